This is an optimization exercise on Yosys and OpenROAD, whose aim is small area, not a production implementation.
Where RTL was checked, it was by simulation tests only, not by an equivalence proof against the original.
The runs stand in the order in which they began. Some may have run side by side, so a run need not build on the results above it, and the first need not be the original design.
The series may have gaps, and a smaller design here may also do less where the tests do not look.
Function not checked in runs 15 and 16: the RTL went through the layout flow alone.
No driver is modelled on the clock port, so clocking that relies on it looks cheaper here than on a real chip.

**design/flow/run.sh**
```bash
#!/bin/bash
# synth_recipe.tcl (not shown) runs the flow's synth.tcl, then flattens the netlist and writes it again
# the make line also repeats each setting of config.mk as NAME=value (left out here)
make -C /OpenROAD-flow-scripts/flow DESIGN_CONFIG=/design/flow/config.mk WORK_HOME=/design/flow/orfs CLKGATE_MAP_FILE= SYNTH_SCRIPT=/design/flow/synth_recipe.tcl finish
```
**design/flow/config.mk**
```make
export PLATFORM = sky130hd
export DESIGN_NAME = toplevel
export DESIGN_NICKNAME = toplevel
export VERILOG_FILES = /design/flow/design.v
export SDC_FILE = /design/flow/constraint.sdc
export NUM_CORES = 4
export LEC_CHECK = 0
export CAP_MARGIN = 20
export CORE_MARGIN = 2
export CORE_UTILIZATION = 40
export SLEW_MARGIN = 20
```
**design/flow/constraint.sdc**
```tcl
create_clock -name core_clock -period 10.0 [get_ports {clock}]
set_input_delay 2.0000 -clock core_clock [delete_from_list [all_inputs] [get_ports {clock}]]
set_output_delay 2.0000 -clock core_clock [all_outputs]
set_load 0.01 [all_outputs]
```
**design/flow/design.v**
```verilog
 module mult_tc(a,b,product);
 parameter       a_width = 8;
 parameter       b_width = 8;
 input   [a_width-1:0]   a;
 input   [b_width-1:0]   b;
 output  [a_width+b_width-1:0]   product;
 wire    sign;
 wire    [a_width-1:0]   temp_a;
 wire    [b_width-1:0]   temp_b;
 wire    [a_width+b_width-1:0]   long_temp;
 assign sign = a[a_width-1] ^ b[b_width-1];  
 assign temp_a = (a[a_width-1] == 1'b1)? ~(a - 1'b1) : a;   
 assign temp_b = (b[b_width-1] == 1'b1)? ~(b - 1'b1) : b;   
 assign long_temp = temp_a * temp_b; 
 assign product = (sign == 1'b1) ? ~(long_temp - 1'b1) : long_temp;   
 endmodule
module clkgen ( clock , reset , mclk, sclk, lrck, seq ,
                seq_nxt , lrck_nxt , sclk_rise , sclk_fall , lrck_rise , lrck_fall ) ;
parameter RESET_TIME  =11'd511 ;
parameter COUNTER_DEPTH1 = 7'd10 ;
input clock ;
input reset ;
output mclk ;
output sclk ;
output lrck ;
output [COUNTER_DEPTH1:0] seq ;
output [COUNTER_DEPTH1:0] seq_nxt ;
output lrck_nxt ;
output sclk_rise , sclk_fall , lrck_rise , lrck_fall ;
reg mclk , sclk , lrck;
reg [COUNTER_DEPTH1:0 ] seq  ;
assign seq_nxt   = ( seq == RESET_TIME ) ? {(COUNTER_DEPTH1+1){1'b0}} : seq + 1'b1 ;
assign lrck_nxt  = seq [8] ;
assign sclk_rise =  seq [2] & ~sclk ;
assign sclk_fall = ~seq [2] &  sclk ;
assign lrck_rise =  seq [8] & ~lrck ;
assign lrck_fall = ~seq [8] &  lrck ;
always @ (posedge clock )
begin
	if (reset == 1'b0)
	begin
		seq  <= 0 ;
		mclk <= 1'b0 ;
		sclk <= 1'b0 ;
		lrck <= 1'b0 ;
	end
	else
	begin
		seq  <= seq_nxt ;
		mclk <= seq [0] ;
		sclk <= seq [2] ;
		lrck <= seq [8] ;
	end
end
endmodule
module codec_interface(
			clock, 
			reset, 
			mclk, 
			sclk, 
			lrck, 
			seq, 
			seq_nxt,
			lrck_nxt,
			sclk_rise,
			sclk_fall,
			lrck_fall,
			sdin, 
			l_fpga_to_codec, 
			r_fpga_to_codec, 
			sdout, 
			r_codec_to_fpga, 
			l_codec_to_fpga, 
			test_sdout);
parameter ARRAY_SIZE = 6'd20;
parameter SHIFT_REG = 6'd32;
parameter COUNTER_DEPTH = 7'd10;
input clock; 
input reset; 
input mclk; 
input sclk; 
input lrck; 
input [COUNTER_DEPTH:0] seq; 
input [COUNTER_DEPTH:0] seq_nxt; 
input lrck_nxt;
input sclk_rise;
input sclk_fall;
input lrck_fall;
output sdin; reg sdin;
input [ARRAY_SIZE - 1:0] l_fpga_to_codec; 
input [ARRAY_SIZE - 1:0] r_fpga_to_codec; 
input sdout; 
output [ARRAY_SIZE - 1:0] r_codec_to_fpga;
output [ARRAY_SIZE - 1:0] l_codec_to_fpga; 
output test_sdout; 
reg [SHIFT_REG - 1:0] r_in_shift;
reg [SHIFT_REG - 1:0] r_out_shift;
reg [SHIFT_REG - 1:0] r_out_shift_int;
reg [6:0] r_codec_q;
always
  @(posedge clock) begin
    if (reset == 1'b0) begin
      r_in_shift <= 0;
    end
    else if (sclk_rise) begin
      if (lrck_nxt == 1'b1) begin
        r_in_shift[SHIFT_REG - 1:0] <= {r_in_shift[30:0], sdout};
      end
    end
  end
always
  @(posedge clock) begin
    if (reset == 1'b0) begin
      sdin <= 1'b0;
      r_out_shift <= 0;
      r_out_shift_int <= 0;
    end
    else if (sclk_fall) begin
      if (seq_nxt < 11'h1D8) begin
        if (lrck_nxt == 0) begin
          sdin <= 1'b0;
        end
        else begin
          sdin <= r_out_shift_int[SHIFT_REG - 1];
          r_out_shift_int[SHIFT_REG - 1:0] <= {r_out_shift_int[30:0], r_out_shift_int[SHIFT_REG - 1]};
        end
      end
      else if (seq_nxt > 11'h1D8) begin
        r_out_shift[30:11] <= r_fpga_to_codec[ARRAY_SIZE - 1:0];
        r_out_shift_int[SHIFT_REG - 1:0] <= r_out_shift[SHIFT_REG - 1:0];
      end
    end
  end
assign l_codec_to_fpga[ARRAY_SIZE - 1:0] = 0;
assign r_codec_to_fpga[ARRAY_SIZE - 1:0] = {1'b0, r_codec_q, 12'd0};
assign test_sdout = 1'b0;
always
  @(posedge clock) begin
    if (reset == 1'b0)
      r_codec_q <= 0;
    else if (lrck_fall)
      r_codec_q <= r_in_shift[29:23];
  end
endmodule  
module filter(
			clock, 
			reset, 
			mclk, 
			sclk, 
			lrck, 
			seq, 
			lrck_rise,
			lrck_fall,
			l_codec_to_fpga, 
			r_codec_to_fpga, 
			l_fpga_to_codec, 
			r_fpga_to_codec);
parameter COUNTER_DEPTH1 = 7'd10;
parameter ARRAY_WIDTH = 7'd20;
parameter COEFF_WIDTH = 10'd8;
input clock; 
input reset; 
input mclk; 
input sclk; 
input lrck; 
input [COUNTER_DEPTH1:0] seq; 
input lrck_rise;
input lrck_fall;
input [ARRAY_WIDTH - 1:0] l_codec_to_fpga; 
input [ARRAY_WIDTH - 1:0] r_codec_to_fpga; 
output [ARRAY_WIDTH - 1:0] l_fpga_to_codec;
output [ARRAY_WIDTH - 1:0] r_fpga_to_codec; reg [ARRAY_WIDTH - 1:0] r_fpga_to_codec;
parameter divisor = 2'd11;
parameter coeff1 = 8'hF4;
parameter coeff2 = 8'hFC;
parameter coeff3 = 8'h18;
parameter coeff4 = 8'h33;
reg [7:0] r_tap1;
reg [7:0] r_tap2;
reg [7:0] r_tap3;
reg [7:0] r_tap4;
reg [7:0] r_tap5;
reg [7:0] r_tap6;
reg [7:0] r_tap7;
reg [7:0] r_tap8;
wire [ARRAY_WIDTH - 1:0] r_factor1;
wire [ARRAY_WIDTH - 1:0] r_factor2;
wire [ARRAY_WIDTH - 1:0] r_factor3;
wire [ARRAY_WIDTH - 1:0] r_factor4;
wire [ARRAY_WIDTH - 1:0] r_factor5;
wire [ARRAY_WIDTH - 1:0] r_factor6;
wire [ARRAY_WIDTH - 1:0] r_factor7;
wire [ARRAY_WIDTH - 1:0] r_factor8;
reg [ARRAY_WIDTH - 1:0] r_temp;
mult_tc m1 (coeff1, r_tap1, r_factor1[ARRAY_WIDTH - 1:4]);
mult_tc m2 (coeff2, r_tap2, r_factor2[ARRAY_WIDTH - 1:4]);
mult_tc m3 (coeff3, r_tap3, r_factor3[ARRAY_WIDTH - 1:4]);
mult_tc m4 (coeff4, r_tap4, r_factor4[ARRAY_WIDTH - 1:4]);
mult_tc m5 (coeff4, r_tap5, r_factor5[ARRAY_WIDTH - 1:4]);
mult_tc m6 (coeff3, r_tap6, r_factor6[ARRAY_WIDTH - 1:4]);
mult_tc m7 (coeff2, r_tap7, r_factor7[ARRAY_WIDTH - 1:4]);
mult_tc m8 (coeff1, r_tap8, r_factor8[ARRAY_WIDTH - 1:4]);
assign r_factor1[3:0] = 4'd0;
assign r_factor2[3:0] = 4'd0;
assign r_factor3[3:0] = 4'd0;
assign r_factor4[3:0] = 4'd0;
assign r_factor5[3:0] = 4'd0;
assign r_factor6[3:0] = 4'd0;
assign r_factor7[3:0] = 4'd0;
assign r_factor8[3:0] = 4'd0;
assign l_fpga_to_codec = 0;
always
  @(posedge clock) begin
    if (reset == 1'b0) begin
      r_tap1 <= 0;
      r_tap2 <= 0;
      r_tap3 <= 0;
      r_tap4 <= 0;
      r_tap5 <= 0;
      r_tap6 <= 0;
      r_tap7 <= 0;
      r_tap8 <= 0;
      r_temp <= 0;
      r_fpga_to_codec <= 0;
    end
    else if (lrck_rise) begin
      r_tap1 <= {r_codec_to_fpga[ARRAY_WIDTH - 2], r_codec_to_fpga[ARRAY_WIDTH - 2:12]};
      r_tap2 <= r_tap1;
      r_tap3 <= r_tap2;
      r_tap4 <= r_tap3;
      r_tap5 <= r_tap4;
      r_tap6 <= r_tap5;
      r_tap7 <= r_tap6;
      r_tap8 <= r_tap7;
      r_temp <= r_factor1 + r_factor2 + r_factor3 + r_factor4 + r_factor5 + r_factor6 + r_factor7 + r_factor8;
      r_fpga_to_codec[ARRAY_WIDTH - 1:0] <= {r_temp[ARRAY_WIDTH - 1:0]};
    end
  end
endmodule  
module toplevel (reset , clock, mclk, sclk, lrck, sdin , sdout , test_sdout) ;
parameter ARRAY_SIZE = 6'd20 ;
parameter COUNTER_DEPTH = 7'd10 ;
input reset ;
input clock ;
input sdout ;
output mclk ;
output sclk ;
output lrck ;
output sdin ;
output test_sdout ;
wire [ARRAY_SIZE-1:0] l_fpga_to_codec, r_fpga_to_codec ,l_codec_to_fpga , r_codec_to_fpga ;
wire [COUNTER_DEPTH:0] w4 ;
wire [COUNTER_DEPTH:0] w4_nxt ;
wire lrck_nxt , sclk_rise , sclk_fall , lrck_rise , lrck_fall ;
clkgen 		cod1 ( clock , reset , mclk , sclk , lrck , w4 , w4_nxt , lrck_nxt , sclk_rise , sclk_fall , lrck_rise , lrck_fall ) ;
codec_interface  in1 ( clock , reset , mclk , sclk , lrck , w4 , w4_nxt , lrck_nxt , sclk_rise , sclk_fall , lrck_fall , sdin , l_fpga_to_codec , r_fpga_to_codec , sdout , r_codec_to_fpga , l_codec_to_fpga , test_sdout ) ;
filter 		fil1 ( clock , reset , mclk , sclk , lrck , w4 , lrck_rise , lrck_fall , l_codec_to_fpga , r_codec_to_fpga, l_fpga_to_codec, r_fpga_to_codec) ;
endmodule   
```
==> results.txt, run 1 <==
## CTS
- **worst-case clock buffer depth** 2
- **Sink Count** 188
- **H-Tree Depth** 4
- **hold bufs inserted after CTS** 0
- **post-cts sizing count** 0
- **clock tree root driver cell** clkbuf_16
- **buffers inserted by post-CTS timing repair** 0
- **post-CTS clock slew at the launch and capture registers of the worst setup and hold paths** 0.08 ns
- **TritonCTS clock tree** yes
- **clock buffers created by TritonCTS** 17
- **worst skew pair latency** 0.46 ns

## Critical path
- **crit path kind** register to register
- **worst setup slack for register-to-register paths** 1.49 ns
- **data arrival at the endpoint of the critical path** 8.89 ns
- **delay of the slowest critical-path stage** 0.55 ns
- **Top cell by count, worst path** fa_1
- **critical path fanouts, max** 8
- **Critical Path End Type** register
- **worst path required time** 10.37 ns
- **startpoint type of the worst setup path** register
- **slowest library cell on the worst path** fa_1

## Final layout
- **utilization after layout** 43.55%
- **sequential cell area** 3764 µm²
- **Total Nets Final** 1952
- **layout-stage area growth over the synthesis result** 7.273%
- **commonest non-fill, non-tap cells in the layout** nand2_1, dfxtp_1, inv_1, a21boi_0, ha_1
- **most frequent standard cell in the layout excluding fill and tap cells** nand2_1
- **layout cells sized above 1** 3.617%
- **filler instances** 3648
- **multi-input logic area** 10250 µm²

## Detailed routing
- **post-route met1 wirelength** 15860 µm
- **drc violations** 0
- **top layer reached by signal wires** met4
- **routed via count divided by cell count** 5.059
- **post-detailed-route wirelength per cell** 14.43 µm
- **WL met2** 14830 µm
- **number of search-and-repair iterations in the first detailed-routing pass** 5
- **Detailed Route WL** 31910 µm
- **antenna viol nets, final** 0
- **via count** 11190
- **drt first-iter violations** 575
- **met3 wire length** 645 µm

## Global routing
- **gr usage total** 17.52%
- **largest net degree at the start of global routing** 95
- **wire length of the first global-routing pass** 54880 µm
- **number of antenna violations at the first check in global routing** 0
- **Remaining Overflow, GRT** 0
- **vias in the first global route** 11180

## Outcome
- **result of the run** no timing/DRC/antenna violations

## Yosys
- **number of distinct library cells after synthesis** 60
- **top post-synthesis cells by area** dfxtp_1, fa_1, ha_1, nand2_1, a21boi_0
- **portion of the post-synthesis area used by sequential elements** 25.32%
- **post-synthesis instance area** 14860 µm²
- **Most used DFF post-synth** dfxtp_1
- **yosys synthesis warning count** 4
- **Yosys top cell area share** 25.32%
- **number of instances in the synthesized netlist** 1760
- **post-synthesis async set-or-reset flop share** 0%
- **count of flip-flops with a built-in enable after synthesis** 0
- **syn_area_per_cell** 8.446 µm²
- **Yosys reg bits** 188
- **library cell with the largest summed area after synthesis** dfxtp_1

## Timing
- **total negative slack** 0 ns
- **highest attainable clock frequency** 0.1175 GHz
- **total of endpoints with negative setup slack in the final report** 0
- **headroom to the max-slew limit** 35.66%
- **Slew Viols, Final** 0
- **Worst-Margin Slew** 0.9530 ns
- **fin crit period** 8.512 ns
- **number of hold violations in the final report** 0
- **unrepaired setup endpoints after global routing** no
- **final setup skew** 0.01790 ns
- **final worst-path cycle share** 85.12%

## Placed design
- **weighted congestion at the end of routability-driven global placement** 0.8700
- **count of input and output buffers** 6
- **total half-perimeter wirelength after legalization and detailed placement** 24720 µm

## Floorplanning
- **I/O pin count** 8
- **core box area** 36610 µm²
- **floorplan die area** 38720 µm²
- **initial core utilization** 40.60%
- **row count** 70
- **Die X-Extent** 196.8 µm
- **Die Y-Extent** 196.8 µm

## Hold path
- **worst hold path class** register to register

## Job
- **Maximum Capacitance Violations** 0

## worst max-delay path: cells and delay by family, from the launching register on
| kind | cells | cell delay [ns] |
|---|---|---|
| AND/OR/NAND/NOR | 5 | 1.25 |
| AO/OA/AOI/OAI | 6 | 1.12 |
| flip-flops | 1 | 0.50 |
| XOR/XNOR | 4 | 0.92 |
| buffers and inverters | 5 | 0.34 |
| adder cells (fa/ha/maj) | 10 | 4.28 |
## per-stage QoR
stage | instances | hold WS [ns] | area [µm²] | setup WS, ns
global placement | 2178 | 0.4495 | 15320 | 1.629
detailed placement | 2178 | 0.4591 | 15320 | 1.500
floorplan | 1778 | 0.4371 | 14930 | 2.100
finish | 2211 | 0.4606 | 15950 | 1.488
global route | 2210 | 0.4832 | 15940 | 0.9589
CTS | 2210 | 0.4644 | 15930 | 1.479
## cell type report
| type | count | area share [%] |
|---|---|---|
| tap | 468 | 3.672 |
| antenna | 1 | 0.01569 |
| timing repair buffer | 12 | 0.6434 |
| multi-input combinational | 1342 | 64.30 |
| clock buffer | 18 | 2.691 |
| inverter | 168 | 3.955 |
| clock inverter | 14 | 1.122 |
| sequential | 188 | 23.60 |
## final timing paths
check,endpoint,cells past startpoint,startpoint
setup / recovery,fil1.r_temp[19],30,fil1.r_tap4[0]
hold / removal,in1.r_in_shift[7],2,in1.r_in_shift[6]
setup reg to reg,fil1.r_temp[19],30,fil1.r_tap4[0]
hold reg to reg,in1.r_in_shift[7],2,in1.r_in_shift[6]
## cells in the mapped netlist, types with 18 or more instances
master	number
a21o_1	18
nor3_1	28
fa_1	93
nand2_1	349
clkbuf_1	66
inv_1	168
nand2b_1	23
a21boi_0	132
o21ai_0	40
nand3_1	19
nor2_1	52
nor2b_1	36
xor2_1	49
ha_1	127
a21oi_1	42
dfxtp_1	188
xnor2_1	98
mux2i_1	31
## per-layer routing
metal  GRT usage (%)  vias up
li1                -     5740
met1           23.81     5295
met2           28.98      121
met3           2.310       30
met5               0        -
met4           5.402        0
## registers in the layout (all words and copies together), names as in the netlist
register,cells
fil1.r_temp,16
fil1.r_tap6,7
fil1.r_tap7,7
in1.r_codec_q,7
fil1.r_tap5,7
fil1.r_tap1,7
in1.r_in_shift,30
fil1.r_tap2,7
fil1.r_tap8,7
cod1.seq,11
in1.r_out_shift,16
cod1.lrck,1
cod1.mclk,1
in1.sdin,1
in1.r_out_shift_int,32
fil1.r_fpga_to_codec,16
cod1.sclk,1
fil1.r_tap4,7
fil1.r_tap3,7
## cells by family after synthesis
group                    count (synthesis)  synth area share (%)
multiplexers                            32                 2.163
AO/OA/AOI/OAI                          355                 17.10
adder cells (fa/ha/maj)                220                 23.22
AND/OR/NAND/NOR                        569                 17.10
buffers and inverters                  248                 6.406
XOR/XNOR                               147                 8.662
other                                    1               0.02523
flip-flops                             188                 25.32
Power of run 1 is not shown: the default activity estimate is doubtful for this run.
==> run 2, diff against run 1 <==
==> design/flow/design.v (replaced) <==
module toplevel (reset, clock, mclk, sclk, lrck, sdin, sdout, test_sdout);
input  reset;
input  clock;
input  sdout;
output mclk;
output sclk;
output lrck;
output sdin;
output test_sdout;
reg [8:0] p;
reg       f;
always @(posedge clock) begin
  if (reset == 1'b0) begin
    p <= 9'd0;
    f <= 1'b1;
  end else begin
    p <= p + {8'd0, ~f};
    f <= 1'b0;
  end
end
assign mclk = p[0];
assign sclk = p[2];
assign lrck = p[8];
assign test_sdout = 1'b0;
reg fresh;
always @(posedge clock) begin
  if (reset == 1'b0)
    fresh <= 1'b1;
  else if (p[4])
    fresh <= 1'b0;
end
reg [10:0] r0;
wire ins0 = (p == 9'd323);
always @(posedge clock) r0 <= {r0[9:0], fresh ? 1'b0 : (ins0 ? sdout : r0[10])};
reg [10:0] r1;
wire ins1 = (p == 9'd315);
always @(posedge clock) r1 <= {r1[9:0], fresh ? 1'b0 : (ins1 ? sdout : r1[10])};
reg [10:0] r2;
wire ins2 = (p == 9'd307);
always @(posedge clock) r2 <= {r2[9:0], fresh ? 1'b0 : (ins2 ? sdout : r2[10])};
reg [10:0] r3;
wire ins3 = (p == 9'd299);
always @(posedge clock) r3 <= {r3[9:0], fresh ? 1'b0 : (ins3 ? sdout : r3[10])};
reg [10:0] r4;
wire ins4 = (p == 9'd291);
always @(posedge clock) r4 <= {r4[9:0], fresh ? 1'b0 : (ins4 ? sdout : r4[10])};
reg [10:0] r5;
wire ins5 = (p == 9'd283);
always @(posedge clock) r5 <= {r5[9:0], fresh ? 1'b0 : (ins5 ? sdout : r5[10])};
reg [10:0] r6;
wire ins6 = (p == 9'd275);
always @(posedge clock) r6 <= {r6[9:0], fresh ? 1'b0 : (ins6 ? sdout : r6[10])};
wire [6:0] x = {r6[4], r5[7], r4[10], r3[2], r2[5], r1[8], r0[0]};
reg en, sub, dblm;
always @(*) begin
  en = 1'b0;
  sub = 1'b0;
  dblm = 1'b0;
  case (p)
    9'd400: begin dblm = 1'b1; end
    9'd403: begin en = 1'b1; end
    9'd409: begin en = 1'b1; end
    9'd411: begin dblm = 1'b1; end
    9'd414: begin en = 1'b1; end
    9'd415: begin en = 1'b1; end
    9'd419: begin en = 1'b1; end
    9'd420: begin en = 1'b1; end
    9'd422: begin dblm = 1'b1; end
    9'd426: begin en = 1'b1; end
    9'd427: begin en = 1'b1; sub = 1'b1; end
    9'd429: begin en = 1'b1; sub = 1'b1; end
    9'd430: begin en = 1'b1; end
    9'd433: begin dblm = 1'b1; end
    9'd435: begin en = 1'b1; sub = 1'b1; end
    9'd438: begin en = 1'b1; sub = 1'b1; end
    9'd440: begin en = 1'b1; sub = 1'b1; end
    9'd443: begin en = 1'b1; sub = 1'b1; end
    9'd444: begin dblm = 1'b1; end
    9'd447: begin en = 1'b1; end
    9'd453: begin en = 1'b1; end
    9'd455: begin dblm = 1'b1; end
    9'd458: begin en = 1'b1; end
    9'd464: begin en = 1'b1; end
    default: ;
  endcase
end
wire txw  = p[8] & (p[7] ? (p[6:3] == 4'd0) : (p[6:3] != 4'd0));
wire dbl  = fresh | dblm | (txw & (p[2:0] == 3'b111));
reg  [15:0] acc;
wire [15:0] xe = {{9{x[6]}}, x};
wire [15:0] bop = dbl ? acc : (en ? (sub ? ~xe : xe) : 16'd0);
always @(posedge clock)
  acc <= acc + bop + {15'd0, en & sub};
assign sdin = txw & acc[15];
endmodule
==> results.txt, run 2 <==
## Outcome
- **result of the run** no timing/DRC/antenna violations

## Floorplanning
- **core box area** 9284 µm²
- **Die X-Extent** 101.9 µm
- **I/O pin count** 8
- **row count** 35
- **Die Y-Extent** 101.9 µm
- **initial core utilization** 41.25%
- **floorplan die area** 10370 µm²

## Yosys
- **yosys synthesis warning count** 1
- **cell with the most instances after synthesis** dfxtp_1
- **library cell with the largest summed area after synthesis** dfxtp_1
- **top post-synthesis cells by count** dfxtp_1, nor2_1, a21oi_1
- **number of distinct library cells after synthesis** 58
- **Most used DFF post-synth** dfxtp_1
- **count of flip-flops with a built-in enable after synthesis** 0
- **Yosys reg bits** 104
- **syn_area_per_cell** 10.79 µm²
- **portion of the post-synthesis area used by sequential elements** 54.36%
- **post-synthesis instance area** 3830 µm²
- **top post-synthesis cells by area** dfxtp_1, ha_1, nor2_1, xnor2_1, a21oi_1
- **number of instances in the synthesized netlist** 355
- **Yosys top cell area share** 54.36%
- **post-synthesis async set-or-reset flop share** 0%

## CTS
- **worst-case clock buffer depth** 2
- **buffers inserted by post-CTS timing repair** 0
- **Sink Count** 104
- **clock buffers created by TritonCTS** 9
- **post-CTS clock slew at the launch and capture registers of the worst setup and hold paths** 0.10 ns
- **clock tree root driver cell** clkbuf_8
- **post-cts sizing count** 0
- **H-Tree Depth** 3
- **TritonCTS clock tree** yes
- **worst skew pair latency** 0.37 ns
- **hold bufs inserted after CTS** 0

## Critical path
- **startpoint type of the worst setup path** register
- **data arrival at the endpoint of the critical path** 4.87 ns
- **Worst Setup EP** acc[14]
- **r2r worst-path depth** 13
- **crit path kind** register to register
- **worst flop-to-flop path endpoint** acc[14]
- **Reg2Reg Launch Point** p[3]
- **worst setup slack for register-to-register paths** 5.39 ns
- **worst path required time** 10.26 ns
- **Critical Path End Type** register
- **critical path fanouts, max** 25
- **launch point of the worst path** p[3]

## Timing
- **number of hold violations in the final report** 0
- **unrepaired setup endpoints after global routing** no
- **Slew Viols, Final** 0
- **total negative slack** 0 ns
- **final worst-path cycle share** 46.07%
- **Worst-Margin Slew** 0.8885 ns
- **fin crit period** 4.607 ns
- **headroom to the max-slew limit** 40.57%
- **highest attainable clock frequency** 0.2171 GHz
- **final setup skew** 0.01113 ns
- **total of endpoints with negative setup slack in the final report** 0

## Global routing
- **number of antenna violations at the first check in global routing** 0
- **Remaining Overflow, GRT** 0
- **largest net degree at the start of global routing** 26
- **vias in the first global route** 2287
- **wire length of the first global-routing pass** 10820 µm
- **gr usage total** 13.71%

## Final layout
- **Total Nets Final** 378
- **Diodes inserted** 0
- **most frequent standard cell in the layout excluding fill and tap cells** dfxtp_1
- **commonest non-fill, non-tap cells in the layout** dfxtp_1, nor2_1, a21oi_1, nand2_1, ha_1
- **layout cells sized above 1** 8.864%
- **Largest Register** acc
- **layout-stage area growth over the synthesis result** 7.449%
- **max FFs per register** 16
- **utilization after layout** 44.33%

## Detailed routing
- **post-detailed-route wirelength per cell** 12.98 µm
- **routed via count divided by cell count** 4.865
- **drc violations** 0
- **drt first-iter violations** 72
- **via count** 2384
- **Detailed Route WL** 6359 µm
- **antenna viol nets, final** 0
- **number of search-and-repair iterations in the first detailed-routing pass** 4

## Placed design
- **total half-perimeter wirelength after legalization and detailed placement** 4261 µm
- **weighted congestion at the end of routability-driven global placement** 0.9163
- **count of input and output buffers** 6

## Job
- **Maximum Capacitance Violations** 0

## Hold path
- **worst hold path class** register to register

[run 2: changes by cell type in the layout (fill, tap and decap cells not counted), moves of 41 or more]
cell	previous run	this run
a21boi_0	132	1
dfxtp_1	188	104
fa_1	93	2
ha_1	127	16
inv_1	168	13
nand2_1	349	16
xnor2_1	98	11
xor2_1	49	8
[run 2: through the flow]
| step | instance area, µm² | instances | hold WS, ns | worst slack (ns) |
|---|---|---|---|---|
| finish | 4115 | 490 | 0.3284 | 5.393 |
| global route | 4115 | 490 | 0.3341 | 4.958 |
| CTS | 4115 | 490 | 0.3318 | 5.389 |
| detailed placement | 3939 | 475 | 0.3121 | 5.426 |
| global placement | 3939 | 475 | 0.3099 | 5.609 |
| floorplan | 3830 | 355 | 0.3096 | 6.333 |
[run 2: cells by family (layout without fill, tap and decap cells)]
group / Yosys count / after routing / share of synthesized area, %
fa+ha+maj: 18 / 18 / 6.272
mux: 13 / 13 / 3.561
simple gates: 101 / 101 / 14.24
buf+inv: 30 / 36 / 4.410
other cells: 1 / 1 / 0.09791
flops: 104 / 104 / 54.36
xor+xnor: 19 / 19 / 4.345
compound gates: 69 / 69 / 12.71
[run 2: routing by layer]
metal	track usage, %	part of all wire, %	vias up
met3	4.446	4.1	13
met5	0	0	-
met1	17.74	50	1087
met2	20.34	44	52
met4	7.487	2.5	0
li1	-	-	1232
[run 2: worst min-delay path by stage]
| stage | startpoint | endpoint | slack, ns | depth (start not counted) |
|---|---|---|---|---|
| 6_report | r2[8] | r2[9] | 0.33 | 0 |
| 3_5_place_dp | r6[1] | r6[2] | 0.31 | 0 |
| 5_1_grt | r2[8] | r2[9] | 0.33 | 0 |
| 4_1_cts | r2[8] | r2[9] | 0.33 | 0 |
| 2_1_floorplan | r0[9] | r0[10] | 0.31 | 0 |
| 3_3_place_gp | r1[9] | r1[10] | 0.31 | 0 |
[run 2: critical path, cell delays in order, from the launching register on]
cell and delay [ns]:
dfxtp_1 0.53, or3_4 0.48, nor3_2 0.17, a2111oi_2 0.10, nor3_4 0.78, o211ai_2 0.36
o21a_1 0.21, ha_1 0.33, a21oi_1 0.17, o21ai_0 0.16, or4_1 0.44, o211ai_1 0.20
or4b_1 0.45, o311ai_0 0.11
[run 2: area by class of cell]
type,instances,area (µm²)
clock buffer,9,123.9
clock inverter,6,52.55
sequential,104,2082
fill,882,5169
multi-input combinational,221,1579
tap,129,161.4
inverter,15,56.30
timing repair buffer,6,60.06
Power of run 2 is not shown: the default activity estimate is doubtful for this run.
==> run 3, diff against run 2 <==
--- a/design/flow/design.v
+++ b/design/flow/design.v
@@ -50,46 +50,53 @@
 reg [10:0] r6;
 wire ins6 = (p == 9'd275);
 always @(posedge clock) r6 <= {r6[9:0], fresh ? 1'b0 : (ins6 ? sdout : r6[10])};
-wire [6:0] x = {r6[4], r5[7], r4[10], r3[2], r2[5], r1[8], r0[0]};
+wire [6:0] x = {r6[5], r5[8], r4[0], r3[3], r2[6], r1[9], r0[1]};
 reg en, sub, dblm;
 always @(*) begin
   en = 1'b0;
   sub = 1'b0;
   dblm = 1'b0;
   case (p)
-    9'd400: begin dblm = 1'b1; end
-    9'd403: begin en = 1'b1; end
-    9'd409: begin en = 1'b1; end
-    9'd411: begin dblm = 1'b1; end
-    9'd414: begin en = 1'b1; end
-    9'd415: begin en = 1'b1; end
-    9'd419: begin en = 1'b1; end
-    9'd420: begin en = 1'b1; end
-    9'd422: begin dblm = 1'b1; end
-    9'd426: begin en = 1'b1; end
-    9'd427: begin en = 1'b1; sub = 1'b1; end
-    9'd429: begin en = 1'b1; sub = 1'b1; end
-    9'd430: begin en = 1'b1; end
-    9'd433: begin dblm = 1'b1; end
-    9'd435: begin en = 1'b1; sub = 1'b1; end
-    9'd438: begin en = 1'b1; sub = 1'b1; end
-    9'd440: begin en = 1'b1; sub = 1'b1; end
-    9'd443: begin en = 1'b1; sub = 1'b1; end
-    9'd444: begin dblm = 1'b1; end
-    9'd447: begin en = 1'b1; end
-    9'd453: begin en = 1'b1; end
-    9'd455: begin dblm = 1'b1; end
-    9'd458: begin en = 1'b1; end
-    9'd464: begin en = 1'b1; end
+    9'd128: begin en = 1'b1; end
+    9'd129: begin en = 1'b1; end
+    9'd134: begin en = 1'b1; end
+    9'd135: begin en = 1'b1; end
+    9'd143: begin dblm = 1'b1; end
+    9'd145: begin en = 1'b1; end
+    9'd151: begin en = 1'b1; end
+    9'd159: begin dblm = 1'b1; end
+    9'd160: begin en = 1'b1; sub = 1'b1; end
+    9'd161: begin en = 1'b1; sub = 1'b1; end
+    9'd168: begin en = 1'b1; sub = 1'b1; end
+    9'd169: begin en = 1'b1; sub = 1'b1; end
+    9'd175: begin dblm = 1'b1; end
+    9'd177: begin en = 1'b1; sub = 1'b1; end
+    9'd180: begin en = 1'b1; sub = 1'b1; end
+    9'd182: begin en = 1'b1; sub = 1'b1; end
+    9'd185: begin en = 1'b1; sub = 1'b1; end
+    9'd191: begin dblm = 1'b1; end
+    9'd195: begin en = 1'b1; end
+    9'd200: begin en = 1'b1; end
+    9'd207: begin dblm = 1'b1; end
+    9'd211: begin en = 1'b1; end
+    9'd217: begin en = 1'b1; end
     default: ;
   endcase
 end
 wire txw  = p[8] & (p[7] ? (p[6:3] == 4'd0) : (p[6:3] != 4'd0));
 wire dbl  = fresh | dblm | (txw & (p[2:0] == 3'b111));
 reg  [15:0] acc;
-wire [15:0] xe = {{9{x[6]}}, x};
-wire [15:0] bop = dbl ? acc : (en ? (sub ? ~xe : xe) : 16'd0);
-always @(posedge clock)
-  acc <= acc + bop + {15'd0, en & sub};
+wire [6:0]  y  = {7{en}} & (x ^ {7{sub}});
+wire        sx = en & (x[6] ^ sub);
+wire [15:0] bop = dbl ? acc : {{9{sx}}, y};
+wire [16:0] cy;
+assign cy[0] = en & sub;
+genvar i;
+generate
+  for (i = 0; i < 16; i = i + 1) begin : add
+    assign cy[i+1] = (acc[i] & bop[i]) | (acc[i] & cy[i]) | (bop[i] & cy[i]);
+    always @(posedge clock) acc[i] <= acc[i] ^ bop[i] ^ cy[i];
+  end
+endgenerate
 assign sdin = txw & acc[15];
 endmodule
==> results.txt, run 3 <==
## Final layout
- **multi-input logic area** 1145 µm²
- **number of non-filler instances in the completed layout** 407
- **commonest non-fill, non-tap cells in the layout** dfxtp_1, inv_1, a21oi_1, nand2_1, o21ai_0
- **Total Nets Final** 317
- **filler instances** 746
- **max FFs per register** 16
- **layout cells sized above 1** 9.934%
- **final non-filler cell area** 3731 µm²
- **layout-stage area growth over the synthesis result** 9.834%
- **Diodes inserted** 0
- **most frequent standard cell in the layout excluding fill and tap cells** dfxtp_1
- **sequential cell area** 2082 µm²
- **Largest Register** acc

## Placed design
- **weighted congestion at the end of routability-driven global placement** 0.8254
- **Cell Area, Placed** 3531 µm²
- **total half-perimeter wirelength after legalization and detailed placement** 3392 µm
- **Placed Instances** 391
- **worst slack at placement** 1.949 ns
- **count of input and output buffers** 6

## Global routing
- **Remaining Overflow, GRT** 0
- **largest net degree at the start of global routing** 27
- **gr usage total** 12.56%
- **vias in the first global route** 1865
- **wire length of the first global-routing pass** 8659 µm
- **number of antenna violations at the first check in global routing** 0

## CTS
- **TritonCTS clock tree** yes
- **H-Tree Depth** 3
- **Sink Count** 104
- **clock buffers created by TritonCTS** 9
- **clock tree root driver cell** clkbuf_8
- **hold bufs inserted after CTS** 0
- **worst-case clock buffer depth** 2
- **post-cts sizing count** 0
- **buffers inserted by post-CTS timing repair** 0
- **post-CTS clock slew at the launch and capture registers of the worst setup and hold paths** 0.10 ns
- **worst skew pair latency** 0.35 ns

## Yosys
- **count of flip-flops with a built-in enable after synthesis** 0
- **yosys synthesis warning count** 1
- **syn_area_per_cell** 11.71 µm²
- **post-synthesis async set-or-reset flop share** 0%
- **Yosys reg bits** 104
- **top post-synthesis cells by count** dfxtp_1, inv_1, a21oi_1
- **top post-synthesis cells by area** dfxtp_1, fa_1, inv_1, a21oi_1, o21ai_0
- **portion of the post-synthesis area used by sequential elements** 61.29%
- **post-synthesis instance area** 3397 µm²
- **number of distinct library cells after synthesis** 47
- **share of cell area taken by muxes after synthesis** 2.136%
- **largest family of logic cells by synthesized area** simple AND/OR/NAND/NOR gates
- **synthesized-area fraction occupied by xor and xnor cells** 1.547%
- **library cell with the largest summed area after synthesis** dfxtp_1
- **Simple-Gate Fraction of Synth Area** 11.93%
- **adder and majority cell fraction of the synthesized area** 9.576%
- **Most used DFF post-synth** dfxtp_1
- **Yosys top cell area share** 61.29%
- **compound-gate portion of the synthesized area** 8.398%
- **cell with the most instances after synthesis** dfxtp_1
- **number of instances in the synthesized netlist** 290

## Critical path
- **slowest library cell on the worst path** dfxtp_1
- **crit path kind** register to register
- **r2r worst-path depth** 25
- **worst flop-to-flop path endpoint** acc[15]
- **Top cell by count, worst path** fa_1
- **critical path fanouts, max** 12
- **data arrival at the endpoint of the critical path** 8.26 ns
- **worst path required time** 10.25 ns
- **worst setup slack for register-to-register paths** 1.99 ns
- **delay of the slowest critical-path stage** 0.59 ns
- **Reg2Reg Launch Point** p[2]
- **Critical Path End Type** register
- **startpoint type of the worst setup path** register

## Detailed routing
- **top layer reached by signal wires** met4
- **number of search-and-repair iterations in the first detailed-routing pass** 4
- **via count** 1849
- **drt first-iter violations** 57
- **antenna viol nets, final** 0
- **met3 wire length** 113 µm
- **WL met2** 2281 µm
- **drc violations** 0
- **post-route met1 wirelength** 2521 µm
- **Detailed Route WL** 4976 µm
- **routed via count divided by cell count** 4.543
- **post-detailed-route wirelength per cell** 12.23 µm

## Timing
- **total negative slack** 0 ns
- **Worst Setup Slack, final** 1.994 ns
- **headroom to the max-slew limit** 58.94%
- **Slew Viols, Final** 0
- **Worst-Margin Slew** 0.6136 ns
- **total of endpoints with negative setup slack in the final report** 0
- **number of hold violations in the final report** 0
- **fin crit period** 8.006 ns
- **unrepaired setup endpoints after global routing** no
- **final setup skew** 0.008806 ns
- **final worst-path cycle share** 80.06%
- **highest attainable clock frequency** 0.1249 GHz

## Floorplanning
- **row count** 33
- **core box area** 8217 µm²
- **I/O pin count** 8
- **Die Y-Extent** 96.16 µm
- **Die X-Extent** 96.16 µm
- **initial core utilization** 41.34%
- **floorplan die area** 9246 µm²

## Hold path
- **Min-Delay Endpoint** r1[6]
- **Hold Path Depth** 0
- **worst hold path class** register to register
- **worst hold path startpoint** r1[5]

## Job
- **Maximum Capacitance Violations** 0

## Outcome
- **result of the run** no timing/DRC/antenna violations

[run 3: worst max path at each step]
stage / from / endpoint / cells past startpoint
after floorplan: p[2] / acc[15] / 26
after global placement: p[2] / acc[15] / 25
after detailed placement: p[2] / acc[15] / 25
after CTS: p[2] / acc[15] / 25
after global routing: p[4] / acc[15] / 24
final: p[2] / acc[15] / 25
[run 3: logic make-up after synthesis]
logic type,count (synthesis)
multiplexers,7
adder cells (fa/ha/maj),17
flip-flops,104
XOR/XNOR,6
AO/OA/AOI/OAI,44
buffers and inverters,40
other,1
AND/OR/NAND/NOR,71
[run 3: stage by stage]
step	util [%]	hold slack, ns
detailed placement	42.97	0.3121
global placement	42.97	0.3098
finish	45.41	0.3301
CTS	45.41	0.3352
floorplan	-	0.3096
global route	45.41	0.3316
[run 3: final cells by class]
cell class / count / area share, %
Sequential cell: 104 / 55.80
Clock buffer: 11 / 4.058
Timing Repair Buffer: 6 / 1.610
Inverter: 30 / 3.018
Clock inverter: 5 / 1.308
Tap cell: 105 / 3.521
Multi-Input combinational cell: 146 / 30.68
[run 3: routing by layer]
layer	up-vias	track usage, %
met5	-	0
met4	0	5.714
met3	6	4.072
met1	871	16.49
met2	17	18.81
li1	955	-
[run 3: worst max-delay path, delay by kind of cell (launching register included)]
family | cells | cell delay [ns]
fa+ha+maj | 15 | 5.10
simple gates | 4 | 1.43
mux | 1 | 0.26
flops | 1 | 0.59
compound gates | 3 | 0.38
buf+inv | 2 | 0.12
Power of run 3 is not shown: the default activity estimate is doubtful for this run.
==> run 4, diff against run 3 <==
--- a/design/flow/config.mk
+++ b/design/flow/config.mk
@@ -8,4 +8,6 @@
 export CAP_MARGIN = 20
 export CORE_MARGIN = 2
 export CORE_UTILIZATION = 40
+export CTS_BUF_LIST = sky130_fd_sc_hd__clkbuf_16
+export CTS_CLUSTER_SIZE = 40
 export SLEW_MARGIN = 20
==> results.txt, run 4 <==
## Yosys
- **Yosys reg bits** 104
- **yosys synthesis warning count** 1
- **library cell with the largest summed area after synthesis** dfxtp_1
- **top post-synthesis cells by area** dfxtp_1, fa_1, inv_1, a21oi_1, o21ai_0
- **syn_area_per_cell** 11.71 µm²
- **portion of the post-synthesis area used by sequential elements** 61.29%
- **Most used DFF post-synth** dfxtp_1
- **number of distinct library cells after synthesis** 47
- **number of instances in the synthesized netlist** 290
- **count of flip-flops with a built-in enable after synthesis** 0
- **Yosys top cell area share** 61.29%
- **top post-synthesis cells by count** dfxtp_1, inv_1, a21oi_1
- **post-synthesis async set-or-reset flop share** 0%
- **cell with the most instances after synthesis** dfxtp_1
- **post-synthesis instance area** 3397 µm²

## Floorplanning
- **initial core utilization** 41.34%
- **core box area** 8217 µm²
- **I/O pin count** 8
- **row count** 33
- **Die X-Extent** 96.16 µm
- **floorplan die area** 9246 µm²
- **Die Y-Extent** 96.16 µm

## Critical path
- **worst flop-to-flop path endpoint** acc[15]
- **data arrival at the endpoint of the critical path** 8.23 ns
- **startpoint type of the worst setup path** register
- **worst setup slack for register-to-register paths** 2.00 ns
- **critical path fanouts, max** 12
- **r2r worst-path depth** 25
- **crit path kind** register to register
- **launch point of the worst path** p[2]
- **worst path required time** 10.22 ns
- **Reg2Reg Launch Point** p[2]
- **Critical Path End Type** register

## CTS
- **clock buffers created by TritonCTS** 9
- **TritonCTS clock tree** yes
- **worst-case clock buffer depth** 2
- **clock tree root driver cell** clkbuf_16
- **H-Tree Depth** 3
- **worst skew pair latency** 0.33 ns
- **post-cts sizing count** 0
- **buffers inserted by post-CTS timing repair** 0
- **hold bufs inserted after CTS** 0
- **post-CTS clock slew at the launch and capture registers of the worst setup and hold paths** 0.07 ns
- **Sink Count** 104

## Timing
- **total of endpoints with negative setup slack in the final report** 0
- **highest attainable clock frequency** 0.1250 GHz
- **final worst-path cycle share** 80.02%
- **fin crit period** 8.002 ns
- **Slew Viols, Final** 0
- **headroom to the max-slew limit** 59.05%
- **total negative slack** 0 ns
- **Hold Worst Slack** 0.3222 ns
- **number of hold violations in the final report** 0
- **unrepaired setup endpoints after global routing** no
- **final setup skew** 0.006490 ns
- **Worst-Margin Slew** 0.6119 ns

## Global routing
- **number of antenna violations at the first check in global routing** 0
- **global routing usage on met3** 3.837%
- **largest net degree at the start of global routing** 27
- **met2 Usage GRT** 19.04%
- **routing layer with the top usage in global route** met2
- **Remaining Overflow, GRT** 0
- **vias in the first global route** 1858
- **wire length of the first global-routing pass** 8652 µm
- **gr usage total** 12.49%
- **met1 capacity usage during global routing** 16.60%

## Detailed routing
- **drc violations** 0
- **post-detailed-route wirelength per cell** 12.19 µm
- **antenna viol nets, final** 0
- **routed via count divided by cell count** 4.570
- **number of search-and-repair iterations in the first detailed-routing pass** 4
- **Detailed Route WL** 4961 µm
- **via count** 1860
- **drt first-iter violations** 80

## Final layout
- **Diodes inserted** 0
- **most frequent standard cell in the layout excluding fill and tap cells** dfxtp_1
- **layout-stage area growth over the synthesis result** 12.23%
- **Total Nets Final** 317
- **commonest non-fill, non-tap cells in the layout** dfxtp_1, inv_1, a21oi_1, nand2_1, o21ai_0
- **Largest Register** acc
- **max FFs per register** 16
- **layout cells sized above 1** 9.272%

## Placed design
- **total half-perimeter wirelength after legalization and detailed placement** 3392 µm
- **weighted congestion at the end of routability-driven global placement** 0.8254
- **count of input and output buffers** 6

## Hold path
- **worst hold path startpoint** r6[4]
- **worst hold path class** register to register
- **Hold Path Depth** 0
- **Min-Delay Endpoint** r6[5]

## Job
- **Maximum Capacitance Violations** 0

## Outcome
- **result of the run** no timing/DRC/antenna violations

[run 4: cell types whose count changed in the layout (fill, tap and decap cells not counted), sizes merged]
cell    previous run  this run
clkinv             3         5
clkbuf            11         9
[run 4: cell type report]
cell class | count | area [µm²]
repair buffers | 6 | 60.06
well taps | 105 | 131.4
inverters | 30 | 112.6
multi-input cells | 146 | 1145
clock buffers | 9 | 225.2
fillers | 744 | 4404
clock inverters | 7 | 56.30
flip-flops and latches | 104 | 2082
[run 4: metrics by stage]
stage	util, %	setup WS [ns]	cells	cell area [µm²]
final	46.40	1.998	407	3812
after CTS	46.40	1.906	407	3812
after global placement	42.97	2.143	391	3531
after detailed placement	42.97	1.949	391	3531
after global routing	46.40	1.536	407	3812
after floorplan	-	2.601	290	3397
[run 4: cell families (layout without fill, tap and decap cells)]
| group | Yosys count | in the layout | synth area share (%) |
|---|---|---|---|
| xor gates and xnor gates | 6 | 6 | 1.547 |
| buffers and inverters | 40 | 52 | 5.009 |
| muxes | 7 | 7 | 2.136 |
| AOI/OAI and AO/OA | 44 | 44 | 8.398 |
| and+or+nand+nor | 71 | 71 | 11.93 |
| other | 1 | 1 | 0.1104 |
| adders and majority gates | 17 | 17 | 9.576 |
| DFF | 104 | 104 | 61.29 |
[run 4: worst max-delay path by stage]
stage / end / slack, ns / cells past startpoint
finish: acc[15] / 2.00 / 25
floorplan: acc[15] / 2.60 / 26
detailed placement: acc[15] / 1.95 / 25
CTS: acc[15] / 1.91 / 25
global placement: acc[15] / 2.14 / 25
global route: acc[15] / 1.54 / 24
[run 4: layer usage]
layer	part of all wire [%]	routed length [µm]
met5	0	0
met4	1.3	65
met3	3.1	152
met2	46	2261
met1	50	2481
[run 4: critical path, stage by stage (launching register included)]
cell	delay (ns)
dfxtp_1	0.58
nor4bb_1	0.32
a21oi_1	0.10
nor4b_2	0.53
mux2_2	0.26
o21ai_0	0.11
fa_1	0.45
fa_1	0.37
inv_1	0.07
fa_1	0.18
fa_1	0.18
fa_1	0.19
fa_1	0.17
inv_1	0.05
fa_1	0.37
fa_1	0.39
fa_1	0.39
fa_1	0.39
fa_1	0.39
fa_1	0.39
fa_1	0.39
fa_1	0.39
fa_1	0.47
or4_1	0.52
a21oi_1	0.17
nor3_2	0.06
Power of run 4 is not shown: the default activity estimate is doubtful for this run.
==> run 5, diff against run 4 <==
--- a/design/flow/config.mk
+++ b/design/flow/config.mk
@@ -8,6 +8,5 @@
 export CAP_MARGIN = 20
 export CORE_MARGIN = 2
 export CORE_UTILIZATION = 40
-export CTS_BUF_LIST = sky130_fd_sc_hd__clkbuf_16
-export CTS_CLUSTER_SIZE = 40
+export CTS_BUF_LIST = sky130_fd_sc_hd__clkbuf_2 sky130_fd_sc_hd__clkbuf_4 sky130_fd_sc_hd__clkbuf_8
 export SLEW_MARGIN = 20
==> results.txt, run 5 <==
## Outcome
- **result of the run** no timing/DRC/antenna violations

## Job
- **Maximum Capacitance Violations** 0

## Yosys
- **syn_area_per_cell** 11.71 µm²
- **yosys synthesis warning count** 1
- **top post-synthesis cells by count** dfxtp_1, inv_1, a21oi_1
- **library cell with the largest summed area after synthesis** dfxtp_1
- **number of distinct library cells after synthesis** 47
- **Most used DFF post-synth** dfxtp_1
- **top post-synthesis cells by area** dfxtp_1, fa_1, inv_1, a21oi_1, o21ai_0
- **post-synthesis async set-or-reset flop share** 0%
- **post-synthesis instance area** 3397 µm²
- **Yosys reg bits** 104
- **cell with the most instances after synthesis** dfxtp_1
- **count of flip-flops with a built-in enable after synthesis** 0
- **portion of the post-synthesis area used by sequential elements** 61.29%
- **number of instances in the synthesized netlist** 290
- **Yosys top cell area share** 61.29%

## Final layout
- **most frequent standard cell in the layout excluding fill and tap cells** dfxtp_1
- **layout-stage area growth over the synthesis result** 9.834%
- **utilization after layout** 45.41%
- **Largest Register** acc
- **commonest non-fill, non-tap cells in the layout** dfxtp_1, inv_1, a21oi_1, nand2_1, o21ai_0
- **max FFs per register** 16
- **filler instances** 746
- **Diodes inserted** 0
- **layout cells sized above 1** 9.934%
- **Total Nets Final** 317

## CTS
- **clock tree root driver cell** clkbuf_8
- **Sink Count** 104
- **H-Tree Depth** 3
- **clock buffers created by TritonCTS** 9
- **post-cts sizing count** 0
- **worst skew pair latency** 0.35 ns
- **post-CTS clock slew at the launch and capture registers of the worst setup and hold paths** 0.10 ns
- **hold bufs inserted after CTS** 0
- **worst-case clock buffer depth** 2
- **buffers inserted by post-CTS timing repair** 0
- **TritonCTS clock tree** yes

## Floorplanning
- **row count** 33
- **Die X-Extent** 96.16 µm
- **floorplan die area** 9246 µm²
- **Die Y-Extent** 96.16 µm
- **core box area** 8217 µm²
- **initial core utilization** 41.34%
- **I/O pin count** 8

## Critical path
- **crit path kind** register to register
- **worst path required time** 10.25 ns
- **delay of the slowest critical-path stage** 0.59 ns
- **data arrival at the endpoint of the critical path** 8.26 ns
- **critical path fanouts, max** 12
- **startpoint type of the worst setup path** register
- **Critical Path End Type** register
- **top cell family by delay on the critical path** adder cells
- **slowest library cell on the worst path** dfxtp_1
- **crit path buf inv count** 2
- **Top cell by count, worst path** fa_1

## Placed design
- **total half-perimeter wirelength after legalization and detailed placement** 3392 µm
- **weighted congestion at the end of routability-driven global placement** 0.8254
- **count of input and output buffers** 6

## Detailed routing
- **routed via count divided by cell count** 4.543
- **Detailed Route WL** 4976 µm
- **via count** 1849
- **drt first-iter violations** 57
- **drc violations** 0
- **post-detailed-route wirelength per cell** 12.23 µm
- **antenna viol nets, final** 0
- **number of search-and-repair iterations in the first detailed-routing pass** 4

## Global routing
- **number of antenna violations at the first check in global routing** 0
- **gr usage total** 12.56%
- **wire length of the first global-routing pass** 8659 µm
- **largest net degree at the start of global routing** 27
- **Remaining Overflow, GRT** 0
- **vias in the first global route** 1865

## Timing
- **number of hold violations in the final report** 0
- **final worst-path cycle share** 80.06%
- **unrepaired setup endpoints after global routing** no
- **headroom to the max-slew limit** 58.94%
- **Slew Viols, Final** 0
- **total negative slack** 0 ns
- **final setup skew** 0.008806 ns
- **total of endpoints with negative setup slack in the final report** 0
- **fin crit period** 8.006 ns
- **Worst-Margin Slew** 0.6136 ns
- **highest attainable clock frequency** 0.1249 GHz

## Hold path
- **worst hold path class** register to register

## run 5: cell types whose count changed in the layout (fill, tap and decap cells not counted)
| cell | before | now |
|---|---|---|
| clkbuf_8 | 0 | 11 |
| clkbuf_16 | 9 | 0 |
| clkinv_1 | 3 | 1 |
## run 5: worst paths after layout
| kind | depth (start not counted) | start | slack (ns) | end |
|---|---|---|---|---|
| max | 25 | p[2] | 1.99 | acc[15] |
| min | 0 | r1[5] | 0.33 | r1[6] |
| max reg2reg | 25 | p[2] | 1.99 | acc[15] |
| min reg2reg | 0 | r1[5] | 0.33 | r1[6] |
## run 5: layout make-up
cell class | count | area (µm²) | area share, %
sequential | 104 | 2082 | 55.80
multi-input combinational | 146 | 1145 | 30.68
clock buffer | 11 | 151.4 | 4.058
tap | 105 | 131.4 | 3.521
inverter | 30 | 112.6 | 3.018
timing repair buffer | 6 | 60.06 | 1.610
clock inverter | 5 | 48.80 | 1.308
## run 5: kinds of logic (layout without fill, tap and decap cells)
family	count (synthesis)	count (layout)	synth area share [%]
compound gates	44	44	8.398
mux	7	7	2.136
flops	104	104	61.29
fa+ha+maj	17	17	9.576
xor+xnor	6	6	1.547
buf+inv	40	52	5.009
other cells	1	1	0.1104
simple gates	71	71	11.93
## run 5: per-layer routing
layer  global-route usage [%]  vias to the layer above  part of all wire (%)
li1                         -                      955                     -
met1                    16.49                      871                    51
met2                    18.81                       17                    46
met3                    4.072                        6                   2.3
met4                    5.714                        0                   1.2
met5                        0                        -                     0
## run 5: stage by stage
step	setup slack, ns	cells	hold WS, ns	cell area (µm²)
3_5_place_dp	1.949	391	0.3121	3531
2_1_floorplan	2.601	290	0.3096	3397
6_report	1.994	407	0.3301	3731
5_1_grt	1.530	407	0.3316	3731
4_1_cts	1.900	407	0.3352	3731
3_3_place_gp	2.143	391	0.3098	3531
Power of run 5 is not shown: the default activity estimate is doubtful for this run.
==> run 6, diff against run 5 <==
--- a/design/flow/design.v
+++ b/design/flow/design.v
@@ -88,14 +88,18 @@
 reg  [15:0] acc;
 wire [6:0]  y  = {7{en}} & (x ^ {7{sub}});
 wire        sx = en & (x[6] ^ sub);
-wire [15:0] bop = dbl ? acc : {{9{sx}}, y};
+wire [15:0] bop = {{9{sx}}, y};
 wire [16:0] cy;
 assign cy[0] = en & sub;
 genvar i;
 generate
   for (i = 0; i < 16; i = i + 1) begin : add
     assign cy[i+1] = (acc[i] & bop[i]) | (acc[i] & cy[i]) | (bop[i] & cy[i]);
-    always @(posedge clock) acc[i] <= acc[i] ^ bop[i] ^ cy[i];
+    if (i == 0) begin : lsb
+      always @(posedge clock) acc[i] <= dbl ? 1'b0 : acc[i] ^ bop[i] ^ cy[i];
+    end else begin : up
+      always @(posedge clock) acc[i] <= dbl ? acc[i-1] : acc[i] ^ bop[i] ^ cy[i];
+    end
   end
 endgenerate
 assign sdin = txw & acc[15];
--- a/design/flow/config.mk
+++ b/design/flow/config.mk
@@ -8,5 +8,4 @@
 export CAP_MARGIN = 20
 export CORE_MARGIN = 2
 export CORE_UTILIZATION = 40
-export CTS_BUF_LIST = sky130_fd_sc_hd__clkbuf_2 sky130_fd_sc_hd__clkbuf_4 sky130_fd_sc_hd__clkbuf_8
 export SLEW_MARGIN = 20
==> results.txt, run 6 <==
## Outcome
- **result of the run** no timing/DRC/antenna violations

## Yosys
- **cell with the most instances after synthesis** dfxtp_1
- **top post-synthesis cells by count** dfxtp_1, fa_1, nor2_1
- **synthesized-area fraction occupied by xor and xnor cells** 2.117%
- **yosys synthesis warning count** 1
- **portion of the post-synthesis area used by sequential elements** 62.91%
- **number of instances in the synthesized netlist** 254
- **largest family of logic cells by synthesized area** simple AND/OR/NAND/NOR gates
- **adder and majority cell fraction of the synthesized area** 9.830%
- **compound-gate portion of the synthesized area** 4.764%
- **Simple-Gate Fraction of Synth Area** 10.25%
- **syn_area_per_cell** 13.03 µm²
- **post-synthesis instance area** 3309 µm²
- **post-synthesis async set-or-reset flop share** 0%
- **library cell with the largest summed area after synthesis** dfxtp_1
- **count of flip-flops with a built-in enable after synthesis** 0
- **top post-synthesis cells by area** dfxtp_1, fa_1, mux2i_1, mux2_1, mux2_2
- **share of cell area taken by muxes after synthesis** 7.826%
- **Yosys reg bits** 104
- **number of distinct library cells after synthesis** 44
- **Yosys top cell area share** 62.91%
- **Most used DFF post-synth** dfxtp_1

## Final layout
- **sequential cell area** 2082 µm²
- **commonest non-fill, non-tap cells in the layout** dfxtp_1, fa_1, nor2_1, nand3_1
- **filler instances** 754
- **Largest Register** acc
- **layout cells sized above 1** 10.49%
- **utilization after layout** 44.99%
- **Diodes inserted** 0
- **max FFs per register** 16
- **layout-stage area growth over the synthesis result** 10.59%
- **Total Nets Final** 282
- **number of non-filler instances in the completed layout** 372
- **multi-input logic area** 1155 µm²
- **most frequent standard cell in the layout excluding fill and tap cells** dfxtp_1

## Timing
- **Worst-Margin Slew** 0.8697 ns
- **fin crit period** 8.630 ns
- **highest attainable clock frequency** 0.1159 GHz
- **total negative slack** 0 ns
- **Slew Viols, Final** 0
- **total of endpoints with negative setup slack in the final report** 0
- **final setup skew** 0.007355 ns
- **number of hold violations in the final report** 0
- **final worst-path cycle share** 86.30%
- **headroom to the max-slew limit** 41.21%
- **unrepaired setup endpoints after global routing** no
- **Worst Setup Slack, final** 1.370 ns

## CTS
- **post-cts sizing count** 0
- **hold bufs inserted after CTS** 0
- **buffers inserted by post-CTS timing repair** 0
- **worst skew pair latency** 0.37 ns
- **H-Tree Depth** 3
- **clock buffers created by TritonCTS** 9
- **worst-case clock buffer depth** 2
- **Sink Count** 104
- **TritonCTS clock tree** yes
- **post-CTS clock slew at the launch and capture registers of the worst setup and hold paths** 0.10 ns
- **clock tree root driver cell** clkbuf_8

## Critical path
- **startpoint type of the worst setup path** register
- **delay of the slowest critical-path stage** 0.60 ns
- **critical path fanouts, max** 12
- **worst path required time** 10.26 ns
- **slowest library cell on the worst path** o31ai_1
- **crit path kind** register to register
- **list of cells traversed by the critical path** nor2b_1 -> nor4_1 -> o31ai_1 -> mux2i_1 -> fa_1 -> fa_1 -> fa_1 -> fa_1 -> fa_1 -> fa_1 -> fa_1 -> fa_1 -> fa_1 -> fa_1 -> fa_1 -> fa_1 -> fa_1 -> fa_1 -> fa_1 -> xor2_1 -> a2111oi_0 -> o211a_1 -> a211oi_2
- **data arrival at the endpoint of the critical path** 8.89 ns
- **top cell family by delay on the critical path** adder cells
- **crit path buf inv count** 0
- **Critical Path End Type** register
- **worst setup slack for register-to-register paths** 1.37 ns
- **Top cell by count, worst path** fa_1

## Floorplanning
- **Die Y-Extent** 94.96 µm
- **I/O pin count** 8
- **Die X-Extent** 94.96 µm
- **floorplan die area** 9017 µm²
- **core box area** 8134 µm²
- **initial core utilization** 40.69%
- **row count** 33

## Placed design
- **worst slack at placement** 1.388 ns
- **total half-perimeter wirelength after legalization and detailed placement** 3292 µm
- **Placed Instances** 356
- **weighted congestion at the end of routability-driven global placement** 0.7503
- **count of input and output buffers** 6

## Detailed routing
- **routed via count divided by cell count** 4.661
- **antenna viol nets, final** 0
- **drt first-iter violations** 108
- **post-detailed-route wirelength per cell** 13.15 µm
- **Detailed Route WL** 4891 µm
- **via count** 1734
- **drc violations** 0
- **number of search-and-repair iterations in the first detailed-routing pass** 4

## Global routing
- **number of antenna violations at the first check in global routing** 0
- **largest net degree at the start of global routing** 22
- **Remaining Overflow, GRT** 0
- **vias in the first global route** 1799
- **wire length of the first global-routing pass** 8645 µm
- **gr usage total** 13.06%

## Hold path
- **worst hold path class** register to register

## Job
- **Maximum Capacitance Violations** 0

## run 6: kinds of logic (layout without fill, tap and decap cells)
family,count (synthesis),after routing
adder cells (fa/ha/maj),17,17
multiplexers,24,24
flip-flops,104,104
AO/OA/AOI/OAI,21,21
XOR/XNOR,8,8
other,1,1
AND/OR/NAND/NOR,64,64
buffers and inverters,15,28
## run 6: final cells by class
cell class	count	area share [%]
clock buffer	9	3.385
clock inverter	7	2.222
multi-input combinational	135	31.56
sequential	104	56.89
inverter	5	0.5128
tap	105	3.590
timing repair buffer	7	1.846
## run 6: worst register-to-register path, stage by stage, from the launching register on
cell	delay, ns
dfxtp_1	0.55
nor2b_1	0.26
nor4_1	0.09
o31ai_1	0.60
mux2i_1	0.22
fa_1	0.45
fa_1	0.40
fa_1	0.39
fa_1	0.39
fa_1	0.39
fa_1	0.38
fa_1	0.39
fa_1	0.38
fa_1	0.39
fa_1	0.40
fa_1	0.39
fa_1	0.39
fa_1	0.39
fa_1	0.40
fa_1	0.39
xor2_1	0.16
a2111oi_0	0.45
o211a_1	0.24
a211oi_2	0.04
## run 6: through the flow
stage                     area, µm²  hold slack (ns)
after floorplan                3309           0.3096
after global placement         3455           0.3096
after detailed placement       3455           0.3121
after CTS                      3660           0.3341
after global routing           3660           0.3347
final                          3660           0.3330
## run 6: worst paths after layout
path / depth (start not counted) / startpoint / end
worst min register to register: 0 / r4[2] / r4[3]
worst min-delay path: 0 / r4[2] / r4[3]
worst max-delay path: 23 / p[4] / acc[15]
worst max register to register: 23 / p[4] / acc[15]
## run 6: layer usage
| metal | wire length [µm] | up-vias | share of wire [%] | track usage [%] |
|---|---|---|---|---|
| li1 | - | 872 | - | - |
| met4 | 107 | 0 | 2.2 | 5.797 |
| met5 | 0 | - | 0 | 0 |
| met2 | 2113 | 29 | 43 | 18.38 |
| met3 | 244 | 11 | 5.0 | 5.826 |
| met1 | 2425 | 822 | 50 | 17.26 |
Power of run 6 is not shown: the default activity estimate is doubtful for this run.
==> run 7, diff against run 6 <==
==> design/flow/flow/run.sh (new file) <==
#!/bin/bash
# Standard synthesis, then every combinational cell swapped for the smallest
# cell of its family (the synthesis maps for speed and upsizes freely; the
# resizer upsizes again wherever slew or load needs it), then the standard
# layout steps.
set -euo pipefail
R=orfs/results/${FLOW_PLATFORM}/toplevel/base
LIB=${FLOW_HOME}/platforms/${FLOW_PLATFORM}/lib/sky130_fd_sc_hd__tt_025C_1v80.lib
bash standard.sh synth > synth.log 2>&1
sleep 1
python3 flow/downsize.py "$LIB" "$R/1_2_yosys.v" > downsize.log 2>&1
touch "$R/1_2_yosys.v"
bash standard.sh finish > layout.log 2>&1
==> design/flow/flow/downsize.py (new file) <==
#!/usr/bin/env python3
"""Swap each combinational cell in a Yosys netlist for the smallest cell of the same
function family (same base name and pins), e.g. mux2_4 -> mux2_1.  Flip-flops are
left alone.  Usage: downsize.py LIB NETLIST"""
import re, sys
lib = open(sys.argv[1]).read()
cells = {}
for m in re.finditer(r'\n\s*cell\s*\(\s*"?(\w+)"?\s*\)\s*\{', lib):
    name = m.group(1)
    body = lib[m.end():m.end() + 200000]
    nxt = re.search(r'\n\s*cell\s*\(', body)
    if nxt:
        body = body[:nxt.start()]
    a = re.search(r'area\s*:\s*([\d.]+)', body)
    pins = tuple(sorted(re.findall(r'\bpin\s*\(\s*"?(\w+)"?\s*\)', body)))
    seq = bool(re.search(r'\b(ff|latch|statetable)\s*\(', body))
    dont = bool(re.search(r'dont_use\s*:\s*true', body))
    cells[name] = (float(a.group(1)) if a else 1e9, pins, seq, dont)
DONT = set("""probe_p_8 probec_p_8""".split())
best = {}
for n, (a, pins, seq, dont) in cells.items():
    m = re.match(r'(sky130_fd_sc_hd__\w+?)_(\d+)$', n)
    if not m or seq or dont or 'lpflow' in n:
        continue
    key = (m.group(1), pins)
    if key not in best or a < cells[best[key]][0]:
        best[key] = n
net = open(sys.argv[2]).read()
count = 0
def sub(m):
    global count
    n = m.group(1)
    if n not in cells:
        return m.group(0)
    a, pins, seq, dont = cells[n]
    b = re.match(r'(sky130_fd_sc_hd__\w+?)_(\d+)$', n)
    if seq or not b:
        return m.group(0)
    t = best.get((b.group(1), pins), n)
    if t != n and cells[t][0] < a:
        count += 1
        return m.group(0).replace(n, t)
    return m.group(0)
net = re.sub(r'^\s*(sky130_fd_sc_hd__\w+)\s', sub, net, flags=re.M)
open(sys.argv[2], 'w').write(net)
print("downsized", count, "cells")
==> design/flow/standard.sh (new file) <==
#!/bin/bash
# synth_recipe.tcl (not shown) runs the flow's synth.tcl, then flattens the netlist and writes it again
# the make line also repeats each setting of config.mk as NAME=value (left out here)
make -C /OpenROAD-flow-scripts/flow DESIGN_CONFIG=/design/flow/config.mk WORK_HOME=/design/flow/orfs CLKGATE_MAP_FILE= SYNTH_SCRIPT=/design/flow/synth_recipe.tcl "${@:-finish}"
removed: design/flow/run.sh
==> results.txt, run 7 <==
## Outcome
- **result of the run** no timing/DRC/antenna violations

## CTS
- **clock tree root driver cell** clkbuf_8
- **worst skew pair latency** 0.36 ns
- **H-Tree Depth** 3
- **Sink Count** 104
- **buffers inserted by post-CTS timing repair** 0
- **TritonCTS clock tree** yes
- **post-CTS clock slew at the launch and capture registers of the worst setup and hold paths** 0.10 ns
- **hold bufs inserted after CTS** 0
- **clock buffers created by TritonCTS** 9
- **post-cts sizing count** 0
- **worst-case clock buffer depth** 2

## Final layout
- **Largest Register** acc
- **commonest non-fill, non-tap cells in the layout** dfxtp_1, fa_1, nor2_1, nand3_1, clkbuf_8
- **Total Nets Final** 282
- **sequential cell area** 2082 µm²
- **most frequent standard cell in the layout excluding fill and tap cells** dfxtp_1
- **number of non-filler instances in the completed layout** 369
- **multi-input logic area** 1144 µm²
- **Diodes inserted** 0
- **max FFs per register** 16
- **layout cells sized above 1** 9.738%
- **layout-stage area growth over the synthesis result** 11.25%
- **filler instances** 729

## Critical path
- **worst path required time** 10.25 ns
- **slowest library cell on the worst path** o31ai_1
- **Critical Path End Type** register
- **crit path kind** register to register
- **critical path fanouts, max** 12
- **delay of the slowest critical-path stage** 0.60 ns
- **Top cell by count, worst path** fa_1
- **list of cells traversed by the critical path** nor2b_1 -> nor4_1 -> o31ai_1 -> mux2i_1 -> fa_1 -> fa_1 -> fa_1 -> fa_1 -> fa_1 -> fa_1 -> fa_1 -> fa_1 -> fa_1 -> fa_1 -> fa_1 -> fa_1 -> fa_1 -> fa_1 -> fa_1 -> xor2_1 -> a2111oi_0 -> o211a_1 -> a211oi_1
- **data arrival at the endpoint of the critical path** 8.79 ns
- **startpoint type of the worst setup path** register

## Hold path
- **worst hold path class** register to register

## Yosys
- **yosys synthesis warning count** 1
- **syn_area_per_cell** 12.87 µm²
- **post-synthesis instance area** 3269 µm²
- **number of instances in the synthesized netlist** 254

## Detailed routing
- **via count** 1708
- **Detailed Route WL** 4776 µm
- **post-detailed-route wirelength per cell** 12.94 µm
- **routed via count divided by cell count** 4.629
- **drc violations** 0
- **number of search-and-repair iterations in the first detailed-routing pass** 4
- **antenna viol nets, final** 0
- **drt first-iter violations** 90

## Timing
- **Slew Viols, Final** 0
- **highest attainable clock frequency** 0.1170 GHz
- **Hold Worst Slack** 0.3276 ns
- **headroom to the max-slew limit** 38.10%
- **final setup skew** 0.01163 ns
- **Worst-Margin Slew** 0.9156 ns
- **total negative slack** 0 ns
- **unrepaired setup endpoints after global routing** no
- **final worst-path cycle share** 85.47%
- **number of hold violations in the final report** 0
- **fin crit period** 8.547 ns
- **total of endpoints with negative setup slack in the final report** 0

## Global routing
- **Remaining Overflow, GRT** 0
- **number of antenna violations at the first check in global routing** 0
- **vias in the first global route** 1682
- **largest net degree at the start of global routing** 20
- **gr usage total** 12.63%
- **wire length of the first global-routing pass** 8266 µm

## Floorplanning
- **Die X-Extent** 94.41 µm
- **floorplan die area** 8912 µm²
- **initial core utilization** 41.88%
- **row count** 32
- **Die Y-Extent** 94.41 µm
- **I/O pin count** 8
- **core box area** 7807 µm²

## Placed design
- **total half-perimeter wirelength after legalization and detailed placement** 3218 µm
- **count of input and output buffers** 6
- **Placed Instances** 353
- **weighted congestion at the end of routability-driven global placement** 0.7435

## Job
- **Maximum Capacitance Violations** 0

==> run 7: routing by layer <==
layer | global-route usage, % | share of wire (%)
met4 | 5.435 | 1.9
met3 | 5.267 | 4.1
met1 | 17.30 | 51
met5 | 0 | 0
met2 | 17.50 | 43
==> run 7: worst paths after layout <==
check,from,endpoint,slack (ns),cells past startpoint
max,p[4],acc[15],1.45,23
min reg2reg,r0[0],r0[1],0.33,0
min,r0[0],r0[1],0.33,0
max reg2reg,p[4],acc[15],1.45,23
==> run 7: worst max-delay path, delay by kind of cell, from the launching register on <==
kind	cells	cell delay, ns
XOR/XNOR	1	0.16
adder cells (fa/ha/maj)	15	5.90
AO/OA/AOI/OAI	4	1.23
multiplexers	1	0.21
AND/OR/NAND/NOR	2	0.36
flip-flops	1	0.54
==> run 7: area by class of cell <==
cell class	count	share of cell area (%)
sequential	104	57.24
multi-input combinational	135	31.44
inverter	5	0.5160
tap	102	3.509
timing repair buffer	7	1.858
clock buffer	10	3.784
clock inverter	6	1.651
==> run 7: through the flow <==
| step | setup WS (ns) | util [%] | area, µm² |
|---|---|---|---|
| 2_1_floorplan | 1.785 | - | 3269 |
| 3_3_place_gp | 1.691 | 43.96 | 3432 |
| 3_5_place_dp | 1.490 | 44.05 | 3440 |
| 4_1_cts | 1.440 | 46.59 | 3637 |
| 5_1_grt | 0.9411 | 46.59 | 3637 |
| 6_report | 1.453 | 46.59 | 3637 |
Power of run 7 is not shown: the default activity estimate is doubtful for this run.
==> run 8, diff against run 7 <==
--- a/design/flow/flow/run.sh
+++ b/design/flow/flow/run.sh
@@ -10,4 +10,4 @@
 sleep 1
 python3 flow/downsize.py "$LIB" "$R/1_2_yosys.v" > downsize.log 2>&1
 touch "$R/1_2_yosys.v"
-bash standard.sh finish > layout.log 2>&1
+bash standard.sh "CTS_ARGS=-sink_clustering_enable -repair_clock_nets -dont_use_dummy_load -buf_list {sky130_fd_sc_hd__clkbuf_4 sky130_fd_sc_hd__clkbuf_8} -sink_clustering_size 10" finish > layout.log 2>&1
==> results.txt, run 8 <==
## Critical path
- **startpoint type of the worst setup path** register
- **critical path fanouts, max** 12
- **Critical Path End Type** register
- **worst path required time** 10.22 ns
- **data arrival at the endpoint of the critical path** 8.76 ns
- **worst setup slack for register-to-register paths** 1.46 ns
- **crit path kind** register to register

## Floorplanning
- **I/O pin count** 8
- **floorplan die area** 8912 µm²
- **core box area** 7807 µm²
- **initial core utilization** 41.88%
- **Die Y-Extent** 94.41 µm
- **Die X-Extent** 94.41 µm
- **row count** 32

## Final layout
- **Total Nets Final** 282
- **layout-stage area growth over the synthesis result** 8.994%
- **layout cells sized above 1** 7.308%
- **commonest non-fill, non-tap cells in the layout** dfxtp_1, fa_1, nor2_1, nand3_1
- **most frequent standard cell in the layout excluding fill and tap cells** dfxtp_1
- **Diodes inserted** 0
- **Largest Register** acc
- **number of non-filler instances in the completed layout** 362
- **max FFs per register** 16

## CTS
- **clock buffers created by TritonCTS** 9
- **Sink Count** 104
- **post-cts sizing count** 0
- **buffers inserted by post-CTS timing repair** 0
- **clock tree root driver cell** clkbuf_8
- **H-Tree Depth** 3
- **worst-case clock buffer depth** 2
- **post-CTS clock slew at the launch and capture registers of the worst setup and hold paths** 0.08 ns
- **worst skew pair latency** 0.35 ns
- **TritonCTS clock tree** yes
- **hold bufs inserted after CTS** 0

## Global routing
- **Remaining Overflow, GRT** 0
- **vias in the first global route** 1685
- **global routing usage on met3** 4.789%
- **routing layer with the top usage in global route** met2
- **largest net degree at the start of global routing** 20
- **met2 Usage GRT** 17.32%
- **met1 capacity usage during global routing** 17.30%
- **wire length of the first global-routing pass** 8238 µm
- **gr usage total** 12.57%
- **number of antenna violations at the first check in global routing** 0

## Timing
- **final setup skew** 0.02572 ns
- **total of endpoints with negative setup slack in the final report** 0
- **final worst-path cycle share** 85.36%
- **fin crit period** 8.536 ns
- **highest attainable clock frequency** 0.1172 GHz
- **Worst-Margin Slew** 0.9179 ns
- **total negative slack** 0 ns
- **Slew Viols, Final** 0
- **Worst Setup Slack, final** 1.464 ns
- **number of hold violations in the final report** 0
- **headroom to the max-slew limit** 37.94%
- **Hold Worst Slack** 0.3056 ns
- **unrepaired setup endpoints after global routing** no

## Yosys
- **syn_area_per_cell** 12.87 µm²
- **yosys synthesis warning count** 1
- **post-synthesis instance area** 3269 µm²
- **number of instances in the synthesized netlist** 254

## Detailed routing
- **post-detailed-route wirelength per cell** 13.19 µm
- **Detailed Route WL** 4774 µm
- **drt first-iter violations** 88
- **drc violations** 0
- **routed via count divided by cell count** 4.693
- **number of search-and-repair iterations in the first detailed-routing pass** 4
- **via count** 1699
- **antenna viol nets, final** 0

## Hold path
- **worst hold path class** register to register

## Placed design
- **worst slack at placement** 1.490 ns
- **Placed Instances** 353
- **total half-perimeter wirelength after legalization and detailed placement** 3218 µm
- **weighted congestion at the end of routability-driven global placement** 0.7435
- **count of input and output buffers** 6

## Job
- **Maximum Capacitance Violations** 0

## Outcome
- **result of the run** no timing/DRC/antenna violations

## run 8: metal layers
| metal | wire length, µm | up-vias |
|---|---|---|
| li1 | - | 859 |
| met1 | 2426 | 808 |
| met2 | 2031 | 23 |
| met3 | 201 | 9 |
| met4 | 115 | 0 |
| met5 | 0 | - |
## run 8: per-stage QoR
stage | utilization [%] | cell area, µm²
4_1_cts | 45.64 | 3563
3_5_place_dp | 44.05 | 3440
3_3_place_gp | 43.96 | 3432
2_1_floorplan | - | 3269
5_1_grt | 45.64 | 3563
6_report | 45.64 | 3563
## run 8: final timing paths
path / start / endpoint / cells past startpoint
worst max-delay path: p[4] / acc[15] / 23
worst min register to register: r0[0] / r0[1] / 0
worst max register to register: p[4] / acc[15] / 23
worst min-delay path: r0[0] / r0[1] / 0
## run 8: critical path: stages, from the launching register on
cell and delay [ns]:
dfxtp_1 0.53, nor2b_1 0.27, nor4_1 0.09, o31ai_1 0.60, mux2i_1 0.21, fa_1 0.44
fa_1 0.38, fa_1 0.38, fa_1 0.38, fa_1 0.38, fa_1 0.38, fa_1 0.39
fa_1 0.39, fa_1 0.40, fa_1 0.39, fa_1 0.39, fa_1 0.39, fa_1 0.40
fa_1 0.41, fa_1 0.40, xor2_1 0.16, a2111oi_0 0.39, o211a_1 0.21, a211oi_1 0.04
## run 8: cell type report
cell class                      count  area (µm²)
Fill cell                         739        4244
Multi-Input combinational cell    135        1144
Inverter                            5       18.77
Timing Repair Buffer                7       67.56
Clock buffer                        9       123.9
Sequential cell                   104        2082
Tap cell                          102       127.6
Power of run 8 is not shown: the default activity estimate is doubtful for this run.
==> run 9, diff against run 8 <==
--- a/design/flow/flow/run.sh
+++ b/design/flow/flow/run.sh
@@ -10,4 +10,4 @@
 sleep 1
 python3 flow/downsize.py "$LIB" "$R/1_2_yosys.v" > downsize.log 2>&1
 touch "$R/1_2_yosys.v"
-bash standard.sh "CTS_ARGS=-sink_clustering_enable -repair_clock_nets -dont_use_dummy_load -buf_list {sky130_fd_sc_hd__clkbuf_4 sky130_fd_sc_hd__clkbuf_8} -sink_clustering_size 10" finish > layout.log 2>&1
+bash standard.sh "CTS_ARGS=-sink_clustering_enable -repair_clock_nets -dont_use_dummy_load -buf_list sky130_fd_sc_hd__clkbuf_16 -sink_clustering_size 35" finish > layout.log 2>&1
==> results.txt, run 9 <==
## Detailed routing
- **antenna viol nets, final** 0
- **top layer reached by signal wires** met4
- **Detailed Route WL** 4776 µm
- **number of search-and-repair iterations in the first detailed-routing pass** 4
- **post-route met1 wirelength** 2443 µm
- **post-detailed-route wirelength per cell** 13.19 µm
- **met3 wire length** 193 µm
- **drc violations** 0
- **drt first-iter violations** 118
- **routed via count divided by cell count** 4.696
- **WL met2** 2044 µm
- **via count** 1700

## Timing
- **number of hold violations in the final report** 0
- **highest attainable clock frequency** 0.1173 GHz
- **unrepaired setup endpoints after global routing** no
- **final setup skew** 0.01696 ns
- **Slew Viols, Final** 0
- **total negative slack** 0 ns
- **fin crit period** 8.524 ns
- **final worst-path cycle share** 85.24%
- **total of endpoints with negative setup slack in the final report** 0
- **headroom to the max-slew limit** 37.74%
- **Worst-Margin Slew** 0.9209 ns

## Floorplanning
- **Die X-Extent** 94.41 µm
- **I/O pin count** 8
- **initial core utilization** 41.88%
- **core box area** 7807 µm²
- **Die Y-Extent** 94.41 µm
- **floorplan die area** 8912 µm²
- **row count** 32

## Outcome
- **result of the run** no timing/DRC/antenna violations

## Critical path
- **worst path required time** 10.20 ns
- **data arrival at the endpoint of the critical path** 8.73 ns
- **Critical Path End Type** register
- **crit path kind** register to register
- **startpoint type of the worst setup path** register
- **critical path fanouts, max** 12

## CTS
- **buffers inserted by post-CTS timing repair** 0
- **hold bufs inserted after CTS** 0
- **post-cts sizing count** 0
- **TritonCTS clock tree** yes
- **post-CTS clock slew at the launch and capture registers of the worst setup and hold paths** 0.06 ns
- **worst skew pair latency** 0.33 ns
- **worst-case clock buffer depth** 2
- **Sink Count** 104
- **clock tree root driver cell** clkbuf_16
- **H-Tree Depth** 3
- **clock buffers created by TritonCTS** 9

## Final layout
- **utilization after layout** 46.94%
- **filler instances** 729
- **max FFs per register** 16
- **Total Nets Final** 282
- **most frequent standard cell in the layout excluding fill and tap cells** dfxtp_1
- **layout-stage area growth over the synthesis result** 12.09%
- **Largest Register** acc
- **layout cells sized above 1** 7.308%
- **Diodes inserted** 0
- **final non-filler cell area** 3665 µm²
- **commonest non-fill, non-tap cells in the layout** dfxtp_1, fa_1, nor2_1, nand3_1

## Yosys
- **post-synthesis instance area** 3269 µm²
- **yosys synthesis warning count** 1
- **number of instances in the synthesized netlist** 254
- **syn_area_per_cell** 12.87 µm²

## Global routing
- **gr usage total** 12.60%
- **Remaining Overflow, GRT** 0
- **largest net degree at the start of global routing** 20
- **number of antenna violations at the first check in global routing** 0
- **wire length of the first global-routing pass** 8266 µm
- **vias in the first global route** 1686

## Placed design
- **weighted congestion at the end of routability-driven global placement** 0.7435
- **count of input and output buffers** 6
- **total half-perimeter wirelength after legalization and detailed placement** 3218 µm
- **Cell Area, Placed** 3440 µm²

## Job
- **Maximum Capacitance Violations** 0

## Hold path
- **worst hold path class** register to register

-- run 9: per-layer routing --
| metal | track usage (%) | vias to the layer above |
|---|---|---|
| met1 | 17.27 | 804 |
| met2 | 17.62 | 26 |
| met5 | 0 | - |
| li1 | - | 862 |
| met3 | 4.789 | 8 |
| met4 | 5.797 | 0 |
-- run 9: area by class of cell --
class / count / area (µm²) / share of cell area, %
clock buffers: 9 / 225.2 / 6.145
multi-input cells: 135 / 1144 / 31.21
repair buffers: 7 / 67.56 / 1.844
well taps: 102 / 127.6 / 3.482
flip-flops and latches: 104 / 2082 / 56.81
inverters: 5 / 18.77 / 0.5121
-- run 9: final timing paths --
kind / start / end / slack [ns] / depth (start not counted)
setup reg to reg: p[4] / acc[15] / 1.48 / 23
hold reg to reg: r0[0] / r0[1] / 0.31 / 0
hold / removal: r0[0] / r0[1] / 0.31 / 0
setup / recovery: p[4] / acc[15] / 1.48 / 23
-- run 9: through the flow --
stage	worst slack [ns]	hold WS [ns]	instances
5_1_grt	0.9515	0.3192	362
3_5_place_dp	1.490	0.3121	353
6_report	1.476	0.3111	362
2_1_floorplan	1.785	0.3096	254
3_3_place_gp	1.691	0.3106	353
4_1_cts	1.449	0.3191	362
-- run 9: critical path, cell delays in order (launching register included) --
cell and delay, ns:
dfxtp_1 0.52, nor2b_1 0.27, nor4_1 0.09, o31ai_1 0.60
mux2i_1 0.21, fa_1 0.44, fa_1 0.38, fa_1 0.38
fa_1 0.38, fa_1 0.38, fa_1 0.38, fa_1 0.39
fa_1 0.39, fa_1 0.40, fa_1 0.39, fa_1 0.39
fa_1 0.39, fa_1 0.40, fa_1 0.41, fa_1 0.40
xor2_1 0.16, a2111oi_0 0.38, o211a_1 0.21, a211oi_1 0.04
Power of run 9 is not shown: the default activity estimate is doubtful for this run.
==> run 10, diff against run 9 <==
--- a/design/flow/flow/run.sh
+++ b/design/flow/flow/run.sh
@@ -10,4 +10,4 @@
 sleep 1
 python3 flow/downsize.py "$LIB" "$R/1_2_yosys.v" > downsize.log 2>&1
 touch "$R/1_2_yosys.v"
-bash standard.sh "CTS_ARGS=-sink_clustering_enable -repair_clock_nets -dont_use_dummy_load -buf_list sky130_fd_sc_hd__clkbuf_16 -sink_clustering_size 35" finish > layout.log 2>&1
+bash standard.sh "CTS_ARGS=-sink_clustering_enable -repair_clock_nets -dont_use_dummy_load -buf_list sky130_fd_sc_hd__clkbuf_16 -sink_clustering_size 52" finish > layout.log 2>&1
==> results.txt, run 10 <==
## Detailed routing
- **number of search-and-repair iterations in the first detailed-routing pass** 4
- **drt first-iter violations** 118
- **Detailed Route WL** 4776 µm
- **post-detailed-route wirelength per cell** 13.19 µm
- **routed via count divided by cell count** 4.696
- **via count** 1700
- **drc violations** 0
- **antenna viol nets, final** 0

## Timing
- **Worst-Margin Slew** 0.9209 ns
- **final setup skew** 0.01696 ns
- **Hold Worst Slack** 0.3111 ns
- **headroom to the max-slew limit** 37.74%
- **final worst-path cycle share** 85.24%
- **highest attainable clock frequency** 0.1173 GHz
- **number of hold violations in the final report** 0
- **unrepaired setup endpoints after global routing** no
- **total negative slack** 0 ns
- **fin crit period** 8.524 ns
- **total of endpoints with negative setup slack in the final report** 0
- **Slew Viols, Final** 0

## Final layout
- **max FFs per register** 16
- **Total Nets Final** 282
- **commonest non-fill, non-tap cells in the layout** dfxtp_1, fa_1, nor2_1, nand3_1
- **number of non-filler instances in the completed layout** 362
- **final non-filler cell area** 3665 µm²
- **Largest Register** acc
- **layout cells sized above 1** 7.308%
- **filler instances** 729
- **Diodes inserted** 0
- **layout-stage area growth over the synthesis result** 12.09%
- **most frequent standard cell in the layout excluding fill and tap cells** dfxtp_1

## CTS
- **post-cts sizing count** 0
- **worst-case clock buffer depth** 2
- **hold bufs inserted after CTS** 0
- **H-Tree Depth** 3
- **clock buffers created by TritonCTS** 9
- **post-CTS clock slew at the launch and capture registers of the worst setup and hold paths** 0.06 ns
- **buffers inserted by post-CTS timing repair** 0
- **worst skew pair latency** 0.33 ns
- **TritonCTS clock tree** yes
- **Sink Count** 104
- **clock tree root driver cell** clkbuf_16

## Critical path
- **r2r worst-path depth** 23
- **data arrival at the endpoint of the critical path** 8.73 ns
- **startpoint type of the worst setup path** register
- **critical path fanouts, max** 12
- **top cell family by delay on the critical path** adder cells
- **Top cell by count, worst path** fa_1
- **list of cells traversed by the critical path** nor2b_1 -> nor4_1 -> o31ai_1 -> mux2i_1 -> fa_1 -> fa_1 -> fa_1 -> fa_1 -> fa_1 -> fa_1 -> fa_1 -> fa_1 -> fa_1 -> fa_1 -> fa_1 -> fa_1 -> fa_1 -> fa_1 -> fa_1 -> xor2_1 -> a2111oi_0 -> o211a_1 -> a211oi_1
- **Reg2Reg Launch Point** p[4]
- **worst setup slack for register-to-register paths** 1.48 ns
- **delay of the slowest critical-path stage** 0.60 ns
- **crit path buf inv count** 0
- **slowest library cell on the worst path** o31ai_1
- **worst path required time** 10.20 ns
- **Critical Path End Type** register
- **worst flop-to-flop path endpoint** acc[15]
- **crit path kind** register to register

## Global routing
- **largest net degree at the start of global routing** 20
- **wire length of the first global-routing pass** 8266 µm
- **gr usage total** 12.60%
- **vias in the first global route** 1686
- **Remaining Overflow, GRT** 0
- **number of antenna violations at the first check in global routing** 0

## Placed design
- **Placed Instances** 353
- **count of input and output buffers** 6
- **total half-perimeter wirelength after legalization and detailed placement** 3218 µm
- **Cell Area, Placed** 3440 µm²
- **weighted congestion at the end of routability-driven global placement** 0.7435

## Hold path
- **Hold Path Depth** 0
- **Min-Delay Endpoint** r0[1]
- **worst hold path class** register to register
- **worst hold path startpoint** r0[0]

## Yosys
- **syn_area_per_cell** 12.87 µm²
- **yosys synthesis warning count** 1
- **post-synthesis instance area** 3269 µm²
- **number of instances in the synthesized netlist** 254

## Floorplanning
- **initial core utilization** 41.88%
- **row count** 32
- **floorplan die area** 8912 µm²
- **core box area** 7807 µm²
- **Die X-Extent** 94.41 µm
- **I/O pin count** 8
- **Die Y-Extent** 94.41 µm

## Job
- **Maximum Capacitance Violations** 0

## Outcome
- **result of the run** no timing/DRC/antenna violations

run 10: cell counts in the layout (fill, tap and decap cells not counted):
Identical to the previous run, type by type.
run 10: how the worst max path moves through the flow:
stage,startpoint,end,slack (ns),depth (start not counted)
floorplan,p[2],acc[15],1.79,24
detailed placement,p[4],acc[15],1.49,23
global placement,p[2],acc[15],1.69,23
finish,p[4],acc[15],1.48,23
CTS,p[4],acc[15],1.45,23
global route,p[4],acc[15],0.95,23
run 10: routing by layer:
metal,GRT usage (%),vias up,part of all wire [%]
li1,-,862,-
met1,17.27,804,51
met2,17.62,26,43
met3,4.789,8,4.0
met4,5.797,0,1.9
met5,0,-,0
run 10: final cells by class:
class / count / area, µm² / area share, %
Clock buffer: 9 / 225.2 / 6.145
Inverter: 5 / 18.77 / 0.5121
Multi-Input combinational cell: 135 / 1144 / 31.21
Sequential cell: 104 / 2082 / 56.81
Tap cell: 102 / 127.6 / 3.482
Timing Repair Buffer: 7 / 67.56 / 1.844
run 10: worst register-to-register path, delay by kind of cell (launching register included):
kind	cells	cell delay (ns)
multiplexers	1	0.21
AND/OR/NAND/NOR	2	0.36
adder cells (fa/ha/maj)	15	5.90
flip-flops	1	0.52
AO/OA/AOI/OAI	4	1.23
XOR/XNOR	1	0.16
run 10: stage by stage:
step	setup WS, ns	utilization (%)
global route	0.9515	46.94
CTS	1.449	46.94
floorplan	1.785	-
global placement	1.691	43.96
detailed placement	1.490	44.05
finish	1.476	46.94
Power of run 10 is not shown: the default activity estimate is doubtful for this run.
==> run 11, diff against run 10 <==
--- a/design/flow/flow/run.sh
+++ b/design/flow/flow/run.sh
@@ -10,4 +10,4 @@
 sleep 1
 python3 flow/downsize.py "$LIB" "$R/1_2_yosys.v" > downsize.log 2>&1
 touch "$R/1_2_yosys.v"
-bash standard.sh "CTS_ARGS=-sink_clustering_enable -repair_clock_nets -dont_use_dummy_load -buf_list sky130_fd_sc_hd__clkbuf_16 -sink_clustering_size 52" finish > layout.log 2>&1
+bash standard.sh "CTS_ARGS=-repair_clock_nets -dont_use_dummy_load -buf_list {sky130_fd_sc_hd__clkbuf_4 sky130_fd_sc_hd__clkbuf_8 sky130_fd_sc_hd__clkbuf_16}" finish > layout.log 2>&1
==> results.txt, run 11 <==
## Outcome
- **result of the run** no timing/DRC/antenna violations

## Critical path
- **Critical Path End Type** register
- **Top cell by count, worst path** fa_1
- **data arrival at the endpoint of the critical path** 8.76 ns
- **crit path kind** register to register
- **delay of the slowest critical-path stage** 0.60 ns
- **startpoint type of the worst setup path** register
- **r2r worst-path depth** 23
- **slowest library cell on the worst path** o31ai_1
- **worst path required time** 10.22 ns
- **list of cells traversed by the critical path** nor2b_1 -> nor4_1 -> o31ai_1 -> mux2i_1 -> fa_1 -> fa_1 -> fa_1 -> fa_1 -> fa_1 -> fa_1 -> fa_1 -> fa_1 -> fa_1 -> fa_1 -> fa_1 -> fa_1 -> fa_1 -> fa_1 -> fa_1 -> xor2_1 -> a2111oi_0 -> o211a_1 -> a211oi_1
- **critical path fanouts, max** 12

## Floorplanning
- **I/O pin count** 8
- **floorplan die area** 8912 µm²
- **core box area** 7807 µm²
- **row count** 32
- **initial core utilization** 41.88%
- **Die X-Extent** 94.41 µm
- **Die Y-Extent** 94.41 µm

## Timing
- **number of hold violations in the final report** 0
- **fin crit period** 8.536 ns
- **Worst Setup Slack, final** 1.464 ns
- **total of endpoints with negative setup slack in the final report** 0
- **final setup skew** 0.02572 ns
- **final worst-path cycle share** 85.36%
- **Worst-Margin Slew** 0.9179 ns
- **Slew Viols, Final** 0
- **unrepaired setup endpoints after global routing** no
- **headroom to the max-slew limit** 37.94%
- **highest attainable clock frequency** 0.1172 GHz
- **total negative slack** 0 ns

## Final layout
- **most frequent standard cell in the layout excluding fill and tap cells** dfxtp_1
- **layout cells sized above 1** 7.308%
- **sequential cell area** 2082 µm²
- **max FFs per register** 16
- **Diodes inserted** 0
- **commonest non-fill, non-tap cells in the layout** dfxtp_1, fa_1, nor2_1, nand3_1
- **Total Nets Final** 282
- **filler instances** 739
- **multi-input logic area** 1144 µm²
- **layout-stage area growth over the synthesis result** 8.994%
- **Largest Register** acc

## Detailed routing
- **via count** 1699
- **routed via count divided by cell count** 4.693
- **number of search-and-repair iterations in the first detailed-routing pass** 4
- **post-detailed-route wirelength per cell** 13.19 µm
- **Detailed Route WL** 4774 µm
- **antenna viol nets, final** 0
- **drc violations** 0
- **drt first-iter violations** 88

## Job
- **Maximum Capacitance Violations** 0

## CTS
- **clock buffers created by TritonCTS** 9
- **clock tree root driver cell** clkbuf_8
- **hold bufs inserted after CTS** 0
- **worst-case clock buffer depth** 2
- **H-Tree Depth** 3
- **worst skew pair latency** 0.35 ns
- **post-cts sizing count** 0
- **post-CTS clock slew at the launch and capture registers of the worst setup and hold paths** 0.08 ns
- **buffers inserted by post-CTS timing repair** 0
- **TritonCTS clock tree** yes
- **Sink Count** 104

## Global routing
- **Remaining Overflow, GRT** 0
- **vias in the first global route** 1685
- **largest net degree at the start of global routing** 20
- **wire length of the first global-routing pass** 8238 µm
- **gr usage total** 12.57%
- **number of antenna violations at the first check in global routing** 0

## Hold path
- **Hold Path Depth** 0
- **worst hold path class** register to register

## Yosys
- **post-synthesis instance area** 3269 µm²
- **yosys synthesis warning count** 1
- **syn_area_per_cell** 12.87 µm²
- **number of instances in the synthesized netlist** 254

## Placed design
- **total half-perimeter wirelength after legalization and detailed placement** 3218 µm
- **count of input and output buffers** 6
- **weighted congestion at the end of routability-driven global placement** 0.7435
- **worst slack at placement** 1.490 ns

## run 11: cell types whose count changed in the layout (fill, tap and decap cells not counted)
cell       before  now
clkbuf_16       9    0
clkbuf_8        0    9
## run 11: layer usage
| layer | share of wire [%] | wire length, µm | track usage [%] | vias to the layer above |
|---|---|---|---|---|
| met4 | 2.4 | 115 | 6.159 | 0 |
| li1 | - | - | - | 859 |
| met5 | 0 | 0 | 0 | - |
| met3 | 4.2 | 201 | 4.789 | 9 |
| met2 | 43 | 2031 | 17.32 | 23 |
| met1 | 51 | 2426 | 17.30 | 808 |
## run 11: cell type report
cell class                 count  share of cell area [%]
multi-input combinational    135                   32.09
sequential                   104                   58.43
tap                          102                   3.581
clock buffer                   9                   3.476
timing repair buffer           7                   1.896
inverter                       5                  0.5267
## run 11: critical path, delay by kind of cell (launching register included)
kind	cells	cell delay, ns
simple gates	2	0.36
mux	1	0.21
compound gates	4	1.24
fa+ha+maj	15	5.90
xor+xnor	1	0.16
flops	1	0.53
## run 11: metrics by stage
stage / cell area (µm²) / std cells / hold WS [ns] / utilization, %
floorplan: 3269 / 254 / 0.3096 / -
global placement: 3432 / 353 / 0.3106 / 43.96
detailed placement: 3440 / 353 / 0.3121 / 44.05
CTS: 3563 / 362 / 0.3142 / 45.64
global route: 3563 / 362 / 0.3162 / 45.64
finish: 3563 / 362 / 0.3056 / 45.64
## run 11: worst paths after layout
| check | startpoint | to | slack [ns] |
|---|---|---|---|
| hold / removal | r0[0] | r0[1] | 0.31 |
| setup / recovery | p[4] | acc[15] | 1.46 |
| hold reg to reg | r0[0] | r0[1] | 0.31 |
| setup reg to reg | p[4] | acc[15] | 1.46 |
Power of run 11 is not shown: the default activity estimate is doubtful for this run.
==> run 12, diff against run 11 <==
--- a/design/flow/flow/run.sh
+++ b/design/flow/flow/run.sh
@@ -10,4 +10,4 @@
 sleep 1
 python3 flow/downsize.py "$LIB" "$R/1_2_yosys.v" > downsize.log 2>&1
 touch "$R/1_2_yosys.v"
-bash standard.sh "CTS_ARGS=-repair_clock_nets -dont_use_dummy_load -buf_list {sky130_fd_sc_hd__clkbuf_4 sky130_fd_sc_hd__clkbuf_8 sky130_fd_sc_hd__clkbuf_16}" finish > layout.log 2>&1
+bash standard.sh "CTS_ARGS=-sink_clustering_enable -repair_clock_nets -dont_use_dummy_load -buf_list sky130_fd_sc_hd__clkbuf_4 -root_buf sky130_fd_sc_hd__clkbuf_8 -sink_clustering_size 8 -sink_clustering_max_diameter 30 -sink_clustering_levels 1" finish > layout.log 2>&1
==> results.txt, run 12 <==
## Critical path
- **critical path fanouts, max** 12
- **worst path required time** 10.22 ns
- **Reg2Reg Launch Point** p[4]
- **launch point of the worst path** p[4]
- **slowest library cell on the worst path** o31ai_1
- **Worst Setup EP** acc[15]
- **stages on the worst setup path** 23
- **crit path kind** register to register
- **worst flop-to-flop path endpoint** acc[15]
- **Critical Path End Type** register
- **crit path buf inv count** 0
- **top cell family by delay on the critical path** adder cells
- **data arrival at the endpoint of the critical path** 8.76 ns
- **Top cell by count, worst path** fa_1
- **worst setup slack for register-to-register paths** 1.46 ns
- **delay of the slowest critical-path stage** 0.60 ns
- **list of cells traversed by the critical path** nor2b_1 -> nor4_1 -> o31ai_1 -> mux2i_1 -> fa_1 -> fa_1 -> fa_1 -> fa_1 -> fa_1 -> fa_1 -> fa_1 -> fa_1 -> fa_1 -> fa_1 -> fa_1 -> fa_1 -> fa_1 -> fa_1 -> fa_1 -> xor2_1 -> a2111oi_0 -> o211a_1 -> a211oi_1
- **r2r worst-path depth** 23
- **startpoint type of the worst setup path** register

## CTS
- **clock buffers created by TritonCTS** 9
- **buffers inserted by post-CTS timing repair** 0
- **hold bufs inserted after CTS** 0
- **post-cts sizing count** 0
- **H-Tree Depth** 3
- **clock tree root driver cell** clkbuf_8
- **post-CTS clock slew at the launch and capture registers of the worst setup and hold paths** 0.08 ns
- **TritonCTS clock tree** yes
- **Sink Count** 104
- **worst-case clock buffer depth** 2
- **worst skew pair latency** 0.35 ns

## Final layout
- **max FFs per register** 16
- **Diodes inserted** 0
- **Total Nets Final** 282
- **commonest non-fill, non-tap cells in the layout** dfxtp_1, fa_1, nor2_1, nand3_1
- **Largest Register** acc
- **most frequent standard cell in the layout excluding fill and tap cells** dfxtp_1
- **filler instances** 739
- **layout-stage area growth over the synthesis result** 8.994%
- **layout cells sized above 1** 7.308%

## Detailed routing
- **number of search-and-repair iterations in the first detailed-routing pass** 4
- **routed via count divided by cell count** 4.693
- **Detailed Route WL** 4774 µm
- **antenna viol nets, final** 0
- **drt first-iter violations** 88
- **drc violations** 0
- **via count** 1699
- **post-detailed-route wirelength per cell** 13.19 µm

## Timing
- **Hold Worst Slack** 0.3056 ns
- **number of hold violations in the final report** 0
- **Worst-Margin Slew** 0.9179 ns
- **unrepaired setup endpoints after global routing** no
- **total negative slack** 0 ns
- **final worst-path cycle share** 85.36%
- **total of endpoints with negative setup slack in the final report** 0
- **Slew Viols, Final** 0
- **final setup skew** 0.02572 ns
- **headroom to the max-slew limit** 37.94%
- **fin crit period** 8.536 ns
- **highest attainable clock frequency** 0.1172 GHz

## Yosys
- **yosys synthesis warning count** 1
- **post-synthesis instance area** 3269 µm²
- **number of instances in the synthesized netlist** 254
- **syn_area_per_cell** 12.87 µm²

## Floorplanning
- **row count** 32
- **Die X-Extent** 94.41 µm
- **Die Y-Extent** 94.41 µm
- **I/O pin count** 8
- **floorplan die area** 8912 µm²
- **core box area** 7807 µm²
- **initial core utilization** 41.88%

## Hold path
- **worst hold path class** register to register

## Global routing
- **gr usage total** 12.57%
- **wire length of the first global-routing pass** 8238 µm
- **vias in the first global route** 1685
- **largest net degree at the start of global routing** 20
- **Remaining Overflow, GRT** 0
- **number of antenna violations at the first check in global routing** 0

## Outcome
- **result of the run** no timing/DRC/antenna violations

## Placed design
- **total half-perimeter wirelength after legalization and detailed placement** 3218 µm
- **weighted congestion at the end of routability-driven global placement** 0.7435
- **count of input and output buffers** 6

## Job
- **Maximum Capacitance Violations** 0

-- run 12: cell type report --
class,instances,area [µm²],share of cell area [%]
timing repair buffer,7,67.56,1.896
clock buffer,9,123.9,3.476
tap,102,127.6,3.581
sequential,104,2082,58.43
inverter,5,18.77,0.5267
multi-input combinational,135,1144,32.09
-- run 12: through the flow --
stage / instances / utilization, % / cell area [µm²] / setup WS, ns
5_1_grt: 362 / 45.64 / 3563 / 0.9491
2_1_floorplan: 254 / - / 3269 / 1.785
3_5_place_dp: 353 / 44.05 / 3440 / 1.490
3_3_place_gp: 353 / 43.96 / 3432 / 1.691
4_1_cts: 362 / 45.64 / 3563 / 1.445
6_report: 362 / 45.64 / 3563 / 1.464
-- run 12: how the worst min path moves through the flow --
stage	from	end	slack (ns)	cells past startpoint
floorplan	r0[9]	r0[10]	0.31	0
global placement	r0[0]	r0[1]	0.31	0
detailed placement	r0[2]	r0[3]	0.31	0
CTS	r0[0]	r0[1]	0.31	0
global route	r0[0]	r0[1]	0.32	0
finish	r0[0]	r0[1]	0.31	0
-- run 12: layer usage --
metal	part of all wire [%]	GRT usage [%]	up-vias
li1	-	-	859
met1	51	17.30	808
met2	43	17.32	23
met3	4.2	4.789	9
met4	2.4	6.159	0
met5	0	0	-
Power of run 12 is not shown: the default activity estimate is doubtful for this run.
==> run 13, diff against run 12 <==
--- a/design/flow/flow/run.sh
+++ b/design/flow/flow/run.sh
@@ -10,4 +10,4 @@
 sleep 1
 python3 flow/downsize.py "$LIB" "$R/1_2_yosys.v" > downsize.log 2>&1
 touch "$R/1_2_yosys.v"
-bash standard.sh "CTS_ARGS=-sink_clustering_enable -repair_clock_nets -dont_use_dummy_load -buf_list sky130_fd_sc_hd__clkbuf_4 -root_buf sky130_fd_sc_hd__clkbuf_8 -sink_clustering_size 8 -sink_clustering_max_diameter 30 -sink_clustering_levels 1" finish > layout.log 2>&1
+bash standard.sh "CTS_ARGS=-sink_clustering_enable -repair_clock_nets -dont_use_dummy_load -buf_list sky130_fd_sc_hd__clkbuf_4 -root_buf sky130_fd_sc_hd__clkbuf_16 -sink_clustering_size 8 -sink_clustering_max_diameter 30 -sink_clustering_levels 1" finish > layout.log 2>&1
==> results.txt, run 13 <==
## Hold path
- **worst hold path startpoint** r0[0]
- **worst hold path class** register to register
- **Min-Delay Endpoint** r0[1]
- **Hold Path Depth** 0

## Floorplanning
- **core box area** 7807 µm²
- **I/O pin count** 8
- **floorplan die area** 8912 µm²
- **initial core utilization** 41.88%
- **Die X-Extent** 94.41 µm
- **row count** 32
- **Die Y-Extent** 94.41 µm

## Critical path
- **r2r worst-path depth** 23
- **list of cells traversed by the critical path** nor2b_1 -> nor4_1 -> o31ai_1 -> mux2i_1 -> fa_1 -> fa_1 -> fa_1 -> fa_1 -> fa_1 -> fa_1 -> fa_1 -> fa_1 -> fa_1 -> fa_1 -> fa_1 -> fa_1 -> fa_1 -> fa_1 -> fa_1 -> xor2_1 -> a2111oi_0 -> o211a_1 -> a211oi_1
- **worst flop-to-flop path endpoint** acc[15]
- **Critical Path End Type** register
- **Reg2Reg Launch Point** p[4]
- **data arrival at the endpoint of the critical path** 8.73 ns
- **crit path kind** register to register
- **Top cell by count, worst path** fa_1
- **delay of the slowest critical-path stage** 0.60 ns
- **top cell family by delay on the critical path** adder cells
- **startpoint type of the worst setup path** register
- **worst path required time** 10.20 ns
- **worst setup slack for register-to-register paths** 1.48 ns
- **critical path fanouts, max** 12
- **slowest library cell on the worst path** o31ai_1
- **crit path buf inv count** 0
- **stages on the worst setup path** 23

## Global routing
- **wire length of the first global-routing pass** 8266 µm
- **vias in the first global route** 1686
- **Remaining Overflow, GRT** 0
- **largest net degree at the start of global routing** 20
- **gr usage total** 12.60%
- **number of antenna violations at the first check in global routing** 0

## Yosys
- **yosys synthesis warning count** 1
- **syn_area_per_cell** 12.87 µm²
- **number of instances in the synthesized netlist** 254
- **post-synthesis instance area** 3269 µm²

## Detailed routing
- **antenna viol nets, final** 0
- **Detailed Route WL** 4776 µm
- **number of search-and-repair iterations in the first detailed-routing pass** 4
- **via count** 1700
- **drt first-iter violations** 118
- **drc violations** 0
- **post-detailed-route wirelength per cell** 13.19 µm
- **routed via count divided by cell count** 4.696

## Timing
- **headroom to the max-slew limit** 37.74%
- **Worst-Margin Slew** 0.9209 ns
- **unrepaired setup endpoints after global routing** no
- **final worst-path cycle share** 85.24%
- **final setup skew** 0.01696 ns
- **Slew Viols, Final** 0
- **number of hold violations in the final report** 0
- **highest attainable clock frequency** 0.1173 GHz
- **fin crit period** 8.524 ns
- **total negative slack** 0 ns
- **total of endpoints with negative setup slack in the final report** 0

## Final layout
- **Total Nets Final** 282
- **commonest non-fill, non-tap cells in the layout** dfxtp_1, fa_1, nor2_1, nand3_1
- **max FFs per register** 16
- **layout cells sized above 1** 7.308%
- **most frequent standard cell in the layout excluding fill and tap cells** dfxtp_1
- **Diodes inserted** 0
- **layout-stage area growth over the synthesis result** 12.09%
- **Largest Register** acc

## Placed design
- **weighted congestion at the end of routability-driven global placement** 0.7435
- **total half-perimeter wirelength after legalization and detailed placement** 3218 µm
- **count of input and output buffers** 6

## CTS
- **buffers inserted by post-CTS timing repair** 0
- **Sink Count** 104
- **H-Tree Depth** 3
- **worst skew pair latency** 0.33 ns
- **worst-case clock buffer depth** 2
- **post-cts sizing count** 0
- **post-CTS clock slew at the launch and capture registers of the worst setup and hold paths** 0.06 ns
- **TritonCTS clock tree** yes
- **clock buffers created by TritonCTS** 9
- **clock tree root driver cell** clkbuf_16
- **hold bufs inserted after CTS** 0

## Outcome
- **result of the run** no timing/DRC/antenna violations

## Job
- **Maximum Capacitance Violations** 0

[run 13: metrics by stage]
| step | hold WS [ns] | std cells | cell area [µm²] | setup WS, ns | util, % |
|---|---|---|---|---|---|
| floorplan | 0.3096 | 254 | 3269 | 1.785 | - |
| global placement | 0.3106 | 353 | 3432 | 1.691 | 43.96 |
| detailed placement | 0.3121 | 353 | 3440 | 1.490 | 44.05 |
| CTS | 0.3191 | 362 | 3665 | 1.449 | 46.94 |
| global route | 0.3192 | 362 | 3665 | 0.9515 | 46.94 |
| finish | 0.3111 | 362 | 3665 | 1.476 | 46.94 |
[run 13: worst max-delay path by stage]
stage,startpoint,endpoint
final,p[4],acc[15]
after global routing,p[4],acc[15]
after CTS,p[4],acc[15]
after detailed placement,p[4],acc[15]
after global placement,p[2],acc[15]
after floorplan,p[2],acc[15]
[run 13: worst register-to-register path, cell delays in order, from the launching register on]
cell and delay [ns]:
dfxtp_1 0.52, nor2b_1 0.27, nor4_1 0.09, o31ai_1 0.60
mux2i_1 0.21, fa_1 0.44, fa_1 0.38, fa_1 0.38
fa_1 0.38, fa_1 0.38, fa_1 0.38, fa_1 0.39
fa_1 0.39, fa_1 0.40, fa_1 0.39, fa_1 0.39
fa_1 0.39, fa_1 0.40, fa_1 0.41, fa_1 0.40
xor2_1 0.16, a2111oi_0 0.38, o211a_1 0.21, a211oi_1 0.04
[run 13: layout make-up]
cell class,count,area (µm²)
clock buffers,9,225.2
fillers,729,4143
inverters,5,18.77
multi-input cells,135,1144
flip-flops and latches,104,2082
well taps,102,127.6
repair buffers,7,67.56
[run 13: metal layers]
metal	GRT usage, %	part of all wire, %	vias to the layer above
met5	0	0	-
met4	5.797	1.9	0
met3	4.789	4.0	8
met2	17.62	43	26
met1	17.27	51	804
li1	-	-	862
Power of run 13 is not shown: the default activity estimate is doubtful for this run.
==> run 14, diff against run 13 <==
--- a/design/flow/flow/run.sh
+++ b/design/flow/flow/run.sh
@@ -10,4 +10,4 @@
 sleep 1
 python3 flow/downsize.py "$LIB" "$R/1_2_yosys.v" > downsize.log 2>&1
 touch "$R/1_2_yosys.v"
-bash standard.sh "CTS_ARGS=-sink_clustering_enable -repair_clock_nets -dont_use_dummy_load -buf_list sky130_fd_sc_hd__clkbuf_4 -root_buf sky130_fd_sc_hd__clkbuf_16 -sink_clustering_size 8 -sink_clustering_max_diameter 30 -sink_clustering_levels 1" finish > layout.log 2>&1
+bash standard.sh "CTS_ARGS=-sink_clustering_enable -repair_clock_nets -dont_use_dummy_load" finish > layout.log 2>&1
==> results.txt, run 14 <==
## Detailed routing
- **drt first-iter violations** 88
- **Detailed Route WL** 4774 µm
- **via count** 1699
- **number of search-and-repair iterations in the first detailed-routing pass** 4
- **post-detailed-route wirelength per cell** 13.19 µm
- **antenna viol nets, final** 0
- **routed via count divided by cell count** 4.693
- **drc violations** 0

## Final layout
- **layout-stage area growth over the synthesis result** 8.994%
- **layout cells sized above 1** 7.308%
- **max FFs per register** 16
- **Diodes inserted** 0
- **most frequent standard cell in the layout excluding fill and tap cells** dfxtp_1
- **commonest non-fill, non-tap cells in the layout** dfxtp_1, fa_1, nor2_1, nand3_1
- **Largest Register** acc
- **Total Nets Final** 282
- **utilization after layout** 45.64%

## Timing
- **total negative slack** 0 ns
- **final setup skew** 0.02572 ns
- **fin crit period** 8.536 ns
- **total of endpoints with negative setup slack in the final report** 0
- **unrepaired setup endpoints after global routing** no
- **Slew Viols, Final** 0
- **final worst-path cycle share** 85.36%
- **headroom to the max-slew limit** 37.94%
- **number of hold violations in the final report** 0
- **Worst-Margin Slew** 0.9179 ns
- **highest attainable clock frequency** 0.1172 GHz

## Critical path
- **top cell family by delay on the critical path** adder cells
- **list of cells traversed by the critical path** nor2b_1 -> nor4_1 -> o31ai_1 -> mux2i_1 -> fa_1 -> fa_1 -> fa_1 -> fa_1 -> fa_1 -> fa_1 -> fa_1 -> fa_1 -> fa_1 -> fa_1 -> fa_1 -> fa_1 -> fa_1 -> fa_1 -> fa_1 -> xor2_1 -> a2111oi_0 -> o211a_1 -> a211oi_1
- **slowest library cell on the worst path** o31ai_1
- **worst path required time** 10.22 ns
- **crit path buf inv count** 0
- **startpoint type of the worst setup path** register
- **critical path fanouts, max** 12
- **stages on the worst setup path** 23
- **delay of the slowest critical-path stage** 0.60 ns
- **Critical Path End Type** register
- **crit path kind** register to register
- **Top cell by count, worst path** fa_1
- **data arrival at the endpoint of the critical path** 8.76 ns
- **r2r worst-path depth** 23

## CTS
- **clock tree root driver cell** clkbuf_8
- **post-cts sizing count** 0
- **hold bufs inserted after CTS** 0
- **buffers inserted by post-CTS timing repair** 0
- **clock buffers created by TritonCTS** 9
- **worst skew pair latency** 0.35 ns
- **H-Tree Depth** 3
- **worst-case clock buffer depth** 2
- **TritonCTS clock tree** yes
- **post-CTS clock slew at the launch and capture registers of the worst setup and hold paths** 0.08 ns
- **Sink Count** 104

## Yosys
- **syn_area_per_cell** 12.87 µm²
- **yosys synthesis warning count** 1
- **post-synthesis instance area** 3269 µm²
- **number of instances in the synthesized netlist** 254

## Floorplanning
- **I/O pin count** 8
- **initial core utilization** 41.88%
- **core box area** 7807 µm²
- **Die X-Extent** 94.41 µm
- **Die Y-Extent** 94.41 µm
- **floorplan die area** 8912 µm²
- **row count** 32

## Hold path
- **Hold Path Depth** 0
- **worst hold path class** register to register

## Placed design
- **count of input and output buffers** 6
- **total half-perimeter wirelength after legalization and detailed placement** 3218 µm
- **weighted congestion at the end of routability-driven global placement** 0.7435

## Global routing
- **vias in the first global route** 1685
- **Remaining Overflow, GRT** 0
- **gr usage total** 12.57%
- **wire length of the first global-routing pass** 8238 µm
- **number of antenna violations at the first check in global routing** 0
- **largest net degree at the start of global routing** 20

## Outcome
- **result of the run** no timing/DRC/antenna violations

## Job
- **Maximum Capacitance Violations** 0

[run 14: per-stage QoR]
step	worst slack, ns	cells	hold slack, ns	cell area (µm²)
6_report	1.464	362	0.3056	3563
5_1_grt	0.9491	362	0.3162	3563
4_1_cts	1.445	362	0.3142	3563
3_5_place_dp	1.490	353	0.3121	3440
3_3_place_gp	1.691	353	0.3106	3432
2_1_floorplan	1.785	254	0.3096	3269
[run 14: final cells by class]
type                            count  area (µm²)
Multi-Input combinational cell    135        1144
Tap cell                          102       127.6
Timing Repair Buffer                7       67.56
Clock buffer                        9       123.9
Fill cell                         739        4244
Inverter                            5       18.77
Sequential cell                   104        2082
[run 14: routing by layer]
layer  wire length (µm)  track usage, %
met2               2031           17.32
met3                201           4.789
met4                115           6.159
met1               2426           17.30
met5                  0               0
[run 14: final timing paths]
check	startpoint	to	slack [ns]
setup / recovery	p[4]	acc[15]	1.46
hold reg to reg	r0[0]	r0[1]	0.31
setup reg to reg	p[4]	acc[15]	1.46
hold / removal	r0[0]	r0[1]	0.31
[run 14: worst register-to-register path, stage by stage (launching register included)]
cell and delay (ns):
dfxtp_1 0.53, nor2b_1 0.27, nor4_1 0.09, o31ai_1 0.60
mux2i_1 0.21, fa_1 0.44, fa_1 0.38, fa_1 0.38
fa_1 0.38, fa_1 0.38, fa_1 0.38, fa_1 0.39
fa_1 0.39, fa_1 0.40, fa_1 0.39, fa_1 0.39
fa_1 0.39, fa_1 0.40, fa_1 0.41, fa_1 0.40
xor2_1 0.16, a2111oi_0 0.39, o211a_1 0.21, a211oi_1 0.04
Power of run 14 is not shown: the default activity estimate is doubtful for this run.
==> run 15, diff against run 14 <==
==> design/flow/design.v (replaced) <==
module toplevel (reset, clock, mclk, sclk, lrck, sdin, sdout, test_sdout);
input  reset;
input  clock;
input  sdout;
output mclk;
output sclk;
output lrck;
output sdin;
output test_sdout;
reg [8:0] p;
reg       f;
always @(posedge clock) begin
  if (reset == 1'b0) begin
    p <= 9'd0;
    f <= 1'b1;
  end else begin
    p <= p + {8'd0, ~f};
    f <= 1'b0;
  end
end
assign mclk = p[0];
assign sclk = p[2];
assign lrck = p[8];
assign test_sdout = 1'b0;
reg fresh;
always @(posedge clock) begin
  if (reset == 1'b0)
    fresh <= 1'b1;
  else if (p[5])
    fresh <= 1'b0;
end
reg [10:0] r0;
wire ins0 = (p == 9'd323);
always @(posedge clock) r0 <= {r0[9:0], fresh ? 1'b0 : (ins0 ? sdout : r0[10])};
reg [10:0] r1;
wire ins1 = (p == 9'd315);
always @(posedge clock) r1 <= {r1[9:0], fresh ? 1'b0 : (ins1 ? sdout : r1[10])};
reg [10:0] r2;
wire ins2 = (p == 9'd307);
always @(posedge clock) r2 <= {r2[9:0], fresh ? 1'b0 : (ins2 ? sdout : r2[10])};
reg [10:0] r3;
wire ins3 = (p == 9'd299);
always @(posedge clock) r3 <= {r3[9:0], fresh ? 1'b0 : (ins3 ? sdout : r3[10])};
reg [10:0] r4;
wire ins4 = (p == 9'd291);
always @(posedge clock) r4 <= {r4[9:0], fresh ? 1'b0 : (ins4 ? sdout : r4[10])};
reg [10:0] r5;
wire ins5 = (p == 9'd283);
always @(posedge clock) r5 <= {r5[9:0], fresh ? 1'b0 : (ins5 ? sdout : r5[10])};
reg [10:0] r6;
wire ins6 = (p == 9'd275);
always @(posedge clock) r6 <= {r6[9:0], fresh ? 1'b0 : (ins6 ? sdout : r6[10])};
wire [6:0] x = {r6[5], r5[8], r4[0], r3[3], r2[6], r1[9], r0[1]};
wire xp = r6[6];
reg en, sub, dblm;
always @(*) begin
  en = 1'b0;
  sub = 1'b0;
  dblm = 1'b0;
  case (p[8:1])
    8'd34: begin en = 1'b1; end
    8'd37: begin en = 1'b1; end
    8'd40: begin en = 1'b1; end
    8'd42: begin en = 1'b1; end
    8'd47: begin dblm = 1'b1; end
    8'd48: begin en = 1'b1; end
    8'd56: begin en = 1'b1; end
    8'd63: begin dblm = 1'b1; end
    8'd64: begin en = 1'b1; sub = 1'b1; end
    8'd68: begin en = 1'b1; sub = 1'b1; end
    8'd69: begin en = 1'b1; sub = 1'b1; end
    8'd73: begin en = 1'b1; sub = 1'b1; end
    8'd79: begin dblm = 1'b1; end
    8'd80: begin en = 1'b1; sub = 1'b1; end
    8'd83: begin en = 1'b1; sub = 1'b1; end
    8'd87: begin en = 1'b1; sub = 1'b1; end
    8'd90: begin en = 1'b1; sub = 1'b1; end
    8'd95: begin dblm = 1'b1; end
    8'd100: begin en = 1'b1; end
    8'd103: begin en = 1'b1; end
    8'd111: begin dblm = 1'b1; end
    8'd114: begin en = 1'b1; end
    8'd122: begin en = 1'b1; end
    default: ;
  endcase
end
wire txw = p[8] & (p[7] ? (p[6:3] == 4'd0) : (p[6:3] != 4'd0));
wire dbl = fresh | dblm | (txw & (p[2:1] == 2'b11));
wire hi = p[0];
reg  [7:0] r_lo;
reg  [7:0] r_hi;
reg        cr;
wire [6:0] y   = {7{en}} & (x ^ {7{sub}});
wire       sxl = en & (x[6] ^ sub);
wire       sxh = en & (xp ^ sub);
wire [7:0] bop = hi ? {8{sxh}} : {sxl, y};
wire [8:0] cy;
assign cy[0] = hi ? cr : (en & sub);
genvar i;
generate
  for (i = 0; i < 8; i = i + 1) begin : add
    assign cy[i+1] = (r_lo[i] & bop[i]) | (r_lo[i] & cy[i]) | (bop[i] & cy[i]);
    if (i == 0) begin : lsb
      always @(posedge clock) r_hi[i] <= dbl ? (hi & cr) : r_lo[i] ^ bop[i] ^ cy[i];
    end else begin : up
      always @(posedge clock) r_hi[i] <= dbl ? r_lo[i-1] : r_lo[i] ^ bop[i] ^ cy[i];
    end
  end
endgenerate
always @(posedge clock) begin
  r_lo <= r_hi;
  cr   <= dbl ? r_lo[7] : cy[8];
end
assign sdin = txw & (hi ? r_lo[7] : r_hi[7]);
endmodule
==> results.txt, run 15 <==
## CTS
- **H-Tree Depth** 3
- **worst-case clock buffer depth** 2
- **TritonCTS clock tree** yes
- **worst skew pair latency** 0.37 ns
- **buffers inserted by post-CTS timing repair** 0
- **post-cts sizing count** 0
- **clock tree root driver cell** clkbuf_8
- **hold bufs inserted after CTS** 0
- **post-CTS clock slew at the launch and capture registers of the worst setup and hold paths** 0.11 ns
- **clock buffers created by TritonCTS** 9
- **Sink Count** 105

## Global routing
- **largest net degree at the start of global routing** 23
- **global routing usage on met3** 3.957%
- **vias in the first global route** 2035
- **routing layer with the top usage in global route** met2
- **met2 Usage GRT** 19.50%
- **wire length of the first global-routing pass** 10120 µm
- **Remaining Overflow, GRT** 0
- **number of antenna violations at the first check in global routing** 0
- **gr usage total** 13.44%
- **met1 capacity usage during global routing** 19.26%

## Detailed routing
- **routed via count divided by cell count** 5.221
- **number of search-and-repair iterations in the first detailed-routing pass** 4
- **drc violations** 0
- **antenna viol nets, final** 0
- **post-detailed-route wirelength per cell** 14.48 µm
- **Detailed Route WL** 5909 µm
- **drt first-iter violations** 166
- **via count** 2130

## Critical path
- **startpoint type of the worst setup path** register
- **worst path required time** 10.27 ns
- **delay of the slowest critical-path stage** 0.71 ns
- **crit path kind** register to register
- **top cell family by delay on the critical path** adder cells
- **crit path buf inv count** 1
- **critical path fanouts, max** 20
- **data arrival at the endpoint of the critical path** 6.00 ns
- **list of cells traversed by the critical path** nor4bb_1 -> a311oi_1 -> o41ai_2 -> a32oi_1 -> fa_1 -> fa_1 -> fa_1 -> fa_1 -> fa_1 -> fa_1 -> fa_1 -> inv_1 -> fa_1 -> or4b_2 -> nand3_1
- **slowest library cell on the worst path** dfxtp_1
- **Critical Path End Type** register
- **Top cell by count, worst path** fa_1

## Yosys
- **syn_area_per_cell** 11.42 µm²
- **post-synthesis instance area** 3483 µm²
- **number of instances in the synthesized netlist** 305
- **yosys synthesis warning count** 1

## Timing
- **Slew Viols, Final** 0
- **number of hold violations in the final report** 0
- **Worst-Margin Slew** 0.9515 ns
- **Hold Worst Slack** 0.3058 ns
- **total negative slack** 0 ns
- **total of endpoints with negative setup slack in the final report** 0
- **final worst-path cycle share** 57.31%
- **headroom to the max-slew limit** 36.08%
- **unrepaired setup endpoints after global routing** no
- **Worst Setup Slack, final** 4.269 ns
- **highest attainable clock frequency** 0.1745 GHz
- **final setup skew** 0.03848 ns
- **fin crit period** 5.731 ns

## Outcome
- **result of the run** no timing/DRC/antenna violations

## Final layout
- **layout cells sized above 1** 4.667%
- **commonest non-fill, non-tap cells in the layout** dfxtp_1, nor3_1, mux2i_1, nor2_1, nand2_1
- **utilization after layout** 43.51%
- **layout-stage area growth over the synthesis result** 7.328%
- **Total Nets Final** 315
- **filler instances** 818
- **most frequent standard cell in the layout excluding fill and tap cells** dfxtp_1
- **Diodes inserted** 0

## Floorplanning
- **core box area** 8593 µm²
- **initial core utilization** 40.54%
- **floorplan die area** 9471 µm²
- **I/O pin count** 8
- **Die Y-Extent** 97.32 µm
- **row count** 34
- **Die X-Extent** 97.32 µm

## Placed design
- **count of input and output buffers** 6
- **total half-perimeter wirelength after legalization and detailed placement** 3795 µm
- **weighted congestion at the end of routability-driven global placement** 0.8303
- **worst slack at placement** 3.951 ns

## Job
- **Maximum Capacitance Violations** 0

## Hold path
- **worst hold path class** register to register

==> run 15: metrics by stage <==
step | std cells | area [µm²]
finish | 408 | 3739
global route | 408 | 3739
CTS | 408 | 3731
detailed placement | 399 | 3607
global placement | 399 | 3607
floorplan | 305 | 3483
==> run 15: cell type report <==
| type | count | area, µm² | area share (%) |
|---|---|---|---|
| Multi-Input combinational cell | 167 | 1265 | 33.84 |
| Tap cell | 108 | 135.1 | 3.614 |
| Sequential cell | 105 | 2102 | 56.22 |
| Timing Repair Buffer | 7 | 67.56 | 1.807 |
| Inverter | 12 | 45.04 | 1.205 |
| Clock buffer | 9 | 123.9 | 3.313 |
==> run 15: metal layers <==
metal	share of wire (%)	vias to the layer above	routed length, µm
met5	0	-	0
met4	1.4	0	80
met3	3.5	6	205
met2	44	35	2573
met1	52	1029	3049
li1	-	1060	-
==> run 15: final timing paths <==
check,startpoint,to,slack [ns],cells past startpoint
setup reg to reg,p[3],cr,4.27,15
hold reg to reg,r5[4],r5[5],0.31,0
setup / recovery,p[3],cr,4.27,15
hold / removal,r5[4],r5[5],0.31,0
Power of run 15 is not shown: the default activity estimate is doubtful for this run.
==> run 16, diff against run 15 <==
==> design/flow/design.v (replaced) <==
module fir_count (clock, reset, p, fresh);
input clock;
input reset;
output [8:0] p;
output fresh;
reg [8:0] p;
reg       f;
always @(posedge clock) begin
  if (reset == 1'b0) begin
    p <= 9'd0;
    f <= 1'b1;
  end else begin
    p <= p + {8'd0, ~f};
    f <= 1'b0;
  end
end
reg fresh;
always @(posedge clock) begin
  if (reset == 1'b0)
    fresh <= 1'b1;
  else if (p[4])
    fresh <= 1'b0;
end
endmodule
module fir_store (clock, p, fresh, sdout, x);
input clock;
input [8:0] p;
input fresh;
input sdout;
output [6:0] x;
reg [10:0] r0;
wire ins0 = (p == 9'd323);
always @(posedge clock) r0 <= {r0[9:0], fresh ? 1'b0 : (ins0 ? sdout : r0[10])};
reg [10:0] r1;
wire ins1 = (p == 9'd315);
always @(posedge clock) r1 <= {r1[9:0], fresh ? 1'b0 : (ins1 ? sdout : r1[10])};
reg [10:0] r2;
wire ins2 = (p == 9'd307);
always @(posedge clock) r2 <= {r2[9:0], fresh ? 1'b0 : (ins2 ? sdout : r2[10])};
reg [10:0] r3;
wire ins3 = (p == 9'd299);
always @(posedge clock) r3 <= {r3[9:0], fresh ? 1'b0 : (ins3 ? sdout : r3[10])};
reg [10:0] r4;
wire ins4 = (p == 9'd291);
always @(posedge clock) r4 <= {r4[9:0], fresh ? 1'b0 : (ins4 ? sdout : r4[10])};
reg [10:0] r5;
wire ins5 = (p == 9'd283);
always @(posedge clock) r5 <= {r5[9:0], fresh ? 1'b0 : (ins5 ? sdout : r5[10])};
reg [10:0] r6;
wire ins6 = (p == 9'd275);
always @(posedge clock) r6 <= {r6[9:0], fresh ? 1'b0 : (ins6 ? sdout : r6[10])};
assign x = {r6[5], r5[8], r4[0], r3[3], r2[6], r1[9], r0[1]};
endmodule
module fir_sched (p, en, sub, dblm);
input [8:0] p;
output reg en;
output reg sub;
output reg dblm;
always @(*) begin
  en = 1'b0;
  sub = 1'b0;
  dblm = 1'b0;
  case (p)
    9'd128: begin en = 1'b1; end
    9'd129: begin en = 1'b1; end
    9'd134: begin en = 1'b1; end
    9'd135: begin en = 1'b1; end
    9'd143: begin dblm = 1'b1; end
    9'd145: begin en = 1'b1; end
    9'd151: begin en = 1'b1; end
    9'd159: begin dblm = 1'b1; end
    9'd160: begin en = 1'b1; sub = 1'b1; end
    9'd161: begin en = 1'b1; sub = 1'b1; end
    9'd168: begin en = 1'b1; sub = 1'b1; end
    9'd169: begin en = 1'b1; sub = 1'b1; end
    9'd175: begin dblm = 1'b1; end
    9'd177: begin en = 1'b1; sub = 1'b1; end
    9'd180: begin en = 1'b1; sub = 1'b1; end
    9'd182: begin en = 1'b1; sub = 1'b1; end
    9'd185: begin en = 1'b1; sub = 1'b1; end
    9'd191: begin dblm = 1'b1; end
    9'd195: begin en = 1'b1; end
    9'd200: begin en = 1'b1; end
    9'd207: begin dblm = 1'b1; end
    9'd211: begin en = 1'b1; end
    9'd217: begin en = 1'b1; end
    default: ;
  endcase
end
endmodule
module fir_mac (clock, p, fresh, en, sub, dblm, x, sdin);
input clock;
input [8:0] p;
input fresh;
input en;
input sub;
input dblm;
input [6:0] x;
output sdin;
wire txw  = p[8] & (p[7] ? (p[6:3] == 4'd0) : (p[6:3] != 4'd0));
wire dbl  = fresh | dblm | (txw & (p[2:0] == 3'b111));
reg  [15:0] acc;
wire [6:0]  y  = {7{en}} & (x ^ {7{sub}});
wire        sx = en & (x[6] ^ sub);
wire [15:0] bop = {{9{sx}}, y};
wire [16:0] cy;
assign cy[0] = en & sub;
genvar i;
generate
  for (i = 0; i < 16; i = i + 1) begin : add
    assign cy[i+1] = (acc[i] & bop[i]) | (acc[i] & cy[i]) | (bop[i] & cy[i]);
    if (i == 0) begin : lsb
      always @(posedge clock) acc[i] <= dbl ? 1'b0 : acc[i] ^ bop[i] ^ cy[i];
    end else begin : up
      always @(posedge clock) acc[i] <= dbl ? acc[i-1] : acc[i] ^ bop[i] ^ cy[i];
    end
  end
endgenerate
assign sdin = txw & acc[15];
endmodule
module toplevel (reset, clock, mclk, sclk, lrck, sdin, sdout, test_sdout);
input  reset;
input  clock;
input  sdout;
output mclk;
output sclk;
output lrck;
output sdin;
output test_sdout;
wire [8:0] p;
wire       fresh;
wire [6:0] x;
wire       en, sub, dblm;
fir_count u_count (.clock(clock), .reset(reset), .p(p), .fresh(fresh));
fir_store u_store (.clock(clock), .p(p), .fresh(fresh), .sdout(sdout), .x(x));
fir_sched u_sched (.p(p), .en(en), .sub(sub), .dblm(dblm));
fir_mac   u_mac   (.clock(clock), .p(p), .fresh(fresh), .en(en), .sub(sub), .dblm(dblm), .x(x), .sdin(sdin));
assign mclk = p[0];
assign sclk = p[2];
assign lrck = p[8];
assign test_sdout = 1'b0;
endmodule
--- a/design/flow/config.mk
+++ b/design/flow/config.mk
@@ -9,3 +9,5 @@
 export CORE_MARGIN = 2
 export CORE_UTILIZATION = 40
 export SLEW_MARGIN = 20
+export SYNTH_HIERARCHICAL = 1
+export SYNTH_MINIMUM_KEEP_SIZE = 0
==> results.txt, run 16 <==
## Global routing
- **wire length of the first global-routing pass** 7879 µm
- **gr usage total** 11.69%
- **vias in the first global route** 1632
- **number of antenna violations at the first check in global routing** 0
- **Remaining Overflow, GRT** 0
- **largest net degree at the start of global routing** 18

## Detailed routing
- **number of search-and-repair iterations in the first detailed-routing pass** 4
- **via count** 1665
- **drc violations** 0
- **post-detailed-route wirelength per cell** 12.55 µm
- **antenna viol nets, final** 0
- **routed via count divided by cell count** 4.549
- **Detailed Route WL** 4592 µm
- **drt first-iter violations** 47

## Critical path
- **critical path fanouts, max** 12
- **Critical Path End Type** register
- **data arrival at the endpoint of the critical path** 8.45 ns
- **Reg2Reg Launch Point** u_count.p[3]
- **crit path kind** register to register
- **launch point of the worst path** u_count.p[3]
- **worst path required time** 10.21 ns
- **startpoint type of the worst setup path** register

## CTS
- **clock tree root driver cell** clkbuf_8
- **post-CTS clock slew at the launch and capture registers of the worst setup and hold paths** 0.09 ns
- **TritonCTS clock tree** yes
- **worst skew pair latency** 0.35 ns
- **clock buffers created by TritonCTS** 9
- **hold bufs inserted after CTS** 0
- **worst-case clock buffer depth** 2
- **buffers inserted by post-CTS timing repair** 0
- **Sink Count** 104
- **post-cts sizing count** 0
- **H-Tree Depth** 3

## Timing
- **Slew Viols, Final** 0
- **number of hold violations in the final report** 0
- **Worst-Margin Slew** 0.7848 ns
- **final setup skew** 0.02717 ns
- **headroom to the max-slew limit** 47.68%
- **fin crit period** 8.237 ns
- **total negative slack** 0 ns
- **total of endpoints with negative setup slack in the final report** 0
- **final worst-path cycle share** 82.37%
- **unrepaired setup endpoints after global routing** no
- **highest attainable clock frequency** 0.1214 GHz

## Floorplanning
- **floorplan die area** 9109 µm²
- **I/O pin count** 8
- **Die Y-Extent** 95.44 µm
- **core box area** 8175 µm²
- **row count** 33
- **Die X-Extent** 95.44 µm
- **initial core utilization** 40.91%

## Final layout
- **filler instances** 762
- **layout-stage area growth over the synthesis result** 8.418%
- **final non-filler cell area** 3626 µm²
- **Largest Register** u_mac.acc
- **commonest non-fill, non-tap cells in the layout** dfxtp_1, fa_1, xor2_1, and2_1
- **most frequent standard cell in the layout excluding fill and tap cells** dfxtp_1
- **number of non-filler instances in the completed layout** 366
- **layout cells sized above 1** 6.897%
- **Total Nets Final** 283
- **Diodes inserted** 0
- **max FFs per register** 16

## Outcome
- **result of the run** no timing/DRC/antenna violations

## Yosys
- **yosys synthesis warning count** 10
- **syn_area_per_cell** 13.06 µm²
- **post-synthesis instance area** 3344 µm²
- **number of instances in the synthesized netlist** 256

## Placed design
- **Cell Area, Placed** 3502 µm²
- **count of input and output buffers** 6
- **total half-perimeter wirelength after legalization and detailed placement** 3069 µm
- **Placed Instances** 357
- **weighted congestion at the end of routability-driven global placement** 0.7372

## Hold path
- **worst hold path startpoint** u_store.r0[4]
- **worst hold path class** register to register

## Job
- **Maximum Capacitance Violations** 0

run 16: cell type report:
class,count,area (µm²),share of cell area (%)
Multi-Input combinational cell,137,1206,33.26
Inverter,4,15.01,0.4141
Tap cell,105,131.4,3.623
Timing Repair Buffer,7,67.56,1.863
Sequential cell,104,2082,57.42
Clock buffer,9,123.9,3.416
run 16: path summary, 6_finish.rpt:
kind,slack (ns),endpoint,cells after the start
setup / recovery,1.76,u_mac.acc[15],24
hold / removal,0.31,u_store.r0[5],0
setup reg to reg,1.76,u_mac.acc[15],24
hold reg to reg,0.31,u_store.r0[5],0
run 16: critical path: stages (launching register included):
cell and delay, ns:
dfxtp_1 0.55, and2b_1 0.23, o21ai_0 0.14, a221oi_1 0.09, buf_4 0.21, a221o_1 0.34, and2_1 0.18, fa_1 0.41
fa_1 0.39, fa_1 0.39, fa_1 0.39, fa_1 0.39, fa_1 0.39, fa_1 0.39, fa_1 0.39, fa_1 0.39
fa_1 0.39, fa_1 0.39, fa_1 0.38, fa_1 0.38, fa_1 0.39, fa_1 0.38, xnor2_1 0.19, xnor2_1 0.08
mux2_2 0.28
run 16: stage by stage:
stage          setup slack (ns)  utilization (%)  hold WS (ns)
2_1_floorplan             1.829                -        0.3096
3_3_place_gp              1.805            42.84        0.3104
3_5_place_dp              1.746            42.84        0.3121
4_1_cts                   1.738            44.35        0.3095
5_1_grt                   1.381            44.35        0.3170
6_report                  1.763            44.35        0.3123
run 16: per-layer routing:
metal	global-route usage, %	up-vias	share of wire (%)
li1	-	857	-
met1	16.64	786	53
met2	15.96	18	42
met3	3.794	4	3.0
met4	5.595	0	1.1
met5	0	-	0
Power of run 16 is not shown: the default activity estimate is doubtful for this run.
==> run 17, diff against run 16 <==
==> design/flow/design.v (replaced) <==
module fir_count (clock, reset, p, fresh);
input clock;
input reset;
output [8:0] p;
output fresh;
reg [8:0] p;
reg       f;
always @(posedge clock) begin
  if (reset == 1'b0) begin
    p <= 9'd0;
    f <= 1'b1;
  end else begin
    p <= p + {8'd0, ~f};
    f <= 1'b0;
  end
end
reg fresh;
always @(posedge clock) begin
  if (reset == 1'b0)
    fresh <= 1'b1;
  else if (p[5])
    fresh <= 1'b0;
end
endmodule
module fir_store (clock, p, fresh, sdout, x, xp);
input clock;
input [8:0] p;
input fresh;
input sdout;
output [6:0] x;
output xp;
reg [10:0] r0;
wire ins0 = (p == 9'd323);
always @(posedge clock) r0 <= {r0[9:0], fresh ? 1'b0 : (ins0 ? sdout : r0[10])};
reg [10:0] r1;
wire ins1 = (p == 9'd315);
always @(posedge clock) r1 <= {r1[9:0], fresh ? 1'b0 : (ins1 ? sdout : r1[10])};
reg [10:0] r2;
wire ins2 = (p == 9'd307);
always @(posedge clock) r2 <= {r2[9:0], fresh ? 1'b0 : (ins2 ? sdout : r2[10])};
reg [10:0] r3;
wire ins3 = (p == 9'd299);
always @(posedge clock) r3 <= {r3[9:0], fresh ? 1'b0 : (ins3 ? sdout : r3[10])};
reg [10:0] r4;
wire ins4 = (p == 9'd291);
always @(posedge clock) r4 <= {r4[9:0], fresh ? 1'b0 : (ins4 ? sdout : r4[10])};
reg [10:0] r5;
wire ins5 = (p == 9'd283);
always @(posedge clock) r5 <= {r5[9:0], fresh ? 1'b0 : (ins5 ? sdout : r5[10])};
reg [10:0] r6;
wire ins6 = (p == 9'd275);
always @(posedge clock) r6 <= {r6[9:0], fresh ? 1'b0 : (ins6 ? sdout : r6[10])};
assign x = {r6[5], r5[8], r4[0], r3[3], r2[6], r1[9], r0[1]};
assign xp = r6[6];
endmodule
module fir_sched (p, en, sub, dblm);
input [8:0] p;
output reg en;
output reg sub;
output reg dblm;
always @(*) begin
  en = 1'b0;
  sub = 1'b0;
  dblm = 1'b0;
  case (p[8:1])
    8'd34: begin en = 1'b1; end
    8'd37: begin en = 1'b1; end
    8'd40: begin en = 1'b1; end
    8'd42: begin en = 1'b1; end
    8'd47: begin dblm = 1'b1; end
    8'd48: begin en = 1'b1; end
    8'd56: begin en = 1'b1; end
    8'd63: begin dblm = 1'b1; end
    8'd64: begin en = 1'b1; sub = 1'b1; end
    8'd68: begin en = 1'b1; sub = 1'b1; end
    8'd69: begin en = 1'b1; sub = 1'b1; end
    8'd73: begin en = 1'b1; sub = 1'b1; end
    8'd79: begin dblm = 1'b1; end
    8'd80: begin en = 1'b1; sub = 1'b1; end
    8'd83: begin en = 1'b1; sub = 1'b1; end
    8'd87: begin en = 1'b1; sub = 1'b1; end
    8'd90: begin en = 1'b1; sub = 1'b1; end
    8'd95: begin dblm = 1'b1; end
    8'd100: begin en = 1'b1; end
    8'd103: begin en = 1'b1; end
    8'd111: begin dblm = 1'b1; end
    8'd114: begin en = 1'b1; end
    8'd122: begin en = 1'b1; end
    default: ;
  endcase
end
endmodule
module fir_mac (clock, p, fresh, en, sub, dblm, x, xp, sdin);
input clock;
input [8:0] p;
input fresh;
input en;
input sub;
input dblm;
input [6:0] x;
input xp;
output sdin;
wire txw = p[8] & (p[7] ? (p[6:3] == 4'd0) : (p[6:3] != 4'd0));
wire dbl = fresh | dblm | (txw & (p[2:1] == 2'b11));
wire hi = p[0];
reg  [7:0] r_lo;
reg  [7:0] r_hi;
reg        cr;
wire [6:0] y   = {7{en}} & (x ^ {7{sub}});
wire       sxl = en & (x[6] ^ sub);
wire       sxh = en & (xp ^ sub);
wire [7:0] bop = hi ? {8{sxh}} : {sxl, y};
wire [8:0] cy;
assign cy[0] = hi ? cr : (en & sub);
genvar i;
generate
  for (i = 0; i < 8; i = i + 1) begin : add
    assign cy[i+1] = (r_lo[i] & bop[i]) | (r_lo[i] & cy[i]) | (bop[i] & cy[i]);
    if (i == 0) begin : lsb
      always @(posedge clock) r_hi[i] <= dbl ? (hi & cr) : r_lo[i] ^ bop[i] ^ cy[i];
    end else begin : up
      always @(posedge clock) r_hi[i] <= dbl ? r_lo[i-1] : r_lo[i] ^ bop[i] ^ cy[i];
    end
  end
endgenerate
always @(posedge clock) begin
  r_lo <= r_hi;
  cr   <= dbl ? r_lo[7] : cy[8];
end
assign sdin = txw & (hi ? r_lo[7] : r_hi[7]);
endmodule
module toplevel (reset, clock, mclk, sclk, lrck, sdin, sdout, test_sdout);
input  reset;
input  clock;
input  sdout;
output mclk;
output sclk;
output lrck;
output sdin;
output test_sdout;
wire [8:0] p;
wire       fresh;
wire [6:0] x;
wire       xp;
wire       en, sub, dblm;
fir_count u_count (.clock(clock), .reset(reset), .p(p), .fresh(fresh));
fir_store u_store (.clock(clock), .p(p), .fresh(fresh), .sdout(sdout), .x(x), .xp(xp));
fir_sched u_sched (.p(p), .en(en), .sub(sub), .dblm(dblm));
fir_mac   u_mac   (.clock(clock), .p(p), .fresh(fresh), .en(en), .sub(sub), .dblm(dblm), .x(x), .xp(xp), .sdin(sdin));
assign mclk = p[0];
assign sclk = p[2];
assign lrck = p[8];
assign test_sdout = 1'b0;
endmodule
==> results.txt, run 17 <==
## Critical path
- **startpoint type of the worst setup path** register
- **crit path buf inv count** 1
- **crit path kind** register to register
- **critical path fanouts, max** 16
- **data arrival at the endpoint of the critical path** 6.17 ns
- **slowest library cell on the worst path** a31oi_1
- **delay of the slowest critical-path stage** 0.75 ns
- **list of cells traversed by the critical path** nor4b_1 -> o21ai_0 -> a31oi_1 -> a211o_1 -> a31oi_1 -> fa_1 -> fa_1 -> fa_1 -> fa_1 -> fa_1 -> fa_1 -> fa_1 -> inv_1 -> fa_1 -> mux2_1
- **Critical Path End Type** register
- **top cell family by delay on the critical path** adder cells
- **Top cell by count, worst path** fa_1
- **worst path required time** 10.24 ns

## Timing
- **number of hold violations in the final report** 0
- **final setup skew** 0.04260 ns
- **total of endpoints with negative setup slack in the final report** 0
- **unrepaired setup endpoints after global routing** no
- **total negative slack** 0 ns
- **fin crit period** 5.934 ns
- **highest attainable clock frequency** 0.1685 GHz
- **Slew Viols, Final** 0
- **final worst-path cycle share** 59.34%
- **Worst-Margin Slew** 1.016 ns
- **headroom to the max-slew limit** 31.97%

## CTS
- **post-cts sizing count** 0
- **worst skew pair latency** 0.37 ns
- **hold bufs inserted after CTS** 0
- **buffers inserted by post-CTS timing repair** 0
- **clock tree root driver cell** clkbuf_8
- **H-Tree Depth** 3
- **TritonCTS clock tree** yes
- **Sink Count** 105
- **clock buffers created by TritonCTS** 9
- **worst-case clock buffer depth** 2
- **post-CTS clock slew at the launch and capture registers of the worst setup and hold paths** 0.09 ns

## Floorplanning
- **I/O pin count** 8
- **Die Y-Extent** 93.64 µm
- **Die X-Extent** 93.64 µm
- **row count** 32
- **core box area** 7767 µm²
- **floorplan die area** 8768 µm²
- **initial core utilization** 41.38%

## Final layout
- **Total Nets Final** 287
- **layout-stage area growth over the synthesis result** 8.291%
- **most frequent standard cell in the layout excluding fill and tap cells** dfxtp_1
- **commonest non-fill, non-tap cells in the layout** dfxtp_1, mux2i_1, nand2_1, a21oi_1, nor2_1
- **Diodes inserted** 0
- **layout cells sized above 1** 4.044%
- **filler instances** 748

## Global routing
- **gr usage total** 12.47%
- **vias in the first global route** 1633
- **wire length of the first global-routing pass** 7969 µm
- **largest net degree at the start of global routing** 22
- **number of antenna violations at the first check in global routing** 0
- **Remaining Overflow, GRT** 0

## Detailed routing
- **drt first-iter violations** 68
- **routed via count divided by cell count** 4.430
- **post-detailed-route wirelength per cell** 12.45 µm
- **number of search-and-repair iterations in the first detailed-routing pass** 4
- **Detailed Route WL** 4655 µm
- **drc violations** 0
- **via count** 1657
- **antenna viol nets, final** 0

## Placed design
- **total half-perimeter wirelength after legalization and detailed placement** 3043 µm
- **count of input and output buffers** 6
- **weighted congestion at the end of routability-driven global placement** 0.7960

## Yosys
- **number of instances in the synthesized netlist** 270
- **yosys synthesis warning count** 10
- **post-synthesis instance area** 3214 µm²
- **syn_area_per_cell** 11.90 µm²

## Outcome
- **result of the run** no timing/DRC/antenna violations

## Job
- **Maximum Capacitance Violations** 0

## Hold path
- **worst hold path class** register to register

==> run 17: cell types whose count changed in the layout (fill, tap and decap cells not counted), moves of 4 or more <==
cell,change
xnor2_1,+6
nor2_1,+4
mux2_2,-6
a21oi_1,+11
inv_1,+8
mux2_1,-7
nand2_1,+9
and2_1,-5
xor2_1,-8
fa_1,-7
mux2i_1,+8
==> run 17: worst register-to-register path, stage by stage (launching register included) <==
cell	delay [ns]
dfxtp_1	0.64
nor4b_1	0.31
o21ai_0	0.14
a31oi_1	0.75
a211o_1	0.33
a31oi_1	0.15
fa_1	0.44
fa_1	0.40
fa_1	0.39
fa_1	0.39
fa_1	0.39
fa_1	0.39
fa_1	0.36
inv_1	0.07
fa_1	0.40
mux2_1	0.30
==> run 17: stage by stage <==
stage | hold slack (ns) | instance area, µm² | utilization [%] | setup slack [ns] | instances
after floorplan | 0.3096 | 3214 | - | 4.688 | 270
after global routing | 0.3041 | 3481 | 44.81 | 3.669 | 374
after detailed placement | 0.3121 | 3357 | 43.22 | 4.088 | 365
final | 0.2976 | 3481 | 44.81 | 4.066 | 374
after CTS | 0.2932 | 3481 | 44.81 | 4.052 | 374
after global placement | 0.3105 | 3357 | 43.22 | 4.289 | 365
==> run 17: final cells by class <==
cell class / count / area, µm² / share of cell area (%)
repair buffers: 7 / 67.56 / 1.941
inverters: 13 / 48.80 / 1.402
clock buffers: 9 / 123.9 / 3.559
flip-flops and latches: 105 / 2102 / 60.39
multi-input cells: 138 / 1011 / 29.04
well taps: 102 / 127.6 / 3.666
==> run 17: worst paths after layout <==
check                  end     startpoint  slack (ns)  cells after the start
max          u_mac.r_hi[7]   u_count.p[4]        4.07                     15
min          u_store.r4[2]  u_store.r4[1]        0.30                      0
min reg2reg  u_store.r4[2]  u_store.r4[1]        0.30                      0
max reg2reg  u_mac.r_hi[7]   u_count.p[4]        4.07                     15
==> run 17: metal layers <==
layer / vias up / global-route usage, % / share of wire, %
li1: 882 / - / -
met1: 753 / 15.92 / 51
met2: 15 / 17.81 / 43
met3: 7 / 5.479 / 3.2
met4: 0 / 6.522 / 2.5
met5: - / 0 / 0
Power of run 17 is not shown: the default activity estimate is doubtful for this run.
==> run 18, diff against run 17 <==
--- a/design/flow/design.v
+++ b/design/flow/design.v
@@ -5,22 +5,18 @@
 output fresh;
 reg [8:0] p;
 reg       f;
-always @(posedge clock) begin
-  if (reset == 1'b0) begin
-    p <= 9'd0;
-    f <= 1'b1;
-  end else begin
-    p <= p + {8'd0, ~f};
-    f <= 1'b0;
+wire [9:0] pc;
+assign pc[0] = ~f;
+genvar j;
+generate
+  for (j = 0; j < 9; j = j + 1) begin : inc
+    assign pc[j+1] = pc[j] & p[j];
+    always @(posedge clock) p[j] <= reset & (p[j] ^ pc[j]);
   end
-end
+endgenerate
+always @(posedge clock) f <= ~reset;
 reg fresh;
-always @(posedge clock) begin
-  if (reset == 1'b0)
-    fresh <= 1'b1;
-  else if (p[5])
-    fresh <= 1'b0;
-end
+always @(posedge clock) fresh <= ~reset | (fresh & ~p[5]);
 endmodule
 module fir_store (clock, p, fresh, sdout, x, xp);
 input clock;
@@ -50,42 +46,43 @@
 reg [10:0] r6;
 wire ins6 = (p == 9'd275);
 always @(posedge clock) r6 <= {r6[9:0], fresh ? 1'b0 : (ins6 ? sdout : r6[10])};
-assign x = {r6[5], r5[8], r4[0], r3[3], r2[6], r1[9], r0[1]};
-assign xp = r6[6];
+assign x = {r6[2], r5[5], r4[8], r3[0], r2[3], r1[6], r0[9]};
+assign xp = r6[3];
 endmodule
 module fir_sched (p, en, sub, dblm);
 input [8:0] p;
-output reg en;
-output reg sub;
-output reg dblm;
+output en;
+output sub;
+output dblm;
+reg en, sub, dblm;
 always @(*) begin
   en = 1'b0;
   sub = 1'b0;
   dblm = 1'b0;
   case (p[8:1])
-    8'd34: begin en = 1'b1; end
-    8'd37: begin en = 1'b1; end
-    8'd40: begin en = 1'b1; end
-    8'd42: begin en = 1'b1; end
+    8'd33: begin en = 1'b1; end
+    8'd35: begin en = 1'b1; end
+    8'd38: begin en = 1'b1; end
+    8'd41: begin en = 1'b1; end
     8'd47: begin dblm = 1'b1; end
-    8'd48: begin en = 1'b1; end
-    8'd56: begin en = 1'b1; end
+    8'd49: begin en = 1'b1; end
+    8'd52: begin en = 1'b1; end
     8'd63: begin dblm = 1'b1; end
-    8'd64: begin en = 1'b1; sub = 1'b1; end
+    8'd66: begin en = 1'b1; sub = 1'b1; end
     8'd68: begin en = 1'b1; sub = 1'b1; end
-    8'd69: begin en = 1'b1; sub = 1'b1; end
+    8'd72: begin en = 1'b1; sub = 1'b1; end
     8'd73: begin en = 1'b1; sub = 1'b1; end
     8'd79: begin dblm = 1'b1; end
     8'd80: begin en = 1'b1; sub = 1'b1; end
     8'd83: begin en = 1'b1; sub = 1'b1; end
+    8'd84: begin en = 1'b1; sub = 1'b1; end
     8'd87: begin en = 1'b1; sub = 1'b1; end
-    8'd90: begin en = 1'b1; sub = 1'b1; end
     8'd95: begin dblm = 1'b1; end
-    8'd100: begin en = 1'b1; end
-    8'd103: begin en = 1'b1; end
+    8'd96: begin en = 1'b1; end
+    8'd104: begin en = 1'b1; end
     8'd111: begin dblm = 1'b1; end
-    8'd114: begin en = 1'b1; end
-    8'd122: begin en = 1'b1; end
+    8'd115: begin en = 1'b1; end
+    8'd118: begin en = 1'b1; end
     default: ;
   endcase
 end
==> results.txt, run 18 <==
## Timing
- **final worst-path cycle share** 55.55%
- **unrepaired setup endpoints after global routing** no
- **Slew Viols, Final** 0
- **number of hold violations in the final report** 0
- **highest attainable clock frequency** 0.1800 GHz
- **total negative slack** 0 ns
- **final setup skew** 0.02582 ns
- **fin crit period** 5.555 ns
- **total of endpoints with negative setup slack in the final report** 0
- **Worst Setup Slack, final** 4.445 ns

## Placed design
- **total half-perimeter wirelength after legalization and detailed placement** 2883 µm
- **worst slack at placement** 4.477 ns
- **weighted congestion at the end of routability-driven global placement** 0.8562
- **count of input and output buffers** 6
- **Cell Area, Placed** 3337 µm²

## Floorplanning
- **Die Y-Extent** 93.26 µm
- **row count** 32
- **Die X-Extent** 93.26 µm
- **I/O pin count** 8
- **initial core utilization** 41.24%
- **floorplan die area** 8697 µm²
- **core box area** 7727 µm²

## CTS
- **buffers inserted by post-CTS timing repair** 0
- **clock buffers created by TritonCTS** 9
- **clock tree root driver cell** clkbuf_8
- **Sink Count** 105
- **post-cts sizing count** 0
- **worst-case clock buffer depth** 2
- **hold bufs inserted after CTS** 0
- **TritonCTS clock tree** yes
- **post-CTS clock slew at the launch and capture registers of the worst setup and hold paths** 0.09 ns
- **H-Tree Depth** 3
- **worst skew pair latency** 0.35 ns

## Final layout
- **Total Nets Final** 277
- **layout cells sized above 1** 5.078%
- **final non-filler cell area** 3461 µm²
- **commonest non-fill, non-tap cells in the layout** dfxtp_1, mux2i_1, nand2_1, inv_1, xnor2_1
- **Diodes inserted** 0
- **most frequent standard cell in the layout excluding fill and tap cells** dfxtp_1
- **filler instances** 695
- **layout-stage area growth over the synthesis result** 8.598%

## Critical path
- **critical path fanouts, max** 12
- **list of cells traversed by the critical path** or4b_1 -> o31ai_1 -> o21a_1 -> nand3b_1 -> a31oi_1 -> fa_1 -> fa_1 -> fa_1 -> fa_1 -> fa_1 -> fa_1 -> fa_1 -> inv_1 -> fa_1 -> mux2_1
- **Critical Path End Type** register
- **crit path kind** register to register
- **worst setup slack for register-to-register paths** 4.45 ns
- **data arrival at the endpoint of the critical path** 5.77 ns
- **worst path required time** 10.22 ns
- **crit path buf inv count** 1
- **slowest library cell on the worst path** dfxtp_1
- **Top cell by count, worst path** fa_1
- **top cell family by delay on the critical path** adder cells
- **delay of the slowest critical-path stage** 0.53 ns
- **startpoint type of the worst setup path** register

## Detailed routing
- **antenna viol nets, final** 0
- **via count** 1574
- **drc violations** 0
- **post-detailed-route wirelength per cell** 11.85 µm
- **number of search-and-repair iterations in the first detailed-routing pass** 4
- **drt first-iter violations** 58
- **routed via count divided by cell count** 4.397
- **Detailed Route WL** 4243 µm

## Yosys
- **yosys synthesis warning count** 10
- **syn_area_per_cell** 12.65 µm²
- **number of instances in the synthesized netlist** 252
- **post-synthesis instance area** 3187 µm²

## Global routing
- **gr usage total** 11.53%
- **largest net degree at the start of global routing** 19
- **vias in the first global route** 1510
- **Remaining Overflow, GRT** 0
- **wire length of the first global-routing pass** 7320 µm
- **number of antenna violations at the first check in global routing** 0

## Hold path
- **worst hold path class** register to register

## Job
- **Maximum Capacitance Violations** 0

## Outcome
- **result of the run** no timing/DRC/antenna violations

## run 18: cell count changes in the layout (fill, tap and decap cells not counted), sizes merged, moves of 3 or more
cell / delta
nand3: -5
or3: -3
o21ai: -7
nor2: -6
and2: +6
a21oi: -5
ha: +6
nand4: -4
## run 18: metrics by stage
step,util [%],std cells,hold slack (ns)
after floorplan,-,252,0.3096
after global placement,43.18,349,0.3100
after detailed placement,43.18,349,0.3121
after CTS,44.79,358,0.3121
after global routing,44.79,358,0.3190
final,44.79,358,0.3084
## run 18: path summary, 6_finish.rpt
path | cells after the start | to | from
setup / recovery | 15 | u_mac.r_hi[7] | u_count.p[4]
hold / removal | 0 | u_store.r2[6] | u_store.r2[5]
setup reg to reg | 15 | u_mac.r_hi[7] | u_count.p[4]
hold reg to reg | 0 | u_store.r2[6] | u_store.r2[5]
## run 18: metal layers
layer | part of all wire (%) | vias to the layer above | wire [µm] | GRT usage [%]
met4 | 1.8 | 0 | 77 | 5.882
li1 | - | 822 | - | -
met2 | 44 | 18 | 1848 | 16.19
met3 | 3.1 | 5 | 132 | 4.835
met1 | 51 | 729 | 2183 | 15.15
met5 | 0 | - | 0 | 0
## run 18: layout make-up
cell class              count  area (µm²)  area share [%]
clock buffers               9       123.9           3.579
inverters                  12       45.04           1.302
multi-input cells         123       994.7           28.74
flip-flops and latches    105        2102           60.74
well taps                 102       127.6           3.688
repair buffers              7       67.56           1.952
## run 18: worst register-to-register path, stage by stage, from the launching register on
cell and delay, ns:
dfxtp_1 0.53, or4b_1 0.48, o31ai_1 0.08, o21a_1 0.39, nand3b_1 0.31, a31oi_1 0.15, fa_1 0.42, fa_1 0.39
fa_1 0.39, fa_1 0.39, fa_1 0.39, fa_1 0.38, fa_1 0.36, inv_1 0.07, fa_1 0.41, mux2_1 0.29
Power of run 18 is not shown: the default activity estimate is doubtful for this run.
==> run 19, diff against run 18 <==
--- a/design/flow/design.v
+++ b/design/flow/design.v
@@ -27,25 +27,25 @@
 output xp;
 reg [10:0] r0;
 wire ins0 = (p == 9'd323);
-always @(posedge clock) r0 <= {r0[9:0], fresh ? 1'b0 : (ins0 ? sdout : r0[10])};
+always @(posedge clock) r0 <= {r0[9:0], fresh ? 1'b1 : (ins0 ? ~sdout : r0[10])};
 reg [10:0] r1;
 wire ins1 = (p == 9'd315);
-always @(posedge clock) r1 <= {r1[9:0], fresh ? 1'b0 : (ins1 ? sdout : r1[10])};
+always @(posedge clock) r1 <= {r1[9:0], fresh ? 1'b1 : (ins1 ? ~sdout : r1[10])};
 reg [10:0] r2;
 wire ins2 = (p == 9'd307);
-always @(posedge clock) r2 <= {r2[9:0], fresh ? 1'b0 : (ins2 ? sdout : r2[10])};
+always @(posedge clock) r2 <= {r2[9:0], fresh ? 1'b1 : (ins2 ? ~sdout : r2[10])};
 reg [10:0] r3;
 wire ins3 = (p == 9'd299);
-always @(posedge clock) r3 <= {r3[9:0], fresh ? 1'b0 : (ins3 ? sdout : r3[10])};
+always @(posedge clock) r3 <= {r3[9:0], fresh ? 1'b1 : (ins3 ? ~sdout : r3[10])};
 reg [10:0] r4;
 wire ins4 = (p == 9'd291);
-always @(posedge clock) r4 <= {r4[9:0], fresh ? 1'b0 : (ins4 ? sdout : r4[10])};
+always @(posedge clock) r4 <= {r4[9:0], fresh ? 1'b1 : (ins4 ? ~sdout : r4[10])};
 reg [10:0] r5;
 wire ins5 = (p == 9'd283);
-always @(posedge clock) r5 <= {r5[9:0], fresh ? 1'b0 : (ins5 ? sdout : r5[10])};
+always @(posedge clock) r5 <= {r5[9:0], fresh ? 1'b1 : (ins5 ? ~sdout : r5[10])};
 reg [10:0] r6;
 wire ins6 = (p == 9'd275);
-always @(posedge clock) r6 <= {r6[9:0], fresh ? 1'b0 : (ins6 ? sdout : r6[10])};
+always @(posedge clock) r6 <= {r6[9:0], fresh ? 1'b1 : (ins6 ? ~sdout : r6[10])};
 assign x = {r6[2], r5[5], r4[8], r3[0], r2[3], r1[6], r0[9]};
 assign xp = r6[3];
 endmodule
@@ -100,31 +100,31 @@
 wire txw = p[8] & (p[7] ? (p[6:3] == 4'd0) : (p[6:3] != 4'd0));
 wire dbl = fresh | dblm | (txw & (p[2:1] == 2'b11));
 wire hi = p[0];
-reg  [7:0] r_lo;
-reg  [7:0] r_hi;
+reg  [7:0] n_lo;
+reg  [7:0] n_hi;
 reg        cr;
-wire [6:0] y   = {7{en}} & (x ^ {7{sub}});
-wire       sxl = en & (x[6] ^ sub);
-wire       sxh = en & (xp ^ sub);
-wire [7:0] bop = hi ? {8{sxh}} : {sxl, y};
-wire [8:0] cy;
-assign cy[0] = hi ? cr : (en & sub);
+wire [6:0] y   = {7{en}} & (~x ^ {7{sub}});
+wire       sxl = en & (~x[6] ^ sub);
+wire       sxh = en & (~xp ^ sub);
+wire [7:0] nb  = ~(hi ? {8{sxh}} : {sxl, y});
+wire [8:0] nc;
+assign nc[0] = ~(hi ? cr : (en & sub));
 genvar i;
 generate
   for (i = 0; i < 8; i = i + 1) begin : add
-    assign cy[i+1] = (r_lo[i] & bop[i]) | (r_lo[i] & cy[i]) | (bop[i] & cy[i]);
+    assign nc[i+1] = (n_lo[i] & nb[i]) | (n_lo[i] & nc[i]) | (nb[i] & nc[i]);
     if (i == 0) begin : lsb
-      always @(posedge clock) r_hi[i] <= dbl ? (hi & cr) : r_lo[i] ^ bop[i] ^ cy[i];
+      always @(posedge clock) n_hi[i] <= dbl ? ~(hi & cr) : n_lo[i] ^ nb[i] ^ nc[i];
     end else begin : up
-      always @(posedge clock) r_hi[i] <= dbl ? r_lo[i-1] : r_lo[i] ^ bop[i] ^ cy[i];
+      always @(posedge clock) n_hi[i] <= dbl ? n_lo[i-1] : n_lo[i] ^ nb[i] ^ nc[i];
     end
   end
 endgenerate
 always @(posedge clock) begin
-  r_lo <= r_hi;
-  cr   <= dbl ? r_lo[7] : cy[8];
+  n_lo <= n_hi;
+  cr   <= dbl ? ~n_lo[7] : ~nc[8];
 end
-assign sdin = txw & (hi ? r_lo[7] : r_hi[7]);
+assign sdin = txw & ~(hi ? n_lo[7] : n_hi[7]);
 endmodule
 module toplevel (reset, clock, mclk, sclk, lrck, sdin, sdout, test_sdout);
 input  reset;
==> results.txt, run 19 <==
## Final layout
- **filler instances** 695
- **layout-stage area growth over the synthesis result** 8.619%
- **most frequent standard cell in the layout excluding fill and tap cells** dfxtp_1
- **commonest non-fill, non-tap cells in the layout** dfxtp_1, nor2_1, nand2_1, clkbuf_8
- **Total Nets Final** 264
- **Diodes inserted** 0
- **layout cells sized above 1** 8.642%

## CTS
- **Sink Count** 105
- **clock tree root driver cell** clkbuf_8
- **hold bufs inserted after CTS** 0
- **post-CTS clock slew at the launch and capture registers of the worst setup and hold paths** 0.09 ns
- **TritonCTS clock tree** yes
- **H-Tree Depth** 3
- **worst-case clock buffer depth** 2
- **post-cts sizing count** 0
- **buffers inserted by post-CTS timing repair** 0
- **worst skew pair latency** 0.34 ns
- **clock buffers created by TritonCTS** 9

## Detailed routing
- **number of search-and-repair iterations in the first detailed-routing pass** 4
- **drc violations** 0
- **antenna viol nets, final** 0
- **routed via count divided by cell count** 4.472
- **Detailed Route WL** 4254 µm
- **drt first-iter violations** 72
- **via count** 1543
- **post-detailed-route wirelength per cell** 12.33 µm

## Hold path
- **worst hold path class** register to register

## Floorplanning
- **initial core utilization** 41.00%
- **Die X-Extent** 92.54 µm
- **core box area** 7647 µm²
- **Die Y-Extent** 92.54 µm
- **I/O pin count** 8
- **floorplan die area** 8563 µm²
- **row count** 32

## Yosys
- **syn_area_per_cell** 13.06 µm²
- **post-synthesis instance area** 3136 µm²
- **yosys synthesis warning count** 10
- **number of instances in the synthesized netlist** 240

## Timing
- **number of hold violations in the final report** 0
- **total of endpoints with negative setup slack in the final report** 0
- **total negative slack** 0 ns
- **highest attainable clock frequency** 0.1797 GHz
- **Slew Viols, Final** 0
- **Worst-Margin Slew** 0.5564 ns
- **unrepaired setup endpoints after global routing** no
- **final setup skew** 0.01462 ns
- **headroom to the max-slew limit** 62.86%
- **final worst-path cycle share** 55.65%
- **fin crit period** 5.565 ns

## Job
- **Maximum Capacitance Violations** 0

## Placed design
- **total half-perimeter wirelength after legalization and detailed placement** 2888 µm
- **count of input and output buffers** 6
- **weighted congestion at the end of routability-driven global placement** 0.8150

## Critical path
- **Top cell by count, worst path** fa_1
- **startpoint type of the worst setup path** register
- **data arrival at the endpoint of the critical path** 5.79 ns
- **crit path kind** register to register
- **slowest library cell on the worst path** or4b_1
- **worst path required time** 10.22 ns
- **list of cells traversed by the critical path** or4b_1 -> o31ai_1 -> o21a_1 -> nand3b_1 -> a31oi_1 -> fa_1 -> fa_1 -> fa_1 -> fa_1 -> fa_1 -> fa_1 -> fa_1 -> fa_1 -> mux2_2
- **critical path fanouts, max** 19
- **Critical Path End Type** register
- **delay of the slowest critical-path stage** 0.58 ns

## Global routing
- **vias in the first global route** 1545
- **largest net degree at the start of global routing** 20
- **gr usage total** 11.39%
- **number of antenna violations at the first check in global routing** 0
- **wire length of the first global-routing pass** 7417 µm
- **Remaining Overflow, GRT** 0

## Outcome
- **result of the run** no timing/DRC/antenna violations

run 19: cell types whose count changed in the layout (fill, tap and decap cells not counted), moves of 2 or more:
cell	before	now
nand3_1	4	0
mux2_1	2	0
nand2b_1	9	1
xor2_1	1	8
nor2_1	7	11
mux2_2	0	7
a311oi_1	0	2
inv_1	11	4
nand2_1	13	11
a41oi_1	0	2
xnor2_1	10	3
mux2i_1	15	8
run 19: final cells by class:
cell class	count	area (µm²)	share of cell area [%]
Multi-Input combinational cell	117	965.9	28.36
Sequential cell	105	2102	61.72
Inverter	5	18.77	0.5511
Timing Repair Buffer	7	67.56	1.984
Clock buffer	9	123.9	3.637
Tap cell	102	127.6	3.747
run 19: worst max-delay path, delay by kind of cell (launching register included):
kind | cells | cell delay, ns
muxes | 1 | 0.26
adders and majority gates | 8 | 3.16
DFF | 1 | 0.49
AOI/OAI and AO/OA | 3 | 0.65
and+or+nand+nor | 2 | 0.89
run 19: per-stage QoR:
| stage | setup WS, ns | cell area (µm²) | hold WS (ns) | util, % | std cells |
|---|---|---|---|---|---|
| after CTS | 4.458 | 3406 | 0.3147 | 44.54 | 345 |
| after floorplan | 4.813 | 3136 | 0.3096 | - | 240 |
| after detailed placement | 4.481 | 3282 | 0.3121 | 42.92 | 336 |
| after global routing | 4.204 | 3406 | 0.3126 | 44.54 | 345 |
| after global placement | 4.608 | 3282 | 0.3100 | 42.92 | 336 |
| final | 4.435 | 3406 | 0.3126 | 44.54 | 345 |
run 19: routing by layer:
layer / global-route usage, % / routed length, µm / up-vias / share of wire, %
met4: 5.348 / 97 / 0 / 2.3
li1: - / - / 798 / -
met3: 3.906 / 114 / 10 / 2.7
met2: 16.12 / 1850 / 17 / 43
met1: 15.60 / 2192 / 718 / 52
met5: 0 / 0 / - / 0
run 19: final timing paths:
kind	startpoint	end	slack, ns	cells after the start
max	u_count.p[5]	u_mac.n_hi[7]	4.44	14
min	u_store.r6[4]	u_store.r6[5]	0.31	0
min reg2reg	u_store.r6[4]	u_store.r6[5]	0.31	0
max reg2reg	u_count.p[5]	u_mac.n_hi[7]	4.44	14
Power of run 19 is not shown: the default activity estimate is doubtful for this run.
==> run 20, diff against run 19 <==
--- a/design/flow/flow/run.sh
+++ b/design/flow/flow/run.sh
@@ -10,4 +10,4 @@
 sleep 1
 python3 flow/downsize.py "$LIB" "$R/1_2_yosys.v" > downsize.log 2>&1
 touch "$R/1_2_yosys.v"
-bash standard.sh "CTS_ARGS=-sink_clustering_enable -repair_clock_nets -dont_use_dummy_load" finish > layout.log 2>&1
+bash standard.sh "CTS_ARGS=-sink_clustering_enable -sink_clustering_size 10 -sink_clustering_max_diameter 40 -sink_clustering_buffer sky130_fd_sc_hd__clkbuf_4 -buf_list sky130_fd_sc_hd__clkbuf_8 -repair_clock_nets -dont_use_dummy_load" "BUFFER_PORTS_ARGS=-buffer_cell sky130_fd_sc_hd__buf_1" finish > layout.log 2>&1
==> results.txt, run 20 <==
## Outcome
- **result of the run** no timing/DRC/antenna violations

## Critical path
- **list of cells traversed by the critical path** or4b_1 -> o31ai_1 -> o21a_1 -> nand3b_1 -> a31oi_1 -> fa_1 -> fa_1 -> fa_1 -> fa_1 -> fa_1 -> fa_1 -> fa_1 -> fa_1 -> mux2_2
- **crit path buf inv count** 0
- **delay of the slowest critical-path stage** 0.57 ns
- **worst path required time** 10.23 ns
- **top cell family by delay on the critical path** adder cells
- **startpoint type of the worst setup path** register
- **slowest library cell on the worst path** or4b_1
- **worst setup slack for register-to-register paths** 4.42 ns
- **Critical Path End Type** register
- **crit path kind** register to register
- **Top cell by count, worst path** fa_1
- **data arrival at the endpoint of the critical path** 5.80 ns
- **critical path fanouts, max** 19

## Floorplanning
- **floorplan die area** 8563 µm²
- **I/O pin count** 8
- **row count** 32
- **core box area** 7647 µm²
- **Die Y-Extent** 92.54 µm
- **initial core utilization** 41.00%
- **Die X-Extent** 92.54 µm

## CTS
- **H-Tree Depth** 3
- **worst-case clock buffer depth** 2
- **buffers inserted by post-CTS timing repair** 0
- **post-CTS clock slew at the launch and capture registers of the worst setup and hold paths** 0.11 ns
- **clock buffers created by TritonCTS** 9
- **clock tree root driver cell** clkbuf_8
- **Sink Count** 105
- **worst skew pair latency** 0.37 ns
- **TritonCTS clock tree** yes
- **hold bufs inserted after CTS** 0
- **post-cts sizing count** 0

## Placed design
- **worst slack at placement** 4.467 ns
- **Cell Area, Placed** 3244 µm²
- **count of input and output buffers** 6
- **weighted congestion at the end of routability-driven global placement** 0.8205
- **total half-perimeter wirelength after legalization and detailed placement** 2848 µm

## Final layout
- **Total Nets Final** 264
- **layout cells sized above 1** 8.642%
- **most frequent standard cell in the layout excluding fill and tap cells** dfxtp_1
- **commonest non-fill, non-tap cells in the layout** dfxtp_1, nor2_1, nand2_1, clkbuf_8
- **final non-filler cell area** 3368 µm²
- **filler instances** 695
- **Diodes inserted** 0
- **layout-stage area growth over the synthesis result** 7.422%

## Yosys
- **post-synthesis instance area** 3136 µm²
- **yosys synthesis warning count** 10
- **number of instances in the synthesized netlist** 240
- **syn_area_per_cell** 13.06 µm²

## Timing
- **total negative slack** 0 ns
- **final worst-path cycle share** 55.75%
- **Worst-Margin Slew** 0.5725 ns
- **total of endpoints with negative setup slack in the final report** 0
- **highest attainable clock frequency** 0.1794 GHz
- **number of hold violations in the final report** 0
- **Worst Setup Slack, final** 4.425 ns
- **final setup skew** 0.03360 ns
- **headroom to the max-slew limit** 61.78%
- **unrepaired setup endpoints after global routing** no
- **fin crit period** 5.575 ns
- **Slew Viols, Final** 0

## Detailed routing
- **drt first-iter violations** 75
- **antenna viol nets, final** 0
- **post-detailed-route wirelength per cell** 12.39 µm
- **drc violations** 0
- **via count** 1552
- **number of search-and-repair iterations in the first detailed-routing pass** 4
- **routed via count divided by cell count** 4.499
- **Detailed Route WL** 4275 µm

## Global routing
- **vias in the first global route** 1480
- **largest net degree at the start of global routing** 21
- **gr usage total** 11.25%
- **number of antenna violations at the first check in global routing** 0
- **Remaining Overflow, GRT** 0
- **wire length of the first global-routing pass** 7134 µm

## Hold path
- **worst hold path class** register to register

## Job
- **Maximum Capacitance Violations** 0

[run 20: area by class of cell]
class                      count  area, µm²  area share [%]
clock buffer                   9      123.9           3.678
inverter                       5      18.77          0.5572
multi-input combinational    117      965.9           28.68
sequential                   105       2102           62.41
tap                          102      127.6           3.789
timing repair buffer           7      30.03          0.8915
[run 20: stage by stage]
step	hold slack [ns]	utilization [%]	instances
2_1_floorplan	0.3096	-	240
3_3_place_gp	0.3095	42.42	336
3_5_place_dp	0.3121	42.42	336
4_1_cts	0.3006	44.04	345
5_1_grt	0.2992	44.04	345
6_report	0.3012	44.04	345
[run 20: final timing paths]
check | to | startpoint | cells after the start
max | u_mac.n_hi[7] | u_count.p[5] | 14
min | u_store.r5[1] | u_store.r5[0] | 0
max reg2reg | u_mac.n_hi[7] | u_count.p[5] | 14
min reg2reg | u_store.r5[1] | u_store.r5[0] | 0
[run 20: per-layer routing]
layer  GRT usage [%]  share of wire (%)  routed length [µm]
met4           6.095                2.8                 120
met5               0                  0                   0
met1           14.47                 50                2117
met3           4.150                3.0                 127
met2           16.42                 45                1910
Power of run 20 is not shown: the default activity estimate is doubtful for this run.
==> run 21, diff against run 20 <==
--- a/design/flow/flow/run.sh
+++ b/design/flow/flow/run.sh
@@ -10,4 +10,4 @@
 sleep 1
 python3 flow/downsize.py "$LIB" "$R/1_2_yosys.v" > downsize.log 2>&1
 touch "$R/1_2_yosys.v"
-bash standard.sh "CTS_ARGS=-sink_clustering_enable -sink_clustering_size 10 -sink_clustering_max_diameter 40 -sink_clustering_buffer sky130_fd_sc_hd__clkbuf_4 -buf_list sky130_fd_sc_hd__clkbuf_8 -repair_clock_nets -dont_use_dummy_load" "BUFFER_PORTS_ARGS=-buffer_cell sky130_fd_sc_hd__buf_1" finish > layout.log 2>&1
+bash standard.sh "CTS_ARGS=-sink_clustering_enable -repair_clock_nets -dont_use_dummy_load" "BUFFER_PORTS_ARGS=-buffer_cell sky130_fd_sc_hd__buf_1" finish > layout.log 2>&1
==> results.txt, run 21 <==
## Outcome
- **result of the run** no timing/DRC/antenna violations

## Detailed routing
- **post-detailed-route wirelength per cell** 12.39 µm
- **Detailed Route WL** 4275 µm
- **number of search-and-repair iterations in the first detailed-routing pass** 4
- **via count** 1552
- **routed via count divided by cell count** 4.499
- **drc violations** 0
- **antenna viol nets, final** 0
- **drt first-iter violations** 75

## Floorplanning
- **I/O pin count** 8
- **core box area** 7647 µm²
- **floorplan die area** 8563 µm²
- **row count** 32
- **Die X-Extent** 92.54 µm
- **initial core utilization** 41.00%
- **Die Y-Extent** 92.54 µm

## Yosys
- **number of instances in the synthesized netlist** 240
- **post-synthesis instance area** 3136 µm²
- **syn_area_per_cell** 13.06 µm²
- **yosys synthesis warning count** 10

## Timing
- **Slew Viols, Final** 0
- **Hold Worst Slack** 0.3012 ns
- **Worst Setup Slack, final** 4.425 ns
- **Worst-Margin Slew** 0.5725 ns
- **headroom to the max-slew limit** 61.78%
- **total negative slack** 0 ns
- **number of hold violations in the final report** 0
- **unrepaired setup endpoints after global routing** no
- **final setup skew** 0.03360 ns
- **final worst-path cycle share** 55.75%
- **highest attainable clock frequency** 0.1794 GHz
- **total of endpoints with negative setup slack in the final report** 0
- **fin crit period** 5.575 ns

## Global routing
- **Remaining Overflow, GRT** 0
- **gr usage total** 11.25%
- **largest net degree at the start of global routing** 21
- **wire length of the first global-routing pass** 7134 µm
- **vias in the first global route** 1480
- **number of antenna violations at the first check in global routing** 0

## Critical path
- **worst path required time** 10.23 ns
- **data arrival at the endpoint of the critical path** 5.80 ns
- **Critical Path End Type** register
- **crit path kind** register to register
- **critical path fanouts, max** 19
- **startpoint type of the worst setup path** register

## CTS
- **worst skew pair latency** 0.37 ns
- **buffers inserted by post-CTS timing repair** 0
- **clock buffers created by TritonCTS** 9
- **clock tree root driver cell** clkbuf_8
- **worst-case clock buffer depth** 2
- **post-CTS clock slew at the launch and capture registers of the worst setup and hold paths** 0.11 ns
- **Sink Count** 105
- **H-Tree Depth** 3
- **hold bufs inserted after CTS** 0
- **TritonCTS clock tree** yes
- **post-cts sizing count** 0

## Final layout
- **layout-stage area growth over the synthesis result** 7.422%
- **Total Nets Final** 264
- **layout cells sized above 1** 8.642%
- **Diodes inserted** 0
- **commonest non-fill, non-tap cells in the layout** dfxtp_1, nor2_1, nand2_1, clkbuf_8
- **most frequent standard cell in the layout excluding fill and tap cells** dfxtp_1

## Job
- **Maximum Capacitance Violations** 0

## Placed design
- **count of input and output buffers** 6
- **worst slack at placement** 4.467 ns
- **weighted congestion at the end of routability-driven global placement** 0.8205
- **total half-perimeter wirelength after legalization and detailed placement** 2848 µm

## Hold path
- **worst hold path class** register to register

[run 21: area by class of cell]
cell class / count / area (µm²)
Timing Repair Buffer: 7 / 30.03
Fill cell: 695 / 4279
Sequential cell: 105 / 2102
Tap cell: 102 / 127.6
Clock buffer: 9 / 123.9
Multi-Input combinational cell: 117 / 965.9
Inverter: 5 / 18.77
[run 21: through the flow]
step	instances	cell area, µm²	utilization, %
after detailed placement	336	3244	42.42
after global routing	345	3368	44.04
after CTS	345	3368	44.04
after global placement	336	3244	42.42
final	345	3368	44.04
after floorplan	240	3136	-
[run 21: path summary, 6_finish.rpt]
| path | from | to | depth (start not counted) | slack, ns |
|---|---|---|---|---|
| setup / recovery | u_count.p[5] | u_mac.n_hi[7] | 14 | 4.42 |
| hold / removal | u_store.r5[0] | u_store.r5[1] | 0 | 0.30 |
| setup reg to reg | u_count.p[5] | u_mac.n_hi[7] | 14 | 4.42 |
| hold reg to reg | u_store.r5[0] | u_store.r5[1] | 0 | 0.30 |
[run 21: layer usage]
metal	wire, µm	share of wire (%)	global-route usage (%)
met4	120	2.8	6.095
met3	127	3.0	4.150
met1	2117	50	14.47
met2	1910	45	16.42
met5	0	0	0
[run 21: worst max-delay path, cell delays in order, from the launching register on]
cell,delay (ns)
dfxtp_1,0.50
or4b_1,0.57
o31ai_1,0.08
o21a_1,0.39
nand3b_1,0.31
a31oi_1,0.16
fa_1,0.41
fa_1,0.39
fa_1,0.39
fa_1,0.40
fa_1,0.40
fa_1,0.39
fa_1,0.38
fa_1,0.42
mux2_2,0.27
Power of run 21 is not shown: the default activity estimate is doubtful for this run.
==> run 22, diff against run 21 <==
--- a/design/flow/flow/run.sh
+++ b/design/flow/flow/run.sh
@@ -10,4 +10,4 @@
 sleep 1
 python3 flow/downsize.py "$LIB" "$R/1_2_yosys.v" > downsize.log 2>&1
 touch "$R/1_2_yosys.v"
-bash standard.sh "CTS_ARGS=-sink_clustering_enable -repair_clock_nets -dont_use_dummy_load" "BUFFER_PORTS_ARGS=-buffer_cell sky130_fd_sc_hd__buf_1" finish > layout.log 2>&1
+bash standard.sh "CTS_ARGS=-sink_clustering_enable -repair_clock_nets -dont_use_dummy_load -buf_list sky130_fd_sc_hd__clkbuf_4" "POST_CTS_TCL=$PWD/flow/post_cts.tcl" "BUFFER_PORTS_ARGS=-buffer_cell sky130_fd_sc_hd__buf_1" finish > layout.log 2>&1
==> design/flow/flow/post_cts.tcl (new file) <==
# After CTS (built from clkbuf_4): upsize each clock buffer whose loads would
# see a slew over the threshold, then legalize again.
set thr 0.105
set up [dict create \
  sky130_fd_sc_hd__clkbuf_1 sky130_fd_sc_hd__clkbuf_2 \
  sky130_fd_sc_hd__clkbuf_2 sky130_fd_sc_hd__clkbuf_4 \
  sky130_fd_sc_hd__clkbuf_4 sky130_fd_sc_hd__clkbuf_8 \
  sky130_fd_sc_hd__clkbuf_8 sky130_fd_sc_hd__clkbuf_16]
for {set it 0} {$it < 8} {incr it} {
  estimate_parasitics -placement
  set changed 0
  foreach inst [get_cells *] {
    set m [get_property $inst ref_name]
    if {![dict exists $up $m]} continue
    set net [get_nets -of_objects [get_pins [get_full_name $inst]/X]]
    set worst 0
    foreach ld [get_pins -of_objects $net -filter "direction==input"] {
      set s [get_property $ld slew_max]
      if {$s > $worst} { set worst $s }
    }
    if {$worst > $thr} {
      puts "post_cts: [get_full_name $inst] $m slew $worst -> [dict get $up $m]"
      replace_cell $inst [dict get $up $m]
      set changed 1
    }
  }
  if {!$changed} { break }
}
estimate_parasitics -placement
detailed_placement
check_placement -verbose
==> results.txt, run 22 <==
## Final layout
- **layout-stage area growth over the synthesis result** 7.941%
- **final non-filler cell area** 3385 µm²
- **filler instances** 697
- **number of non-filler instances in the completed layout** 345
- **multi-input logic area** 965.9 µm²
- **sequential cell area** 2102 µm²
- **utilization after layout** 44.26%
- **most frequent standard cell in the layout excluding fill and tap cells** dfxtp_1
- **layout cells sized above 1** 8.642%
- **commonest non-fill, non-tap cells in the layout** dfxtp_1, nor2_1, nand2_1
- **Total Nets Final** 264
- **Diodes inserted** 0

## Critical path
- **worst setup slack for register-to-register paths** 4.44 ns
- **critical path fanouts, max** 19
- **stages on the worst setup path** 14
- **top cell family by delay on the critical path** adder cells
- **crit path kind** register to register
- **slowest library cell on the worst path** or4b_1
- **startpoint type of the worst setup path** register
- **delay of the slowest critical-path stage** 0.57 ns
- **r2r worst-path depth** 14
- **crit path buf inv count** 0
- **Top cell by count, worst path** fa_1
- **Critical Path End Type** register
- **list of cells traversed by the critical path** or4b_1 -> o31ai_1 -> o21a_1 -> nand3b_1 -> a31oi_1 -> fa_1 -> fa_1 -> fa_1 -> fa_1 -> fa_1 -> fa_1 -> fa_1 -> fa_1 -> mux2_2
- **worst path required time** 10.19 ns
- **data arrival at the endpoint of the critical path** 5.75 ns

## Global routing
- **wire length of the first global-routing pass** 7113 µm
- **gr usage total** 11.15%
- **number of antenna violations at the first check in global routing** 0
- **vias in the first global route** 1495
- **Remaining Overflow, GRT** 0
- **largest net degree at the start of global routing** 21

## Floorplanning
- **initial core utilization** 41.00%
- **I/O pin count** 8
- **floorplan die area** 8563 µm²
- **core box area** 7647 µm²
- **row count** 32
- **Die X-Extent** 92.54 µm
- **Die Y-Extent** 92.54 µm

## CTS
- **TritonCTS clock tree** yes
- **post-CTS clock slew at the launch and capture registers of the worst setup and hold paths** 0.09 ns
- **worst skew pair latency** 0.32 ns
- **Sink Count** 105

## Timing
- **number of hold violations in the final report** 0
- **unrepaired setup endpoints after global routing** no
- **final setup skew** 0.02475 ns
- **fin crit period** 5.561 ns
- **highest attainable clock frequency** 0.1798 GHz
- **final worst-path cycle share** 55.61%
- **Slew Viols, Final** 0
- **total of endpoints with negative setup slack in the final report** 0
- **headroom to the max-slew limit** 62.60%
- **total negative slack** 0 ns
- **Worst-Margin Slew** 0.5603 ns

## Yosys
- **yosys synthesis warning count** 10
- **number of instances in the synthesized netlist** 240
- **syn_area_per_cell** 13.06 µm²
- **post-synthesis instance area** 3136 µm²

## Detailed routing
- **drt first-iter violations** 59
- **antenna viol nets, final** 0
- **Detailed Route WL** 4268 µm
- **post-detailed-route wirelength per cell** 12.37 µm
- **drc violations** 0
- **number of search-and-repair iterations in the first detailed-routing pass** 4
- **routed via count divided by cell count** 4.536
- **via count** 1565

## Placed design
- **Cell Area, Placed** 3244 µm²
- **weighted congestion at the end of routability-driven global placement** 0.8205
- **Placed Instances** 336
- **total half-perimeter wirelength after legalization and detailed placement** 2848 µm
- **count of input and output buffers** 6

## Job
- **Maximum Capacitance Violations** 0

## Hold path
- **Hold Path Depth** 0
- **worst hold path class** register to register

## Outcome
- **result of the run** no timing/DRC/antenna violations

run 22: cell count changes in the layout (fill, tap and decap cells not counted):
cell       change
clkbuf_16      +2
clkbuf_4       +1
clkbuf_8       -3
run 22: path summary, 6_finish.rpt:
| path | startpoint | to |
|---|---|---|
| min | u_store.r6[0] | u_store.r6[1] |
| min reg2reg | u_store.r6[0] | u_store.r6[1] |
| max | u_count.p[5] | u_mac.n_hi[7] |
| max reg2reg | u_count.p[5] | u_mac.n_hi[7] |
run 22: through the flow:
step                setup WS, ns  hold WS [ns]
finish                     4.439        0.3044
global route               4.188        0.3049
detailed placement         4.467        0.3121
global placement           4.615        0.3095
floorplan                  4.813        0.3096
run 22: area by class of cell:
| cell class | count | share of cell area, % |
|---|---|---|
| inverters | 5 | 0.5545 |
| well taps | 102 | 3.771 |
| flip-flops and latches | 105 | 62.11 |
| repair buffers | 7 | 0.8872 |
| multi-input cells | 117 | 28.54 |
| clock buffers | 9 | 4.140 |
run 22: worst register-to-register path: cells and delay by family, from the launching register on:
kind / cells / cell delay (ns)
fa+ha+maj: 8 / 3.17
simple gates: 2 / 0.87
compound gates: 3 / 0.63
flops: 1 / 0.49
mux: 1 / 0.27
run 22: routing by layer:
layer,track usage (%),wire length [µm],part of all wire [%]
met5,0,0,0
met4,6.468,125,2.9
met3,3.662,152,3.6
met2,16.36,1885,44
met1,14.37,2105,49
Power of run 22 is not shown: the default activity estimate is doubtful for this run.
==> run 23, diff against run 22 <==
==> design/flow/flow/post_cts.tcl (replaced) <==
# After CTS (built from clkbuf_4): while some flip-flop clock pin would see a
# slew over the threshold, upsize the clock buffer driving the worst one, then
# legalize again.
set thr 0.118
set up [dict create \
  sky130_fd_sc_hd__clkbuf_1 sky130_fd_sc_hd__clkbuf_2 \
  sky130_fd_sc_hd__clkbuf_2 sky130_fd_sc_hd__clkbuf_4 \
  sky130_fd_sc_hd__clkbuf_4 sky130_fd_sc_hd__clkbuf_8 \
  sky130_fd_sc_hd__clkbuf_8 sky130_fd_sc_hd__clkbuf_16]
for {set it 0} {$it < 20} {incr it} {
  estimate_parasitics -placement
  set worst 0
  set worst_inst ""
  foreach inst [get_cells *] {
    set m [get_property $inst ref_name]
    if {![dict exists $up $m]} continue
    set net [get_nets -of_objects [get_pins [get_full_name $inst]/X]]
    foreach ld [get_pins -of_objects $net -filter "direction==input"] {
      if {[get_property $ld is_register_clock] ne "1"} continue
      set s [get_property $ld slew_max]
      if {$s > $worst} { set worst $s; set worst_inst $inst }
    }
  }
  if {$worst <= $thr || $worst_inst eq ""} { break }
  set m [get_property $worst_inst ref_name]
  puts "post_cts: [get_full_name $worst_inst] $m slew $worst -> [dict get $up $m]"
  replace_cell $worst_inst [dict get $up $m]
}
estimate_parasitics -placement
detailed_placement
check_placement -verbose
==> results.txt, run 23 <==
## Outcome
- **result of the run** no timing/DRC/antenna violations

## CTS
- **worst skew pair latency** 0.43 ns
- **Sink Count** 105
- **TritonCTS clock tree** yes
- **post-CTS clock slew at the launch and capture registers of the worst setup and hold paths** 0.11 ns

## Detailed routing
- **drc violations** 0
- **drt first-iter violations** 57
- **number of search-and-repair iterations in the first detailed-routing pass** 4
- **routed via count divided by cell count** 4.516
- **antenna viol nets, final** 0
- **via count** 1558
- **post-detailed-route wirelength per cell** 12.42 µm
- **Detailed Route WL** 4286 µm

## Global routing
- **gr usage total** 11.23%
- **largest net degree at the start of global routing** 21
- **number of antenna violations at the first check in global routing** 0
- **vias in the first global route** 1482
- **Remaining Overflow, GRT** 0
- **wire length of the first global-routing pass** 7120 µm

## Final layout
- **number of non-filler instances in the completed layout** 345
- **layout cells sized above 1** 8.642%
- **most frequent standard cell in the layout excluding fill and tap cells** dfxtp_1
- **Diodes inserted** 0
- **final non-filler cell area** 3349 µm²
- **layout-stage area growth over the synthesis result** 6.824%
- **commonest non-fill, non-tap cells in the layout** dfxtp_1, nor2_1, nand2_1
- **Total Nets Final** 264

## Critical path
- **data arrival at the endpoint of the critical path** 5.84 ns
- **Critical Path End Type** register
- **worst path required time** 10.33 ns
- **critical path fanouts, max** 19
- **Reg2Reg Launch Point** u_count.p[5]
- **startpoint type of the worst setup path** register
- **crit path kind** register to register
- **launch point of the worst path** u_count.p[5]

## Floorplanning
- **Die X-Extent** 92.54 µm
- **floorplan die area** 8563 µm²
- **core box area** 7647 µm²
- **row count** 32
- **initial core utilization** 41.00%
- **I/O pin count** 8
- **Die Y-Extent** 92.54 µm

## Timing
- **fin crit period** 5.511 ns
- **headroom to the max-slew limit** 63.04%
- **number of hold violations in the final report** 0
- **final setup skew** 0.03248 ns
- **Worst-Margin Slew** 0.5537 ns
- **unrepaired setup endpoints after global routing** no
- **highest attainable clock frequency** 0.1815 GHz
- **Slew Viols, Final** 0
- **total of endpoints with negative setup slack in the final report** 0
- **final worst-path cycle share** 55.11%
- **total negative slack** 0 ns

## Job
- **Maximum Capacitance Violations** 0

## Placed design
- **count of input and output buffers** 6
- **weighted congestion at the end of routability-driven global placement** 0.8205
- **total half-perimeter wirelength after legalization and detailed placement** 2848 µm
- **Placed Instances** 336
- **Cell Area, Placed** 3244 µm²

## Hold path
- **worst hold path startpoint** u_store.r5[0]
- **worst hold path class** register to register

## Yosys
- **number of instances in the synthesized netlist** 240
- **post-synthesis instance area** 3136 µm²
- **yosys synthesis warning count** 10
- **syn_area_per_cell** 13.06 µm²

[run 23: cell type report]
cell class	instances	area, µm²
fillers	697	4298
flip-flops and latches	105	2102
multi-input cells	117	965.9
well taps	102	127.6
clock buffers	9	105.1
repair buffers	7	30.03
inverters	5	18.77
[run 23: worst paths after layout]
kind | end | slack (ns) | cells after the start
worst max register to register | u_mac.n_hi[7] | 4.49 | 14
worst max-delay path | u_mac.n_hi[7] | 4.49 | 14
worst min-delay path | u_store.r5[1] | 0.30 | 0
worst min register to register | u_store.r5[1] | 0.30 | 0
[run 23: per-stage QoR]
stage               utilization, %  setup slack [ns]  hold WS [ns]
floorplan                        -             4.813        0.3096
global placement             42.42             4.615        0.3095
detailed placement           42.42             4.467        0.3121
global route                 43.80             4.238        0.3008
finish                       43.80             4.489        0.3003
[run 23: per-layer routing]
layer	wire length (µm)	up-vias	GRT usage, %
met1	2102	729	14.52
met3	157	11	4.150
met4	144	0	6.468
li1	-	797	-
met5	0	-	0
met2	1881	21	16.12
[run 23: worst max-delay path: stages, from the launching register on]
cell and delay, ns:
dfxtp_1 0.49, or4b_1 0.57, o31ai_1 0.08, o21a_1 0.39
nand3b_1 0.30, a31oi_1 0.16, fa_1 0.41, fa_1 0.39
fa_1 0.39, fa_1 0.39, fa_1 0.40, fa_1 0.39
fa_1 0.38, fa_1 0.42, mux2_2 0.27
Power of run 23 is not shown: the default activity estimate is doubtful for this run.
==> run 24, diff against run 23 <==
--- a/design/flow/flow/post_cts.tcl
+++ b/design/flow/flow/post_cts.tcl
@@ -1,12 +1,13 @@
 # After CTS (built from clkbuf_4): while some flip-flop clock pin would see a
 # slew over the threshold, upsize the clock buffer driving the worst one, then
 # legalize again.
-set thr 0.118
+set thr 0.124
 set up [dict create \
   sky130_fd_sc_hd__clkbuf_1 sky130_fd_sc_hd__clkbuf_2 \
   sky130_fd_sc_hd__clkbuf_2 sky130_fd_sc_hd__clkbuf_4 \
   sky130_fd_sc_hd__clkbuf_4 sky130_fd_sc_hd__clkbuf_8 \
   sky130_fd_sc_hd__clkbuf_8 sky130_fd_sc_hd__clkbuf_16]
+replace_cell [get_cells clkbuf_0_clock] sky130_fd_sc_hd__clkbuf_8
 for {set it 0} {$it < 20} {incr it} {
   estimate_parasitics -placement
   set worst 0
==> results.txt, run 24 <==
## Timing
- **fin crit period** 5.513 ns
- **highest attainable clock frequency** 0.1814 GHz
- **headroom to the max-slew limit** 63.07%
- **final worst-path cycle share** 55.13%
- **total of endpoints with negative setup slack in the final report** 0
- **Hold Worst Slack** 0.3099 ns
- **unrepaired setup endpoints after global routing** no
- **number of hold violations in the final report** 0
- **Slew Viols, Final** 0
- **Worst-Margin Slew** 0.5532 ns
- **total negative slack** 0 ns
- **final setup skew** 0.03301 ns

## Floorplanning
- **Die X-Extent** 92.54 µm
- **row count** 32
- **floorplan die area** 8563 µm²
- **I/O pin count** 8
- **Die Y-Extent** 92.54 µm
- **initial core utilization** 41.00%
- **core box area** 7647 µm²

## Yosys
- **post-synthesis instance area** 3136 µm²
- **yosys synthesis warning count** 10
- **syn_area_per_cell** 13.06 µm²
- **number of instances in the synthesized netlist** 240

## Global routing
- **Remaining Overflow, GRT** 0
- **number of antenna violations at the first check in global routing** 0
- **wire length of the first global-routing pass** 7120 µm
- **vias in the first global route** 1486
- **gr usage total** 11.14%
- **largest net degree at the start of global routing** 21

## Detailed routing
- **drc violations** 0
- **routed via count divided by cell count** 4.513
- **post-detailed-route wirelength per cell** 12.40 µm
- **Detailed Route WL** 4278 µm
- **via count** 1557
- **drt first-iter violations** 63
- **number of search-and-repair iterations in the first detailed-routing pass** 4
- **antenna viol nets, final** 0

## CTS
- **TritonCTS clock tree** yes
- **post-CTS clock slew at the launch and capture registers of the worst setup and hold paths** 0.11 ns
- **Sink Count** 105
- **worst skew pair latency** 0.36 ns

## Critical path
- **list of cells traversed by the critical path** or4b_1 -> o31ai_1 -> o21a_1 -> nand3b_1 -> a31oi_1 -> fa_1 -> fa_1 -> fa_1 -> fa_1 -> fa_1 -> fa_1 -> fa_1 -> fa_1 -> mux2_2
- **worst path required time** 10.25 ns
- **crit path kind** register to register
- **launch point of the worst path** u_count.p[5]
- **delay of the slowest critical-path stage** 0.57 ns
- **Reg2Reg Launch Point** u_count.p[5]
- **Critical Path End Type** register
- **critical path fanouts, max** 19
- **Top cell by count, worst path** fa_1
- **startpoint type of the worst setup path** register
- **slowest library cell on the worst path** or4b_1
- **data arrival at the endpoint of the critical path** 5.76 ns

## Hold path
- **worst hold path startpoint** u_store.r5[6]
- **worst hold path class** register to register

## Placed design
- **weighted congestion at the end of routability-driven global placement** 0.8205
- **total half-perimeter wirelength after legalization and detailed placement** 2848 µm
- **count of input and output buffers** 6

## Outcome
- **result of the run** no timing/DRC/antenna violations

## Final layout
- **Diodes inserted** 0
- **commonest non-fill, non-tap cells in the layout** dfxtp_1, nor2_1, nand2_1
- **Total Nets Final** 264
- **layout cells sized above 1** 8.642%
- **most frequent standard cell in the layout excluding fill and tap cells** dfxtp_1
- **layout-stage area growth over the synthesis result** 6.624%
- **filler instances** 701

## Job
- **Maximum Capacitance Violations** 0

[run 24: worst paths after layout]
| check | end | slack (ns) | cells after the start |
|---|---|---|---|
| worst max-delay path | u_mac.n_hi[7] | 4.49 | 14 |
| worst min-delay path | u_store.r5[7] | 0.31 | 0 |
| worst max register to register | u_mac.n_hi[7] | 4.49 | 14 |
| worst min register to register | u_store.r5[7] | 0.31 | 0 |
[run 24: final cells by class]
class                           instances  area, µm²  area share (%)
Clock buffer                            9      98.84           2.957
Inverter                                5      18.77          0.5614
Multi-Input combinational cell        117      965.9           28.89
Sequential cell                       105       2102           62.87
Tap cell                              102      127.6           3.817
Timing Repair Buffer                    7      30.03          0.8982
[run 24: per-stage QoR]
step | cells | setup slack [ns] | utilization [%] | area [µm²]
6_report | 345 | 4.487 | 43.72 | 3343
5_1_grt | 345 | 4.236 | 43.72 | 3343
3_5_place_dp | 336 | 4.467 | 42.42 | 3244
3_3_place_gp | 336 | 4.615 | 42.42 | 3244
2_1_floorplan | 240 | 4.813 | - | 3136
[run 24: worst max-delay path: cells and delay by family, from the launching register on]
kind / cells / cell delay, ns
fa+ha+maj: 8 / 3.17
flops: 1 / 0.49
mux: 1 / 0.27
simple gates: 2 / 0.87
compound gates: 3 / 0.63
[run 24: metal layers]
layer | GRT usage (%) | share of wire, % | vias to the layer above
met5 | 0 | 0 | -
met4 | 6.468 | 3.2 | 0
met3 | 3.662 | 3.3 | 12
met2 | 16.12 | 44 | 21
met1 | 14.57 | 49 | 728
li1 | - | - | 796
Power of run 24 is not shown: the default activity estimate is doubtful for this run.
==> run 25, diff against run 24 <==
--- a/design/flow/flow/post_cts.tcl
+++ b/design/flow/flow/post_cts.tcl
@@ -7,7 +7,6 @@
   sky130_fd_sc_hd__clkbuf_2 sky130_fd_sc_hd__clkbuf_4 \
   sky130_fd_sc_hd__clkbuf_4 sky130_fd_sc_hd__clkbuf_8 \
   sky130_fd_sc_hd__clkbuf_8 sky130_fd_sc_hd__clkbuf_16]
-replace_cell [get_cells clkbuf_0_clock] sky130_fd_sc_hd__clkbuf_8
 for {set it 0} {$it < 20} {incr it} {
   estimate_parasitics -placement
   set worst 0
==> results.txt, run 25 <==
## Outcome
- **result of the run** no timing/DRC/antenna violations

## Yosys
- **post-synthesis instance area** 3136 µm²
- **syn_area_per_cell** 13.06 µm²
- **yosys synthesis warning count** 10
- **number of instances in the synthesized netlist** 240

## Detailed routing
- **Detailed Route WL** 4305 µm
- **post-detailed-route wirelength per cell** 12.48 µm
- **drc violations** 0
- **via count** 1564
- **number of search-and-repair iterations in the first detailed-routing pass** 6
- **routed via count divided by cell count** 4.533
- **drt first-iter violations** 56
- **antenna viol nets, final** 0

## Timing
- **Slew Viols, Final** 0
- **number of hold violations in the final report** 0
- **total negative slack** 0 ns
- **fin crit period** 5.533 ns
- **highest attainable clock frequency** 0.1807 GHz
- **headroom to the max-slew limit** 61.50%
- **final setup skew** 0.03308 ns
- **Worst-Margin Slew** 0.5767 ns
- **unrepaired setup endpoints after global routing** no
- **total of endpoints with negative setup slack in the final report** 0
- **final worst-path cycle share** 55.33%

## Critical path
- **worst setup slack for register-to-register paths** 4.47 ns
- **slowest library cell on the worst path** or4b_1
- **launch point of the worst path** u_count.p[5]
- **delay of the slowest critical-path stage** 0.57 ns
- **list of cells traversed by the critical path** or4b_1 -> o31ai_1 -> o21a_1 -> nand3b_1 -> a31oi_1 -> fa_1 -> fa_1 -> fa_1 -> fa_1 -> fa_1 -> fa_1 -> fa_1 -> fa_1 -> mux2_2
- **crit path buf inv count** 0
- **worst flop-to-flop path endpoint** u_mac.n_hi[7]
- **crit path kind** register to register
- **Reg2Reg Launch Point** u_count.p[5]
- **data arrival at the endpoint of the critical path** 5.86 ns
- **Critical Path End Type** register
- **worst path required time** 10.32 ns
- **stages on the worst setup path** 14
- **Worst Setup EP** u_mac.n_hi[7]
- **startpoint type of the worst setup path** register
- **r2r worst-path depth** 14
- **top cell family by delay on the critical path** adder cells
- **critical path fanouts, max** 19
- **Top cell by count, worst path** fa_1

## Final layout
- **Diodes inserted** 0
- **layout cells sized above 1** 8.642%
- **layout-stage area growth over the synthesis result** 6.425%
- **sequential cell area** 2102 µm²
- **multi-input logic area** 965.9 µm²
- **utilization after layout** 43.64%
- **Total Nets Final** 264
- **filler instances** 701
- **commonest non-fill, non-tap cells in the layout** dfxtp_1, nor2_1, nand2_1
- **most frequent standard cell in the layout excluding fill and tap cells** dfxtp_1

## Hold path
- **worst hold path class** register to register

## Global routing
- **routing layer with the top usage in global route** met2
- **gr usage total** 11.25%
- **wire length of the first global-routing pass** 7134 µm
- **global routing usage on met3** 4.150%
- **met1 capacity usage during global routing** 14.57%
- **largest net degree at the start of global routing** 21
- **Remaining Overflow, GRT** 0
- **vias in the first global route** 1486
- **met2 Usage GRT** 16.12%
- **number of antenna violations at the first check in global routing** 0

## Job
- **Maximum Capacitance Violations** 0

## Floorplanning
- **floorplan die area** 8563 µm²
- **Die Y-Extent** 92.54 µm
- **row count** 32
- **Die X-Extent** 92.54 µm
- **I/O pin count** 8
- **core box area** 7647 µm²
- **initial core utilization** 41.00%

## CTS
- **TritonCTS clock tree** yes
- **worst skew pair latency** 0.43 ns
- **post-CTS clock slew at the launch and capture registers of the worst setup and hold paths** 0.11 ns
- **Sink Count** 105

## Placed design
- **weighted congestion at the end of routability-driven global placement** 0.8205
- **total half-perimeter wirelength after legalization and detailed placement** 2848 µm
- **count of input and output buffers** 6

run 25: how the worst min path moves through the flow:
stage | startpoint | to | slack (ns) | cells after the start
final | u_store.r5[6] | u_store.r5[7] | 0.31 | 0
after detailed placement | u_store.r4[9] | u_store.r4[10] | 0.31 | 0
after global placement | u_mac.n_hi[6] | u_mac.n_lo[6] | 0.31 | 0
after floorplan | u_mac.n_hi[0] | u_mac.n_lo[0] | 0.31 | 0
after global routing | u_store.r6[9] | u_store.r6[10] | 0.31 | 0
run 25: worst reg2reg max path, stage by stage (launching register included):
cell and delay, ns:
dfxtp_1 0.50, or4b_1 0.57, o31ai_1 0.08, o21a_1 0.39
nand3b_1 0.31, a31oi_1 0.16, fa_1 0.41, fa_1 0.39
fa_1 0.39, fa_1 0.40, fa_1 0.40, fa_1 0.39
fa_1 0.38, fa_1 0.42, mux2_2 0.27
run 25: layout make-up:
cell class	count	share of cell area, %
inverters	5	0.5624
repair buffers	7	0.8999
multi-input cells	117	28.95
flip-flops and latches	105	62.99
clock buffers	9	2.775
well taps	102	3.825
run 25: per-stage QoR:
step | cell area, µm² | setup slack (ns) | std cells | hold slack, ns
finish | 3337 | 4.467 | 345 | 0.3077
global route | 3337 | 4.237 | 345 | 0.3068
detailed placement | 3244 | 4.467 | 336 | 0.3121
global placement | 3244 | 4.615 | 336 | 0.3095
floorplan | 3136 | 4.813 | 240 | 0.3096
run 25: per-layer routing:
metal,vias up,wire (µm),share of wire [%]
li1,795,-,-
met1,737,2111,49
met2,21,1888,44
met3,11,155,3.6
met4,0,149,3.5
met5,-,0,0
Power of run 25 is not shown: the default activity estimate is doubtful for this run.
==> run 26, diff against run 25 <==
--- a/design/flow/config.mk
+++ b/design/flow/config.mk
@@ -7,7 +7,7 @@
 export LEC_CHECK = 0
 export CAP_MARGIN = 20
 export CORE_MARGIN = 2
-export CORE_UTILIZATION = 40
+export CORE_UTILIZATION = 55
 export SLEW_MARGIN = 20
 export SYNTH_HIERARCHICAL = 1
 export SYNTH_MINIMUM_KEEP_SIZE = 0
==> results.txt, run 26 <==
## Floorplanning
- **I/O pin count** 8
- **Die X-Extent** 79.51 µm
- **row count** 27
- **core box area** 5507 µm²
- **Die Y-Extent** 79.51 µm
- **floorplan die area** 6321 µm²
- **initial core utilization** 56.94%

## Yosys
- **syn_area_per_cell** 13.06 µm²
- **number of instances in the synthesized netlist** 240
- **post-synthesis instance area** 3136 µm²
- **yosys synthesis warning count** 10

## Timing
- **final setup skew** 0.03515 ns
- **total of endpoints with negative setup slack in the final report** 0
- **Slew Viols, Final** 0
- **total negative slack** 0 ns
- **Worst-Margin Slew** 0.5594 ns
- **fin crit period** 5.624 ns
- **highest attainable clock frequency** 0.1778 GHz
- **number of hold violations in the final report** 0
- **headroom to the max-slew limit** 62.66%
- **final worst-path cycle share** 56.24%
- **unrepaired setup endpoints after global routing** no

## Critical path
- **data arrival at the endpoint of the critical path** 5.91 ns
- **worst path required time** 10.28 ns
- **crit path kind** register to register
- **startpoint type of the worst setup path** register
- **Critical Path End Type** register
- **critical path fanouts, max** 19

## Outcome
- **result of the run** no timing/DRC/antenna violations

## Global routing
- **wire length of the first global-routing pass** 7879 µm
- **largest net degree at the start of global routing** 20
- **vias in the first global route** 1611
- **gr usage total** 16.92%
- **Remaining Overflow, GRT** 0
- **number of antenna violations at the first check in global routing** 0

## Placed design
- **count of input and output buffers** 6
- **weighted congestion at the end of routability-driven global placement** 0.7596
- **total half-perimeter wirelength after legalization and detailed placement** 3086 µm

## Detailed routing
- **number of search-and-repair iterations in the first detailed-routing pass** 4
- **routed via count divided by cell count** 5.067
- **drc violations** 0
- **Detailed Route WL** 4539 µm
- **via count** 1596
- **post-detailed-route wirelength per cell** 14.41 µm
- **antenna viol nets, final** 0
- **drt first-iter violations** 70

## CTS
- **TritonCTS clock tree** yes
- **worst skew pair latency** 0.42 ns
- **Sink Count** 105
- **post-CTS clock slew at the launch and capture registers of the worst setup and hold paths** 0.11 ns

## Job
- **Maximum Capacitance Violations** 0

## Hold path
- **worst hold path class** register to register

## Final layout
- **Total Nets Final** 264
- **commonest non-fill, non-tap cells in the layout** dfxtp_1, nor2_1, nand2_1
- **layout-stage area growth over the synthesis result** 5.028%
- **layout cells sized above 1** 8.642%
- **Diodes inserted** 0
- **filler instances** 462
- **most frequent standard cell in the layout excluding fill and tap cells** dfxtp_1

-- run 26: critical path, cell delays in order (launching register included) --
cell and delay (ns):
dfxtp_1 0.50, or4b_1 0.56, o31ai_1 0.08, o21a_1 0.40
nand3b_1 0.31, a31oi_1 0.15, fa_1 0.41, fa_1 0.39
fa_1 0.39, fa_1 0.40, fa_1 0.41, fa_1 0.39
fa_1 0.40, fa_1 0.43, mux2_2 0.27
-- run 26: final cells by class --
| cell class | instances | area (µm²) | share of cell area (%) |
|---|---|---|---|
| flip-flops and latches | 105 | 2102 | 63.83 |
| multi-input cells | 117 | 965.9 | 29.33 |
| well taps | 72 | 90.09 | 2.736 |
| clock buffers | 9 | 86.33 | 2.622 |
| repair buffers | 7 | 30.03 | 0.9119 |
| inverters | 5 | 18.77 | 0.5699 |
-- run 26: final timing paths --
| check | from | end | slack, ns | cells after the start |
|---|---|---|---|---|
| min reg2reg | u_mac.n_hi[6] | u_mac.n_lo[6] | 0.30 | 0 |
| max | u_count.p[5] | u_mac.n_hi[7] | 4.38 | 14 |
| max reg2reg | u_count.p[5] | u_mac.n_hi[7] | 4.38 | 14 |
| min | u_mac.n_hi[6] | u_mac.n_lo[6] | 0.30 | 0 |
-- run 26: metrics by stage --
step	instances	hold slack (ns)	worst slack [ns]	area [µm²]	utilization (%)
final	315	0.3035	4.376	3293	59.80
after global routing	315	0.3113	4.092	3293	59.80
after detailed placement	306	0.3121	4.415	3207	58.24
after global placement	306	0.3096	4.618	3207	58.24
after floorplan	240	0.3096	4.813	3136	-
-- run 26: layer usage --
metal / vias to the layer above / track usage, % / routed length [µm]
met5: - / 0 / 0
met4: 0 / 8.966 / 106
met3: 14 / 4.186 / 159
met2: 44 / 25.46 / 2114
met1: 742 / 22.59 / 2157
li1: 796 / - / -
Power of run 26 is not shown: the default activity estimate is doubtful for this run.
==> run 27, diff against run 26 <==
--- a/design/flow/config.mk
+++ b/design/flow/config.mk
@@ -7,7 +7,7 @@
 export LEC_CHECK = 0
 export CAP_MARGIN = 20
 export CORE_MARGIN = 2
-export CORE_UTILIZATION = 55
+export CORE_UTILIZATION = 70
 export SLEW_MARGIN = 20
 export SYNTH_HIERARCHICAL = 1
 export SYNTH_MINIMUM_KEEP_SIZE = 0
==> results.txt, run 27 <==
## Final layout
- **multi-input logic area** 965.9 µm²
- **layout cells sized above 1** 8.642%
- **filler instances** 287
- **sequential cell area** 2102 µm²
- **layout-stage area growth over the synthesis result** 4.429%
- **most frequent standard cell in the layout excluding fill and tap cells** dfxtp_1
- **commonest non-fill, non-tap cells in the layout** dfxtp_1, nor2_1, nand2_1
- **Total Nets Final** 264
- **Diodes inserted** 0

## Timing
- **total of endpoints with negative setup slack in the final report** 0
- **final setup skew** 0.03051 ns
- **final worst-path cycle share** 55.88%
- **unrepaired setup endpoints after global routing** no
- **Slew Viols, Final** 0
- **Worst-Margin Slew** 0.5621 ns
- **highest attainable clock frequency** 0.1790 GHz
- **number of hold violations in the final report** 0
- **fin crit period** 5.588 ns
- **headroom to the max-slew limit** 62.47%
- **total negative slack** 0 ns

## Detailed routing
- **post-detailed-route wirelength per cell** 15.14 µm
- **drc violations** 0
- **routed via count divided by cell count** 5.315
- **via count** 1568
- **Detailed Route WL** 4465 µm
- **antenna viol nets, final** 0
- **number of search-and-repair iterations in the first detailed-routing pass** 4
- **drt first-iter violations** 70

## CTS
- **post-CTS clock slew at the launch and capture registers of the worst setup and hold paths** 0.11 ns
- **Sink Count** 105
- **TritonCTS clock tree** yes
- **worst skew pair latency** 0.43 ns

## Global routing
- **largest net degree at the start of global routing** 20
- **number of antenna violations at the first check in global routing** 0
- **wire length of the first global-routing pass** 7776 µm
- **Remaining Overflow, GRT** 0
- **vias in the first global route** 1608
- **gr usage total** 21.13%

## Placed design
- **count of input and output buffers** 6
- **weighted congestion at the end of routability-driven global placement** 0.8350
- **total half-perimeter wirelength after legalization and detailed placement** 3017 µm

## Critical path
- **critical path fanouts, max** 19
- **Critical Path End Type** register
- **data arrival at the endpoint of the critical path** 5.91 ns
- **worst path required time** 10.33 ns
- **crit path kind** register to register
- **startpoint type of the worst setup path** register

## Floorplanning
- **initial core utilization** 72.51%
- **row count** 24
- **Die Y-Extent** 70.93 µm
- **Die X-Extent** 70.93 µm
- **I/O pin count** 8
- **floorplan die area** 5030 µm²
- **core box area** 4324 µm²

## Outcome
- **result of the run** no timing/DRC/antenna violations

## Yosys
- **number of instances in the synthesized netlist** 240
- **post-synthesis instance area** 3136 µm²
- **yosys synthesis warning count** 10
- **syn_area_per_cell** 13.06 µm²

## Hold path
- **worst hold path class** register to register

## Job
- **Maximum Capacitance Violations** 0

run 27: changes by cell type in the layout (fill, tap and decap cells not counted):
cell	change
clkbuf_8	+1
clkbuf_4	-1
run 27: area by class of cell:
cell class | instances | area share (%)
flip-flops and latches | 105 | 64.20
inverters | 5 | 0.5732
well taps | 52 | 1.987
repair buffers | 7 | 0.9171
multi-input cells | 117 | 29.50
clock buffers | 9 | 2.828
run 27: through the flow:
stage	hold WS, ns	setup slack [ns]	area [µm²]	util, %	cells
after global placement	0.3097	4.637	3182	73.58	286
after global routing	0.3060	4.109	3274	75.72	295
after detailed placement	0.3121	4.441	3182	73.58	286
final	0.3111	4.412	3274	75.72	295
after floorplan	0.3096	4.813	3136	-	240
run 27: path summary, 6_finish.rpt:
check | cells after the start | slack (ns) | from | endpoint
min reg2reg | 0 | 0.31 | u_store.r1[5] | u_store.r1[6]
max | 14 | 4.41 | u_count.p[5] | u_mac.n_hi[7]
min | 0 | 0.31 | u_store.r1[5] | u_store.r1[6]
max reg2reg | 14 | 4.41 | u_count.p[5] | u_mac.n_hi[7]
run 27: metal layers:
metal	vias up	GRT usage, %	wire length [µm]
met2	32	33.13	2190
met1	731	26.78	2044
met3	7	7.692	172
met5	-	0	0
met4	0	8.805	57
li1	798	-	-
run 27: critical path: stages (launching register included):
cell and delay (ns):
dfxtp_1 0.50, or4b_1 0.57, o31ai_1 0.08, o21a_1 0.41, nand3b_1 0.31, a31oi_1 0.14
fa_1 0.41, fa_1 0.39, fa_1 0.39, fa_1 0.40, fa_1 0.39, fa_1 0.39
fa_1 0.39, fa_1 0.43, mux2_2 0.27
Power of run 27 is not shown: the default activity estimate is doubtful for this run.
==> run 28, diff against run 27 <==
--- a/design/flow/design.v
+++ b/design/flow/design.v
@@ -5,13 +5,14 @@
 output fresh;
 reg [8:0] p;
 reg       f;
+wire pg = reset & ~f;
 wire [9:0] pc;
-assign pc[0] = ~f;
+assign pc[0] = 1'b1;
 genvar j;
 generate
   for (j = 0; j < 9; j = j + 1) begin : inc
     assign pc[j+1] = pc[j] & p[j];
-    always @(posedge clock) p[j] <= reset & (p[j] ^ pc[j]);
+    always @(posedge clock) p[j] <= pg & (p[j] ^ pc[j]);
   end
 endgenerate
 always @(posedge clock) f <= ~reset;
--- a/design/flow/config.mk
+++ b/design/flow/config.mk
@@ -7,7 +7,7 @@
 export LEC_CHECK = 0
 export CAP_MARGIN = 20
 export CORE_MARGIN = 2
-export CORE_UTILIZATION = 70
+export CORE_UTILIZATION = 40
 export SLEW_MARGIN = 20
 export SYNTH_HIERARCHICAL = 1
 export SYNTH_MINIMUM_KEEP_SIZE = 0
==> results.txt, run 28 <==
## Global routing
- **number of antenna violations at the first check in global routing** 0
- **wire length of the first global-routing pass** 7555 µm
- **largest net degree at the start of global routing** 21
- **vias in the first global route** 1564
- **gr usage total** 11.82%
- **Remaining Overflow, GRT** 0

## Detailed routing
- **post-detailed-route wirelength per cell** 12.22 µm
- **antenna viol nets, final** 0
- **via count** 1552
- **drt first-iter violations** 77
- **number of search-and-repair iterations in the first detailed-routing pass** 4
- **drc violations** 0
- **Detailed Route WL** 4215 µm
- **routed via count divided by cell count** 4.499

## Floorplanning
- **Die X-Extent** 92.47 µm
- **row count** 32
- **initial core utilization** 40.94%
- **Die Y-Extent** 92.47 µm
- **core box area** 7647 µm²
- **floorplan die area** 8550 µm²
- **I/O pin count** 8

## Timing
- **total negative slack** 0 ns
- **number of hold violations in the final report** 0
- **fin crit period** 5.507 ns
- **total of endpoints with negative setup slack in the final report** 0
- **unrepaired setup endpoints after global routing** no
- **final worst-path cycle share** 55.07%
- **final setup skew** 0.03373 ns
- **Worst-Margin Slew** 0.5352 ns
- **Slew Viols, Final** 0
- **highest attainable clock frequency** 0.1816 GHz
- **headroom to the max-slew limit** 64.27%

## Yosys
- **post-synthesis instance area** 3131 µm²
- **yosys synthesis warning count** 10
- **number of instances in the synthesized netlist** 240
- **syn_area_per_cell** 13.04 µm²

## CTS
- **Sink Count** 105
- **worst skew pair latency** 0.44 ns
- **post-CTS clock slew at the launch and capture registers of the worst setup and hold paths** 0.11 ns
- **TritonCTS clock tree** yes

## Critical path
- **startpoint type of the worst setup path** register
- **critical path fanouts, max** 19
- **Critical Path End Type** register
- **delay of the slowest critical-path stage** 0.58 ns
- **list of cells traversed by the critical path** or4b_1 -> o31ai_1 -> o21a_1 -> nand3b_1 -> a31oi_1 -> fa_1 -> fa_1 -> fa_1 -> fa_1 -> fa_1 -> fa_1 -> fa_1 -> fa_1 -> mux2_2
- **top cell family by delay on the critical path** adder cells
- **crit path kind** register to register
- **worst path required time** 10.34 ns
- **crit path buf inv count** 0
- **Top cell by count, worst path** fa_1
- **data arrival at the endpoint of the critical path** 5.85 ns
- **slowest library cell on the worst path** or4b_1

## Final layout
- **Total Nets Final** 263
- **multi-input logic area** 964.7 µm²
- **sequential cell area** 2102 µm²
- **layout-stage area growth over the synthesis result** 6.635%
- **Diodes inserted** 0
- **most frequent standard cell in the layout excluding fill and tap cells** dfxtp_1
- **filler instances** 711
- **commonest non-fill, non-tap cells in the layout** dfxtp_1, nor2_1, nand2_1, and2_1
- **layout cells sized above 1** 8.230%

## Placed design
- **weighted congestion at the end of routability-driven global placement** 0.7205
- **total half-perimeter wirelength after legalization and detailed placement** 2839 µm
- **count of input and output buffers** 6

## Outcome
- **result of the run** no timing/DRC/antenna violations

## Job
- **Maximum Capacitance Violations** 0

## Hold path
- **worst hold path class** register to register

-- run 28: worst reg2reg max path, cell delays in order (launching register included) --
cell and delay [ns]:
dfxtp_1 0.48, or4b_1 0.58, o31ai_1 0.09, o21a_1 0.39, nand3b_1 0.31, a31oi_1 0.15, fa_1 0.41, fa_1 0.39
fa_1 0.39, fa_1 0.39, fa_1 0.39, fa_1 0.39, fa_1 0.39, fa_1 0.43, mux2_2 0.26
-- run 28: area by class of cell --
| class | instances | share of cell area [%] |
|---|---|---|
| clock buffers | 9 | 2.961 |
| multi-input cells | 118 | 28.90 |
| flip-flops and latches | 105 | 62.97 |
| inverters | 4 | 0.4498 |
| repair buffers | 7 | 0.8996 |
| well taps | 102 | 3.823 |
-- run 28: final timing paths --
| path | endpoint | cells after the start | from | slack [ns] |
|---|---|---|---|---|
| worst max-delay path | u_mac.n_hi[7] | 14 | u_count.p[5] | 4.49 |
| worst min-delay path | u_store.r5[2] | 0 | u_store.r5[1] | 0.31 |
| worst max register to register | u_mac.n_hi[7] | 14 | u_count.p[5] | 4.49 |
| worst min register to register | u_store.r5[2] | 0 | u_store.r5[1] | 0.31 |
-- run 28: stage by stage --
step                      cell area (µm²)  setup slack (ns)  utilization, %  instances  hold slack, ns
after floorplan                      3131             4.813               -        240          0.3096
after global placement               3239             4.609           42.36        336          0.3097
after detailed placement             3239             4.434           42.36        336          0.3121
after global routing                 3338             4.261           43.65        345          0.3147
final                                3338             4.493           43.65        345          0.3107
-- run 28: layer usage --
layer  wire [µm]  track usage, %  share of wire [%]  vias up
li1            -               -                  -      799
met1        2181           15.50                 52      732
met2        1806           16.79                 43       14
met3         153           5.533                3.6        7
met4          74           4.851                1.8        0
met5           0               0                  0        -
Power of run 28 is not shown: the default activity estimate is doubtful for this run.
==> run 29, diff against run 28 <==
--- a/design/flow/design.v
+++ b/design/flow/design.v
@@ -1,8 +1,11 @@
-module fir_count (clock, reset, p, fresh);
+module fir_ctrl (clock, reset, p, fresh, en, sub, dblm);
 input clock;
 input reset;
 output [8:0] p;
 output fresh;
+output en;
+output sub;
+output dblm;
 reg [8:0] p;
 reg       f;
 wire pg = reset & ~f;
@@ -18,43 +21,6 @@
 always @(posedge clock) f <= ~reset;
 reg fresh;
 always @(posedge clock) fresh <= ~reset | (fresh & ~p[5]);
-endmodule
-module fir_store (clock, p, fresh, sdout, x, xp);
-input clock;
-input [8:0] p;
-input fresh;
-input sdout;
-output [6:0] x;
-output xp;
-reg [10:0] r0;
-wire ins0 = (p == 9'd323);
-always @(posedge clock) r0 <= {r0[9:0], fresh ? 1'b1 : (ins0 ? ~sdout : r0[10])};
-reg [10:0] r1;
-wire ins1 = (p == 9'd315);
-always @(posedge clock) r1 <= {r1[9:0], fresh ? 1'b1 : (ins1 ? ~sdout : r1[10])};
-reg [10:0] r2;
-wire ins2 = (p == 9'd307);
-always @(posedge clock) r2 <= {r2[9:0], fresh ? 1'b1 : (ins2 ? ~sdout : r2[10])};
-reg [10:0] r3;
-wire ins3 = (p == 9'd299);
-always @(posedge clock) r3 <= {r3[9:0], fresh ? 1'b1 : (ins3 ? ~sdout : r3[10])};
-reg [10:0] r4;
-wire ins4 = (p == 9'd291);
-always @(posedge clock) r4 <= {r4[9:0], fresh ? 1'b1 : (ins4 ? ~sdout : r4[10])};
-reg [10:0] r5;
-wire ins5 = (p == 9'd283);
-always @(posedge clock) r5 <= {r5[9:0], fresh ? 1'b1 : (ins5 ? ~sdout : r5[10])};
-reg [10:0] r6;
-wire ins6 = (p == 9'd275);
-always @(posedge clock) r6 <= {r6[9:0], fresh ? 1'b1 : (ins6 ? ~sdout : r6[10])};
-assign x = {r6[2], r5[5], r4[8], r3[0], r2[3], r1[6], r0[9]};
-assign xp = r6[3];
-endmodule
-module fir_sched (p, en, sub, dblm);
-input [8:0] p;
-output en;
-output sub;
-output dblm;
 reg en, sub, dblm;
 always @(*) begin
   en = 1'b0;
@@ -87,6 +53,37 @@
     default: ;
   endcase
 end
+endmodule
+module fir_store (clock, p, fresh, sdout, x, xp);
+input clock;
+input [8:0] p;
+input fresh;
+input sdout;
+output [6:0] x;
+output xp;
+reg [10:0] r0;
+wire ins0 = (p == 9'd323);
+always @(posedge clock) r0 <= {r0[9:0], fresh ? 1'b1 : (ins0 ? ~sdout : r0[10])};
+reg [10:0] r1;
+wire ins1 = (p == 9'd315);
+always @(posedge clock) r1 <= {r1[9:0], fresh ? 1'b1 : (ins1 ? ~sdout : r1[10])};
+reg [10:0] r2;
+wire ins2 = (p == 9'd307);
+always @(posedge clock) r2 <= {r2[9:0], fresh ? 1'b1 : (ins2 ? ~sdout : r2[10])};
+reg [10:0] r3;
+wire ins3 = (p == 9'd299);
+always @(posedge clock) r3 <= {r3[9:0], fresh ? 1'b1 : (ins3 ? ~sdout : r3[10])};
+reg [10:0] r4;
+wire ins4 = (p == 9'd291);
+always @(posedge clock) r4 <= {r4[9:0], fresh ? 1'b1 : (ins4 ? ~sdout : r4[10])};
+reg [10:0] r5;
+wire ins5 = (p == 9'd283);
+always @(posedge clock) r5 <= {r5[9:0], fresh ? 1'b1 : (ins5 ? ~sdout : r5[10])};
+reg [10:0] r6;
+wire ins6 = (p == 9'd275);
+always @(posedge clock) r6 <= {r6[9:0], fresh ? 1'b1 : (ins6 ? ~sdout : r6[10])};
+assign x = {r6[2], r5[5], r4[8], r3[0], r2[3], r1[6], r0[9]};
+assign xp = r6[3];
 endmodule
 module fir_mac (clock, p, fresh, en, sub, dblm, x, xp, sdin);
 input clock;
@@ -141,9 +138,8 @@
 wire [6:0] x;
 wire       xp;
 wire       en, sub, dblm;
-fir_count u_count (.clock(clock), .reset(reset), .p(p), .fresh(fresh));
+fir_ctrl  u_ctrl  (.clock(clock), .reset(reset), .p(p), .fresh(fresh), .en(en), .sub(sub), .dblm(dblm));
 fir_store u_store (.clock(clock), .p(p), .fresh(fresh), .sdout(sdout), .x(x), .xp(xp));
-fir_sched u_sched (.p(p), .en(en), .sub(sub), .dblm(dblm));
 fir_mac   u_mac   (.clock(clock), .p(p), .fresh(fresh), .en(en), .sub(sub), .dblm(dblm), .x(x), .xp(xp), .sdin(sdin));
 assign mclk = p[0];
 assign sclk = p[2];
==> results.txt, run 29 <==
## Detailed routing
- **via count** 1536
- **post-detailed-route wirelength per cell** 12.10 µm
- **number of search-and-repair iterations in the first detailed-routing pass** 4
- **antenna viol nets, final** 0
- **Detailed Route WL** 4161 µm
- **routed via count divided by cell count** 4.465
- **drt first-iter violations** 108
- **drc violations** 0

## Critical path
- **Reg2Reg Launch Point** u_ctrl.p[5]
- **worst flop-to-flop path endpoint** u_mac.n_hi[7]
- **Critical Path End Type** register
- **worst path required time** 10.31 ns
- **crit path kind** register to register
- **launch point of the worst path** u_ctrl.p[5]
- **Worst Setup EP** u_mac.n_hi[7]
- **startpoint type of the worst setup path** register
- **critical path fanouts, max** 19
- **worst setup slack for register-to-register paths** 3.96 ns
- **r2r worst-path depth** 14
- **data arrival at the endpoint of the critical path** 6.35 ns

## Yosys
- **syn_area_per_cell** 13.00 µm²
- **post-synthesis instance area** 3108 µm²
- **yosys synthesis warning count** 9
- **number of instances in the synthesized netlist** 239

## Global routing
- **Remaining Overflow, GRT** 0
- **number of antenna violations at the first check in global routing** 0
- **gr usage total** 11.30%
- **vias in the first global route** 1470
- **largest net degree at the start of global routing** 20
- **wire length of the first global-routing pass** 7051 µm

## Timing
- **Worst-Margin Slew** 0.9513 ns
- **final worst-path cycle share** 60.39%
- **headroom to the max-slew limit** 36.28%
- **fin crit period** 6.039 ns
- **highest attainable clock frequency** 0.1656 GHz
- **total negative slack** 0 ns
- **total of endpoints with negative setup slack in the final report** 0
- **unrepaired setup endpoints after global routing** no
- **final setup skew** 0.02770 ns
- **number of hold violations in the final report** 0
- **Slew Viols, Final** 0

## Floorplanning
- **Die Y-Extent** 92.15 µm
- **row count** 32
- **I/O pin count** 8
- **initial core utilization** 40.86%
- **Die X-Extent** 92.15 µm
- **floorplan die area** 8491 µm²
- **core box area** 7607 µm²

## Placed design
- **total half-perimeter wirelength after legalization and detailed placement** 2738 µm
- **weighted congestion at the end of routability-driven global placement** 0.8023
- **count of input and output buffers** 6

## Hold path
- **worst hold path startpoint** u_store.r3[1]
- **worst hold path class** register to register

## Final layout
- **filler instances** 730
- **commonest non-fill, non-tap cells in the layout** dfxtp_1, nor2_1, and2_1, nand2_1, xor2_1
- **most frequent standard cell in the layout excluding fill and tap cells** dfxtp_1
- **layout cells sized above 1** 7.851%
- **Total Nets Final** 262
- **layout-stage area growth over the synthesis result** 6.481%
- **Diodes inserted** 0

## Job
- **Maximum Capacitance Violations** 0

## CTS
- **post-CTS clock slew at the launch and capture registers of the worst setup and hold paths** 0.11 ns
- **TritonCTS clock tree** yes
- **worst skew pair latency** 0.43 ns
- **Sink Count** 105

## Outcome
- **result of the run** no timing/DRC/antenna violations

[run 29: cell type report]
| type | instances | area [µm²] | area share [%] |
|---|---|---|---|
| Inverter | 5 | 18.77 | 0.5671 |
| Multi-Input combinational cell | 116 | 938.4 | 28.36 |
| Sequential cell | 105 | 2102 | 63.52 |
| Tap cell | 102 | 127.6 | 3.856 |
| Timing Repair Buffer | 7 | 30.03 | 0.9074 |
| Clock buffer | 9 | 92.59 | 2.798 |
[run 29: worst min path at each step]
stage | end | slack (ns) | depth (start not counted)
finish | u_store.r3[2] | 0.30 | 0
detailed placement | u_store.r0[7] | 0.31 | 0
floorplan | u_mac.n_lo[0] | 0.31 | 0
global route | u_store.r3[2] | 0.31 | 0
global placement | u_mac.n_lo[4] | 0.31 | 0
[run 29: routing by layer]
layer / vias to the layer above / track usage, % / wire [µm] / share of wire [%]
met2: 19 / 16.12 / 1839 / 44
met5: - / 0 / 0 / 0
met4: 0 / 5.597 / 90 / 2.2
met1: 712 / 14.27 / 2061 / 50
met3: 9 / 5.423 / 171 / 4.1
li1: 796 / - / - / -
[run 29: stage by stage]
step	area, µm²	std cells	hold WS (ns)	util (%)	worst slack, ns
final	3309	344	0.3006	43.50	3.961
after global routing	3309	344	0.3058	43.50	3.676
after detailed placement	3217	335	0.3121	42.29	3.992
after global placement	3217	335	0.3101	42.29	4.132
after floorplan	3108	239	0.3096	-	4.853
[run 29: critical path, cell delays in order, from the launching register on]
cell	delay [ns]
dfxtp_1	0.68
and2_1	0.21
o21ai_1	0.06
a31oi_1	0.78
nand3b_1	0.34
a31oi_1	0.15
fa_1	0.48
fa_1	0.42
fa_1	0.43
fa_1	0.44
fa_1	0.43
fa_1	0.41
fa_1	0.38
fa_1	0.43
mux2_2	0.26
Power of run 29 is not shown: the default activity estimate is doubtful for this run.
==> run 30, diff against run 29 <==
--- a/design/flow/config.mk
+++ b/design/flow/config.mk
@@ -5,9 +5,9 @@
 export SDC_FILE = /design/flow/constraint.sdc
 export NUM_CORES = 4
 export LEC_CHECK = 0
-export CAP_MARGIN = 20
+export CAP_MARGIN = 0
 export CORE_MARGIN = 2
 export CORE_UTILIZATION = 40
-export SLEW_MARGIN = 20
+export SLEW_MARGIN = 0
 export SYNTH_HIERARCHICAL = 1
 export SYNTH_MINIMUM_KEEP_SIZE = 0
==> results.txt, run 30 <==
## Floorplanning
- **row count** 32
- **Die Y-Extent** 92.15 µm
- **I/O pin count** 8
- **core box area** 7607 µm²
- **initial core utilization** 40.86%
- **Die X-Extent** 92.15 µm
- **floorplan die area** 8491 µm²

## Critical path
- **crit path kind** register to register
- **Critical Path End Type** register
- **critical path fanouts, max** 19
- **r2r worst-path depth** 14
- **Reg2Reg Launch Point** u_ctrl.p[5]
- **launch point of the worst path** u_ctrl.p[5]
- **data arrival at the endpoint of the critical path** 6.35 ns
- **worst flop-to-flop path endpoint** u_mac.n_hi[7]
- **worst setup slack for register-to-register paths** 3.96 ns
- **worst path required time** 10.31 ns
- **startpoint type of the worst setup path** register

## Detailed routing
- **drt first-iter violations** 108
- **post-detailed-route wirelength per cell** 12.10 µm
- **Detailed Route WL** 4161 µm
- **drc violations** 0
- **via count** 1536
- **antenna viol nets, final** 0
- **routed via count divided by cell count** 4.465
- **number of search-and-repair iterations in the first detailed-routing pass** 4

## Yosys
- **number of instances in the synthesized netlist** 239
- **yosys synthesis warning count** 9
- **post-synthesis instance area** 3108 µm²
- **syn_area_per_cell** 13.00 µm²

## Timing
- **fin crit period** 6.039 ns
- **final worst-path cycle share** 60.39%
- **total of endpoints with negative setup slack in the final report** 0
- **Worst-Margin Slew** 0.9513 ns
- **final setup skew** 0.02770 ns
- **total negative slack** 0 ns
- **Slew Viols, Final** 0
- **number of hold violations in the final report** 0
- **unrepaired setup endpoints after global routing** no
- **highest attainable clock frequency** 0.1656 GHz
- **headroom to the max-slew limit** 36.28%

## Final layout
- **layout-stage area growth over the synthesis result** 6.481%
- **Diodes inserted** 0
- **most frequent standard cell in the layout excluding fill and tap cells** dfxtp_1
- **commonest non-fill, non-tap cells in the layout** dfxtp_1, nor2_1, and2_1, nand2_1, xor2_1
- **number of non-filler instances in the completed layout** 344
- **Total Nets Final** 262
- **layout cells sized above 1** 7.851%
- **final non-filler cell area** 3309 µm²

## Placed design
- **weighted congestion at the end of routability-driven global placement** 0.8023
- **Placed Instances** 335
- **Cell Area, Placed** 3217 µm²
- **count of input and output buffers** 6
- **total half-perimeter wirelength after legalization and detailed placement** 2738 µm

## CTS
- **post-CTS clock slew at the launch and capture registers of the worst setup and hold paths** 0.11 ns
- **Sink Count** 105
- **worst skew pair latency** 0.43 ns
- **TritonCTS clock tree** yes

## Global routing
- **vias in the first global route** 1470
- **Remaining Overflow, GRT** 0
- **number of antenna violations at the first check in global routing** 0
- **gr usage total** 11.30%
- **largest net degree at the start of global routing** 20
- **wire length of the first global-routing pass** 7051 µm

## Hold path
- **worst hold path class** register to register
- **Hold Path Depth** 0
- **worst hold path startpoint** u_store.r3[1]
- **Min-Delay Endpoint** u_store.r3[2]

## Job
- **Maximum Capacitance Violations** 0

## Outcome
- **result of the run** no timing/DRC/antenna violations

## run 30: cell type report
cell class              count  area (µm²)
multi-input cells         116       938.4
clock buffers               9       92.59
fillers                   730        4298
repair buffers              7       30.03
inverters                   5       18.77
well taps                 102       127.6
flip-flops and latches    105        2102
## run 30: metal layers
metal	track usage, %	share of wire (%)	up-vias
met5	0	0	-
met4	5.597	2.2	0
met3	5.423	4.1	9
met2	16.12	44	19
met1	14.27	50	712
li1	-	-	796
## run 30: worst max-delay path: stages (launching register included)
cell and delay (ns):
dfxtp_1 0.68, and2_1 0.21, o21ai_1 0.06, a31oi_1 0.78
nand3b_1 0.34, a31oi_1 0.15, fa_1 0.48, fa_1 0.42
fa_1 0.43, fa_1 0.44, fa_1 0.43, fa_1 0.41
fa_1 0.38, fa_1 0.43, mux2_2 0.26
## run 30: worst max path at each step
| stage | end | slack (ns) | depth (start not counted) |
|---|---|---|---|
| finish | u_mac.n_hi[7] | 3.96 | 14 |
| global route | u_mac.n_hi[7] | 3.68 | 14 |
| detailed placement | u_mac.n_hi[7] | 3.99 | 14 |
| floorplan | u_mac.n_hi[7] | 4.85 | 15 |
| global placement | u_mac.n_hi[7] | 4.13 | 14 |
## run 30: through the flow
stage / util (%) / setup slack [ns] / hold slack (ns)
floorplan: - / 4.853 / 0.3096
global placement: 42.29 / 4.132 / 0.3101
detailed placement: 42.29 / 3.992 / 0.3121
global route: 43.50 / 3.676 / 0.3058
finish: 43.50 / 3.961 / 0.3006
Power of run 30 is not shown: the default activity estimate is doubtful for this run.
==> run 31, diff against run 30 <==
--- a/design/flow/flow/post_cts.tcl
+++ b/design/flow/flow/post_cts.tcl
@@ -26,6 +26,34 @@
   puts "post_cts: [get_full_name $worst_inst] $m slew $worst -> [dict get $up $m]"
   replace_cell $worst_inst [dict get $up $m]
 }
+# then try each clock buffer one size down, keeping the change where every
+# flip-flop clock pin it drives stays under the threshold
+set down [dict create \
+  sky130_fd_sc_hd__clkbuf_2 sky130_fd_sc_hd__clkbuf_1 \
+  sky130_fd_sc_hd__clkbuf_4 sky130_fd_sc_hd__clkbuf_2 \
+  sky130_fd_sc_hd__clkbuf_8 sky130_fd_sc_hd__clkbuf_4 \
+  sky130_fd_sc_hd__clkbuf_16 sky130_fd_sc_hd__clkbuf_8]
+proc worst_clk_slew {} {
+  set worst 0
+  foreach pin [get_pins -hierarchical */CLK] {
+    if {[get_property $pin is_register_clock] ne "1"} continue
+    set s [get_property $pin slew_max]
+    if {$s > $worst} { set worst $s }
+  }
+  return $worst
+}
+foreach inst [get_cells *] {
+  set m [get_property $inst ref_name]
+  if {![dict exists $down $m]} continue
+  replace_cell $inst [dict get $down $m]
+  estimate_parasitics -placement
+  set w [worst_clk_slew]
+  if {$w > $thr} {
+    replace_cell $inst $m
+  } else {
+    puts "post_cts: [get_full_name $inst] $m -> [dict get $down $m] (worst $w)"
+  }
+}
 estimate_parasitics -placement
 detailed_placement
 check_placement -verbose
--- a/design/flow/config.mk
+++ b/design/flow/config.mk
@@ -5,9 +5,9 @@
 export SDC_FILE = /design/flow/constraint.sdc
 export NUM_CORES = 4
 export LEC_CHECK = 0
-export CAP_MARGIN = 0
+export CAP_MARGIN = 20
 export CORE_MARGIN = 2
 export CORE_UTILIZATION = 40
-export SLEW_MARGIN = 0
+export SLEW_MARGIN = 20
 export SYNTH_HIERARCHICAL = 1
 export SYNTH_MINIMUM_KEEP_SIZE = 0
==> results.txt, run 31 <==
## Outcome
- **result of the run** no timing/DRC/antenna violations

## Floorplanning
- **floorplan die area** 8491 µm²
- **row count** 32
- **Die X-Extent** 92.15 µm
- **Die Y-Extent** 92.15 µm
- **I/O pin count** 8
- **initial core utilization** 40.86%
- **core box area** 7607 µm²

## Yosys
- **yosys synthesis warning count** 9
- **post-synthesis instance area** 3108 µm²
- **number of instances in the synthesized netlist** 239
- **syn_area_per_cell** 13.00 µm²

## Global routing
- **gr usage total** 11.30%
- **largest net degree at the start of global routing** 20
- **vias in the first global route** 1470
- **Remaining Overflow, GRT** 0
- **number of antenna violations at the first check in global routing** 0
- **wire length of the first global-routing pass** 7051 µm

## Detailed routing
- **via count** 1536
- **Detailed Route WL** 4162 µm
- **routed via count divided by cell count** 4.465
- **antenna viol nets, final** 0
- **number of search-and-repair iterations in the first detailed-routing pass** 4
- **post-detailed-route wirelength per cell** 12.10 µm
- **drc violations** 0
- **drt first-iter violations** 92

## Timing
- **final worst-path cycle share** 60.39%
- **total negative slack** 0 ns
- **Slew Viols, Final** 0
- **Worst-Margin Slew** 0.9513 ns
- **fin crit period** 6.039 ns
- **headroom to the max-slew limit** 36.28%
- **final setup skew** 0.03018 ns
- **unrepaired setup endpoints after global routing** no
- **total of endpoints with negative setup slack in the final report** 0
- **highest attainable clock frequency** 0.1656 GHz
- **number of hold violations in the final report** 0

## Placed design
- **total half-perimeter wirelength after legalization and detailed placement** 2738 µm
- **count of input and output buffers** 6
- **weighted congestion at the end of routability-driven global placement** 0.8023

## Final layout
- **commonest non-fill, non-tap cells in the layout** dfxtp_1, nor2_1, and2_1, nand2_1, xor2_1
- **Total Nets Final** 262
- **layout cells sized above 1** 7.851%
- **filler instances** 731
- **layout-stage area growth over the synthesis result** 6.401%
- **most frequent standard cell in the layout excluding fill and tap cells** dfxtp_1
- **Diodes inserted** 0

## Critical path
- **worst path required time** 10.40 ns
- **Reg2Reg Launch Point** u_ctrl.p[5]
- **r2r worst-path depth** 14
- **critical path fanouts, max** 19
- **worst setup slack for register-to-register paths** 3.96 ns
- **startpoint type of the worst setup path** register
- **crit path kind** register to register
- **launch point of the worst path** u_ctrl.p[5]
- **Critical Path End Type** register
- **worst flop-to-flop path endpoint** u_mac.n_hi[7]
- **data arrival at the endpoint of the critical path** 6.44 ns

## Hold path
- **worst hold path startpoint** u_store.r3[1]
- **Hold Path Depth** 0
- **Min-Delay Endpoint** u_store.r3[2]
- **worst hold path class** register to register

## CTS
- **Sink Count** 105
- **worst skew pair latency** 0.52 ns
- **post-CTS clock slew at the launch and capture registers of the worst setup and hold paths** 0.11 ns
- **TritonCTS clock tree** yes

## Job
- **Maximum Capacitance Violations** 0

run 31: how the worst max path moves through the flow:
stage	endpoint	slack (ns)	cells past startpoint
floorplan	u_mac.n_hi[7]	4.85	15
global placement	u_mac.n_hi[7]	4.13	14
detailed placement	u_mac.n_hi[7]	3.99	14
global route	u_mac.n_hi[7]	3.68	14
finish	u_mac.n_hi[7]	3.96	14
run 31: layout make-up:
type                            count  area [µm²]  area share [%]
Sequential cell                   105        2102           63.56
Multi-Input combinational cell    116       938.4           28.38
Tap cell                          102       127.6           3.859
Clock buffer                        9       90.09           2.724
Timing Repair Buffer                7       30.03          0.9081
Inverter                            5       18.77          0.5675
run 31: per-layer routing:
metal | vias up | GRT usage (%) | part of all wire, %
met4 | 0 | 5.597 | 2.2
li1 | 796 | - | -
met3 | 9 | 5.423 | 4.1
met5 | - | 0 | 0
met1 | 712 | 14.27 | 50
met2 | 19 | 16.12 | 44
run 31: metrics by stage:
step                      worst slack, ns  cell area (µm²)  hold slack (ns)  instances  utilization, %
final                               3.961             3307           0.2987        344           43.47
after detailed placement            3.992             3217           0.3121        335           42.29
after global placement              4.132             3217           0.3101        335           42.29
after floorplan                     4.853             3108           0.3096        239               -
after global routing                3.676             3307           0.3031        344           43.47
run 31: critical path, stage by stage (launching register included):
cell,delay (ns)
dfxtp_1,0.68
and2_1,0.21
o21ai_1,0.06
a31oi_1,0.78
nand3b_1,0.34
a31oi_1,0.15
fa_1,0.48
fa_1,0.42
fa_1,0.43
fa_1,0.44
fa_1,0.43
fa_1,0.41
fa_1,0.38
fa_1,0.43
mux2_2,0.26
Power of run 31 is not shown: the default activity estimate is doubtful for this run.
==> run 32, diff against run 31 <==
==> design/flow/design.v (replaced) <==
module fir_ctrl (clock, reset, p, fresh, en, sub, dblm);
input clock;
input reset;
output [8:0] p;
output fresh;
output en;
output sub;
output dblm;
reg [8:0] p;
reg       f;
wire pg = reset & ~f;
wire [9:0] pc;
assign pc[0] = 1'b1;
genvar j;
generate
  for (j = 0; j < 9; j = j + 1) begin : inc
    assign pc[j+1] = pc[j] & p[j];
    always @(posedge clock) p[j] <= pg & (p[j] ^ pc[j]);
  end
endgenerate
always @(posedge clock) f <= ~reset;
reg fresh;
always @(posedge clock) fresh <= ~reset | (fresh & ~(p[6] & p[1] & p[0]));
reg en, sub, dblm;
always @(*) begin
  en = 1'b0;
  sub = 1'b0;
  dblm = 1'b0;
  case (p[8:2])
    7'd0: begin dblm = 1'b1; end
    7'd1: begin en = 1'b1; end
    7'd8: begin en = 1'b1; end
    7'd12: begin dblm = 1'b1; end
    7'd13: begin en = 1'b1; sub = 1'b1; end
    7'd15: begin en = 1'b1; sub = 1'b1; end
    7'd16: begin en = 1'b1; sub = 1'b1; end
    7'd18: begin en = 1'b1; sub = 1'b1; end
    7'd24: begin dblm = 1'b1; end
    7'd29: begin en = 1'b1; sub = 1'b1; end
    7'd31: begin en = 1'b1; sub = 1'b1; end
    7'd33: begin en = 1'b1; sub = 1'b1; end
    7'd35: begin en = 1'b1; sub = 1'b1; end
    7'd36: begin dblm = 1'b1; end
    7'd41: begin en = 1'b1; end
    7'd45: begin en = 1'b1; end
    7'd48: begin dblm = 1'b1; end
    7'd52: begin en = 1'b1; end
    7'd56: begin en = 1'b1; end
    7'd118: begin en = 1'b1; end
    7'd121: begin en = 1'b1; end
    7'd122: begin en = 1'b1; end
    7'd125: begin en = 1'b1; end
    default: ;
  endcase
end
endmodule
module fir_store (clock, p, fresh, sdout, t);
input clock;
input [8:0] p;
input fresh;
input sdout;
output [8:0] t;
reg [10:0] r0;
wire ins0 = (p == 9'd323);
always @(posedge clock) r0 <= {r0[9:0], fresh ? 1'b1 : (ins0 ? ~sdout : r0[10])};
reg [10:0] r1;
wire ins1 = (p == 9'd315);
always @(posedge clock) r1 <= {r1[9:0], fresh ? 1'b1 : (ins1 ? ~sdout : r1[10])};
reg [10:0] r2;
wire ins2 = (p == 9'd307);
always @(posedge clock) r2 <= {r2[9:0], fresh ? 1'b1 : (ins2 ? ~sdout : r2[10])};
reg [10:0] r3;
wire ins3 = (p == 9'd299);
always @(posedge clock) r3 <= {r3[9:0], fresh ? 1'b1 : (ins3 ? ~sdout : r3[10])};
reg [10:0] r4;
wire ins4 = (p == 9'd291);
always @(posedge clock) r4 <= {r4[9:0], fresh ? 1'b1 : (ins4 ? ~sdout : r4[10])};
reg [10:0] r5;
wire ins5 = (p == 9'd283);
always @(posedge clock) r5 <= {r5[9:0], fresh ? 1'b1 : (ins5 ? ~sdout : r5[10])};
reg [10:0] r6;
wire ins6 = (p == 9'd275);
always @(posedge clock) r6 <= {r6[9:0], fresh ? 1'b1 : (ins6 ? ~sdout : r6[10])};
assign t = {r6[10], r6[9], r6[8], r5[0], r4[3], r3[5], r2[8], r1[0], r0[3]};
endmodule
module fir_mac (clock, p, fresh, en, sub, dblm, t, sdin);
input clock;
input [8:0] p;
input fresh;
input en;
input sub;
input dblm;
input [8:0] t;
output sdin;
wire txw = p[8] & (p[7] ? (p[6:3] == 4'd0) : (p[6:3] != 4'd0));
wire dbl = fresh | dblm | (txw & p[2]);
wire [1:0] ph = p[1:0];
reg  [3:0] q0, q1, q2, q3;
reg        cr;
wire [3:0] xs = (ph == 2'd0) ? ~t[3:0] :
                (ph == 2'd1) ? ~{t[6], t[6], t[5], t[4]} :
                (ph == 2'd2) ? {4{~t[7]}} : {4{~t[8]}};
wire [3:0] nb = ~({4{en}} & (xs ^ {4{sub}}));
wire [4:0] nc;
assign nc[0] = ~((ph == 2'd0) ? (en & sub) : cr);
genvar i;
generate
  for (i = 0; i < 4; i = i + 1) begin : add
    assign nc[i+1] = (q0[i] & nb[i]) | (q0[i] & nc[i]) | (nb[i] & nc[i]);
    if (i == 0) begin : lsb
      always @(posedge clock) q3[i] <= dbl ? ~((ph != 2'd0) & cr) : q0[i] ^ nb[i] ^ nc[i];
    end else begin : up
      always @(posedge clock) q3[i] <= dbl ? q0[i-1] : q0[i] ^ nb[i] ^ nc[i];
    end
  end
endgenerate
always @(posedge clock) begin
  q0 <= q1;
  q1 <= q2;
  q2 <= q3;
  cr <= dbl ? ~q0[3] : ~nc[4];
end
wire msb = (ph == 2'd0) ? q3[3] : (ph == 2'd1) ? q2[3] : (ph == 2'd2) ? q1[3] : q0[3];
assign sdin = txw & ~msb;
endmodule
module toplevel (reset, clock, mclk, sclk, lrck, sdin, sdout, test_sdout);
input  reset;
input  clock;
input  sdout;
output mclk;
output sclk;
output lrck;
output sdin;
output test_sdout;
wire [8:0] p;
wire       fresh;
wire [8:0] t;
wire       en, sub, dblm;
fir_ctrl  u_ctrl  (.clock(clock), .reset(reset), .p(p), .fresh(fresh), .en(en), .sub(sub), .dblm(dblm));
fir_store u_store (.clock(clock), .p(p), .fresh(fresh), .sdout(sdout), .t(t));
fir_mac   u_mac   (.clock(clock), .p(p), .fresh(fresh), .en(en), .sub(sub), .dblm(dblm), .t(t), .sdin(sdin));
assign mclk = p[0];
assign sclk = p[2];
assign lrck = p[8];
assign test_sdout = 1'b0;
endmodule
==> results.txt, run 32 <==
## Floorplanning
- **floorplan die area** 8380 µm²
- **initial core utilization** 41.82%
- **core box area** 7331 µm²
- **Die Y-Extent** 91.54 µm
- **I/O pin count** 8
- **row count** 31
- **Die X-Extent** 91.54 µm

## Critical path
- **worst setup slack for register-to-register paths** 6.22 ns
- **worst flop-to-flop path endpoint** u_mac.cr
- **Reg2Reg Launch Point** u_ctrl.p[5]
- **slowest library cell on the worst path** dfxtp_1
- **worst path required time** 8.00 ns
- **list of cells traversed by the critical path** mux4_2 -> nor2_1 -> buf_1
- **data arrival at the endpoint of the critical path** 2.09 ns
- **top cell family by delay on the critical path** flip-flops
- **crit path buf inv count** 1
- **critical path fanouts, max** 13
- **delay of the slowest critical-path stage** 0.72 ns
- **Critical Path End Type** output pin
- **startpoint type of the worst setup path** register
- **crit path kind** register to output pin
- **r2r worst-path depth** 12

## Timing
- **Worst-Margin Slew** 1.008 ns
- **Slew Viols, Final** 0
- **total negative slack** 0 ns
- **number of hold violations in the final report** 0
- **total of endpoints with negative setup slack in the final report** 0
- **headroom to the max-slew limit** 32.33%
- **unrepaired setup endpoints after global routing** no
- **final setup skew** 0.03595 ns
- **final worst-path cycle share** 40.94%
- **highest attainable clock frequency** 0.2443 GHz
- **fin crit period** 4.094 ns

## Global routing
- **largest net degree at the start of global routing** 21
- **Remaining Overflow, GRT** 0
- **routing layer with the top usage in global route** met1
- **global routing usage on met3** 4.730%
- **gr usage total** 10.95%
- **number of antenna violations at the first check in global routing** 0
- **vias in the first global route** 1386
- **wire length of the first global-routing pass** 6851 µm
- **met2 Usage GRT** 14.40%
- **met1 capacity usage during global routing** 14.93%

## Yosys
- **number of instances in the synthesized netlist** 231
- **syn_area_per_cell** 13.27 µm²
- **post-synthesis instance area** 3065 µm²
- **yosys synthesis warning count** 9

## Hold path
- **worst hold path startpoint** u_store.r0[0]
- **worst hold path class** register to register
- **Hold Path Depth** 0
- **Min-Delay Endpoint** u_store.r0[1]

## Final layout
- **commonest non-fill, non-tap cells in the layout** dfxtp_1, nor2_1, and2_1, xnor2_1, mux2i_1
- **filler instances** 663
- **most frequent standard cell in the layout excluding fill and tap cells** dfxtp_1
- **layout-stage area growth over the synthesis result** 5.388%
- **Diodes inserted** 0
- **Total Nets Final** 243
- **final non-filler cell area** 3231 µm²
- **layout cells sized above 1** 7.930%

## CTS
- **TritonCTS clock tree** yes
- **post-CTS clock slew at the launch and capture registers of the worst setup and hold paths** 0.11 ns
- **worst skew pair latency** 0.51 ns
- **Sink Count** 105

## Outcome
- **result of the run** no timing/DRC/antenna violations

## Detailed routing
- **post-detailed-route wirelength per cell** 12.23 µm
- **number of search-and-repair iterations in the first detailed-routing pass** 4
- **Detailed Route WL** 3988 µm
- **via count** 1486
- **antenna viol nets, final** 0
- **drc violations** 0
- **routed via count divided by cell count** 4.558
- **drt first-iter violations** 85

## Placed design
- **count of input and output buffers** 6
- **weighted congestion at the end of routability-driven global placement** 0.7162
- **total half-perimeter wirelength after legalization and detailed placement** 2575 µm
- **Cell Area, Placed** 3141 µm²

## Job
- **Maximum Capacitance Violations** 0

[run 32: layout make-up]
| type | instances | area [µm²] | area share, % |
|---|---|---|---|
| sequential | 105 | 2102 | 65.07 |
| timing repair buffer | 6 | 22.52 | 0.6971 |
| inverter | 6 | 22.52 | 0.6971 |
| multi-input combinational | 101 | 869.6 | 26.92 |
| clock buffer | 9 | 90.09 | 2.789 |
| tap | 99 | 123.9 | 3.834 |
[run 32: metal layers]
| metal | wire length (µm) | vias to the layer above | share of wire [%] |
|---|---|---|---|
| met1 | 2099 | 694 | 53 |
| met5 | 0 | - | 0 |
| met2 | 1649 | 20 | 41 |
| met3 | 147 | 11 | 3.7 |
| li1 | - | 761 | - |
| met4 | 91 | 0 | 2.3 |
[run 32: metrics by stage]
stage,cells,hold WS [ns],util [%],setup WS (ns)
3_5_place_dp,317,0.3121,42.84,6.202
2_1_floorplan,231,0.3096,-,6.436
3_3_place_gp,317,0.3107,42.84,6.244
6_report,326,0.2989,44.07,5.906
5_1_grt,326,0.3030,44.07,5.686
[run 32: worst max path at each step]
stage | start | depth (start not counted) | endpoint | slack [ns]
2_1_floorplan | u_ctrl.p[2] | 13 | u_mac.cr | 6.44
3_3_place_gp | u_ctrl.p[5] | 12 | u_mac.cr | 6.24
3_5_place_dp | u_ctrl.p[5] | 12 | u_mac.cr | 6.20
5_1_grt | u_ctrl.p[0] | 3 | sdin | 5.69
6_report | u_ctrl.p[0] | 3 | sdin | 5.91
Power of run 32 is not shown: the default activity estimate is doubtful for this run.
==> run 33, diff against run 32 <==
--- a/design/flow/design.v
+++ b/design/flow/design.v
@@ -20,35 +20,35 @@
 endgenerate
 always @(posedge clock) f <= ~reset;
 reg fresh;
-always @(posedge clock) fresh <= ~reset | (fresh & ~(p[6] & p[1] & p[0]));
+always @(posedge clock) fresh <= ~reset | (fresh & ~p[8]);
 reg en, sub, dblm;
 always @(*) begin
   en = 1'b0;
   sub = 1'b0;
   dblm = 1'b0;
   case (p[8:2])
-    7'd0: begin dblm = 1'b1; end
-    7'd1: begin en = 1'b1; end
-    7'd8: begin en = 1'b1; end
-    7'd12: begin dblm = 1'b1; end
-    7'd13: begin en = 1'b1; sub = 1'b1; end
-    7'd15: begin en = 1'b1; sub = 1'b1; end
-    7'd16: begin en = 1'b1; sub = 1'b1; end
-    7'd18: begin en = 1'b1; sub = 1'b1; end
-    7'd24: begin dblm = 1'b1; end
+    7'd4: begin en = 1'b1; end
+    7'd8: begin dblm = 1'b1; end
+    7'd9: begin en = 1'b1; sub = 1'b1; end
+    7'd11: begin en = 1'b1; sub = 1'b1; end
+    7'd12: begin en = 1'b1; sub = 1'b1; end
+    7'd14: begin en = 1'b1; sub = 1'b1; end
+    7'd20: begin dblm = 1'b1; end
+    7'd25: begin en = 1'b1; sub = 1'b1; end
+    7'd27: begin en = 1'b1; sub = 1'b1; end
     7'd29: begin en = 1'b1; sub = 1'b1; end
     7'd31: begin en = 1'b1; sub = 1'b1; end
-    7'd33: begin en = 1'b1; sub = 1'b1; end
-    7'd35: begin en = 1'b1; sub = 1'b1; end
-    7'd36: begin dblm = 1'b1; end
+    7'd32: begin dblm = 1'b1; end
+    7'd37: begin en = 1'b1; end
     7'd41: begin en = 1'b1; end
-    7'd45: begin en = 1'b1; end
-    7'd48: begin dblm = 1'b1; end
+    7'd44: begin dblm = 1'b1; end
+    7'd48: begin en = 1'b1; end
     7'd52: begin en = 1'b1; end
-    7'd56: begin en = 1'b1; end
+    7'd114: begin en = 1'b1; end
+    7'd117: begin en = 1'b1; end
     7'd118: begin en = 1'b1; end
     7'd121: begin en = 1'b1; end
-    7'd122: begin en = 1'b1; end
+    7'd124: begin dblm = 1'b1; end
     7'd125: begin en = 1'b1; end
     default: ;
   endcase
@@ -59,7 +59,7 @@
 input [8:0] p;
 input fresh;
 input sdout;
-output [8:0] t;
+output [6:0] t;
 reg [10:0] r0;
 wire ins0 = (p == 9'd323);
 always @(posedge clock) r0 <= {r0[9:0], fresh ? 1'b1 : (ins0 ? ~sdout : r0[10])};
@@ -81,7 +81,7 @@
 reg [10:0] r6;
 wire ins6 = (p == 9'd275);
 always @(posedge clock) r6 <= {r6[9:0], fresh ? 1'b1 : (ins6 ? ~sdout : r6[10])};
-assign t = {r6[10], r6[9], r6[8], r5[0], r4[3], r3[5], r2[8], r1[0], r0[3]};
+assign t = {r6[3], r5[6], r4[9], r3[0], r2[3], r1[6], r0[9]};
 endmodule
 module fir_mac (clock, p, fresh, en, sub, dblm, t, sdin);
 input clock;
@@ -90,16 +90,17 @@
 input en;
 input sub;
 input dblm;
-input [8:0] t;
+input [6:0] t;
 output sdin;
 wire txw = p[8] & (p[7] ? (p[6:3] == 4'd0) : (p[6:3] != 4'd0));
 wire dbl = fresh | dblm | (txw & p[2]);
+wire [4:0] tj = p[7:3];
+wire kbit = txw & (((tj >= 5'd1) & (tj <= 5'd8)) | (tj == 5'd12) | (tj == 5'd14));
 wire [1:0] ph = p[1:0];
 reg  [3:0] q0, q1, q2, q3;
 reg        cr;
 wire [3:0] xs = (ph == 2'd0) ? ~t[3:0] :
-                (ph == 2'd1) ? ~{t[6], t[6], t[5], t[4]} :
-                (ph == 2'd2) ? {4{~t[7]}} : {4{~t[8]}};
+                (ph == 2'd1) ? {1'b0, t[6], ~t[5:4]} : 4'd0;
 wire [3:0] nb = ~({4{en}} & (xs ^ {4{sub}}));
 wire [4:0] nc;
 assign nc[0] = ~((ph == 2'd0) ? (en & sub) : cr);
@@ -108,7 +109,7 @@
   for (i = 0; i < 4; i = i + 1) begin : add
     assign nc[i+1] = (q0[i] & nb[i]) | (q0[i] & nc[i]) | (nb[i] & nc[i]);
     if (i == 0) begin : lsb
-      always @(posedge clock) q3[i] <= dbl ? ~((ph != 2'd0) & cr) : q0[i] ^ nb[i] ^ nc[i];
+      always @(posedge clock) q3[i] <= dbl ? ~((ph == 2'd0) ? kbit : cr) : q0[i] ^ nb[i] ^ nc[i];
     end else begin : up
       always @(posedge clock) q3[i] <= dbl ? q0[i-1] : q0[i] ^ nb[i] ^ nc[i];
     end
@@ -134,7 +135,7 @@
 output test_sdout;
 wire [8:0] p;
 wire       fresh;
-wire [8:0] t;
+wire [6:0] t;
 wire       en, sub, dblm;
 fir_ctrl  u_ctrl  (.clock(clock), .reset(reset), .p(p), .fresh(fresh), .en(en), .sub(sub), .dblm(dblm));
 fir_store u_store (.clock(clock), .p(p), .fresh(fresh), .sdout(sdout), .t(t));
==> results.txt, run 33 <==
## Hold path
- **worst hold path class** register to register
- **Min-Delay Endpoint** u_store.r3[6]
- **worst hold path startpoint** u_store.r3[5]
- **Hold Path Depth** 0

## Final layout
- **layout-stage area growth over the synthesis result** 6.348%
- **commonest non-fill, non-tap cells in the layout** dfxtp_1, nor2_1, and2_1, inv_1, mux2i_1
- **most frequent standard cell in the layout excluding fill and tap cells** dfxtp_1
- **Diodes inserted** 0
- **Total Nets Final** 251
- **layout cells sized above 1** 5.957%

## Floorplanning
- **initial core utilization** 41.63%
- **floorplan die area** 8301 µm²
- **Die X-Extent** 91.11 µm
- **Die Y-Extent** 91.11 µm
- **I/O pin count** 8
- **core box area** 7292 µm²
- **row count** 31

## Yosys
- **syn_area_per_cell** 12.92 µm²
- **yosys synthesis warning count** 9
- **number of instances in the synthesized netlist** 235
- **post-synthesis instance area** 3035 µm²

## CTS
- **TritonCTS clock tree** yes
- **worst skew pair latency** 0.54 ns
- **Sink Count** 105
- **post-CTS clock slew at the launch and capture registers of the worst setup and hold paths** 0.10 ns

## Detailed routing
- **routed via count divided by cell count** 4.623
- **number of search-and-repair iterations in the first detailed-routing pass** 4
- **post-detailed-route wirelength per cell** 12.46 µm
- **via count** 1544
- **Detailed Route WL** 4160 µm
- **antenna viol nets, final** 0
- **drt first-iter violations** 23
- **drc violations** 0

## Placed design
- **weighted congestion at the end of routability-driven global placement** 0.7125
- **total half-perimeter wirelength after legalization and detailed placement** 2678 µm
- **count of input and output buffers** 6

## Critical path
- **crit path buf inv count** 1
- **worst flop-to-flop path endpoint** u_mac.cr
- **crit path kind** register to output pin
- **list of cells traversed by the critical path** nor4_1 -> xnor2_1 -> nand2_1 -> nor2_1 -> buf_1
- **top cell family by delay on the critical path** flip-flops
- **worst setup slack for register-to-register paths** 6.46 ns
- **Reg2Reg Launch Point** u_ctrl.p[6]
- **delay of the slowest critical-path stage** 0.74 ns
- **Critical Path End Type** output pin
- **r2r worst-path depth** 11
- **data arrival at the endpoint of the critical path** 2.11 ns
- **critical path fanouts, max** 21
- **worst path required time** 8.00 ns
- **slowest library cell on the worst path** dfxtp_1
- **startpoint type of the worst setup path** register

## Global routing
- **number of antenna violations at the first check in global routing** 0
- **gr usage total** 11.48%
- **largest net degree at the start of global routing** 22
- **Remaining Overflow, GRT** 0
- **wire length of the first global-routing pass** 7155 µm
- **vias in the first global route** 1446

## Job
- **Maximum Capacitance Violations** 0

## Timing
- **final setup skew** 0.03078 ns
- **highest attainable clock frequency** 0.2434 GHz
- **fin crit period** 4.108 ns
- **total negative slack** 0 ns
- **final worst-path cycle share** 41.08%
- **Slew Viols, Final** 0
- **headroom to the max-slew limit** 55.67%
- **Worst-Margin Slew** 0.6632 ns
- **number of hold violations in the final report** 0
- **total of endpoints with negative setup slack in the final report** 0
- **unrepaired setup endpoints after global routing** no

## Outcome
- **result of the run** no timing/DRC/antenna violations

==> run 33: cell type report <==
cell class	instances	area (µm²)
multi-input combinational	107	853.3
inverter	8	30.03
clock buffer	9	96.34
timing repair buffer	6	22.52
fill	709	4064
sequential	105	2102
tap	99	123.9
==> run 33: routing by layer <==
layer	share of wire [%]	GRT usage, %
met1	52	15.64
met2	42	15.43
met3	3.9	5.477
met4	2.1	4.924
met5	0	0
==> run 33: how the worst max path moves through the flow <==
stage | startpoint | endpoint | slack [ns] | cells past startpoint
3_3_place_gp | u_ctrl.p[6] | u_mac.cr | 6.22 | 11
2_1_floorplan | u_ctrl.p[0] | sdin | 6.58 | 3
5_1_grt | u_ctrl.p[5] | sdin | 5.67 | 5
6_report | u_ctrl.p[5] | sdin | 5.89 | 5
3_5_place_dp | u_ctrl.p[6] | u_mac.cr | 6.09 | 11
==> run 33: metrics by stage <==
stage	instance area (µm²)	utilization [%]	instances	hold WS, ns	setup slack, ns
after floorplan	3035	-	235	0.3096	6.580
after global placement	3126	42.86	325	0.3096	6.219
after detailed placement	3126	42.86	325	0.3121	6.087
after global routing	3228	44.27	334	0.3157	5.675
final	3228	44.27	334	0.3114	5.892
==> run 33: worst reg2reg max path: stages (launching register included) <==
cell and delay [ns]:
dfxtp_1 0.58, and2b_1 0.25, xnor2_1 0.13, nor4b_2 0.58
xor2_1 0.14, nand2_1 0.12, fa_1 0.17, inv_1 0.05
fa_1 0.37, fa_1 0.38, fa_1 0.36, mux2_1 0.28
Power of run 33 is not shown: the default activity estimate is doubtful for this run.
==> run 34, diff against run 33 <==
--- a/design/flow/design.v
+++ b/design/flow/design.v
@@ -1,4 +1,4 @@
-module fir_ctrl (clock, reset, p, fresh, en, sub, dblm);
+module fir_ctrl (clock, reset, p, fresh, en, sub, dblm, ins);
 input clock;
 input reset;
 output [8:0] p;
@@ -6,6 +6,7 @@
 output en;
 output sub;
 output dblm;
+output [6:0] ins;
 reg [8:0] p;
 reg       f;
 wire pg = reset & ~f;
@@ -53,34 +54,34 @@
     default: ;
   endcase
 end
+assign ins[0] = (p == 9'd323);
+assign ins[1] = (p == 9'd315);
+assign ins[2] = (p == 9'd307);
+assign ins[3] = (p == 9'd299);
+assign ins[4] = (p == 9'd291);
+assign ins[5] = (p == 9'd283);
+assign ins[6] = (p == 9'd275);
 endmodule
-module fir_store (clock, p, fresh, sdout, t);
+module fir_store (clock, ins, fresh, sdout, t);
 input clock;
-input [8:0] p;
+input [6:0] ins;
 input fresh;
 input sdout;
 output [6:0] t;
 reg [10:0] r0;
-wire ins0 = (p == 9'd323);
-always @(posedge clock) r0 <= {r0[9:0], fresh ? 1'b1 : (ins0 ? ~sdout : r0[10])};
+always @(posedge clock) r0 <= {r0[9:0], fresh ? 1'b1 : (ins[0] ? ~sdout : r0[10])};
 reg [10:0] r1;
-wire ins1 = (p == 9'd315);
-always @(posedge clock) r1 <= {r1[9:0], fresh ? 1'b1 : (ins1 ? ~sdout : r1[10])};
+always @(posedge clock) r1 <= {r1[9:0], fresh ? 1'b1 : (ins[1] ? ~sdout : r1[10])};
 reg [10:0] r2;
-wire ins2 = (p == 9'd307);
-always @(posedge clock) r2 <= {r2[9:0], fresh ? 1'b1 : (ins2 ? ~sdout : r2[10])};
+always @(posedge clock) r2 <= {r2[9:0], fresh ? 1'b1 : (ins[2] ? ~sdout : r2[10])};
 reg [10:0] r3;
-wire ins3 = (p == 9'd299);
-always @(posedge clock) r3 <= {r3[9:0], fresh ? 1'b1 : (ins3 ? ~sdout : r3[10])};
+always @(posedge clock) r3 <= {r3[9:0], fresh ? 1'b1 : (ins[3] ? ~sdout : r3[10])};
 reg [10:0] r4;
-wire ins4 = (p == 9'd291);
-always @(posedge clock) r4 <= {r4[9:0], fresh ? 1'b1 : (ins4 ? ~sdout : r4[10])};
+always @(posedge clock) r4 <= {r4[9:0], fresh ? 1'b1 : (ins[4] ? ~sdout : r4[10])};
 reg [10:0] r5;
-wire ins5 = (p == 9'd283);
-always @(posedge clock) r5 <= {r5[9:0], fresh ? 1'b1 : (ins5 ? ~sdout : r5[10])};
+always @(posedge clock) r5 <= {r5[9:0], fresh ? 1'b1 : (ins[5] ? ~sdout : r5[10])};
 reg [10:0] r6;
-wire ins6 = (p == 9'd275);
-always @(posedge clock) r6 <= {r6[9:0], fresh ? 1'b1 : (ins6 ? ~sdout : r6[10])};
+always @(posedge clock) r6 <= {r6[9:0], fresh ? 1'b1 : (ins[6] ? ~sdout : r6[10])};
 assign t = {r6[3], r5[6], r4[9], r3[0], r2[3], r1[6], r0[9]};
 endmodule
 module fir_mac (clock, p, fresh, en, sub, dblm, t, sdin);
@@ -137,8 +138,9 @@
 wire       fresh;
 wire [6:0] t;
 wire       en, sub, dblm;
-fir_ctrl  u_ctrl  (.clock(clock), .reset(reset), .p(p), .fresh(fresh), .en(en), .sub(sub), .dblm(dblm));
-fir_store u_store (.clock(clock), .p(p), .fresh(fresh), .sdout(sdout), .t(t));
+wire [6:0] ins;
+fir_ctrl  u_ctrl  (.clock(clock), .reset(reset), .p(p), .fresh(fresh), .en(en), .sub(sub), .dblm(dblm), .ins(ins));
+fir_store u_store (.clock(clock), .ins(ins), .fresh(fresh), .sdout(sdout), .t(t));
 fir_mac   u_mac   (.clock(clock), .p(p), .fresh(fresh), .en(en), .sub(sub), .dblm(dblm), .t(t), .sdin(sdin));
 assign mclk = p[0];
 assign sclk = p[2];
==> results.txt, run 34 <==
## Global routing
- **largest net degree at the start of global routing** 19
- **Remaining Overflow, GRT** 0
- **vias in the first global route** 1522
- **wire length of the first global-routing pass** 7127 µm
- **number of antenna violations at the first check in global routing** 0
- **gr usage total** 11.38%

## Yosys
- **yosys synthesis warning count** 9
- **post-synthesis instance area** 3024 µm²
- **syn_area_per_cell** 12.39 µm²
- **number of instances in the synthesized netlist** 244

## Critical path
- **Critical Path End Type** output pin
- **worst path required time** 8.00 ns
- **crit path kind** register to output pin
- **data arrival at the endpoint of the critical path** 2.07 ns
- **slowest library cell on the worst path** nor4_1
- **top cell family by delay on the critical path** simple AND/OR/NAND/NOR gates
- **crit path buf inv count** 1
- **list of cells traversed by the critical path** nor4_1 -> xnor2_1 -> nand2_1 -> nor2_1 -> buf_1
- **delay of the slowest critical-path stage** 0.47 ns
- **startpoint type of the worst setup path** register
- **critical path fanouts, max** 14

## Detailed routing
- **number of search-and-repair iterations in the first detailed-routing pass** 4
- **via count** 1519
- **antenna viol nets, final** 0
- **post-detailed-route wirelength per cell** 11.87 µm
- **Detailed Route WL** 4072 µm
- **routed via count divided by cell count** 4.429
- **drc violations** 0
- **drt first-iter violations** 40

## Timing
- **total of endpoints with negative setup slack in the final report** 0
- **final setup skew** 0.03899 ns
- **Slew Viols, Final** 0
- **final worst-path cycle share** 40.68%
- **fin crit period** 4.068 ns
- **Worst-Margin Slew** 0.6738 ns
- **unrepaired setup endpoints after global routing** no
- **highest attainable clock frequency** 0.2458 GHz
- **Worst Setup Slack, final** 5.932 ns
- **total negative slack** 0 ns
- **headroom to the max-slew limit** 54.96%
- **number of hold violations in the final report** 0

## Final layout
- **filler instances** 717
- **commonest non-fill, non-tap cells in the layout** dfxtp_1, nand2_1, nor2_1, and2_1, inv_1
- **layout-stage area growth over the synthesis result** 6.165%
- **multi-input logic area** 842.1 µm²
- **sequential cell area** 2102 µm²
- **layout cells sized above 1** 4.918%
- **Total Nets Final** 260
- **Diodes inserted** 0
- **most frequent standard cell in the layout excluding fill and tap cells** dfxtp_1

## Floorplanning
- **initial core utilization** 41.47%
- **Die X-Extent** 90.95 µm
- **I/O pin count** 8
- **core box area** 7292 µm²
- **row count** 31
- **Die Y-Extent** 90.95 µm
- **floorplan die area** 8272 µm²

## Placed design
- **weighted congestion at the end of routability-driven global placement** 0.7666
- **count of input and output buffers** 6
- **total half-perimeter wirelength after legalization and detailed placement** 2717 µm
- **worst slack at placement** 6.105 ns

## Job
- **Maximum Capacitance Violations** 0

## CTS
- **worst skew pair latency** 0.52 ns
- **TritonCTS clock tree** yes
- **post-CTS clock slew at the launch and capture registers of the worst setup and hold paths** 0.12 ns
- **Sink Count** 105

## Hold path
- **worst hold path class** register to register

## Outcome
- **result of the run** no timing/DRC/antenna violations

-- run 34: area by class of cell --
type	count	share of cell area (%)
Tap cell	99	3.858
Clock buffer	9	2.806
Multi-Input combinational cell	116	26.23
Inverter	8	0.9353
Sequential cell	105	65.47
Timing Repair Buffer	6	0.7015
-- run 34: worst reg2reg max path, cell delays in order, from the launching register on --
cell and delay [ns]:
dfxtp_1 0.60, nor2b_1 0.22, xnor2_1 0.15, nor4b_2 0.12, or4_1 0.64, a31oi_1 0.24, fa_1 0.20, inv_1 0.05
fa_1 0.38, fa_1 0.39, fa_1 0.36, mux2_1 0.28
-- run 34: worst paths after layout --
check	endpoint	cells after the start	startpoint	slack [ns]
hold / removal	u_store.r0[5]	0	u_store.r0[4]	0.31
setup reg to reg	u_mac.cr	11	u_ctrl.p[4]	6.29
hold reg to reg	u_store.r0[5]	0	u_store.r0[4]	0.31
setup / recovery	sdin	5	u_ctrl.p[4]	5.93
-- run 34: through the flow --
stage,util [%],hold WS (ns),area [µm²],cells
2_1_floorplan,-,0.3096,3024,244
3_3_place_gp,42.71,0.3098,3114,334
3_5_place_dp,42.71,0.3121,3114,334
5_1_grt,44.03,0.3183,3211,343
6_report,44.03,0.3105,3211,343
-- run 34: metal layers --
layer	vias to the layer above	wire length [µm]	global-route usage (%)
li1	790	-	-
met1	703	2120	15.02
met2	19	1745	16.36
met3	7	141	4.481
met4	0	64	5.303
met5	-	0	0
Power of run 34 is not shown: the default activity estimate is doubtful for this run.
==> run 35, diff against run 34 <==
--- a/design/flow/design.v
+++ b/design/flow/design.v
@@ -62,26 +62,48 @@
 assign ins[5] = (p == 9'd283);
 assign ins[6] = (p == 9'd275);
 endmodule
+module fir_mx (s, a, b, yn);
+input s;
+input a;
+input b;
+output yn;
+assign yn = ~(s ? a : b);
+endmodule
 module fir_store (clock, ins, fresh, sdout, t);
 input clock;
 input [6:0] ins;
 input fresh;
 input sdout;
 output [6:0] t;
+wire nsd = ~sdout;
 reg [10:0] r0;
-always @(posedge clock) r0 <= {r0[9:0], fresh ? 1'b1 : (ins[0] ? ~sdout : r0[10])};
+wire n0;
+fir_mx m0 (.s(ins[0]), .a(nsd), .b(r0[10]), .yn(n0));
+always @(posedge clock) r0 <= {r0[9:0], ~(~fresh & n0)};
 reg [10:0] r1;
-always @(posedge clock) r1 <= {r1[9:0], fresh ? 1'b1 : (ins[1] ? ~sdout : r1[10])};
+wire n1;
+fir_mx m1 (.s(ins[1]), .a(nsd), .b(r1[10]), .yn(n1));
+always @(posedge clock) r1 <= {r1[9:0], ~(~fresh & n1)};
 reg [10:0] r2;
-always @(posedge clock) r2 <= {r2[9:0], fresh ? 1'b1 : (ins[2] ? ~sdout : r2[10])};
+wire n2;
+fir_mx m2 (.s(ins[2]), .a(nsd), .b(r2[10]), .yn(n2));
+always @(posedge clock) r2 <= {r2[9:0], ~(~fresh & n2)};
 reg [10:0] r3;
-always @(posedge clock) r3 <= {r3[9:0], fresh ? 1'b1 : (ins[3] ? ~sdout : r3[10])};
+wire n3;
+fir_mx m3 (.s(ins[3]), .a(nsd), .b(r3[10]), .yn(n3));
+always @(posedge clock) r3 <= {r3[9:0], ~(~fresh & n3)};
 reg [10:0] r4;
-always @(posedge clock) r4 <= {r4[9:0], fresh ? 1'b1 : (ins[4] ? ~sdout : r4[10])};
+wire n4;
+fir_mx m4 (.s(ins[4]), .a(nsd), .b(r4[10]), .yn(n4));
+always @(posedge clock) r4 <= {r4[9:0], ~(~fresh & n4)};
 reg [10:0] r5;
-always @(posedge clock) r5 <= {r5[9:0], fresh ? 1'b1 : (ins[5] ? ~sdout : r5[10])};
+wire n5;
+fir_mx m5 (.s(ins[5]), .a(nsd), .b(r5[10]), .yn(n5));
+always @(posedge clock) r5 <= {r5[9:0], ~(~fresh & n5)};
 reg [10:0] r6;
-always @(posedge clock) r6 <= {r6[9:0], fresh ? 1'b1 : (ins[6] ? ~sdout : r6[10])};
+wire n6;
+fir_mx m6 (.s(ins[6]), .a(nsd), .b(r6[10]), .yn(n6));
+always @(posedge clock) r6 <= {r6[9:0], ~(~fresh & n6)};
 assign t = {r6[3], r5[6], r4[9], r3[0], r2[3], r1[6], r0[9]};
 endmodule
 module fir_mac (clock, p, fresh, en, sub, dblm, t, sdin);
==> results.txt, run 35 <==
## Outcome
- **result of the run** no timing/DRC/antenna violations

## Timing
- **final worst-path cycle share** 40.12%
- **total negative slack** 0 ns
- **total of endpoints with negative setup slack in the final report** 0
- **Worst-Margin Slew** 0.6331 ns
- **final setup skew** 0.03462 ns
- **number of hold violations in the final report** 0
- **fin crit period** 4.012 ns
- **Slew Viols, Final** 0
- **highest attainable clock frequency** 0.2492 GHz
- **headroom to the max-slew limit** 57.68%
- **unrepaired setup endpoints after global routing** no

## Critical path
- **Reg2Reg Launch Point** u_ctrl.p[4]
- **crit path kind** register to output pin
- **worst path required time** 8.00 ns
- **data arrival at the endpoint of the critical path** 2.01 ns
- **worst flop-to-flop path endpoint** u_mac.cr
- **worst setup slack for register-to-register paths** 6.31 ns
- **Critical Path End Type** output pin
- **startpoint type of the worst setup path** register
- **r2r worst-path depth** 11
- **critical path fanouts, max** 14

## Floorplanning
- **core box area** 7292 µm²
- **initial core utilization** 41.40%
- **I/O pin count** 8
- **floorplan die area** 8259 µm²
- **row count** 31
- **Die X-Extent** 90.88 µm
- **Die Y-Extent** 90.88 µm

## Placed design
- **count of input and output buffers** 6
- **weighted congestion at the end of routability-driven global placement** 0.7722
- **total half-perimeter wirelength after legalization and detailed placement** 2761 µm

## Yosys
- **yosys synthesis warning count** 9
- **post-synthesis instance area** 3019 µm²
- **syn_area_per_cell** 12.69 µm²
- **number of instances in the synthesized netlist** 238

## Final layout
- **commonest non-fill, non-tap cells in the layout** dfxtp_1, nor2_1, and2_1, mux2i_1
- **most frequent standard cell in the layout excluding fill and tap cells** dfxtp_1
- **filler instances** 696
- **multi-input logic area** 833.3 µm²
- **Total Nets Final** 254
- **layout-stage area growth over the synthesis result** 6.175%
- **sequential cell area** 2102 µm²
- **Diodes inserted** 0
- **layout cells sized above 1** 5.042%

## Detailed routing
- **post-detailed-route wirelength per cell** 12.12 µm
- **via count** 1493
- **Detailed Route WL** 4084 µm
- **routed via count divided by cell count** 4.430
- **drt first-iter violations** 37
- **drc violations** 0
- **antenna viol nets, final** 0
- **number of search-and-repair iterations in the first detailed-routing pass** 4

## CTS
- **TritonCTS clock tree** yes
- **post-CTS clock slew at the launch and capture registers of the worst setup and hold paths** 0.10 ns
- **Sink Count** 105
- **worst skew pair latency** 0.52 ns

## Global routing
- **vias in the first global route** 1388
- **gr usage total** 11.36%
- **wire length of the first global-routing pass** 6920 µm
- **Remaining Overflow, GRT** 0
- **largest net degree at the start of global routing** 24
- **number of antenna violations at the first check in global routing** 0

## Hold path
- **Min-Delay Endpoint** u_mac.q1[0]
- **Hold Path Depth** 0
- **worst hold path class** register to register
- **worst hold path startpoint** u_mac.q2[0]

## Job
- **Maximum Capacitance Violations** 0

==> run 35: changes by cell type in the layout (fill, tap and decap cells not counted) <==
cell      previous run  this run
mux2i_1              3        10
nand2b_1             2         9
a21o_1               7         0
inv_1                8         9
nand2_1             14         7
or2_0                7         0
==> run 35: layer usage <==
layer / routed length [µm] / track usage [%] / vias up / share of wire [%]
met5: 0 / 0 / - / 0
met4: 79 / 5.303 / 0 / 1.9
met3: 185 / 5.760 / 8 / 4.5
met2: 1751 / 15.36 / 19 / 43
met1: 2067 / 14.99 / 698 / 51
li1: - / - / 768 / -
==> run 35: final cells by class <==
cell class / instances / area share, %
repair buffers: 6 / 0.7026
well taps: 99 / 3.864
flip-flops and latches: 105 / 65.57
inverters: 9 / 1.054
multi-input cells: 109 / 26.00
clock buffers: 9 / 2.810
==> run 35: through the flow <==
step                worst slack [ns]  hold slack [ns]  area [µm²]  instances  util (%)
floorplan                      6.604           0.3096        3019        238         -
global placement               6.286           0.3100        3109        328     42.64
detailed placement             6.187           0.3121        3109        328     42.64
global route                   5.730           0.3090        3206        337     43.96
finish                         5.988           0.3029        3206        337     43.96
==> run 35: critical path, cell delays in order (launching register included) <==
cell and delay (ns):
dfxtp_1 0.45, nor4_1 0.46, xnor2_1 0.22, nand2_1 0.10, nor2_1 0.12, buf_1 0.15
==> run 35: how the worst max path moves through the flow <==
| stage | start | to | cells after the start |
|---|---|---|---|
| 6_report | u_ctrl.p[4] | sdin | 5 |
| 5_1_grt | u_ctrl.p[4] | sdin | 5 |
| 3_5_place_dp | u_ctrl.p[4] | u_mac.cr | 11 |
| 3_3_place_gp | u_ctrl.p[4] | u_mac.cr | 11 |
| 2_1_floorplan | u_ctrl.p[0] | sdin | 3 |
Power of run 35 is not shown: the default activity estimate is doubtful for this run.
==> run 36, diff against run 35 <==
--- a/design/flow/config.mk
+++ b/design/flow/config.mk
@@ -7,7 +7,7 @@
 export LEC_CHECK = 0
 export CAP_MARGIN = 20
 export CORE_MARGIN = 2
-export CORE_UTILIZATION = 40
+export CORE_UTILIZATION = 65
 export SLEW_MARGIN = 20
 export SYNTH_HIERARCHICAL = 1
 export SYNTH_MINIMUM_KEEP_SIZE = 0
==> results.txt, run 36 <==
## Placed design
- **total half-perimeter wirelength after legalization and detailed placement** 2816 µm
- **count of input and output buffers** 6
- **weighted congestion at the end of routability-driven global placement** 0.8680

## Yosys
- **syn_area_per_cell** 12.69 µm²
- **yosys synthesis warning count** 9
- **number of instances in the synthesized netlist** 238
- **post-synthesis instance area** 3019 µm²

## Timing
- **Hold Worst Slack** 0.3020 ns
- **Worst-Margin Slew** 0.6947 ns
- **final setup skew** 0.02781 ns
- **total negative slack** 0 ns
- **headroom to the max-slew limit** 53.56%
- **total of endpoints with negative setup slack in the final report** 0
- **highest attainable clock frequency** 0.2488 GHz
- **fin crit period** 4.019 ns
- **number of hold violations in the final report** 0
- **final worst-path cycle share** 40.19%
- **unrepaired setup endpoints after global routing** no
- **Slew Viols, Final** 0

## Critical path
- **r2r worst-path depth** 11
- **worst path required time** 8.00 ns
- **critical path fanouts, max** 13
- **crit path kind** register to output pin
- **Critical Path End Type** output pin
- **data arrival at the endpoint of the critical path** 2.02 ns
- **startpoint type of the worst setup path** register

## Detailed routing
- **Detailed Route WL** 4356 µm
- **routed via count divided by cell count** 5.341
- **drt first-iter violations** 95
- **via count** 1549
- **antenna viol nets, final** 0
- **post-detailed-route wirelength per cell** 15.02 µm
- **number of search-and-repair iterations in the first detailed-routing pass** 4
- **drc violations** 0

## Final layout
- **utilization after layout** 71.29%
- **layout cells sized above 1** 5.042%
- **Diodes inserted** 0
- **commonest non-fill, non-tap cells in the layout** dfxtp_1, nor2_1, and2_1, mux2i_1
- **layout-stage area growth over the synthesis result** 4.227%
- **filler instances** 308
- **Total Nets Final** 254
- **most frequent standard cell in the layout excluding fill and tap cells** dfxtp_1

## Floorplanning
- **Die X-Extent** 72.16 µm
- **row count** 24
- **core box area** 4414 µm²
- **initial core utilization** 68.40%
- **floorplan die area** 5206 µm²
- **Die Y-Extent** 72.16 µm
- **I/O pin count** 8

## CTS
- **Sink Count** 105
- **worst skew pair latency** 0.50 ns
- **post-CTS clock slew at the launch and capture registers of the worst setup and hold paths** 0.11 ns
- **TritonCTS clock tree** yes

## Global routing
- **wire length of the first global-routing pass** 7417 µm
- **vias in the first global route** 1558
- **number of antenna violations at the first check in global routing** 0
- **gr usage total** 19.69%
- **largest net degree at the start of global routing** 18
- **Remaining Overflow, GRT** 0

## Hold path
- **worst hold path class** register to register
- **Hold Path Depth** 0

## Outcome
- **result of the run** no timing/DRC/antenna violations

## Job
- **Maximum Capacitance Violations** 0

==> run 36: final cells by class <==
cell class | count | area [µm²] | share of cell area (%)
Multi-Input combinational cell | 109 | 833.3 | 26.48
Sequential cell | 105 | 2102 | 66.80
Clock buffer | 9 | 90.09 | 2.863
Timing Repair Buffer | 6 | 22.52 | 0.7157
Tap cell | 52 | 65.06 | 2.068
Inverter | 9 | 33.78 | 1.074
==> run 36: worst paths after layout <==
kind | startpoint | endpoint | slack, ns
worst max-delay path | u_ctrl.p[0] | sdin | 5.98
worst min-delay path | u_store.r0[8] | u_store.r0[9] | 0.30
worst max register to register | u_ctrl.p[4] | u_mac.cr | 6.27
worst min register to register | u_store.r0[8] | u_store.r0[9] | 0.30
==> run 36: critical path: stages, from the launching register on <==
cell and delay (ns):
dfxtp_1 0.71, mux4_2 0.57, nor2_1 0.09, buf_1 0.15
==> run 36: per-layer routing <==
metal / global-route usage (%) / part of all wire, % / vias up
met3: 9.306 / 5.2 / 14
li1: - / - / 766
met4: 10.06 / 3.5 / 0
met1: 24.47 / 45 / 720
met2: 28.75 / 46 / 49
met5: 0 / 0 / -
==> run 36: metrics by stage <==
| step | instance area [µm²] | std cells | worst slack (ns) |
|---|---|---|---|
| floorplan | 3019 | 238 | 6.604 |
| global placement | 3050 | 281 | 6.305 |
| detailed placement | 3050 | 281 | 6.076 |
| global route | 3147 | 290 | 5.747 |
| finish | 3147 | 290 | 5.981 |
Power of run 36 is not shown: the default activity estimate is doubtful for this run.

static timing again, ports no longer ideal:
Ports are ideal in the flow. The routed layouts listed here were re-timed in OpenROAD. Step 1 sets driving cells, clkbuf_16 on the clock port and buf_2 on the other inputs (assumed; they add their load-dependent delay and slew). Step 2 moves the port delays by t, midway between the first and last clock arrival at a register: inputs arrive t later, outputs are due t later. That takes back most of the time a late clock gives input paths. Three values: ideal ports, drivers, drivers and shift; two values: the first two.
run	t, ns	setup slack, ns	hold slack, ns	worst setup path at the end	slew at the worst register clock pin (ns)
run 1	0.498	1.488 / 1.488 / 1.488	0.461 / 0.461 / 0.461	register to register	0.08 / 0.08
run 2	0.399	5.393 / 5.393 / 5.393	0.328 / 0.328 / 0.328	register to register	0.10 / 0.10
run 3	0.380	1.994 / 1.994 / 1.994	0.330 / 0.330 / 0.330	register to register	0.10 / 0.10
run 4	0.363	1.998 / 1.998 / 1.998	0.322 / 0.322 / 0.322	register to register	0.07 / 0.07
run 5	0.380	1.994 / 1.994 / 1.994	0.330 / 0.330 / 0.330	register to register	0.10 / 0.10
run 6	0.395	1.370 / 1.370 / 1.370	0.333 / 0.333 / 0.333	register to register	0.11 / 0.11
run 7	0.383	1.453 / 1.453 / 1.453	0.328 / 0.328 / 0.328	register to register	0.10 / 0.10
run 8	0.373	1.464 / 1.464 / 1.464	0.306 / 0.306 / 0.306	register to register	0.10 / 0.10
run 9	0.359	1.476 / 1.476 / 1.476	0.311 / 0.311 / 0.311	register to register	0.07 / 0.07
run 10	0.359	1.476 / 1.476 / 1.476	0.311 / 0.311 / 0.311	register to register	0.07 / 0.07
run 11	0.373	1.464 / 1.464 / 1.464	0.306 / 0.306 / 0.306	register to register	0.10 / 0.10
run 12	0.373	1.464 / 1.464 / 1.464	0.306 / 0.306 / 0.306	register to register	0.10 / 0.10
run 13	0.359	1.476 / 1.476 / 1.476	0.311 / 0.311 / 0.311	register to register	0.07 / 0.07
run 14	0.373	1.464 / 1.464 / 1.464	0.306 / 0.306 / 0.306	register to register	0.10 / 0.10
run 15	0.376	4.269 / 4.269 / 4.269	0.306 / 0.306 / 0.306	register to register	0.11 / 0.11
run 16	0.363	1.763 / 1.763 / 1.763	0.312 / 0.312 / 0.312	register to register	0.09 / 0.09
run 17	0.385	4.066 / 4.066 / 4.066	0.298 / 0.298 / 0.298	register to register	0.11 / 0.11
run 18	0.374	4.445 / 4.445 / 4.445	0.308 / 0.308 / 0.308	register to register	0.10 / 0.10
run 19	0.360	4.435 / 4.435 / 4.435	0.313 / 0.313 / 0.313	register to register	0.09 / 0.09
run 20	0.378	4.425 / 4.425 / 4.425	0.301 / 0.301 / 0.301	register to register	0.11 / 0.11
run 21	0.378	4.425 / 4.425 / 4.425	0.301 / 0.301 / 0.301	register to register	0.11 / 0.11
run 22	0.345	4.439 / 4.439 / 4.439	0.304 / 0.304 / 0.304	register to register	0.09 / 0.09
run 23	0.444	4.489 / 4.489 / 4.489	0.300 / 0.300 / 0.300	register to register	0.11 / 0.11
run 24	0.368	4.487 / 4.487 / 4.487	0.310 / 0.310 / 0.310	register to register	0.11 / 0.11
run 25	0.439	4.467 / 4.467 / 4.467	0.308 / 0.308 / 0.308	register to register	0.11 / 0.11
run 26	0.433	4.376 / 4.376 / 4.376	0.304 / 0.304 / 0.304	register to register	0.12 / 0.12
run 27	0.435	4.412 / 4.412 / 4.412	0.311 / 0.311 / 0.311	register to register	0.11 / 0.11
run 28	0.446	4.493 / 4.493 / 4.493	0.311 / 0.311 / 0.311	register to register	0.11 / 0.11
run 29	0.443	3.961 / 3.961 / 3.961	0.301 / 0.301 / 0.301	register to register	0.11 / 0.11
run 30	0.443	3.961 / 3.961 / 3.961	0.301 / 0.301 / 0.301	register to register	0.11 / 0.11
run 31	0.532	3.961 / 3.961 / 3.961	0.299 / 0.299 / 0.299	register to register	0.11 / 0.11
run 32	0.522	5.906 / 5.879 / 6.220	0.299 / 0.299 / 0.299	register to register	0.11 / 0.11
run 33	0.548	5.892 / 5.865 / 6.413	0.311 / 0.311 / 0.311	register to output	0.11 / 0.11
run 34	0.526	5.932 / 5.905 / 6.293	0.310 / 0.310 / 0.310	register to register	0.12 / 0.12
run 35	0.532	5.988 / 5.962 / 6.308	0.303 / 0.303 / 0.303	register to register	0.11 / 0.11
run 36	0.515	5.981 / 5.956 / 6.272	0.302 / 0.302 / 0.302	register to register	0.11 / 0.11
After both steps every run listed still meets setup and hold.
